From an optimization exercise on the open Yosys and OpenROAD flow, aimed at a short achievable clock period and few clock cycles; shortcuts taken in it are not production practice.
In this exercise RTL edits were held to simulation tests only and were not proved equivalent to the original.
The runs stand in the order in which they began. Some may have run side by side, so a run need not build on the results above it, and the first need not be the original design.
Some runs may be left out. An edit can pass the tests and still lose a function that they never use.
Power and IR drop assume default switching activity.

==> flow/design.v <==
module antares_top (
    input         clk,
    input         rst,
    output        halted,
    input  [31:0] iport_data_i,
    input         iport_ready,
    output [31:0] iport_address,
    output [3:0]  iport_wr,
    output        iport_enable,
    input  [31:0] dport_data_i,
    input         dport_ready,
    output [31:0] dport_address,
    output [31:0] dport_data_o,
    output [3:0]  dport_wr,
    output        dport_enable
);
    antares_core #(.ENABLE_HW_MULT(1), .ENABLE_HW_DIV(1), .ENABLE_HW_CLOZ(1)) core (
        .clk           (clk),
        .rst           (rst),
        .halted        (halted),
        .interrupts    (5'b0),
        .nmi           (1'b0),
        .iport_data_i  (iport_data_i),
        .iport_ready   (iport_ready),
        .iport_error   (1'b0),
        .iport_address (iport_address),
        .iport_wr      (iport_wr),
        .iport_enable  (iport_enable),
        .dport_data_i  (dport_data_i),
        .dport_ready   (dport_ready),
        .dport_error   (1'b0),
        .dport_address (dport_address),
        .dport_data_o  (dport_data_o),
        .dport_wr      (dport_wr),
        .dport_enable  (dport_enable)
    );
endmodule

module antares_add (
                    input [31:0]  a,
                    input [31:0]  b,
                    output [31:0] c
                    );
    assign c = a + b;
endmodule  
module antares_mux_2_1 #(parameter WIDTH = 32)
    (
     input [WIDTH-1:0]      in0,
     input [WIDTH-1:0]      in1,
     input                  select,
     output reg [WIDTH-1:0] out
    );
    always @( in0 or in1 or select) begin
        case (select)
            1'b0: out = in0;
            1'b1: out = in1;
        endcase  
    end  
endmodule  
module antares_mux_4_1 #(parameter WIDTH = 32)
    (
     input [1:0]            select,
     input [WIDTH-1:0]      in0,
     input [WIDTH-1:0]      in1,
     input [WIDTH-1:0]      in2,
     input [WIDTH-1:0]      in3,
     output reg [WIDTH-1:0] out
     );
    always @ (  in0 or in1 or in2 or in3 or select) begin
        case (select)
            2'b00: out = in0;
            2'b01: out = in1;
            2'b10: out = in2;
            2'b11: out = in3;
        endcase  
    end  
endmodule  
module antares_pc_register (
                            input             clk,
                            input             rst,
                            input [31:0]      if_new_pc,
                            input             if_stall,
                            output reg [31:0] if_pc
                            );
    always @ ( posedge clk ) begin
        if_pc <= (rst) ? 32'h0000_0010 : ((if_stall) ? if_pc : if_new_pc);
    end
endmodule  
module antares_ifid_register (
                              input             clk,              
                              input             rst,              
                              input [31:0]      if_instruction,   
                              input [31:0]      if_pc_add4,       
                              input [31:0]      if_exception_pc,  
                              input             if_is_bds,        
                              input             if_flush,         
                              input             if_stall,         
                              input             id_stall,         
                              output reg [31:0] id_instruction,   
                              output reg [31:0] id_pc_add4,       
                              output reg [31:0] id_exception_pc,  
                              output reg        id_is_bds,        
                              output reg        id_is_flushed     
                              );
    always @(posedge clk) begin
        id_instruction  <= (rst) ? 32'b0 : ((id_stall) ? id_instruction  : ((if_stall | if_flush) ? 32'b0 : if_instruction));
        id_pc_add4      <= (rst) ? 32'b0 : ((id_stall) ? id_pc_add4                                       : if_pc_add4);
        id_exception_pc <= (rst) ? 32'b0 : ((id_stall) ? id_exception_pc                                  : if_exception_pc);
        id_is_bds       <= (rst) ? 1'b0  : ((id_stall) ? id_is_bds                                        : if_is_bds);
        id_is_flushed   <= (rst) ? 1'b0  : ((id_stall) ? id_is_flushed                                    : if_flush);
    end
endmodule  
module antares_reg_file (
                         input         clk,
                         input [4:0]   gpr_ra_a,
                         input [4:0]   gpr_ra_b,
                         input [4:0]   gpr_wa,
                         input [31:0]  gpr_wd,
                         input         gpr_we,
                         output [31:0] gpr_rd_a,
                         output [31:0] gpr_rd_b
                         );
    reg [31:0]    registers [1:31];
    always @ ( posedge clk ) begin
        if(gpr_wa != 5'b0)
          registers[gpr_wa] <= (gpr_we) ? gpr_wd :  registers[gpr_wa];
    end
    assign gpr_rd_a = (gpr_ra_a == 5'b0) ? 32'b0 : registers[gpr_ra_a];
    assign gpr_rd_b = (gpr_ra_b == 5'b0) ? 32'b0 : registers[gpr_ra_b];
endmodule  
module antares_branch_unit (
                            input [5:0]       opcode,             
                            input [31:0]      id_pc_add4,         
                            input [31:0]      id_data_rs,         
                            input [31:0]      id_data_rt,         
                            input [25:0]      op_imm26,           
                            output reg [31:0] pc_branch_address,  
                            output reg        id_take_branch      
                            ) ;
    wire              beq;
    wire              bne;
    wire              bgez;
    wire              bgtz;
    wire              blez;
    wire              bltz;
    wire [31:0]       long_jump;
    wire [31:0]       short_jump;
    wire [5:0]        inst_function;
    wire [4:0]        op_rt;
    assign beq           = id_data_rs == id_data_rt;
    assign bne           = ~beq;
    assign bgez          = ~bltz;
    assign bgtz          = ~blez;
    assign blez          = bltz | ~(|id_data_rs);
    assign bltz          = id_data_rs[31];
    assign long_jump     = {id_pc_add4[31:28], op_imm26, 2'b00 };
    assign short_jump    = $signed(id_pc_add4) + $signed( { {14{op_imm26[15]}}, op_imm26[15:0], 2'b00 } );
    assign inst_function = op_imm26[5:0];
    assign op_rt         = op_imm26[20:16];
    always @(*) begin
        case (opcode)
            6'b00_0100         : begin pc_branch_address = short_jump; id_take_branch = beq;  end
            6'b00_0111        : begin pc_branch_address = short_jump; id_take_branch = bgtz; end
            6'b00_0110        : begin pc_branch_address = short_jump; id_take_branch = blez; end
            6'b00_0101         : begin pc_branch_address = short_jump; id_take_branch = bne;  end
            6'b00_0010           : begin pc_branch_address = long_jump;  id_take_branch = 1'b1; end
            6'b00_0011         : begin pc_branch_address = long_jump;  id_take_branch = 1'b1; end
            6'b00_0001 : begin
                case (op_rt)
                    5'b00001   : begin pc_branch_address = short_jump; id_take_branch = bgez; end
                    5'b10001 : begin pc_branch_address = short_jump; id_take_branch = bgez; end
                    5'b00000   : begin pc_branch_address = short_jump; id_take_branch = bltz; end
                    5'b10000 : begin pc_branch_address = short_jump; id_take_branch = bltz; end
                    default       : begin pc_branch_address = 32'bx;    id_take_branch = 1'b0; end
                endcase  
            end
            6'b00_0000      : begin
                case(inst_function)
                    6'b00_1001 : begin pc_branch_address = id_data_rs; id_take_branch = 1'b1; end
                    6'b00_1000   : begin pc_branch_address = id_data_rs; id_take_branch = 1'b1; end
                    default           : begin pc_branch_address = 32'bx; id_take_branch = 1'b0; end
                endcase  
            end
            default         : begin pc_branch_address = 32'bx; id_take_branch = 1'b0;    end
        endcase  
    end  
endmodule  
module antares_control_unit #(parameter ENABLE_HW_MULT = 1,  
                              parameter ENABLE_HW_DIV = 1,   
                              parameter ENABLE_HW_CLOZ = 1   
                              )(
                                input [5:0]  opcode,                   
                                input [5:0]  op_function,              
                                input [4:0]  op_rs,                    
                                input [4:0]  op_rt,                    
                                output [7:0] dp_hazard,
                                output       id_imm_sign_ext,          
                                output       id_movn,                  
                                output       id_movz,                  
                                output       id_llsc,                  
                                output       id_syscall,               
                                output       id_breakpoint,            
                                output       id_reserved,              
                                output       id_mfc0,                  
                                output       id_mtc0,                  
                                output       id_eret,                  
                                output       id_cp1_instruction,       
                                output       id_cp2_instruction,       
                                output       id_cp3_instruction,       
                                output       id_id_exception_source,   
                                output       id_ex_exception_source,   
                                output       id_mem_exception_source,  
                                output       id_trap,                  
                                output       id_trap_condition,        
                                output       id_gpr_we,                
                                output       id_mem_to_gpr_select,     
                                output [4:0] id_alu_operation,         
                                output [1:0] id_alu_port_a_select,     
                                output [1:0] id_alu_port_b_select,     
                                output [1:0] id_gpr_wa_select,         
                                output       id_jump,                  
                                output       id_branch,                
                                output       id_mem_write,             
                                output       id_mem_byte,              
                                output       id_mem_halfword,          
                                output       id_mem_data_sign_ext      
                                );
    reg     [31:0]  datapath;                
    wire    no_mult;
    wire    no_div;
    wire    no_clo_clz;
    assign id_imm_sign_ext     = (opcode != 6'b00_1100) & (opcode != 6'b00_1101) & (opcode != 6'b00_1110);
    assign id_movn             = (opcode == 6'b00_0000) & (op_function == 6'b00_1011);
    assign id_movz             = (opcode == 6'b00_0000) & (op_function == 6'b00_1010);
    assign id_llsc             = (opcode == 6'b11_0000) | (opcode == 6'b11_1000);
    assign id_syscall          = (opcode == 6'b00_0000) & (op_function == 6'b00_1100);
    assign id_breakpoint       = (opcode == 6'b00_0000) & (op_function == 6'b00_1101);
    assign id_mfc0             = (opcode == 6'b01_0000) & (op_rs == 5'b00000);
    assign id_mtc0             = (opcode == 6'b01_0000) & (op_rs == 5'b00100);
    assign id_eret             = (opcode == 6'b01_0000) & (op_rs == 5'b10000) & (op_function == 6'b01_1000);
    assign id_cp1_instruction  = (opcode == 6'b01_0001);
    assign id_cp2_instruction  = (opcode == 6'b01_0010);
    assign id_cp3_instruction  = (opcode == 6'b01_0011);
    assign id_reserved         = no_mult | no_div | no_clo_clz;
    generate
        if(ENABLE_HW_MULT) begin
            assign no_mult = 1'b0;
        end
        else begin
            assign no_mult = ((datapath[20:16] == 5'd23) | (datapath[20:16] == 5'd24) |
                              (datapath[20:16] == 5'd25) | (datapath[20:16] == 5'd26) |
                              (datapath[20:16] == 5'd5) | (datapath[20:16] == 5'd6));
        end
    endgenerate
    generate
        if(ENABLE_HW_DIV) begin
            assign no_div = 1'b0;
        end
        else begin
            assign no_div = ((datapath[20:16] == 5'd19) | (datapath[20:16] == 5'd20));
        end
    endgenerate
    generate
        if(ENABLE_HW_CLOZ) begin
            assign no_clo_clz = 1'b0;
        end
        else begin
            assign no_clo_clz = ((datapath[20:16] == 5'd21) | (datapath[20:16] == 5'd22));
        end
    endgenerate
    assign dp_hazard                = datapath[31:24];
    assign id_id_exception_source   = datapath[23];
    assign id_ex_exception_source   = datapath[22];
    assign id_mem_exception_source  = datapath[21];
    assign id_alu_operation         = datapath[20:16];
    assign id_trap                  = datapath[15];
    assign id_trap_condition        = datapath[14];
    assign id_gpr_we                = datapath[13];
    assign id_mem_to_gpr_select     = datapath[12];
    assign id_alu_port_a_select     = datapath[11:10];
    assign id_alu_port_b_select     = datapath[9:8];
    assign id_gpr_wa_select         = datapath[7:6];
    assign id_jump                  = datapath[5];
    assign id_branch                = datapath[4];
    assign id_mem_write             = datapath[3];
    assign id_mem_byte              = datapath[2];
    assign id_mem_halfword          = datapath[1];
    assign id_mem_data_sign_ext     = datapath[0];
    always @(*) begin
        case(opcode)
            6'b00_0000      :   begin
                                    case (op_function)
                                        6'b10_0000     : begin datapath = {8'b10101111, 3'b010  , 5'd1,   16'b00_10_000000_00_0000};     end
                                        6'b10_0001    : begin datapath = {8'b10101111, 3'b000, 5'd0,  16'b00_10_000000_00_0000};    end
                                        6'b10_0100     : begin datapath = {8'b10101111, 3'b000, 5'd4,   16'b00_10_000000_00_0000};     end
                                        6'b00_1101   : begin datapath = {8'b00000000    , 3'b100  , 5'd4,   16'b00_00_000000_00_0000};   end
                                        6'b01_1010     : begin datapath = {8'b10101111, 3'b000, 5'd19,   16'b00_00_000000_00_0000};     end
                                        6'b01_1011    : begin datapath = {8'b10101111, 3'b000, 5'd20,  16'b00_00_000000_00_0000};    end
                                        6'b00_1001    : begin datapath = {8'b11000000      , 3'b000, 5'd1,   16'b00_10_101010_01_0000};    end
                                        6'b00_1000      : begin datapath = {8'b11000000      , 3'b000, 5'd4,   16'b00_00_000000_01_0000};      end
                                        6'b01_0000    : begin datapath = {8'b00000000    , 3'b000, 5'd13,  16'b00_10_000000_00_0000};    end
                                        6'b01_0010    : begin datapath = {8'b00000000    , 3'b000, 5'd14,  16'b00_10_000000_00_0000};    end
                                        6'b00_1011    : begin datapath = {8'b10111100, 3'b000, 5'd27,     16'b00_00_000000_00_0000};    end
                                        6'b00_1010    : begin datapath = {8'b10111100, 3'b000, 5'd27,     16'b00_00_000000_00_0000};    end
                                        6'b01_0001    : begin datapath = {8'b10001100      , 3'b000, 5'd15,  16'b00_00_000000_00_0000};    end
                                        6'b01_0011    : begin datapath = {8'b10001100      , 3'b000, 5'd16,  16'b00_00_000000_00_0000};    end
                                        6'b01_1000    : begin datapath = {8'b10101111, 3'b000, 5'd5,  16'b00_00_000000_00_0000};    end
                                        6'b01_1001   : begin datapath = {8'b10101111, 3'b000, 5'd6,  16'b00_00_000000_00_0000};   end
                                        6'b10_0111     : begin datapath = {8'b10101111, 3'b000, 5'd7,   16'b00_10_000000_00_0000};     end
                                        6'b10_0101      : begin datapath = {8'b10101111, 3'b000, 5'd8,    16'b00_10_000000_00_0000};      end
                                        6'b00_0000     : begin datapath = {8'b00100011      , 3'b000, 5'd9,   16'b00_10_010000_00_0000};     end
                                        6'b00_0100    : begin datapath = {8'b10101111, 3'b000, 5'd9,   16'b00_10_000000_00_0000};    end
                                        6'b10_1010     : begin datapath = {8'b10101111, 3'b000, 5'd17,   16'b00_10_000000_00_0000};     end
                                        6'b10_1011    : begin datapath = {8'b10101111, 3'b000, 5'd18,  16'b00_10_000000_00_0000};    end
                                        6'b00_0011     : begin datapath = {8'b00100011      , 3'b000, 5'd10,   16'b00_10_010000_00_0000};     end
                                        6'b00_0111    : begin datapath = {8'b10101111, 3'b000, 5'd10,   16'b00_10_000000_00_0000};    end
                                        6'b00_0010     : begin datapath = {8'b00100011      , 3'b000, 5'd11,   16'b00_10_010000_00_0000};     end
                                        6'b00_0110    : begin datapath = {8'b10101111, 3'b000, 5'd11,   16'b00_10_000000_00_0000};    end
                                        6'b10_0010     : begin datapath = {8'b10101111, 3'b010  , 5'd2,   16'b00_10_000000_00_0000};     end
                                        6'b10_0011    : begin datapath = {8'b10101111, 3'b010  , 5'd3,  16'b00_10_000000_00_0000};    end
                                        6'b00_1100 : begin datapath = {8'b00000000    , 3'b100  , 5'd0,  16'b00_00_000000_00_0000}; end
                                        6'b11_0100     : begin datapath = {8'b10101111, 3'b001 , 5'd3,  16'b10_00_000000_00_0000};     end
                                        6'b11_0000     : begin datapath = {8'b10101111, 3'b001 , 5'd17,   16'b10_00_000000_00_0000};     end
                                        6'b11_0001    : begin datapath = {8'b10101111, 3'b001 , 5'd18,  16'b10_00_000000_00_0000};    end
                                        6'b11_0010     : begin datapath = {8'b10101111, 3'b001 , 5'd17,   16'b11_00_000000_00_0000};     end
                                        6'b11_0011    : begin datapath = {8'b10101111, 3'b001 , 5'd18,  16'b11_00_000000_00_0000};    end
                                        6'b11_0110     : begin datapath = {8'b10101111, 3'b001 , 5'd3,  16'b11_00_000000_00_0000};     end
                                        6'b10_0110     : begin datapath = {8'b10101111, 3'b000, 5'd12,   16'b00_10_000000_00_0000};     end
                                        default              : begin datapath = {8'b00000000    , 3'b000, 5'd4,   16'b00_00_000000_00_0000};    end
                                    endcase  
            end  
            6'b01_1100     :   begin
                                    case (op_function)
                                        6'b10_0001   : begin datapath = {8'b10001100      , 3'b000, 5'd21,   16'b00_10_000000_00_0000};   end
                                        6'b10_0000   : begin datapath = {8'b10001100      , 3'b000, 5'd22,   16'b00_10_000000_00_0000};   end
                                        6'b00_0000  : begin datapath = {8'b10101111, 3'b000, 5'd23,  16'b00_00_000000_00_0000};  end
                                        6'b00_0001 : begin datapath = {8'b10101111, 3'b000, 5'd24, 16'b00_00_000000_00_0000}; end
                                        6'b00_0100  : begin datapath = {8'b10101111, 3'b000, 5'd25,  16'b00_00_000000_00_0000};  end
                                        6'b00_0101 : begin datapath = {8'b10101111, 3'b000, 5'd26, 16'b00_00_000000_00_0000}; end
                                        default            : begin datapath = {8'b00000000    , 3'b000, 5'd4,   16'b00_00_000000_00_0000};  end
                                    endcase  
            end  
            6'b00_0001 :   begin
                                    case (op_rt)
                                        5'b00001   : begin datapath = {8'b11000000      , 3'b000, 5'd4,   16'b00_00_000000_01_0000};   end
                                        5'b10001 : begin datapath = {8'b11000000      , 3'b000, 5'd1,   16'b00_10_101010_01_0000}; end
                                        5'b00000   : begin datapath = {8'b11000000      , 3'b000, 5'd4,   16'b00_00_000000_01_0000};   end
                                        5'b10000 : begin datapath = {8'b11000000      , 3'b000, 5'd1,   16'b00_10_101010_01_0000}; end
                                        5'b01100   : begin datapath = {8'b10001100      , 3'b001 , 5'd3,  16'b10_00_000000_00_0000};   end
                                        5'b01000   : begin datapath = {8'b10001100      , 3'b001 , 5'd17,   16'b10_00_000000_00_0000};   end
                                        5'b01001  : begin datapath = {8'b10001100      , 3'b001 , 5'd18,  16'b10_00_000000_00_0000};  end
                                        5'b01010   : begin datapath = {8'b10001100      , 3'b001 , 5'd17,   16'b11_00_000000_00_0000};   end
                                        5'b01011  : begin datapath = {8'b10001100      , 3'b001 , 5'd18,  16'b11_00_000000_00_0000};  end
                                        5'b01110   : begin datapath = {8'b10001100      , 3'b001 , 5'd3,  16'b11_00_000000_00_0000};   end
                                        default       : begin datapath = {8'b00000000    , 3'b000, 5'd4,   16'b00_00_000000_00_0000};   end
                                    endcase  
            end  
            6'b01_0000    :   begin
                                    case (op_rs)
                                        5'b00000  : begin datapath = {8'b00000000    , 3'b100  , 5'd28,     16'b00_10_001101_00_0000}; end
                                        5'b00100  : begin datapath = {8'b00110000      , 3'b100  , 5'd4,   16'b00_00_000000_00_0000}; end
                                        5'b10000 : begin datapath = {8'b00000000    , 3'b100  , 5'd4,   16'b00_00_000000_00_0000}; end
                                        default     : begin datapath = {8'b00000000    , 3'b000, 5'd4,   16'b00_00_000000_00_0000}; end
                                    endcase  
            end
            6'b00_1000        :   begin datapath = {8'b10001100      , 3'b010  , 5'd1,   16'b00_10_000101_00_0000};  end
            6'b00_1001       :   begin datapath = {8'b10001100      , 3'b000, 5'd0,  16'b00_10_000101_00_0000}; end
            6'b00_1100        :   begin datapath = {8'b10001100      , 3'b000, 5'd4,   16'b00_10_000101_00_0000};  end
            6'b00_0100         :   begin datapath = {8'b11110000, 3'b000, 5'd4,   16'b00_00_000000_01_0000};   end
            6'b00_0111        :   begin datapath = {8'b11000000      , 3'b000, 5'd4,   16'b00_00_000000_01_0000};  end
            6'b00_0110        :   begin datapath = {8'b11000000      , 3'b000, 5'd4,   16'b00_00_000000_01_0000};  end
            6'b00_0101         :   begin datapath = {8'b11110000, 3'b000, 5'd4,   16'b00_00_000000_01_0000};   end
            6'b00_0010           :   begin datapath = {8'b00000000    , 3'b000, 5'd4,   16'b00_00_000000_10_0000};     end
            6'b00_0011         :   begin datapath = {8'b00000000    , 3'b000, 5'd1,   16'b00_10_101010_10_0000};   end
            6'b10_0000          :   begin datapath = {8'b10001100      , 3'b001 , 5'd0,  16'b00_11_000101_00_0101};    end
            6'b10_0100         :   begin datapath = {8'b10001100      , 3'b001 , 5'd0,  16'b00_11_000101_00_0100};   end
            6'b10_0001          :   begin datapath = {8'b10001100      , 3'b001 , 5'd0,  16'b00_11_000101_00_0011};    end
            6'b10_0101         :   begin datapath = {8'b10001100      , 3'b001 , 5'd0,  16'b00_11_000101_00_0010};   end
            6'b11_0000          :   begin datapath = {8'b10001100      , 3'b001 , 5'd0,  16'b00_11_000101_00_0000};    end
            6'b00_1111         :   begin datapath = {8'b00000000    , 3'b000, 5'd9,   16'b00_10_110101_00_0000};   end
            6'b10_0011          :   begin datapath = {8'b10001100      , 3'b001 , 5'd0,  16'b00_11_000101_00_0000};    end
            6'b00_1101         :   begin datapath = {8'b10001100      , 3'b000, 5'd8,    16'b00_10_000101_00_0000};   end
            6'b10_1000          :   begin datapath = {8'b10101110 , 3'b001 , 5'd0,  16'b00_00_000100_00_1100};    end
            6'b11_1000          :   begin datapath = {8'b10101110 , 3'b001 , 5'd0,  16'b00_11_000101_00_1000};    end
            6'b10_1001          :   begin datapath = {8'b10101110 , 3'b001 , 5'd0,  16'b00_00_000100_00_1010};    end
            6'b00_1010        :   begin datapath = {8'b10001100      , 3'b000, 5'd17,   16'b00_10_000101_00_0000};  end
            6'b00_1011       :   begin datapath = {8'b10001100      , 3'b000, 5'd18,  16'b00_10_000101_00_0000}; end
            6'b10_1011          :   begin datapath = {8'b10101110 , 3'b001 , 5'd0,  16'b00_00_000100_00_1000};    end
            6'b00_1110        :   begin datapath = {8'b10001100      , 3'b000, 5'd12,   16'b00_10_000101_00_0000};  end
            default         :   begin datapath = {8'b00000000    , 3'b000, 5'd4,   16'b00_00_000000_00_0000};  end
        endcase  
    end  
endmodule  
module antares_hazard_unit (
                            input [7:0]  DP_Hazards,          
                            input [4:0]  id_rs,                
                            input [4:0]  id_rt,                
                            input [4:0]  ex_rs,                
                            input [4:0]  ex_rt,                
                            input [4:0]  ex_gpr_wa,            
                            input [4:0]  mem_gpr_wa,           
                            input [4:0]  wb_gpr_wa,            
                            input        ex_gpr_we,            
                            input        mem_gpr_we,           
                            input        wb_gpr_we,            
                            input        mem_mem_write,       
                            input        mem_mem_read,        
                            input        ex_request_stall,     
                            input        dmem_request_stall,   
                            input        imem_request_stall,   
                            input        if_exception_stall,   
                            input        id_exception_stall,   
                            input        ex_exception_stall,   
                            input        mem_exception_stall, 
                            output [1:0] forward_id_rs,        
                            output [1:0] forward_id_rt,        
                            output [1:0] forward_ex_rs,        
                            output [1:0] forward_ex_rt,        
                            output       if_stall,             
                            output       id_stall,             
                            output       ex_stall,             
                            output       mem_stall,            
                            output       wb_stall              
                            );
    wire         ex_wa_nz;
    wire         mem_wa_nz;
    wire         wb_wa_nz;
    wire         WantRsID;
    wire         WantRtID;
    wire         WantRsEX;
    wire         WantRtEX;
    wire         NeedRsID;
    wire         NeedRtID;
    wire         NeedRsEX;
    wire         NeedRtEX;
    wire         id_ex_rs_match;
    wire         id_ex_rt_match;
    wire         id_mem_rs_match;
    wire         id_mem_rt_match;
    wire         id_wb_rs_match;
    wire         id_wb_rt_match;
    wire         ex_mem_rs_match;
    wire         ex_mem_rt_match;
    wire         ex_wb_rs_match;
    wire         ex_wb_rt_match;
    wire         stall_id_1;
    wire         stall_id_2;
    wire         stall_id_3;
    wire         stall_id_4;
    wire         stall_ex_1;
    wire         stall_ex_2;
    wire         forward_mem_id_rs;
    wire         forward_mem_id_rt;
    wire         forward_wb_id_rs;
    wire         forward_wb_id_rt;
    wire         forward_mem_ex_rs;
    wire         forward_mem_ex_rt;
    wire         forward_wb_ex_rs;
    wire         forward_wb_ex_rt;
    assign WantRsID = DP_Hazards[7];
    assign NeedRsID = DP_Hazards[6];
    assign WantRtID = DP_Hazards[5];
    assign NeedRtID = DP_Hazards[4];
    assign WantRsEX = DP_Hazards[3];
    assign NeedRsEX = DP_Hazards[2];
    assign WantRtEX = DP_Hazards[1];
    assign NeedRtEX = DP_Hazards[0];
    assign ex_wa_nz  = |(ex_gpr_wa);
    assign mem_wa_nz = |(mem_gpr_wa);
    assign wb_wa_nz  = |(wb_gpr_wa);
    assign id_ex_rs_match  = (ex_wa_nz)  & (id_rs == ex_gpr_wa)  & (WantRsID | NeedRsID) & ex_gpr_we;
    assign id_ex_rt_match  = (ex_wa_nz)  & (id_rt == ex_gpr_wa)  & (WantRtID | NeedRtID) & ex_gpr_we;
    assign id_mem_rs_match = (mem_wa_nz) & (id_rs == mem_gpr_wa) & (WantRsID | NeedRsID) & mem_gpr_we;
    assign id_mem_rt_match = (mem_wa_nz) & (id_rt == mem_gpr_wa) & (WantRtID | NeedRtID) & mem_gpr_we;
    assign id_wb_rs_match  = (wb_wa_nz)  & (id_rs == wb_gpr_wa)  & (WantRsID | NeedRsID) & wb_gpr_we;
    assign id_wb_rt_match  = (wb_wa_nz)  & (id_rt == wb_gpr_wa)  & (WantRtID | NeedRtID) & wb_gpr_we;
    assign ex_mem_rs_match = (mem_wa_nz) & (ex_rs == mem_gpr_wa) & (WantRsEX | NeedRsEX) & mem_gpr_we;
    assign ex_mem_rt_match = (mem_wa_nz) & (ex_rt == mem_gpr_wa) & (WantRtEX | NeedRtEX) & mem_gpr_we;
    assign ex_wb_rs_match  = (wb_wa_nz)  & (ex_rs == wb_gpr_wa)  & (WantRsEX | NeedRsEX) & wb_gpr_we;
    assign ex_wb_rt_match  = (wb_wa_nz)  & (ex_rt == wb_gpr_wa)  & (WantRtEX | NeedRtEX) & wb_gpr_we;
    assign stall_id_1 = id_ex_rs_match & NeedRsID;  
    assign stall_id_2 = id_ex_rt_match & NeedRtID;  
    assign stall_id_3 = id_mem_rs_match & NeedRsID & (mem_mem_read | mem_mem_write);  
    assign stall_id_4 = id_mem_rt_match & NeedRtID & (mem_mem_read | mem_mem_write);  
    assign stall_ex_1 = ex_mem_rs_match & NeedRsEX & (mem_mem_read | mem_mem_write);  
    assign stall_ex_2 = ex_mem_rt_match & NeedRtEX & (mem_mem_read | mem_mem_write);  
    assign forward_mem_id_rs = id_mem_rs_match & ~(mem_mem_read | mem_mem_write);  
    assign forward_mem_id_rt = id_mem_rt_match & ~(mem_mem_read | mem_mem_write);  
    assign forward_wb_id_rs  = id_wb_rs_match;
    assign forward_wb_id_rt  = id_wb_rt_match;
    assign forward_mem_ex_rs = ex_mem_rs_match & ~(mem_mem_read | mem_mem_write);
    assign forward_mem_ex_rt = ex_mem_rt_match & ~(mem_mem_read | mem_mem_write);
    assign forward_wb_ex_rs  = ex_wb_rs_match;
    assign forward_wb_ex_rt  = ex_wb_rt_match;
    assign wb_stall  = mem_stall;
    assign mem_stall = dmem_request_stall | mem_exception_stall | if_stall;  
    assign ex_stall  = stall_ex_1 | stall_ex_2 | ex_exception_stall | ex_request_stall | mem_stall;
    assign id_stall  = stall_id_1 | stall_id_2 | stall_id_3 | stall_id_4 | id_exception_stall | ex_stall;
    assign if_stall  = imem_request_stall | if_exception_stall;
    assign forward_id_rs = (forward_mem_id_rs) ? 2'b01 : ((forward_wb_id_rs) ? 2'b10 : 2'b00);
    assign forward_id_rt = (forward_mem_id_rt) ? 2'b01 : ((forward_wb_id_rt) ? 2'b10 : 2'b00);
    assign forward_ex_rs = (forward_mem_ex_rs) ? 2'b01 : ((forward_wb_ex_rs) ? 2'b10 : 2'b00);
    assign forward_ex_rt = (forward_mem_ex_rt) ? 2'b01 : ((forward_wb_ex_rt) ? 2'b10 : 2'b00);
endmodule  
module antares_idex_register (
                              input             clk,                      
                              input             rst,                      
                              input [4:0]       id_alu_operation,         
                              input [31:0]      id_data_rs,               
                              input [31:0]      id_data_rt,               
                              input             id_gpr_we,                
                              input             id_mem_to_gpr_select,     
                              input             id_mem_write,             
                              input [1:0]       id_alu_port_a_select,     
                              input [1:0]       id_alu_port_b_select,     
                              input [1:0]       id_gpr_wa_select,         
                              input             id_mem_byte,              
                              input             id_mem_halfword,          
                              input             id_mem_data_sign_ext,     
                              input [4:0]       id_rs,                    
                              input [4:0]       id_rt,                    
                              input [3:0]       id_dp_hazard,
                              input             id_imm_sign_ext,          
                              input [15:0]      id_sign_imm16,            
                              input [31:0]      id_cp0_data,             
                              input [31:0]      id_exception_pc,          
                              input             id_movn,
                              input             id_movz,
                              input             id_llsc,
                              input             id_kernel_mode,
                              input             id_is_bds,
                              input             id_trap,
                              input             id_trap_condition,
                              input             id_ex_exception_source,
                              input             id_mem_exception_source,
                              input             id_flush,                 
                              input             id_stall,                 
                              input             ex_stall,                 
                              output reg [4:0]  ex_alu_operation,         
                              output reg [31:0] ex_data_rs,              
                              output reg [31:0] ex_data_rt,              
                              output reg        ex_gpr_we,               
                              output reg        ex_mem_to_gpr_select,    
                              output reg        ex_mem_write,            
                              output reg [1:0]  ex_alu_port_a_select,    
                              output reg [1:0]  ex_alu_port_b_select,    
                              output reg [1:0]  ex_gpr_wa_select,        
                              output reg        ex_mem_byte,             
                              output reg        ex_mem_halfword,         
                              output reg        ex_mem_data_sign_ext,    
                              output reg [4:0]  ex_rs,                   
                              output reg [4:0]  ex_rt,                   
                              output reg [3:0]  ex_dp_hazard,
                              output reg [16:0] ex_sign_imm16,           
                              output reg [31:0] ex_cp0_data,
                              output reg [31:0] ex_exception_pc,
                              output reg        ex_movn,
                              output reg        ex_movz,
                              output reg        ex_llsc,
                              output reg        ex_kernel_mode,
                              output reg        ex_is_bds,
                              output reg        ex_trap,
                              output reg        ex_trap_condition,
                              output reg        ex_ex_exception_source,
                              output reg        ex_mem_exception_source
                              );
    wire [16:0] id_imm_extended = (id_imm_sign_ext) ? {id_sign_imm16[15], id_sign_imm16[15:0]} : {1'b0, id_sign_imm16};
    always @(posedge clk) begin
        ex_alu_operation        <= (rst) ? 5'b0  : ((ex_stall & ~id_flush) ? ex_alu_operation        : ((id_stall | id_flush) ? 5'b0 : id_alu_operation));
        ex_data_rs              <= (rst) ? 32'b0 : ((ex_stall & ~id_flush) ? ex_data_rs                                              : id_data_rs);
        ex_data_rt              <= (rst) ? 32'b0 : ((ex_stall & ~id_flush) ? ex_data_rt                                              : id_data_rt);
        ex_gpr_we               <= (rst) ? 1'b0  : ((ex_stall & ~id_flush) ? ex_gpr_we               : ((id_stall | id_flush) ? 1'b0 : id_gpr_we));
        ex_mem_to_gpr_select    <= (rst) ? 1'b0  : ((ex_stall & ~id_flush) ? ex_mem_to_gpr_select    : ((id_stall | id_flush) ? 1'b0 : id_mem_to_gpr_select));
        ex_mem_write            <= (rst) ? 1'b0  : ((ex_stall & ~id_flush) ? ex_mem_write            : ((id_stall | id_flush) ? 1'b0 : id_mem_write));
        ex_alu_port_a_select    <= (rst) ? 2'b0  : ((ex_stall & ~id_flush) ? ex_alu_port_a_select                                    : id_alu_port_a_select);
        ex_alu_port_b_select    <= (rst) ? 2'b0  : ((ex_stall & ~id_flush) ? ex_alu_port_b_select                                    : id_alu_port_b_select);
        ex_gpr_wa_select        <= (rst) ? 2'b0  : ((ex_stall & ~id_flush) ? ex_gpr_wa_select                                        : id_gpr_wa_select);
        ex_mem_byte             <= (rst) ? 1'b0  : ((ex_stall & ~id_flush) ? ex_mem_byte                                             : id_mem_byte);
        ex_mem_halfword         <= (rst) ? 1'b0  : ((ex_stall & ~id_flush) ? ex_mem_halfword                                         : id_mem_halfword);
        ex_mem_data_sign_ext    <= (rst) ? 1'b0  : ((ex_stall & ~id_flush) ? ex_mem_data_sign_ext                                    : id_mem_data_sign_ext);
        ex_rs                   <= (rst) ? 5'b0  : ((ex_stall & ~id_flush) ? ex_rs                                                   : id_rs);
        ex_rt                   <= (rst) ? 5'b0  : ((ex_stall & ~id_flush) ? ex_rt                                                   : id_rt);
        ex_dp_hazard            <= (rst) ? 4'b0  : ((ex_stall & ~id_flush) ? ex_dp_hazard            : ((id_stall | id_flush) ? 4'b0 : id_dp_hazard));
        ex_sign_imm16           <= (rst) ? 17'b0 : ((ex_stall & ~id_flush) ? ex_sign_imm16                                           : id_imm_extended);
        ex_cp0_data             <= (rst) ? 32'b0 : ((ex_stall & ~id_flush) ? ex_cp0_data                                             : id_cp0_data);
        ex_exception_pc         <= (rst) ? 32'b0 : ((ex_stall & ~id_flush) ? ex_exception_pc                                         : id_exception_pc);
        ex_movn                 <= (rst) ? 1'b0  : ((ex_stall & ~id_flush) ? ex_movn                 : ((id_stall | id_flush) ? 1'b0 : id_movn));
        ex_movz                 <= (rst) ? 1'b0  : ((ex_stall & ~id_flush) ? ex_movz                 : ((id_stall | id_flush) ? 1'b0 : id_movz));
        ex_llsc                 <= (rst) ? 1'b0  : ((ex_stall & ~id_flush) ? ex_llsc                                                 : id_llsc);
        ex_kernel_mode          <= (rst) ? 1'b0  : ((ex_stall & ~id_flush) ? ex_kernel_mode                                          : id_kernel_mode);
        ex_is_bds               <= (rst) ? 1'b0  : ((ex_stall & ~id_flush) ? ex_is_bds                                               : id_is_bds);
        ex_trap                 <= (rst) ? 1'b0  : ((ex_stall & ~id_flush) ? ex_trap                 : ((id_stall | id_flush) ? 1'b0 : id_trap));
        ex_trap_condition       <= (rst) ? 1'b0  : ((ex_stall & ~id_flush) ? ex_trap_condition                                       : id_trap_condition);
        ex_ex_exception_source  <= (rst) ? 1'b0  : ((ex_stall & ~id_flush) ? ex_ex_exception_source  : ((id_stall | id_flush) ? 1'b0 : id_ex_exception_source));
        ex_mem_exception_source <= (rst) ? 1'b0  : ((ex_stall & ~id_flush) ? ex_mem_exception_source : ((id_stall | id_flush) ? 1'b0 : id_mem_exception_source));
    end  
endmodule  
module antares_cloz (
                     input [31:0] A,
                     output reg [5:0] clo_result,
                     output reg [5:0] clz_result
                     );
    always @(*) begin
        casez (A)
            32'b0zzz_zzzz_zzzz_zzzz_zzzz_zzzz_zzzz_zzzz : clo_result  = 6'd0;
            32'b10zz_zzzz_zzzz_zzzz_zzzz_zzzz_zzzz_zzzz : clo_result  = 6'd1;
            32'b110z_zzzz_zzzz_zzzz_zzzz_zzzz_zzzz_zzzz : clo_result  = 6'd2;
            32'b1110_zzzz_zzzz_zzzz_zzzz_zzzz_zzzz_zzzz : clo_result  = 6'd3;
            32'b1111_0zzz_zzzz_zzzz_zzzz_zzzz_zzzz_zzzz : clo_result  = 6'd4;
            32'b1111_10zz_zzzz_zzzz_zzzz_zzzz_zzzz_zzzz : clo_result  = 6'd5;
            32'b1111_110z_zzzz_zzzz_zzzz_zzzz_zzzz_zzzz : clo_result  = 6'd6;
            32'b1111_1110_zzzz_zzzz_zzzz_zzzz_zzzz_zzzz : clo_result  = 6'd7;
            32'b1111_1111_0zzz_zzzz_zzzz_zzzz_zzzz_zzzz : clo_result  = 6'd8;
            32'b1111_1111_10zz_zzzz_zzzz_zzzz_zzzz_zzzz : clo_result  = 6'd9;
            32'b1111_1111_110z_zzzz_zzzz_zzzz_zzzz_zzzz : clo_result  = 6'd10;
            32'b1111_1111_1110_zzzz_zzzz_zzzz_zzzz_zzzz : clo_result  = 6'd11;
            32'b1111_1111_1111_0zzz_zzzz_zzzz_zzzz_zzzz : clo_result  = 6'd12;
            32'b1111_1111_1111_10zz_zzzz_zzzz_zzzz_zzzz : clo_result  = 6'd13;
            32'b1111_1111_1111_110z_zzzz_zzzz_zzzz_zzzz : clo_result  = 6'd14;
            32'b1111_1111_1111_1110_zzzz_zzzz_zzzz_zzzz : clo_result  = 6'd15;
            32'b1111_1111_1111_1111_0zzz_zzzz_zzzz_zzzz : clo_result  = 6'd16;
            32'b1111_1111_1111_1111_10zz_zzzz_zzzz_zzzz : clo_result  = 6'd17;
            32'b1111_1111_1111_1111_110z_zzzz_zzzz_zzzz : clo_result  = 6'd18;
            32'b1111_1111_1111_1111_1110_zzzz_zzzz_zzzz : clo_result  = 6'd19;
            32'b1111_1111_1111_1111_1111_0zzz_zzzz_zzzz : clo_result  = 6'd20;
            32'b1111_1111_1111_1111_1111_10zz_zzzz_zzzz : clo_result  = 6'd21;
            32'b1111_1111_1111_1111_1111_110z_zzzz_zzzz : clo_result  = 6'd22;
            32'b1111_1111_1111_1111_1111_1110_zzzz_zzzz : clo_result  = 6'd23;
            32'b1111_1111_1111_1111_1111_1111_0zzz_zzzz : clo_result  = 6'd24;
            32'b1111_1111_1111_1111_1111_1111_10zz_zzzz : clo_result  = 6'd25;
            32'b1111_1111_1111_1111_1111_1111_110z_zzzz : clo_result  = 6'd26;
            32'b1111_1111_1111_1111_1111_1111_1110_zzzz : clo_result  = 6'd27;
            32'b1111_1111_1111_1111_1111_1111_1111_0zzz : clo_result  = 6'd28;
            32'b1111_1111_1111_1111_1111_1111_1111_10zz : clo_result  = 6'd29;
            32'b1111_1111_1111_1111_1111_1111_1111_110z : clo_result  = 6'd30;
            32'b1111_1111_1111_1111_1111_1111_1111_1110 : clo_result  = 6'd31;
            32'b1111_1111_1111_1111_1111_1111_1111_1111 : clo_result  = 6'd32;
            default : clo_result                                      = 6'd0;
        endcase  
    end  
    always @(*) begin
        casez (A)
            32'b1zzz_zzzz_zzzz_zzzz_zzzz_zzzz_zzzz_zzzz : clz_result  = 6'd0;
            32'b01zz_zzzz_zzzz_zzzz_zzzz_zzzz_zzzz_zzzz : clz_result  = 6'd1;
            32'b001z_zzzz_zzzz_zzzz_zzzz_zzzz_zzzz_zzzz : clz_result  = 6'd2;
            32'b0001_zzzz_zzzz_zzzz_zzzz_zzzz_zzzz_zzzz : clz_result  = 6'd3;
            32'b0000_1zzz_zzzz_zzzz_zzzz_zzzz_zzzz_zzzz : clz_result  = 6'd4;
            32'b0000_01zz_zzzz_zzzz_zzzz_zzzz_zzzz_zzzz : clz_result  = 6'd5;
            32'b0000_001z_zzzz_zzzz_zzzz_zzzz_zzzz_zzzz : clz_result  = 6'd6;
            32'b0000_0001_zzzz_zzzz_zzzz_zzzz_zzzz_zzzz : clz_result  = 6'd7;
            32'b0000_0000_1zzz_zzzz_zzzz_zzzz_zzzz_zzzz : clz_result  = 6'd8;
            32'b0000_0000_01zz_zzzz_zzzz_zzzz_zzzz_zzzz : clz_result  = 6'd9;
            32'b0000_0000_001z_zzzz_zzzz_zzzz_zzzz_zzzz : clz_result  = 6'd10;
            32'b0000_0000_0001_zzzz_zzzz_zzzz_zzzz_zzzz : clz_result  = 6'd11;
            32'b0000_0000_0000_1zzz_zzzz_zzzz_zzzz_zzzz : clz_result  = 6'd12;
            32'b0000_0000_0000_01zz_zzzz_zzzz_zzzz_zzzz : clz_result  = 6'd13;
            32'b0000_0000_0000_001z_zzzz_zzzz_zzzz_zzzz : clz_result  = 6'd14;
            32'b0000_0000_0000_0001_zzzz_zzzz_zzzz_zzzz : clz_result  = 6'd15;
            32'b0000_0000_0000_0000_1zzz_zzzz_zzzz_zzzz : clz_result  = 6'd16;
            32'b0000_0000_0000_0000_01zz_zzzz_zzzz_zzzz : clz_result  = 6'd17;
            32'b0000_0000_0000_0000_001z_zzzz_zzzz_zzzz : clz_result  = 6'd18;
            32'b0000_0000_0000_0000_0001_zzzz_zzzz_zzzz : clz_result  = 6'd19;
            32'b0000_0000_0000_0000_0000_1zzz_zzzz_zzzz : clz_result  = 6'd20;
            32'b0000_0000_0000_0000_0000_01zz_zzzz_zzzz : clz_result  = 6'd21;
            32'b0000_0000_0000_0000_0000_001z_zzzz_zzzz : clz_result  = 6'd22;
            32'b0000_0000_0000_0000_0000_0001_zzzz_zzzz : clz_result  = 6'd23;
            32'b0000_0000_0000_0000_0000_0000_1zzz_zzzz : clz_result  = 6'd24;
            32'b0000_0000_0000_0000_0000_0000_01zz_zzzz : clz_result  = 6'd25;
            32'b0000_0000_0000_0000_0000_0000_001z_zzzz : clz_result  = 6'd26;
            32'b0000_0000_0000_0000_0000_0000_0001_zzzz : clz_result  = 6'd27;
            32'b0000_0000_0000_0000_0000_0000_0000_1zzz : clz_result  = 6'd28;
            32'b0000_0000_0000_0000_0000_0000_0000_01zz : clz_result  = 6'd29;
            32'b0000_0000_0000_0000_0000_0000_0000_001z : clz_result  = 6'd30;
            32'b0000_0000_0000_0000_0000_0000_0000_0001 : clz_result  = 6'd31;
            32'b0000_0000_0000_0000_0000_0000_0000_0000 : clz_result  = 6'd32;
            default : clz_result                                      = 6'd0;
        endcase  
    end  
endmodule  
module antares_shifter (
                        input [31:0]  shift_input_data,   
                        input [4:0]   shift_shamnt,       
                        input         shift_direction,    
                        input         shift_sign_extend,  
                        output [31:0] shift_result        
                        );
    reg [31:0]    input_inv;           
    reg [31:0]    result_shift_temp;   
    reg [31:0]    result_inv;          
    wire          sign;
    wire [31:0]   operand;
    assign sign         = (shift_sign_extend) ? shift_input_data[31] : 1'b0;
    assign operand      = (shift_direction) ? input_inv : shift_input_data;
    assign shift_result = (shift_direction) ? result_inv : result_shift_temp;
    integer       index0;
    integer       index1;
    always @ (*) begin
        for (index0 = 0; index0 < 32; index0 = index0 + 1) begin
            input_inv[31 - index0] = shift_input_data[index0];
        end
    end
    always @(*) begin
        for (index1 = 0; index1 < 32; index1 = index1 + 1)
          result_inv[31 - index1] = result_shift_temp[index1];
    end
    always @(*) begin
        case(shift_shamnt)
            5'd0    : result_shift_temp =               operand[31:0];
            5'd1    : result_shift_temp = { {1 {sign}}, operand[31:1] };
            5'd2    : result_shift_temp = { {2 {sign}}, operand[31:2] };
            5'd3    : result_shift_temp = { {3 {sign}}, operand[31:3] };
            5'd4    : result_shift_temp = { {4 {sign}}, operand[31:4] };
            5'd5    : result_shift_temp = { {5 {sign}}, operand[31:5] };
            5'd6    : result_shift_temp = { {6 {sign}}, operand[31:6] };
            5'd7    : result_shift_temp = { {7 {sign}}, operand[31:7] };
            5'd8    : result_shift_temp = { {8 {sign}}, operand[31:8] };
            5'd9    : result_shift_temp = { {9 {sign}}, operand[31:9] };
            5'd10   : result_shift_temp = { {10{sign}}, operand[31:10] };
            5'd11   : result_shift_temp = { {11{sign}}, operand[31:11] };
            5'd12   : result_shift_temp = { {12{sign}}, operand[31:12] };
            5'd13   : result_shift_temp = { {13{sign}}, operand[31:13] };
            5'd14   : result_shift_temp = { {14{sign}}, operand[31:14] };
            5'd15   : result_shift_temp = { {15{sign}}, operand[31:15] };
            5'd16   : result_shift_temp = { {16{sign}}, operand[31:16] };
            5'd17   : result_shift_temp = { {17{sign}}, operand[31:17] };
            5'd18   : result_shift_temp = { {18{sign}}, operand[31:18] };
            5'd19   : result_shift_temp = { {19{sign}}, operand[31:19] };
            5'd20   : result_shift_temp = { {20{sign}}, operand[31:20] };
            5'd21   : result_shift_temp = { {21{sign}}, operand[31:21] };
            5'd22   : result_shift_temp = { {22{sign}}, operand[31:22] };
            5'd23   : result_shift_temp = { {23{sign}}, operand[31:23] };
            5'd24   : result_shift_temp = { {24{sign}}, operand[31:24] };
            5'd25   : result_shift_temp = { {25{sign}}, operand[31:25] };
            5'd26   : result_shift_temp = { {26{sign}}, operand[31:26] };
            5'd27   : result_shift_temp = { {27{sign}}, operand[31:27] };
            5'd28   : result_shift_temp = { {28{sign}}, operand[31:28] };
            5'd29   : result_shift_temp = { {29{sign}}, operand[31:29] };
            5'd30   : result_shift_temp = { {30{sign}}, operand[31:30] };
            5'd31   : result_shift_temp = { {31{sign}}, operand[31:31] };
            default : result_shift_temp = 32'bx;
        endcase
    end
endmodule  
module antares_multiplier(
                          input         clk,             
                          input         rst,             
                          input [31:0]  mult_input_a,    
                          input [31:0]  mult_input_b,    
                          input         mult_signed_op,  
                          input         mult_enable_op,  
                          input         mult_stall,      
                          input         flush,           
                          output [63:0] mult_result,     
                          output        mult_active,     
                          output        mult_ready       
                          );
    reg [32:0]    A;
    reg [32:0]    B;
    reg [31:0]    result_ll_0;
    reg [31:0]    result_lh_0;
    reg [31:0]    result_hl_0;
    reg [31:0]    result_hh_0;  
    reg [31:0]    result_ll_1;
    reg [31:0]    result_hh_1;  
    reg [32:0]    result_mid_1;
    reg [63:0]    result_mult;
    reg           active0;      
    reg           active1;
    reg           active2;
    reg           active3;
    reg           sign_result0;
    reg           sign_result1;
    reg           sign_result2;
    reg           sign_result3;
    wire          sign_a;
    wire          sign_b;
    wire [47:0]   partial_sum;
    wire [32:0]   a_sign_ext;
    wire [32:0]   b_sign_ext;
    assign sign_a      = (mult_signed_op) ? mult_input_a[31] : 1'b0;
    assign sign_b      = (mult_signed_op) ? mult_input_b[31] : 1'b0;
    assign a_sign_ext  = {sign_a, mult_input_a};
    assign b_sign_ext  = {sign_b, mult_input_b};
    assign partial_sum = {15'b0, result_mid_1} + {result_hh_1[31:0], result_ll_1[31:16]};
    assign mult_result = (sign_result3) ? -result_mult : result_mult;                          
    assign mult_ready  = active3;
    assign mult_active = active0 | active1 | active2 | active3;                              
    always @(posedge clk) begin
        if (rst | flush) begin
            A <= 33'h0;
            B <= 33'h0;
            active0 <= 1'h0;
            active1 <= 1'h0;
            active2 <= 1'h0;
            active3 <= 1'h0;
            result_hh_0 <= 32'h0;
            result_hh_1 <= 32'h0;
            result_hl_0 <= 32'h0;
            result_lh_0 <= 32'h0;
            result_ll_0 <= 32'h0;
            result_ll_1 <= 32'h0;
            result_mid_1 <= 33'h0;
            result_mult <= 64'h0;
            sign_result0 <= 1'h0;
            sign_result1 <= 1'h0;
            sign_result2 <= 1'h0;
            sign_result3 <= 1'h0;
        end
        else if(~mult_stall) begin
            A            <= sign_a ? -a_sign_ext : a_sign_ext;
            B            <= sign_b ? -b_sign_ext : b_sign_ext;
            sign_result0 <= sign_a ^ sign_b;
            active0      <= mult_enable_op;
            result_ll_0  <= A[15:0]  *  B[15:0];        
            result_lh_0  <= A[15:0]  *  B[32:16];       
            result_hl_0  <= A[32:16] *  B[15:0];        
            result_hh_0  <= A[31:16] *  B[31:16];       
            sign_result1 <= sign_result0;
            active1      <= active0;
            result_ll_1  <= result_ll_0;
            result_hh_1  <= result_hh_0;
            result_mid_1 <= result_lh_0 + result_hl_0;       
            sign_result2 <= sign_result1;
            active2      <= active1;
            result_mult  <= {partial_sum, result_ll_1[15:0]};
            sign_result3 <= sign_result2;
            active3      <= active2;
        end
    end
endmodule
module antares_divider (
                        input         clk,
                        input         rst,
                        input         op_divs,
                        input         op_divu,
                        input [31:0]  dividend,
                        input [31:0]  divisor,
                        output [31:0] quotient,
                        output [31:0] remainder,
                        output        div_stall
                        );
    reg           active;           
    reg           neg_result;       
    reg           neg_remainder;    
    reg [4:0]     cycle;            
    reg [31:0]    result;           
    reg [31:0]    denominator;      
    reg [31:0]    residual;         
    wire [32:0]   partial_sub;         
    assign quotient    = !neg_result ? result : -result;
    assign remainder   = !neg_remainder ? residual : -residual;
    assign div_stall   = active;
    assign partial_sub = {residual[30:0], result[31]} - denominator;             
    always @(posedge clk) begin
        if (rst) begin
            active <= 1'h0;
            cycle <= 5'h0;
            denominator <= 32'h0;
            neg_result <= 1'h0;
            neg_remainder <= 1'h0;
            residual <= 32'h0;
            result <= 32'h0;
        end
        else begin
            if(op_divs) begin
                cycle         <= 5'd31;
                result        <= (dividend[31] == 1'b0) ? dividend : -dividend;
                denominator   <= (divisor[31] == 1'b0) ? divisor : -divisor;
                residual      <= 32'b0;
                neg_result    <= dividend[31] ^ divisor[31];
                neg_remainder <= dividend[31];
                active        <= 1'b1;
            end
            else if (op_divu) begin
                cycle         <= 5'd31;
                result        <= dividend;
                denominator   <= divisor;
                residual      <= 32'b0;
                neg_result    <= 1'b0;
                neg_remainder <= 1'h0;
                active        <= 1'b1;
            end
            else if (active) begin
                if(partial_sub[32] == 1'b0) begin
                    residual <= partial_sub[31:0];
                    result   <= {result[30:0], 1'b1};
                end
                else begin
                    residual <= {residual[30:0], result[31]};
                    result   <= {result[30:0], 1'b0};
                end
                if (cycle == 5'b0) begin
                    active <= 1'b0;
                end
                cycle <= cycle - 5'd1;
            end
        end
    end
endmodule  
module antares_alu #(parameter ENABLE_HW_MULT = 1,
                     parameter ENABLE_HW_DIV  = 1,
                     parameter ENABLE_HW_CLOZ = 1
                     )(
                       input             clk,
                       input             rst,
                       input [31:0]      ex_alu_port_a,
                       input [31:0]      ex_alu_port_b,
                       input [4:0]       ex_alu_operation,
                       input             ex_stall,
                       input             ex_flush,
                       output            ex_request_stall,
                       output reg [31:0] ex_alu_result,
                       output            ex_b_is_zero,
                       output reg        exc_overflow
                       );
    reg [63:0]         hilo;  
    reg                div_active;  
    reg                hilo_access;         
    wire [31:0]        A;                 
    wire [31:0]        B;                 
    wire signed [31:0] add_sub_result;    
    wire [63:0]        mult_result;       
    wire [31:0]        hi;                
    wire [31:0]        lo;                
    wire [31:0]        shift_result;      
    wire [31:0]        quotient;          
    wire [31:0]        remainder;         
    wire               op_divs;           
    wire               op_divu;           
    wire               div_stall;         
    wire [31:0]        dividend;
    wire [31:0]        divisor;
    wire               enable_ex;         
    wire               op_mults;          
    wire               op_multu;          
    wire               mult_active;       
    wire               mult_ready;        
    wire               mult_stall;
    wire [31:0]        mult_input_a;
    wire [31:0]        mult_input_b;
    wire               mult_signed_op;
    wire               mult_enable_op;
    wire               _op_divs;
    wire               _op_divu;
    wire               _op_mults;
    wire               _op_multu;
    wire [31:0]        shift_input_data;
    wire [4:0]         shift_shamnt;
    wire               shift_direction;
    wire               shift_sign_extend;
    wire [5:0]         clo_result;
    wire [5:0]         clz_result;
    assign A                  = ex_alu_port_a;                                                   
    assign B                  = ex_alu_port_b;                                                   
    assign ex_b_is_zero       = (B == 32'b0);
    assign add_sub_result     = ((ex_alu_operation == 5'd1) | (ex_alu_operation == 5'd0)) ? (A + B) : (A - B);
    assign hi                 = hilo[63:32];
    assign lo                 = hilo[31:0];
    assign enable_ex          = ~((ex_stall ^ ex_request_stall) | ex_flush);
    assign _op_divs           = (B != 32'd0) & (div_active == 1'b0) & (ex_alu_operation == 5'd19);
    assign _op_divu           = (B != 32'd0) & (div_active == 1'b0) & (ex_alu_operation == 5'd20);
    assign _op_mults          = (mult_active == 1'b0) & (ex_alu_operation == 5'd5);
    assign _op_multu          = (mult_active == 1'b0) & (ex_alu_operation == 5'd6);
    assign op_divs            =  _op_divs & enable_ex;
    assign op_divu            =  _op_divu & enable_ex;
    assign op_mults           =  _op_mults & enable_ex;
    assign op_multu           =  _op_multu & enable_ex;
    assign ex_request_stall   = (_op_divu | _op_divs | div_stall | _op_mults | _op_multu | (mult_active ^ mult_ready)) & hilo_access;
    assign mult_stall         = ex_stall ^ex_request_stall;
    assign mult_input_a       = ex_alu_port_a[31:0];
    assign mult_input_b       = ex_alu_port_b[31:0];
    assign mult_signed_op     = ex_alu_operation == 5'd5;
    assign mult_enable_op     = op_mults | op_multu;
    assign shift_input_data   = ex_alu_port_b;
    assign shift_shamnt       = ex_alu_port_a[4:0];
    assign shift_direction    = ex_alu_operation == 5'd9;
    assign shift_sign_extend  = ex_alu_operation == 5'd10;
    assign dividend           = ex_alu_port_a[31:0];
    assign divisor            = ex_alu_port_b[31:0];
    always @(*) begin
        case(ex_alu_operation)
            5'd1  : ex_alu_result = add_sub_result;
            5'd0 : ex_alu_result = add_sub_result;
            5'd2  : ex_alu_result = add_sub_result;
            5'd3 : ex_alu_result = add_sub_result;
            5'd4  : ex_alu_result = ex_alu_port_a & ex_alu_port_b;
            5'd21  : ex_alu_result = {26'b0, clo_result};
            5'd22  : ex_alu_result = {26'b0, clz_result};
            5'd7  : ex_alu_result = ~(ex_alu_port_a | ex_alu_port_b);
            5'd8   : ex_alu_result = ex_alu_port_a | ex_alu_port_b;
            5'd9  : ex_alu_result = shift_result;
            5'd10  : ex_alu_result = shift_result;
            5'd11  : ex_alu_result = shift_result;
            5'd12  : ex_alu_result = ex_alu_port_a ^ ex_alu_port_b;
            5'd13 : ex_alu_result = hi;
            5'd14 : ex_alu_result = lo;
            5'd17  : ex_alu_result = {31'b0, $signed(ex_alu_port_a) < $signed(ex_alu_port_b)};
            5'd18 : ex_alu_result = {31'b0, ex_alu_port_a < ex_alu_port_b};
            5'd27    : ex_alu_result = ex_alu_port_a;
            5'd28    : ex_alu_result = ex_alu_port_b;
            default      : ex_alu_result = 32'bx;
        endcase  
    end  
    always @(*) begin
        case (ex_alu_operation)
            5'd1 : exc_overflow = ((A[31] ~^ B[31]) & (A[31] ^ add_sub_result[31]));
            5'd2 : exc_overflow = ((A[31]  ^ B[31]) & (A[31] ^ add_sub_result[31]));
            default     : exc_overflow = 1'b0;
        endcase  
    end
    always @(posedge clk) begin
        if (rst) begin
            hilo <= 64'h0;
        end
        else if ((div_stall == 1'b0) & (div_active == 1'b1)) begin  
            hilo <= {remainder, quotient};
        end
        else if(mult_ready) begin
            case (ex_alu_operation)
                5'd5    : hilo <= mult_result;
                5'd6    : hilo <= mult_result;
                5'd23    : hilo <= hilo + mult_result;
                5'd24   : hilo <= hilo + mult_result;
                5'd25    : hilo <= hilo - mult_result;
                5'd26   : hilo <= hilo - mult_result;
                default         : hilo <= hilo;
            endcase  
        end  
        else if (enable_ex) begin
            case (ex_alu_operation)
                5'd15    : hilo <= {A, lo};
                5'd16    : hilo <= {hi, A};
                default         : hilo <= hilo;
            endcase  
        end
    end  
    always @(posedge clk) begin
        if (rst) begin
            div_active <= 1'h0;
        end
        else begin
            case(div_active)
                1'd0 : div_active <= (op_divs || op_divu) ? 1'b1 : 1'b0;
                1'd1 : div_active <= (~div_stall) ? 1'b0 : 1'b1;
            endcase  
        end  
    end  
    always @(*) begin
        case (ex_alu_operation)
            5'd19   : hilo_access = 1'b1;
            5'd20  : hilo_access = 1'b1;
            5'd5  : hilo_access = 1'b1;
            5'd6  : hilo_access = 1'b1;
            5'd23  : hilo_access = 1'b1;
            5'd24 : hilo_access = 1'b1;
            5'd25  : hilo_access = 1'b1;
            5'd26 : hilo_access = 1'b1;
            5'd15  : hilo_access = 1'b1;
            5'd16  : hilo_access = 1'b1;
            5'd13  : hilo_access = 1'b1;
            5'd14  : hilo_access = 1'b1;
            default       : hilo_access = 1'b0;
        endcase
    end
    antares_cloz cloz( 
                      .clo_result       (clo_result[5:0]),
                      .clz_result       (clz_result[5:0]),
                      .A                (A[31:0]));
    antares_shifter shifter( 
                            .shift_result       (shift_result[31:0]),
                            .shift_input_data   (shift_input_data[31:0]),
                            .shift_shamnt       (shift_shamnt[4:0]),
                            .shift_direction    (shift_direction),
                            .shift_sign_extend  (shift_sign_extend));
    antares_multiplier mult( 
                            .flush              (ex_flush),
                            .mult_result        (mult_result[63:0]),
                            .mult_active        (mult_active),
                            .mult_ready         (mult_ready),
                            .clk                (clk),
                            .rst                (rst),
                            .mult_input_a       (mult_input_a[31:0]),
                            .mult_input_b       (mult_input_b[31:0]),
                            .mult_signed_op     (mult_signed_op),
                            .mult_enable_op     (mult_enable_op),
                            .mult_stall         (mult_stall));
    antares_divider divider( 
                            .quotient           (quotient[31:0]),
                            .remainder          (remainder[31:0]),
                            .div_stall          (div_stall),
                            .clk                (clk),
                            .rst                (rst),
                            .op_divs            (op_divs),
                            .op_divu            (op_divu),
                            .dividend           (dividend[31:0]),
                            .divisor            (divisor[31:0]));
endmodule  
module antares_exmem_register (
                               input             clk,                       
                               input             rst,                       
                               input [31:0]      ex_alu_result,             
                               input [31:0]      ex_mem_store_data,         
                               input [4:0]       ex_gpr_wa,                 
                               input             ex_gpr_we,                 
                               input             ex_mem_to_gpr_select,      
                               input             ex_mem_write,              
                               input             ex_mem_byte,               
                               input             ex_mem_halfword,           
                               input             ex_mem_data_sign_ext,      
                               input [31:0]      ex_exception_pc,
                               input             ex_movn,
                               input             ex_movz,
                               input             ex_b_is_zero,
                               input             ex_llsc,
                               input             ex_kernel_mode,
                               input             ex_is_bds,
                               input             ex_trap,
                               input             ex_trap_condition,
                               input             ex_mem_exception_source,  
                               input             ex_flush,                  
                               input             ex_stall,                  
                               input             mem_stall,                 
                               output reg [31:0] mem_alu_result,            
                               output reg [31:0] mem_mem_store_data,       
                               output reg [4:0]  mem_gpr_wa,               
                               output reg        mem_gpr_we,               
                               output reg        mem_mem_to_gpr_select,    
                               output reg        mem_mem_write,            
                               output reg        mem_mem_byte,             
                               output reg        mem_mem_halfword,         
                               output reg        mem_mem_data_sign_ext,    
                               output reg [31:0] mem_exception_pc,
                               output reg        mem_llsc,
                               output reg        mem_kernel_mode,
                               output reg        mem_is_bds,
                               output reg        mem_trap,
                               output reg        mem_trap_condition,
                               output reg        mem_mem_exception_source
                               );
    wire    mov_reg_write = (ex_movn &  ~ex_b_is_zero) | (ex_movz &  ex_b_is_zero);
    always @(posedge clk) begin
        mem_alu_result           <= (rst) ? 32'b0 : ((mem_stall) ? mem_alu_result                                           : ex_alu_result);
        mem_mem_store_data       <= (rst) ? 32'b0 : ((mem_stall) ? mem_mem_store_data                                       : ex_mem_store_data);
        mem_gpr_wa               <= (rst) ? 5'b0  : ((mem_stall) ? mem_gpr_wa                                               : ex_gpr_wa);
        mem_gpr_we               <= (rst) ? 1'b0  : ((mem_stall) ? mem_gpr_we               : ((ex_stall | ex_flush) ? 1'b0 : ((ex_movz | ex_movn) ? mov_reg_write : ex_gpr_we)));
        mem_mem_to_gpr_select    <= (rst) ? 1'b0  : ((mem_stall) ? mem_mem_to_gpr_select    : ((ex_stall | ex_flush) ? 1'b0 : ex_mem_to_gpr_select));      
        mem_mem_write            <= (rst) ? 1'b0  : ((mem_stall) ? mem_mem_write            : ((ex_stall | ex_flush) ? 1'b0 : ex_mem_write));
        mem_mem_byte             <= (rst) ? 1'b0  : ((mem_stall) ? mem_mem_byte                                             : ex_mem_byte);
        mem_mem_halfword         <= (rst) ? 1'b0  : ((mem_stall) ? mem_mem_halfword                                         : ex_mem_halfword);
        mem_mem_data_sign_ext    <= (rst) ? 1'b0  : ((mem_stall) ? mem_mem_data_sign_ext                                    : ex_mem_data_sign_ext);
        mem_exception_pc         <= (rst) ? 32'b0 : ((mem_stall) ? mem_exception_pc                                         : ex_exception_pc);
        mem_llsc                 <= (rst) ? 1'b0  : ((mem_stall) ? mem_llsc                                                 : ex_llsc);
        mem_kernel_mode          <= (rst) ? 1'b0  : ((mem_stall) ? mem_kernel_mode                                          : ex_kernel_mode);
        mem_is_bds               <= (rst) ? 1'b0  : ((mem_stall) ? mem_is_bds                                               : ex_is_bds);
        mem_trap                 <= (rst) ? 1'b0  : ((mem_stall) ? mem_trap                 : ((ex_stall | ex_flush) ? 1'b0 : ex_trap));
        mem_trap_condition       <= (rst) ? 1'b0  : ((mem_stall) ? mem_trap_condition                                       : ex_trap_condition);
        mem_mem_exception_source <= (rst) ? 1'b0  : ((mem_stall) ? mem_mem_exception_source : ((ex_stall | ex_flush) ? 1'b0 : ex_mem_exception_source));
    end  
endmodule  
module antares_load_store_unit (
                                input             clk,                 
                                input             rst,                 
                                input [31:0]      imem_address,        
                                output reg [31:0] imem_data,           
                                input [31:0]      dmem_address,        
                                input [31:0]      dmem_data_i,         
                                input             dmem_halfword,       
                                input             dmem_byte,           
                                input             dmem_read,           
                                input             dmem_write,          
                                input             dmem_sign_extend,    
                                output reg [31:0] dmem_data_o,         
                                input [31:0]      iport_data_i,        
                                input             iport_ready,         
                                input             iport_error,         
                                output [31:0]     iport_address,       
                                output [3:0]      iport_wr,            
                                output            iport_enable,        
                                input [31:0]      dport_data_i,        
                                input             dport_ready,         
                                input             dport_error,         
                                output [31:0]     dport_address,       
                                output [31:0]     dport_data_o,        
                                output reg [3:0]  dport_wr,            
                                output            dport_enable,        
                                input             exception_ready,
                                input             mem_stall,           
                                input             mem_kernel_mode,     
                                input             mem_llsc,            
                                input             id_eret,             
                                output            exc_address_if,      
                                output            exc_address_l_mem,   
                                output            exc_address_s_mem,   
                                output            imem_request_stall,  
                                output            dmem_request_stall   
                                );
    wire              exc_invalid_word_iaddress;       
    wire              exc_invalid_space_iaddress;      
    wire              exc_invalid_word_maddress;       
    wire              exc_invalid_half_maddress;       
    wire              exc_invalid_space_maddress;      
    wire              dmem_operation;                  
    wire              data_word;                       
    wire              exc_invalid_maddress;
    wire              write_enable;
    wire              read_enable;
    reg [29:0]        llsc_address;
    reg               llsc_atomic;
    wire              llsc_mem_write_mask;
    assign exc_invalid_word_iaddress  = imem_address[1] | imem_address[0];
    assign exc_invalid_space_iaddress = 0;  
    assign exc_invalid_word_maddress  = (dmem_address[1] | dmem_address[0]) & data_word;
    assign exc_invalid_half_maddress  = dmem_address[0] & dmem_halfword;
    assign exc_invalid_space_maddress = ~mem_kernel_mode & (dmem_address < 32'h2000_0000);
    assign exc_invalid_maddress       = exc_invalid_space_maddress | exc_invalid_word_maddress | exc_invalid_half_maddress;
    assign exc_address_if             = exc_invalid_word_iaddress | exc_invalid_space_iaddress;
    assign exc_address_l_mem          = dmem_read  & exc_invalid_maddress;
    assign exc_address_s_mem          = dmem_write & exc_invalid_maddress;
    assign write_enable               = dmem_write & ~exc_invalid_maddress & ~llsc_mem_write_mask;
    assign read_enable                = dmem_read  & ~exc_invalid_maddress;
    assign dmem_operation             = (write_enable ^ read_enable) | mem_llsc;
    assign data_word                  = ~(dmem_halfword | dmem_byte);
    assign imem_request_stall         = iport_enable;
    assign dmem_request_stall         = dport_enable;
    assign iport_enable               = (~rst & ~iport_ready & ~exception_ready & ~iport_error);
    assign dport_enable               = ~dport_ready & ~dport_done & dmem_operation & ~dport_error;
    reg               dport_done;
    reg [31:0]        dport_data_hold;
    wire [31:0]       dport_rdata = (dport_done) ? dport_data_hold : dport_data_i;
    always @(posedge clk) begin
        if (rst | ~mem_stall) begin
            dport_done <= 1'b0;
        end
        else if (dport_ready) begin
            dport_done <= 1'b1;
        end
    end
    always @(posedge clk) begin
        if (dport_ready & ~dport_done) dport_data_hold <= dport_data_i;
    end
    always @(posedge clk) begin
        llsc_address <= (rst) ? 30'b0 : ( (dmem_read & mem_llsc) ? dmem_address[31:2] : llsc_address );
    end
    always @(posedge clk) begin
        if (rst) begin
            llsc_atomic <= 1'h0;
        end
        else if (dmem_read) begin
            llsc_atomic <= (mem_llsc) ? 1'b1 : llsc_atomic;
        end
        else if (id_eret | (~dmem_request_stall & dmem_write & (dmem_address[31:2] == llsc_address))) begin
            llsc_atomic <= 1'b0;
        end
        else begin
            llsc_atomic <= llsc_atomic;
        end
    end  
    assign llsc_mem_write_mask = (mem_llsc & dmem_write & (~llsc_atomic | (dmem_address[31:2] != llsc_address)));
    assign iport_address = imem_address[31:0];  
    assign dport_address = dmem_address[31:0];  
    assign iport_wr = 4'b0000;   
    always @(*) begin
        imem_data = iport_data_i;   
    end
    always @(*) begin
        if (dmem_byte) begin
            case (dmem_address[1:0])
                2'b00   : dmem_data_o = (dmem_sign_extend) ? { {24{dport_rdata[7]} },  dport_rdata[7:0] }   : {24'b0, dport_rdata[7:0]};
                2'b01   : dmem_data_o = (dmem_sign_extend) ? { {24{dport_rdata[15]} }, dport_rdata[15:8] }  : {24'b0, dport_rdata[15:8]};
                2'b10   : dmem_data_o = (dmem_sign_extend) ? { {24{dport_rdata[23]} }, dport_rdata[23:16] } : {24'b0, dport_rdata[23:16]};
                2'b11   : dmem_data_o = (dmem_sign_extend) ? { {24{dport_rdata[31]} }, dport_rdata[31:24] } : {24'b0, dport_rdata[31:24]};
                default : dmem_data_o = 32'hx;
            endcase  
        end
        else if (dmem_halfword) begin
            case (dmem_address[1])
                1'b0    : dmem_data_o = (dmem_sign_extend) ? { {16{dport_rdata[15]} }, dport_rdata[15:0] }   : {16'b0, dport_rdata[15:0]};
                1'b1    : dmem_data_o = (dmem_sign_extend) ? { {16{dport_rdata[31]} }, dport_rdata[31:16] }  : {16'b0, dport_rdata[31:16]};
                default : dmem_data_o = 32'hx;
            endcase  
        end
        else if (mem_llsc & dmem_write) begin
            dmem_data_o = (llsc_atomic & (dmem_address[31:2] == llsc_address)) ? 32'h0000_0001 : 32'h0000_0000;
        end
        else begin
            dmem_data_o = dport_rdata;
        end
    end  
    always @(*) begin
        dport_wr = 4'b0000;
        if (write_enable) begin
             dport_wr[3] = (dmem_byte & (dmem_address[1:0] == 2'b11)) | (dmem_halfword & dmem_address[1])  | data_word;
             dport_wr[2] = (dmem_byte & (dmem_address[1:0] == 2'b10)) | (dmem_halfword & dmem_address[1])  | data_word;
             dport_wr[1] = (dmem_byte & (dmem_address[1:0] == 2'b01)) | (dmem_halfword & ~dmem_address[1]) | data_word;
             dport_wr[0] = (dmem_byte & (dmem_address[1:0] == 2'b00)) | (dmem_halfword & ~dmem_address[1]) | data_word;
        end
    end
    assign dport_data_o[31:24] = (dmem_byte) ? dmem_data_i[7:0] : ((dmem_halfword) ? dmem_data_i[15:8] : dmem_data_i[31:24]);
    assign dport_data_o[23:16] = (dmem_byte | dmem_halfword) ? dmem_data_i[7:0] : dmem_data_i[23:16];
    assign dport_data_o[15:8]  = (dmem_byte) ? dmem_data_i[7:0]: dmem_data_i[15:8];
    assign dport_data_o[7:0]   = dmem_data_i[7:0];
endmodule  
module antares_memwb_register (
                               input             clk,                    
                               input             rst,                    
                               input [31:0]      mem_read_data,          
                               input [31:0]      mem_alu_data,           
                               input [4:0]       mem_gpr_wa,             
                               input             mem_mem_to_gpr_select,  
                               input             mem_gpr_we,             
                               input             mem_flush,
                               input             mem_stall,              
                               input             wb_stall,               
                               output reg [31:0] wb_read_data,           
                               output reg [31:0] wb_alu_data,            
                               output reg [4:0]  wb_gpr_wa,              
                               output reg        wb_mem_to_gpr_select,   
                               output reg        wb_gpr_we               
                               );
    always @(posedge clk) begin
        wb_read_data         <= (rst) ? 32'b0 : ((wb_stall) ? wb_read_data                                           : mem_read_data);
        wb_alu_data          <= (rst) ? 32'b0 : ((wb_stall) ? wb_alu_data                                            : mem_alu_data);
        wb_gpr_wa            <= (rst) ? 5'b0  : ((wb_stall) ? wb_gpr_wa                                              : mem_gpr_wa);
        wb_mem_to_gpr_select <= (rst) ? 1'b0  : ((wb_stall) ? wb_mem_to_gpr_select                                   : mem_mem_to_gpr_select);
        wb_gpr_we            <= (rst) ? 1'b0  : ((wb_stall) ? wb_gpr_we            : ((mem_stall | mem_flush) ? 1'b0 : mem_gpr_we));
    end
endmodule  
module antares_cpzero (
                       input             clk,
                       input             mfc0,                  
                       input             mtc0,                  
                       input             eret,                  
                       input             cp1_instruction,       
                       input             cp2_instruction,       
                       input             cp3_instruction,       
                       input [4:0]       register_address,      
                       input [2:0]       select,                
                       input [31:0]      data_input,            
                       input             if_stall,              
                       input             id_stall,              
                       output reg [31:0] cp0_data_output,       
                       output            id_kernel_mode,        
                       input [4:0]       interrupts,            
                       input             rst,                   
                       input             exc_nmi,               
                       input             exc_address_if,        
                       input             exc_address_l_mem,     
                       input             exc_address_s_mem,     
                       input             exc_ibus_error,        
                       input             exc_dbus_error,        
                       input             exc_overflow,          
                       input             exc_trap,              
                       input             exc_syscall,           
                       input             exc_breakpoint,        
                       input             exc_reserved,          
                       input [31:0]      id_exception_pc,       
                       input [31:0]      ex_exception_pc,       
                       input [31:0]      mem_exception_pc,      
                       input [31:0]      bad_address_if,        
                       input [31:0]      bad_address_mem,       
                       input             id_exception_source,   
                       input             ex_exception_source,   
                       input             mem_exception_source,  
                       input             id_is_flushed,         
                       input             if_is_bds,             
                       input             id_is_bds,             
                       input             ex_is_bds,             
                       input             mem_is_bds,            
                       output            halt,                  
                       output            if_exception_stall,    
                       output            id_exception_stall,    
                       output            ex_exception_stall,    
                       output            mem_exception_stall,   
                       output            if_flush,              
                       output            id_flush,              
                       output            ex_flush,              
                       output            mem_flush,             
                       output            exception_ready,
                       output            exception_pc_select,   
                       output reg [31:0] pc_exception           
                       );
    wire              exception_cp;             
    wire              interrupt_5;              
    wire              interrupt_enabled;        
    wire              exception_interrupt;      
    wire              cp0_enable_write;         
    wire              exception_no_interrupts;  
    reg [4:0]         cause_ExcCode_aux;        
    wire              if_exception;             
    wire              id_exception;             
    wire              ex_exception;             
    wire              mem_exception;            
    wire              if_exception_mask;        
    wire              id_exception_mask;        
    wire              ex_exception_mask;        
    wire              mem_exception_mask;       
    wire              if_exception_ready;       
    wire              id_exception_ready;       
    wire              ex_exception_ready;       
    wire              mem_exception_ready;      
    wire    [2:0]   Status_CU_321 = 3'b000;                  
    reg             Status_CU_0;                             
    wire            Status_RP     = 0;
    wire            Status_FR     = 0;
    wire            Status_RE     = 0;                       
    wire            Status_MX     = 0;
    wire            Status_PX     = 0;
    reg             Status_BEV;                              
    wire            Status_TS     = 0;
    wire            Status_SR     = 0;                       
    reg             Status_NMI;                              
    wire    [1:0]   Status_RES    = 0;                       
    reg             Status_HALT;                             
    reg     [7:0]   Status_IM;                               
    wire            Status_KX     = 0;                       
    wire            Status_SX     = 0;                       
    wire            Status_UX     = 0;                       
    reg     [1:0]   Status_KSU;                              
    reg             Status_ERL;                              
    reg             Status_EXL;                              
    reg             Status_IE;                               
    wire    [31:0]  Status;                                  
    reg             Cause_BD;                                
    reg     [1:0]   Cause_CE;                                
    reg             Cause_IV;                                
    wire            Cause_WP = 0;                            
    reg     [7:0]   Cause_IP;                                
    reg     [4:0]   Cause_ExcCode;                           
    wire    [31:0]  Cause;                                   
    wire    [7:0]   ID_Options = 8'b0000_0000;               
    wire    [7:0]   ID_CID     = 8'b0000_0000;               
    wire    [7:0]   ID_PID     = 8'b0000_0000;               
    wire    [7:0]   ID_Rev     = 8'b0000_0001;               
    wire    [31:0]  PRId;                                    
    wire            Config_M    = 1;                         
    wire    [14:0]  Config_Impl = 15'b000_0000_0000_0000;    
    wire            Config_BE   = 0;    
    wire    [1:0]   Config_AT   = 2'b00;                     
    wire    [2:0]   Config_AR   = 3'b000;                    
    wire    [2:0]   Config_MT   = 3'b000;                    
    wire            Config_VI   = 1'b0;                      
    wire    [2:0]   Config_K0   = 3'b000;                    
    wire    [31:0]  Config;                                  
    wire            Config1_M   = 0;                         
    wire    [5:0]   Config1_MMU = 6'b000000;                 
    wire    [2:0]   Config1_IS  = 3'b000;                    
    wire    [2:0]   Config1_IL  = 3'b000;                    
    wire    [2:0]   Config1_IA  = 3'b000;                    
    wire    [2:0]   Config1_DS  = 3'b000;                    
    wire    [2:0]   Config1_DL  = 3'b000;                    
    wire    [2:0]   Config1_DA  = 3'b000;                    
    wire            Config1_C2  = 0;                         
    wire            Config1_MD  = 0;                         
    wire            Config1_PC  = 0;                         
    wire            Config1_WR  = 0;                         
    wire            Config1_CA  = 0;                         
    wire            Config1_EP  = 0;                         
    wire            Config1_FP  = 0;                         
    wire    [31:0]  Config1;                                 
    reg     [31:0]  BadVAddr;                                
    reg     [31:0]  Count;                                   
    reg     [31:0]  Compare;                                 
    reg     [31:0]  EPC;                                     
    reg     [31:0]  ErrorEPC;                                
    assign  Status  = {Status_CU_321, Status_CU_0, Status_RP, Status_FR, Status_RE, Status_MX,            
                       Status_PX, Status_BEV, Status_TS, Status_SR, Status_NMI, Status_RES, Status_HALT,  
                       Status_IM,                                                                         
                       Status_KX, Status_SX, Status_UX, Status_KSU, Status_ERL, Status_EXL, Status_IE};   
    assign  Cause   = {Cause_BD, 1'b0, Cause_CE, 4'b0000,                                                 
                       Cause_IV, Cause_WP, 6'b000000,                                                     
                       Cause_IP,                                                                          
                       1'b0, Cause_ExcCode, 2'b0};                                                        
    assign  PRId    = {ID_Options,                                                                        
                       ID_CID,                                                                            
                       ID_PID,                                                                            
                       ID_Rev};                                                                           
    assign  Config  = {Config_M, Config_Impl,                                                             
                       Config_BE, Config_AT, Config_AR, Config_MT,                                        
                       3'b000, Config_VI, Config_K0};                                                     
    assign  Config1 = {Config1_M, Config1_MMU,
                       Config1_IS, Config1_IL, Config1_IA,
                       Config1_DS, Config1_DL, Config1_DA,
                       Config1_C2, Config1_MD, Config1_PC, Config1_WR, Config1_CA, Config1_EP, Config1_FP};
    assign exception_cp = cp1_instruction | cp2_instruction | cp3_instruction |                          
                          ( (mtc0 | mfc0 | eret) & ~(Status_CU_0 | id_kernel_mode) );                       
    assign exception_no_interrupts = exc_address_if | exc_ibus_error | exc_syscall | exc_breakpoint | exc_reserved |     
                                     exception_cp | exc_overflow | exc_address_l_mem | exc_address_s_mem |              
                                     exc_dbus_error | exc_trap;                                                         
    assign id_kernel_mode         = (Status_KSU != 2'b10) | Status_EXL | Status_ERL;                         
    assign interrupt_5         = (Count == Compare) & Status_IM[7];                                       
    assign interrupt_enabled   = exc_nmi | ( Status_IE & ( (Cause_IP[7:0] & Status_IM[7:0]) != 8'b0 ) );  
    assign exception_interrupt = interrupt_enabled & ~Status_EXL & ~Status_ERL & ~id_is_flushed;          
    assign cp0_enable_write    = mtc0 & ~id_stall & (Status_CU_0 | id_kernel_mode) &
                               (~mem_exception & ~ex_exception & ~id_exception & ~if_exception);          
    assign halt                = Status_HALT;
    assign mem_exception = exc_address_l_mem | exc_address_s_mem | exc_dbus_error | exc_trap;                 
    assign ex_exception  = exc_overflow;                                                                      
    assign id_exception  = exc_syscall | exc_breakpoint | exc_reserved | exception_cp | exception_interrupt;  
    assign if_exception  = exc_address_if | exc_ibus_error;                                                   
    assign mem_exception_mask = 0;
    assign ex_exception_mask  = mem_exception_source;
    assign id_exception_mask  = mem_exception_source | ex_exception_source;
    assign if_exception_mask  = mem_exception_source | ex_exception_source | id_exception_source | exception_interrupt;  
    assign mem_exception_stall = mem_exception & mem_exception_mask;
    assign ex_exception_stall  = ex_exception & ex_exception_mask & ~mem_exception;
    assign id_exception_stall  = (id_exception | eret | mtc0) & id_exception_mask & ~(mem_exception | ex_exception);
    assign if_exception_stall  = if_exception & if_exception_mask & ~(mem_exception | ex_exception | id_exception);
    assign mem_exception_ready = mem_exception & ~mem_exception_mask;
    assign ex_exception_ready  = ex_exception & ~ex_exception_mask;
    assign id_exception_ready  = id_exception & ~id_exception_mask;
    assign if_exception_ready  = if_exception & ~if_exception_mask;
    assign mem_flush = mem_exception;
    assign ex_flush  = mem_exception | ex_exception;
    assign id_flush  = mem_exception | ex_exception | id_exception;
    assign if_flush  = mem_exception | ex_exception | id_exception | if_exception | (eret & ~id_stall);        
    always @(*) begin
        if(mfc0 & (Status_CU_0 | id_kernel_mode)) begin
            case (register_address)
                5'd8   : cp0_data_output = BadVAddr;
                5'd9   : cp0_data_output = Count;
                5'd11  : cp0_data_output = Compare;
                5'd12  : cp0_data_output = Status;
                5'd13  : cp0_data_output = Cause;
                5'd14  : cp0_data_output = EPC;
                5'd15  : cp0_data_output = PRId;
                5'd16  : cp0_data_output = (select == 3'b000) ? Config : Config1;
                5'd30  : cp0_data_output = ErrorEPC;
                default: cp0_data_output = 32'h0000_0000;
            endcase
        end
        else begin
            cp0_data_output = 32'h0000_0000;
        end
    end
    always @(posedge clk) begin
        if (rst) begin
            Status_BEV <= 1'b1;
            Status_NMI <= 1'b0;
            Status_ERL <= 1'b1;
            ErrorEPC   <= 32'b0;
        end
        else if (id_exception_ready & exc_nmi) begin
            Status_BEV <= 1'b1;
            Status_NMI <= 1'b1;
            Status_ERL <= 1'b1;
            ErrorEPC   <= id_exception_pc;
        end
        else begin
            Status_BEV <= (cp0_enable_write & (register_address == 5'd12) & (select == 3'b000)) ? data_input[22] : Status_BEV;
            Status_NMI <= (cp0_enable_write & (register_address == 5'd12) & (select == 3'b000)) ? data_input[19] : Status_NMI;
            Status_ERL <= (cp0_enable_write & (register_address == 5'd12) & (select == 3'b000)) ? data_input[2]  : ((Status_ERL & eret & ~id_stall) ? 1'b0 : Status_ERL);
            ErrorEPC   <= (cp0_enable_write & (register_address == 5'd30) & (select == 3'b000)) ? data_input     : ErrorEPC;
        end
    end
    always @(posedge clk) begin
        if (rst) begin
            Count         <= 32'b0;
            Compare       <= 32'b0;
            Status_HALT   <= 1'b0;
            Status_CU_0   <= 1'b0;
            Status_IM     <= 8'b0;
            Status_KSU    <= 2'b0;
            Status_IE     <= 1'b0;
            Cause_IV      <= 1'b0;
            Cause_IP      <= 8'b0;
        end
        else begin
            Count         <= (cp0_enable_write & (register_address == 5'd9 ) & (select == 3'b000)) ? data_input       : Count + 1'b1;
            Compare       <= (cp0_enable_write & (register_address == 5'd11) & (select == 3'b000)) ? data_input       : Compare;
            Status_HALT   <= (cp0_enable_write & (register_address == 5'd12) & (select == 3'b000)) ? data_input[16]   : Status_HALT;
            Status_CU_0   <= (cp0_enable_write & (register_address == 5'd12) & (select == 3'b000)) ? data_input[28]   : Status_CU_0;
            Status_IM     <= (cp0_enable_write & (register_address == 5'd12) & (select == 3'b000)) ? data_input[15:8] : Status_IM;
            Status_KSU    <= (cp0_enable_write & (register_address == 5'd12) & (select == 3'b000)) ? data_input[4:3]  : Status_KSU;
            Status_IE     <= (cp0_enable_write & (register_address == 5'd12) & (select == 3'b000)) ? data_input[0]    : Status_IE;
            Cause_IV      <= (cp0_enable_write & (register_address == 5'd13) & (select == 3'b000)) ? data_input[23]   : Cause_IV;
            Cause_IP[7]   <= (cp0_enable_write & (register_address == 5'd11) & (select == 3'b000)) ? 1'b0 : ((Cause_IP[7] == 0) ? interrupt_5 : Cause_IP[7]);     
            Cause_IP[6:2] <= interrupts[4:0];
            Cause_IP[1:0] <= (cp0_enable_write & (register_address == 5'd13) & (select == 3'b000)) ? data_input[9:8] : Cause_IP[1:0];
        end
    end
    always @(posedge clk) begin
        if (rst) begin
            Cause_BD      <= 1'b0;
            Cause_CE      <= 2'b00;
            Cause_ExcCode <= 5'b0;
            Status_EXL    <= 1'b0;
            EPC           <= 32'h0;
            BadVAddr      <= 32'h0;
        end
        else begin
            if (mem_exception_ready) begin
                Cause_BD      <= (Status_EXL) ? Cause_BD : mem_is_bds;
                Cause_CE      <= (cp3_instruction) ? 2'b11 : ((cp2_instruction) ? 2'b10 : ((cp1_instruction) ? 2'b01 : 2'b00));
                Cause_ExcCode <= cause_ExcCode_aux;
                Status_EXL    <= 1'b1;
                EPC           <= (Status_EXL) ? EPC : mem_exception_pc;
                BadVAddr      <= bad_address_mem;
            end
            else if (ex_exception_ready) begin
                Cause_BD      <= (Status_EXL) ? Cause_BD : ex_is_bds;
                Cause_CE      <= (cp3_instruction) ? 2'b11 : ((cp2_instruction) ? 2'b10 : ((cp1_instruction) ? 2'b01 : 2'b00));
                Cause_ExcCode <= cause_ExcCode_aux;
                Status_EXL    <= 1'b1;
                EPC           <= (Status_EXL) ? EPC : ex_exception_pc;
                BadVAddr      <= BadVAddr;
            end
            else if (id_exception_ready) begin
                Cause_BD      <= (Status_EXL) ? Cause_BD : id_is_bds;
                Cause_CE      <= (cp3_instruction) ? 2'b11 : ((cp2_instruction) ? 2'b10 : ((cp1_instruction) ? 2'b01 : 2'b00));
                Cause_ExcCode <= cause_ExcCode_aux;
                Status_EXL    <= 1'b1;
                EPC           <= (Status_EXL) ? EPC : id_exception_pc;
                BadVAddr      <= BadVAddr;
            end
            else if (if_exception_ready) begin
                Cause_BD      <= (Status_EXL) ? Cause_BD : if_is_bds;
                Cause_CE      <= (cp3_instruction) ? 2'b11 : ((cp2_instruction) ? 2'b10 : ((cp1_instruction) ? 2'b01 : 2'b00));
                Cause_ExcCode <= cause_ExcCode_aux;
                Status_EXL    <= 1'b1;
                EPC           <= (Status_EXL) ? EPC : bad_address_if;
                BadVAddr      <= bad_address_if;
            end
            else begin
                Cause_BD      <= 1'b0;
                Cause_CE      <= Cause_CE;
                Cause_ExcCode <= Cause_ExcCode;
                Status_EXL    <= (cp0_enable_write & (register_address == 5'd12) & (select == 3'b000)) ? data_input[1] : ((Status_EXL & eret & ~id_stall) ? 1'b0 : Status_EXL);
                EPC           <= (cp0_enable_write & (register_address == 5'd14) & (select == 3'b000)) ? data_input : EPC;
                BadVAddr      <= BadVAddr;
            end
        end
    end
    always @(*) begin
        if (rst) begin
            pc_exception = 32'h0000_0010;
        end
        if (eret & ~id_stall) begin
            pc_exception = (Status_ERL) ? ErrorEPC : EPC;
        end
        else if (exception_no_interrupts) begin
            pc_exception = (Status_BEV) ? (32'h0000_0000 + 32'h0000_0000) : (32'h0000_0000 + 32'h0000_0000);
        end
        else if (exc_nmi) begin
            pc_exception = 32'h0000_0010;
        end
        else if (exception_interrupt & Cause_IV) begin
            pc_exception = (Status_BEV) ? (32'h0000_0000 + 32'h0000_0008) : (32'h0000_0000 + 32'h0000_0008);
        end
        else begin
            pc_exception = (Status_BEV) ? (32'h0000_0000 + 32'h0000_0000) : (32'h0000_0000 + 32'h0000_0000);
        end
    end
    assign exception_ready     = if_exception_ready | id_exception_ready | ex_exception_ready | mem_exception_ready;
    assign exception_pc_select = rst | (eret & ~id_stall) | exception_ready;
    always @(*) begin
        if      (exc_address_l_mem)   cause_ExcCode_aux = 5'h4;      
        else if (exc_address_s_mem)   cause_ExcCode_aux = 5'h5;      
        else if (exc_dbus_error)      cause_ExcCode_aux = 5'h7;      
        else if (exc_trap)            cause_ExcCode_aux = 5'hd;      
        else if (exc_overflow)        cause_ExcCode_aux = 5'hc;      
        else if (exc_syscall)         cause_ExcCode_aux = 5'h8;      
        else if (exc_breakpoint)      cause_ExcCode_aux = 5'h9;      
        else if (exc_reserved)        cause_ExcCode_aux = 5'ha;      
        else if (exception_cp)        cause_ExcCode_aux = 5'hb;      
        else if (exc_address_if)      cause_ExcCode_aux = 5'h4;      
        else if (exc_ibus_error)      cause_ExcCode_aux = 5'h6;      
        else if (exception_interrupt) cause_ExcCode_aux = 5'h0;      
        else                          cause_ExcCode_aux = 5'bxxxx;   
    end
endmodule  
module antares_core #(parameter ENABLE_HW_MULT = 1,
                      parameter ENABLE_HW_DIV = 1,
                      parameter ENABLE_HW_CLOZ = 1
                      )(
                        input         clk,
                        input         rst,
                        output        halted,  
                        input [4:0]   interrupts,  
                        input         nmi,  
                        input [31:0]  iport_data_i,  
                        input         iport_ready,  
                        input         iport_error,  
                        output [31:0] iport_address,  
                        output [3:0]  iport_wr,  
                        output        iport_enable,  
                        input [31:0]  dport_data_i,  
                        input         dport_ready,  
                        input         dport_error,  
                        output [31:0] dport_address,  
                        output [31:0] dport_data_o,  
                        output [3:0]  dport_wr,  
                        output        dport_enable    
                        );
    wire [31:0]         cp0_data_output;         
    wire                dmem_request_stall;      
    wire [7:0]          dp_hazard;               
    wire [4:0]          ex_alu_operation;        
    wire [1:0]          ex_alu_port_a_select;    
    wire [1:0]          ex_alu_port_b_select;    
    wire [31:0]         ex_data_rs;              
    wire [31:0]         ex_data_rt;              
    wire [3:0]          ex_dp_hazard;            
    wire                ex_flush;                
    wire [1:0]          ex_gpr_wa_select;        
    wire                ex_gpr_we;               
    wire                ex_mem_byte;             
    wire                ex_mem_data_sign_ext;    
    wire                ex_mem_halfword;         
    wire                ex_mem_to_gpr_select;    
    wire                ex_mem_write;            
    wire [4:0]          ex_rs;                   
    wire [4:0]          ex_rt;                   
    wire [16:0]         ex_sign_imm16;           
    wire                ex_stall;                
    wire                exc_address_if;          
    wire                exc_address_l_mem;       
    wire                exc_address_s_mem;       
    wire                exc_syscall;             
    wire [1:0]          forward_ex_rs;           
    wire [1:0]          forward_ex_rt;           
    wire [1:0]          forward_id_rs;           
    wire [1:0]          forward_id_rt;           
    wire [4:0]          id_alu_operation;        
    wire [1:0]          id_alu_port_a_select;    
    wire [1:0]          id_alu_port_b_select;    
    wire                id_branch;               
    wire                id_flush;                
    wire [1:0]          id_gpr_wa_select;        
    wire                id_gpr_we;               
    wire [31:0]         id_instruction;          
    wire                id_jump;                 
    wire                id_mem_byte;             
    wire                id_mem_data_sign_ext;    
    wire                id_mem_halfword;         
    wire                id_mem_to_gpr_select;    
    wire                id_mem_write;            
    wire [31:0]         id_pc_add4;              
    wire                id_stall;                
    wire                id_take_branch;          
    wire                if_flush;                
    wire [31:0]         if_new_pc;               
    wire [31:0]         if_pc;                   
    wire [31:0]         if_pc_add4;              
    wire                if_stall;                
    wire                imem_request_stall;      
    wire [31:0]         mem_alu_result;          
    wire                mem_flush;               
    wire [4:0]          mem_gpr_wa;              
    wire                mem_gpr_we;              
    wire                mem_mem_byte;            
    wire                mem_mem_data_sign_ext;   
    wire                mem_mem_halfword;        
    wire [31:0]         mem_mem_store_data;      
    wire                mem_mem_to_gpr_select;   
    wire                mem_mem_write;           
    wire                mem_stall;               
    wire [31:0]         pc_branch_address;       
    wire [31:0]         wb_alu_data;             
    wire [4:0]          wb_gpr_wa;               
    wire                wb_gpr_we;               
    wire                wb_mem_to_gpr_select;    
    wire [31:0]         wb_read_data;            
    wire                wb_stall;                
    wire [5:0]          opcode;
    wire [4:0]          op_rs;
    wire [4:0]          op_rt;
    wire [4:0]          op_rd;
    wire [5:0]          op_function;
    wire [15:0]         op_imm16;
    wire [25:0]         op_imm26;
    wire [2:0]          op_cp0_select;
    wire    [31:0]  if_instruction;
    wire    [31:0]  id_gpr_rs;
    wire    [31:0]  id_gpr_rt;
    wire    [31:0]  wb_gpr_wd;
    wire    [31:0]  id_forward_rs;
    wire    [31:0]  id_forward_rt;
    wire    [31:0]  ex_forward_rs;
    wire    [31:0]  ex_forward_rt;
    wire    [31:0]  ex_alu_result;
    wire            ex_request_stall;
    wire    [31:0]  ex_alu_port_a;
    wire    [31:0]  ex_alu_port_b;
    wire    [4:0]   ex_gpr_wa;
    wire    [31:0]  mem_read_data;
    wire            halt_0;
    reg             halt_1;
    reg             halt_2;
    reg             halt_3;
    wire            id_mfc0;
    wire            id_mtc0;
    wire            id_eret;
    wire            id_cp1_instruction;
    wire            id_cp2_instruction;
    wire            id_cp3_instruction;
    wire            exc_overflow;
    wire            exc_trap;
    wire            exc_breakpoint;
    wire            exc_reserved;
    wire    [31:0]  id_exception_pc;
    wire    [31:0]  ex_exception_pc;
    wire    [31:0]  mem_exception_pc;
    wire            id_exception_source;
    wire            ex_exception_source;
    wire            mem_exception_source;
    wire            id_is_flushed;
    wire            if_is_bds;
    wire            id_is_bds;
    wire            ex_is_bds;
    wire            mem_is_bds;
    wire            id_kernel_mode;
    wire            ex_kernel_mode;
    wire            mem_kernel_mode;
    wire            if_exception_stall;
    wire            id_exception_stall;
    wire            ex_exception_stall;
    wire            mem_exception_stall;
    wire            exception_pc_select;
    wire    [31:0]  pc_exception;
    wire    [31:0]  pc_pre_exc_selection;
    wire            id_llsc;
    wire            ex_llsc;
    wire            mem_llsc;
    wire            id_movn;
    wire            id_movz;
    wire            ex_movn;
    wire            ex_movz;
    wire            ex_b_is_zero;
    wire            id_trap;
    wire            ex_trap;
    wire            id_trap_condition;
    wire            ex_trap_condition;
    wire            mem_trap;
    wire            mem_trap_condition;
    wire            id_id_exception_source;
    wire            id_ex_exception_source;
    wire            id_mem_exception_source;
    wire            ex_ex_exception_source;
    wire            ex_mem_exception_source;
    wire            mem_mem_exception_source;
    wire            id_imm_sign_ext;
    wire    [31:0]  ex_cp0_data;
    wire            exception_ready;
    wire            pc_source_select;
    wire            if_stall_pc_register;
    wire            ifid_stall;
    wire [7:0]      haz_dp_hazards;
    assign opcode                = id_instruction[31:26];
    assign op_rs                 = id_instruction[25:21];
    assign op_rt                 = id_instruction[20:16];
    assign op_rd                 = id_instruction[15:11];
    assign op_function           = id_instruction[5:0];
    assign op_imm16              = id_instruction[15:0];
    assign op_imm26              = id_instruction[25:0];
    assign op_cp0_select         = id_instruction[2:0];
    assign id_exception_source   = id_id_exception_source | id_ex_exception_source | id_mem_exception_source;
    assign ex_exception_source   = ex_ex_exception_source | ex_mem_exception_source;
    assign mem_exception_source  = mem_mem_exception_source;
    assign if_is_bds             = id_take_branch;
    assign exc_trap              = mem_trap & (mem_trap_condition ^ (mem_alu_result == 32'b0));
    assign pc_source_select      = (id_take_branch & id_branch) | id_jump;
    assign if_stall_pc_register  = (if_stall | id_stall | halt_0) & ~exception_ready;
    assign ifid_stall            = id_stall & ~exception_ready;
    assign haz_dp_hazards = {dp_hazard[7:4], ex_dp_hazard};
    always @(posedge clk) begin
        if (rst) begin
            halt_1 <= 1'b0;
            halt_2 <= 1'b0;
            halt_3 <= 1'b0;
        end
        else begin
            halt_1 <= halt_0;
            halt_2 <= halt_1;
            halt_3 <= halt_2;
        end
    end  
    assign halted  = halt_3;
    antares_mux_2_1 pc_source( 
                              .out    (pc_pre_exc_selection[31:0]),
                              .in0    (if_pc_add4[31:0]),
                              .in1    (pc_branch_address[31:0]),
                              .select (pc_source_select)
                               );
    antares_mux_2_1 pc_source_exception ( 
                                         .out    (if_new_pc[31:0]),
                                         .in0    (pc_pre_exc_selection[31:0]),
                                         .in1    (pc_exception[31:0]),
                                         .select (exception_pc_select)
                                          );
    antares_pc_register pc_register ( 
                                     .if_stall          (if_stall_pc_register),
                                     .if_pc             (if_pc[31:0]),
                                     .clk               (clk),
                                     .rst               (rst),
                                     .if_new_pc         (if_new_pc[31:0]));
    antares_add pc_add4 ( 
                         .c (if_pc_add4[31:0]),
                         .a (if_pc[31:0]),
                         .b (32'd4)
                          );
    antares_ifid_register IFID_register ( 
                                         .if_exception_pc       (if_pc[31:0]),
                                         .id_instruction        (id_instruction[31:0]),
                                         .id_pc_add4            (id_pc_add4[31:0]),
                                         .id_exception_pc       (id_exception_pc[31:0]),
                                         .id_is_bds             (id_is_bds),
                                         .id_is_flushed         (id_is_flushed),
                                         .clk                   (clk),
                                         .rst                   (rst),
                                         .if_instruction        (if_instruction[31:0]),
                                         .if_pc_add4            (if_pc_add4[31:0]),
                                         .if_is_bds             (if_is_bds),
                                         .if_flush              (if_flush),
                                         .if_stall              (if_stall),
                                         .id_stall              (ifid_stall));
    antares_reg_file GPR ( 
                          .gpr_rd_a   (id_gpr_rs[31:0]),
                          .gpr_rd_b   (id_gpr_rt[31:0]),
                          .clk        (clk),
                          .gpr_ra_a   (op_rs[4:0]),
                          .gpr_ra_b   (op_rt[4:0]),
                          .gpr_wa     (wb_gpr_wa[4:0]),
                          .gpr_wd     (wb_gpr_wd[31:0]),
                          .gpr_we     (wb_gpr_we)
                           );
    antares_branch_unit branch_unit0 ( 
                                      .id_data_rs       (id_forward_rs[31:0]),
                                      .id_data_rt       (id_forward_rt[31:0]),
                                      .pc_branch_address(pc_branch_address[31:0]),
                                      .id_take_branch   (id_take_branch),
                                      .opcode           (opcode[5:0]),
                                      .id_pc_add4       (id_pc_add4[31:0]),
                                      .op_imm26         (op_imm26[25:0]));
    antares_control_unit #( 
                           .ENABLE_HW_MULT      (ENABLE_HW_MULT),
                           .ENABLE_HW_DIV       (ENABLE_HW_DIV),
                           .ENABLE_HW_CLOZ      (ENABLE_HW_CLOZ))
                         control_unit0 ( 
                                        .id_syscall              (exc_syscall),
                                        .id_breakpoint           (exc_breakpoint),
                                        .id_reserved             (exc_reserved),
                                        .dp_hazard               (dp_hazard[7:0]),
                                        .id_imm_sign_ext         (id_imm_sign_ext),
                                        .id_movn                 (id_movn),
                                        .id_movz                 (id_movz),
                                        .id_llsc                 (id_llsc),
                                        .id_mfc0                 (id_mfc0),
                                        .id_mtc0                 (id_mtc0),
                                        .id_eret                 (id_eret),
                                        .id_cp1_instruction      (id_cp1_instruction),
                                        .id_cp2_instruction      (id_cp2_instruction),
                                        .id_cp3_instruction      (id_cp3_instruction),
                                        .id_id_exception_source  (id_id_exception_source),
                                        .id_ex_exception_source  (id_ex_exception_source),
                                        .id_mem_exception_source (id_mem_exception_source),
                                        .id_trap                 (id_trap),
                                        .id_trap_condition       (id_trap_condition),
                                        .id_gpr_we               (id_gpr_we),
                                        .id_mem_to_gpr_select    (id_mem_to_gpr_select),
                                        .id_alu_operation        (id_alu_operation[4:0]),
                                        .id_alu_port_a_select    (id_alu_port_a_select[1:0]),
                                        .id_alu_port_b_select    (id_alu_port_b_select[1:0]),
                                        .id_gpr_wa_select        (id_gpr_wa_select[1:0]),
                                        .id_jump                 (id_jump),
                                        .id_branch               (id_branch),
                                        .id_mem_write            (id_mem_write),
                                        .id_mem_byte             (id_mem_byte),
                                        .id_mem_halfword         (id_mem_halfword),
                                        .id_mem_data_sign_ext    (id_mem_data_sign_ext),
                                        .opcode                  (opcode[5:0]),
                                        .op_function             (op_function[5:0]),
                                        .op_rs                   (op_rs[4:0]),
                                        .op_rt                   (op_rt[4:0]));
    antares_mux_4_1 ForwardRsID ( 
                                   .out    (id_forward_rs[31:0]),
                                   .in0    (id_gpr_rs[31:0]),
                                   .in1    (mem_alu_result[31:0]),
                                   .in2    (wb_gpr_wd[31:0]),
                                   .in3    (32'bx),
                                   .select (forward_id_rs[1:0])
                                    );
    antares_mux_4_1 ForwardRtID ( 
                                   .out    (id_forward_rt[31:0]),
                                   .in0    (id_gpr_rt[31:0]),
                                   .in1    (mem_alu_result[31:0]),
                                   .in2    (wb_gpr_wd[31:0]),
                                   .in3    (32'bx),
                                   .select (forward_id_rt[1:0])
                                    );
    antares_idex_register IDEX_register ( 
                                         .id_data_rs              (id_forward_rs[31:0]),
                                         .id_data_rt              (id_forward_rt[31:0]),
                                         .id_sign_imm16           (op_imm16[15:0]),
                                         .id_cp0_data             (cp0_data_output[31:0]),
                                         .id_rs                   (op_rs[4:0]),
                                         .id_rt                   (op_rt[4:0]),
                                         .id_dp_hazard            (dp_hazard[3:0]),
                                         .ex_alu_operation        (ex_alu_operation[4:0]),
                                         .ex_data_rs              (ex_data_rs[31:0]),
                                         .ex_data_rt              (ex_data_rt[31:0]),
                                         .ex_gpr_we               (ex_gpr_we),
                                         .ex_mem_to_gpr_select    (ex_mem_to_gpr_select),
                                         .ex_mem_write            (ex_mem_write),
                                         .ex_alu_port_a_select    (ex_alu_port_a_select[1:0]),
                                         .ex_alu_port_b_select    (ex_alu_port_b_select[1:0]),
                                         .ex_gpr_wa_select        (ex_gpr_wa_select[1:0]),
                                         .ex_mem_byte             (ex_mem_byte),
                                         .ex_mem_halfword         (ex_mem_halfword),
                                         .ex_mem_data_sign_ext    (ex_mem_data_sign_ext),
                                         .ex_rs                   (ex_rs[4:0]),
                                         .ex_rt                   (ex_rt[4:0]),
                                         .ex_dp_hazard            (ex_dp_hazard[3:0]),
                                         .ex_sign_imm16           (ex_sign_imm16[16:0]),
                                         .ex_cp0_data             (ex_cp0_data[31:0]),
                                         .ex_exception_pc         (ex_exception_pc[31:0]),
                                         .ex_movn                 (ex_movn),
                                         .ex_movz                 (ex_movz),
                                         .ex_llsc                 (ex_llsc),
                                         .ex_kernel_mode          (ex_kernel_mode),
                                         .ex_is_bds               (ex_is_bds),
                                         .ex_trap                 (ex_trap),
                                         .ex_trap_condition       (ex_trap_condition),
                                         .ex_ex_exception_source  (ex_ex_exception_source),
                                         .ex_mem_exception_source (ex_mem_exception_source),
                                         .clk                     (clk),
                                         .rst                     (rst),
                                         .id_alu_operation        (id_alu_operation[4:0]),
                                         .id_gpr_we               (id_gpr_we),
                                         .id_mem_to_gpr_select    (id_mem_to_gpr_select),
                                         .id_mem_write            (id_mem_write),
                                         .id_alu_port_a_select    (id_alu_port_a_select[1:0]),
                                         .id_alu_port_b_select    (id_alu_port_b_select[1:0]),
                                         .id_gpr_wa_select        (id_gpr_wa_select[1:0]),
                                         .id_mem_byte             (id_mem_byte),
                                         .id_mem_halfword         (id_mem_halfword),
                                         .id_mem_data_sign_ext    (id_mem_data_sign_ext),
                                         .id_imm_sign_ext         (id_imm_sign_ext),
                                         .id_exception_pc         (id_exception_pc[31:0]),
                                         .id_movn                 (id_movn),
                                         .id_movz                 (id_movz),
                                         .id_llsc                 (id_llsc),
                                         .id_kernel_mode          (id_kernel_mode),
                                         .id_is_bds               (id_is_bds),
                                         .id_trap                 (id_trap),
                                         .id_trap_condition       (id_trap_condition),
                                         .id_ex_exception_source  (id_ex_exception_source),
                                         .id_mem_exception_source (id_mem_exception_source),
                                         .id_flush                (id_flush),
                                         .id_stall                (id_stall),
                                         .ex_stall                (ex_stall));
    antares_alu #( 
                  .ENABLE_HW_MULT       (ENABLE_HW_MULT),
                  .ENABLE_HW_DIV        (ENABLE_HW_DIV),
                  .ENABLE_HW_CLOZ       (ENABLE_HW_CLOZ))
                execution_unit ( 
                                .ex_request_stall (ex_request_stall),
                                .ex_alu_result    (ex_alu_result[31:0]),
                                .ex_b_is_zero     (ex_b_is_zero),
                                .exc_overflow     (exc_overflow),
                                .clk              (clk),
                                .rst              (rst),
                                .ex_alu_port_a    (ex_alu_port_a[31:0]),
                                .ex_alu_port_b    (ex_alu_port_b[31:0]),
                                .ex_alu_operation (ex_alu_operation[4:0]),
                                .ex_stall         (ex_stall),
                                .ex_flush         (ex_flush));
    antares_mux_4_1 forward_rs_ex ( 
                                   .out    (ex_forward_rs[31:0]),
                                   .in0    (ex_data_rs[31:0]),
                                   .in1    (mem_alu_result[31:0]),
                                   .in2    (wb_gpr_wd[31:0]),
                                   .in3    (32'bx),
                                   .select (forward_ex_rs[1:0])
                                    );
    antares_mux_4_1 forward_rt_ex ( 
                                   .out    (ex_forward_rt[31:0]),
                                   .in0    (ex_data_rt[31:0]),
                                   .in1    (mem_alu_result[31:0]),
                                   .in2    (wb_gpr_wd[31:0]),
                                   .in3    (32'bx),
                                   .select (forward_ex_rt[1:0])
                                    );
    antares_mux_4_1 ALUPortA ( 
                              .out    (ex_alu_port_a[31:0]),
                              .in0    (ex_forward_rs[31:0]),
                              .in1    ({27'b0, ex_sign_imm16[10:6]}),  
                              .in2    (32'd8),  
                              .in3    (32'd16),
                              .select (ex_alu_port_a_select[1:0])
                               );
    antares_mux_4_1 ALUPortB ( 
                              .out    (ex_alu_port_b[31:0]),
                              .in0    (ex_forward_rt[31:0]),
                              .in1    ({{15{ex_sign_imm16[16]}}, ex_sign_imm16[16:0]}),
                              .in2    (ex_exception_pc[31:0]),
                              .in3    (ex_cp0_data[31:0]),
                              .select (ex_alu_port_b_select[1:0])
                               );
    antares_mux_4_1 #(.WIDTH(5))
        mux_reg_wa( 
                   .out    (ex_gpr_wa[4:0]),
                   .in0    (ex_sign_imm16[15:11]),  
                   .in1    (ex_rt[4:0]),
                   .in2    (5'b11111),  
                   .in3    (5'b00000),  
                   .select (ex_gpr_wa_select[1:0])
                    );
    antares_exmem_register EXMEM_register ( 
                                           .ex_mem_store_data        (ex_forward_rt[31:0]),
                                           .mem_alu_result           (mem_alu_result[31:0]),
                                           .mem_mem_store_data       (mem_mem_store_data[31:0]),
                                           .mem_gpr_wa               (mem_gpr_wa[4:0]),
                                           .mem_gpr_we               (mem_gpr_we),
                                           .mem_mem_to_gpr_select    (mem_mem_to_gpr_select),
                                           .mem_mem_write            (mem_mem_write),
                                           .mem_mem_byte             (mem_mem_byte),
                                           .mem_mem_halfword         (mem_mem_halfword),
                                           .mem_mem_data_sign_ext    (mem_mem_data_sign_ext),
                                           .mem_exception_pc         (mem_exception_pc[31:0]),
                                           .mem_llsc                 (mem_llsc),
                                           .mem_kernel_mode          (mem_kernel_mode),
                                           .mem_is_bds               (mem_is_bds),
                                           .mem_trap                 (mem_trap),
                                           .mem_trap_condition       (mem_trap_condition),
                                           .mem_mem_exception_source (mem_mem_exception_source),
                                           .clk                      (clk),
                                           .rst                      (rst),
                                           .ex_alu_result            (ex_alu_result[31:0]),
                                           .ex_gpr_wa                (ex_gpr_wa[4:0]),
                                           .ex_gpr_we                (ex_gpr_we),
                                           .ex_mem_to_gpr_select     (ex_mem_to_gpr_select),
                                           .ex_mem_write             (ex_mem_write),
                                           .ex_mem_byte              (ex_mem_byte),
                                           .ex_mem_halfword          (ex_mem_halfword),
                                           .ex_mem_data_sign_ext     (ex_mem_data_sign_ext),
                                           .ex_exception_pc          (ex_exception_pc[31:0]),
                                           .ex_movn                  (ex_movn),
                                           .ex_movz                  (ex_movz),
                                           .ex_b_is_zero             (ex_b_is_zero),
                                           .ex_llsc                  (ex_llsc),
                                           .ex_kernel_mode           (ex_kernel_mode),
                                           .ex_is_bds                (ex_is_bds),
                                           .ex_trap                  (ex_trap),
                                           .ex_trap_condition        (ex_trap_condition),
                                           .ex_mem_exception_source  (ex_mem_exception_source),
                                           .ex_flush                 (ex_flush),
                                           .ex_stall                 (ex_stall),
                                           .mem_stall                (mem_stall));
    antares_memwb_register MEMWB_register ( 
                                           .mem_alu_data          (mem_alu_result[31:0]),
                                           .wb_read_data          (wb_read_data[31:0]),
                                           .wb_alu_data           (wb_alu_data[31:0]),
                                           .wb_gpr_wa             (wb_gpr_wa[4:0]),
                                           .wb_mem_to_gpr_select  (wb_mem_to_gpr_select),
                                           .wb_gpr_we             (wb_gpr_we),
                                           .clk                   (clk),
                                           .rst                   (rst),
                                           .mem_read_data         (mem_read_data[31:0]),
                                           .mem_gpr_wa            (mem_gpr_wa[4:0]),
                                           .mem_mem_to_gpr_select (mem_mem_to_gpr_select),
                                           .mem_gpr_we            (mem_gpr_we),
                                           .mem_flush             (mem_flush),
                                           .mem_stall             (mem_stall),
                                           .wb_stall              (wb_stall));
    antares_mux_2_1 mux_mem_ex_result ( 
                                       .out    (wb_gpr_wd[31:0]),
                                       .in0    (wb_alu_data[31:0]),
                                       .in1    (wb_read_data[31:0]),
                                       .select (wb_mem_to_gpr_select)
                                        );
    antares_hazard_unit hazard_unit0 ( 
                                      .id_rs               (op_rs[4:0]),
                                      .id_rt               (op_rt[4:0]),
                                      .mem_mem_read        (mem_mem_to_gpr_select),
                                      .DP_Hazards          (haz_dp_hazards[7:0]),
                                      .forward_id_rs       (forward_id_rs[1:0]),
                                      .forward_id_rt       (forward_id_rt[1:0]),
                                      .forward_ex_rs       (forward_ex_rs[1:0]),
                                      .forward_ex_rt       (forward_ex_rt[1:0]),
                                      .if_stall            (if_stall),
                                      .id_stall            (id_stall),
                                      .ex_stall            (ex_stall),
                                      .mem_stall           (mem_stall),
                                      .wb_stall            (wb_stall),
                                      .ex_rs               (ex_rs[4:0]),
                                      .ex_rt               (ex_rt[4:0]),
                                      .ex_gpr_wa           (ex_gpr_wa[4:0]),
                                      .mem_gpr_wa          (mem_gpr_wa[4:0]),
                                      .wb_gpr_wa           (wb_gpr_wa[4:0]),
                                      .ex_gpr_we           (ex_gpr_we),
                                      .mem_gpr_we          (mem_gpr_we),
                                      .wb_gpr_we           (wb_gpr_we),
                                      .mem_mem_write       (mem_mem_write),
                                      .ex_request_stall    (ex_request_stall),
                                      .dmem_request_stall  (dmem_request_stall),
                                      .imem_request_stall  (imem_request_stall),
                                      .if_exception_stall  (if_exception_stall),
                                      .id_exception_stall  (id_exception_stall),
                                      .ex_exception_stall  (ex_exception_stall),
                                      .mem_exception_stall (mem_exception_stall));
    antares_load_store_unit load_store_unit0 ( 
                                              .imem_data          (if_instruction[31:0]),
                                              .dmem_data_o        (mem_read_data[31:0]),
                                              .imem_address       (if_pc[31:0]),
                                              .dmem_address       (mem_alu_result[31:0]),
                                              .dmem_data_i        (mem_mem_store_data[31:0]),
                                              .dmem_halfword      (mem_mem_halfword),
                                              .dmem_byte          (mem_mem_byte),
                                              .dmem_read          (mem_mem_to_gpr_select),
                                              .dmem_write         (mem_mem_write),
                                              .dmem_sign_extend   (mem_mem_data_sign_ext),
                                              .iport_address      (iport_address[31:0]),
                                              .iport_wr           (iport_wr[3:0]),
                                              .iport_enable       (iport_enable),
                                              .dport_address      (dport_address[31:0]),
                                              .dport_data_o       (dport_data_o[31:0]),
                                              .dport_wr           (dport_wr[3:0]),
                                              .dport_enable       (dport_enable),
                                              .exc_address_if     (exc_address_if),
                                              .exc_address_l_mem  (exc_address_l_mem),
                                              .exc_address_s_mem  (exc_address_s_mem),
                                              .imem_request_stall (imem_request_stall),
                                              .dmem_request_stall (dmem_request_stall),
                                              .mem_stall          (mem_stall),
                                              .clk                (clk),
                                              .rst                (rst),
                                              .iport_data_i       (iport_data_i[31:0]),
                                              .iport_ready        (iport_ready),
                                              .iport_error        (iport_error),
                                              .dport_data_i       (dport_data_i[31:0]),
                                              .dport_ready        (dport_ready),
                                              .dport_error        (dport_error),
                                              .exception_ready    (exception_ready),
                                              .mem_kernel_mode    (mem_kernel_mode),
                                              .mem_llsc           (mem_llsc),
                                              .id_eret            (id_eret));
    antares_cpzero cpzero0 ( 
                            .halt                 (halt_0),
                            .mfc0                 (id_mfc0),
                            .mtc0                 (id_mtc0),
                            .eret                 (id_eret),
                            .cp1_instruction      (id_cp1_instruction),
                            .cp2_instruction      (id_cp2_instruction),
                            .cp3_instruction      (id_cp3_instruction),
                            .register_address     (op_rd[4:0]),
                            .select               (op_cp0_select[2:0]),
                            .data_input           (id_forward_rt[31:0]),
                            .exc_nmi              (nmi),
                            .exc_ibus_error       (iport_error),
                            .exc_dbus_error       (dport_error),
                            .bad_address_if       (if_pc[31:0]),
                            .bad_address_mem      (mem_alu_result[31:0]),
                            .cp0_data_output      (cp0_data_output[31:0]),
                            .id_kernel_mode       (id_kernel_mode),
                            .if_exception_stall   (if_exception_stall),
                            .id_exception_stall   (id_exception_stall),
                            .ex_exception_stall   (ex_exception_stall),
                            .mem_exception_stall  (mem_exception_stall),
                            .if_flush             (if_flush),
                            .id_flush             (id_flush),
                            .ex_flush             (ex_flush),
                            .mem_flush            (mem_flush),
                            .exception_ready      (exception_ready),
                            .exception_pc_select  (exception_pc_select),
                            .pc_exception         (pc_exception[31:0]),
                            .clk                  (clk),
                            .if_stall             (if_stall),
                            .id_stall             (id_stall),
                            .interrupts           (interrupts[4:0]),
                            .rst                  (rst),
                            .exc_address_if       (exc_address_if),
                            .exc_address_l_mem    (exc_address_l_mem),
                            .exc_address_s_mem    (exc_address_s_mem),
                            .exc_overflow         (exc_overflow),
                            .exc_trap             (exc_trap),
                            .exc_syscall          (exc_syscall),
                            .exc_breakpoint       (exc_breakpoint),
                            .exc_reserved         (exc_reserved),
                            .id_exception_pc      (id_exception_pc[31:0]),
                            .ex_exception_pc      (ex_exception_pc[31:0]),
                            .mem_exception_pc     (mem_exception_pc[31:0]),
                            .id_exception_source  (id_exception_source),
                            .ex_exception_source  (ex_exception_source),
                            .mem_exception_source (mem_exception_source),
                            .id_is_flushed        (id_is_flushed),
                            .if_is_bds            (if_is_bds),
                            .id_is_bds            (id_is_bds),
                            .ex_is_bds            (ex_is_bds),
                            .mem_is_bds           (mem_is_bds));
endmodule  
==> flow/run.sh <==
#!/bin/bash
# synth_recipe.tcl (not shown) runs the flow's synth.tcl, then flattens the netlist and writes it again
# the make line also repeats each setting of config.mk as NAME=value (left out here)
make -C /OpenROAD-flow-scripts/flow DESIGN_CONFIG=/design/flow/config.mk WORK_HOME=/design/flow/orfs CLKGATE_MAP_FILE= SYNTH_SCRIPT=/design/flow/synth_recipe.tcl finish
==> flow/config.mk <==
export PLATFORM = sky130hd
export DESIGN_NAME = antares_top
export DESIGN_NICKNAME = antares_top
export VERILOG_FILES = /design/flow/design.v
export SDC_FILE = /design/flow/constraint.sdc
export NUM_CORES = 4
export LEC_CHECK = 0
export CAP_MARGIN = 20
export CORE_MARGIN = 2
export CORE_UTILIZATION = 40
export SLEW_MARGIN = 20
==> flow/constraint.sdc <==
create_clock -name core_clock -period 13.0 [get_ports {clk}]
set_input_delay 2.6000 -clock core_clock [delete_from_list [all_inputs] [get_ports {clk}]]
set_output_delay 2.6000 -clock core_clock [all_outputs]
set_load 0.01 [all_outputs]
==> key figures, run 1 <==
Outcome
  • Status: complete, no violations

Finish
  • Layout Nets: 19,400
  • Area Growth Syn to Fin: 10.5%
  • Commonest non-fill, non-tap cells in the layout: nand2_1, nor2_1, a21oi_1
  • Final Non-Filler Cells: 23,500
  • Final instance area: 0.186 mm2
  • Final core occ: 0.444
  • Filler cell count: 40,200
  • Most common cell after layout, fill and taps aside: nand2_1
  • Layout cells sized above 1: 0.105

Place
  • Dpl cell area: 0.177 mm2
  • Post-placement setup slack: 2.20 ns
  • Placed Cells: 23,000
  • Gpl congestion: 1.05
  • Placed wire-length estimate: 494 mm
  • Number of port buffers: 170

Timing
  • Min Tclk post-route: 12.11 ns
  • Final Worst Setup Slack: 0.892 ns
  • Setup TNS: 0 ns
  • Worst hold-check slack: 0.443 ns
  • Final Hold Fails: 0
  • Worst Tran Pin Value: 1.38 ns
  • RSZ-0062 raised after global routing: false
  • Slew margin rel.: 0.0639
  • Fmax: 82.6 MHz
  • Final Setup Violations: 0
  • Tcrit/Tclk final: 0.931
  • Pins Over Slew Limit: 0
  • Max Clock Skew: 0.115 ns

Yosys
  • Sequential element share of the synthesized area: 0.336
  • Synth Area in XOR/XNOR: 0.0400
  • Mux cell area share after synthesis: 0.106
  • Synth Instances: 18,100
  • Number of synthesized flops with an enable pin: 1,024
  • Commonest register cell after synthesis: dfxtp_1
  • Post-Syn Area: 0.168 mm2
  • Adder and majority cell fraction of the synthesized area: 0.150
  • Fraction of registers with async set/reset: 0
  • Synth Area per Inst: 9.28 um2
  • Post-synthesis cell type count: 107
  • YS warnings: 19
  • Largest family of logic cells by synthesized area: simple AND/OR/NAND/NOR gates
  • Post-Synth Simple-Gate Area: 0.155
  • FF+latch count, synth: 2,313
  • Synth Area in Compound Gates: 0.154

Clock network
  • # clock sinks: 2,313
  • Worst-path clk slew: 0.06 ns
  • CTS root buf: clkbuf_16
  • Post-cts sizing count: 0
  • CTS Buf Count: 274
  • Bufs on Longest Clock Path: 4
  • CTS Hold Buffers Added: 0
  • CTS tree: done
  • H-tree depth: 5
  • Post-CTS setup buffer count: 0
  • Clk Latency, worst-skew pair: 1.00 ns

Setup path
  • Worst reg2reg path depth: 27
  • Arrival @ worst endpoint: 9.51 ns
  • Setup CP Type: reg -> out
  • Max FO, Critical Path: 36
  • CP max stage cell: o31ai_4
  • CP startpoint kind: flop
  • Buffer and inverter count on the worst path: 3
  • Levels on crit path: 22
  • CP Capture Type: primary output
  • Required @ worst endpoint: 10.40 ns
  • Delay-heaviest family, CP: compound AO/OA/AOI/OAI gates
  • CP peak stage delay: 0.74 ns
  • CP Cell Sequence: or3_1 > o31ai_4 > nor3_4 > buf_4 > mux2i_1 > o21ai_0 > mux4_2 > inv_1 > ha_1 > a211oi_1 > o21ai_0 > a311oi_1 > o221ai_1 > a21oi_1 > a22o_1 > o41ai_1 > mux2i_1 > o311a_1 > or2_2 > nand2_1 > nor3_1 > clkdlybuf4s50_1

Routing
  • DR vias: 148,000
  • Routed vias/inst: 6.28
  • Post-route DRC: 0
  • Post-route ant nets: 0
  • 1st-iter DRT viols: 19,700
  • DR WL/cell: 30.4 um
  • First-pass iteration count of the detailed router: 8
  • Final WL: 716 mm

Floorplan
  • Core box area: 0.420 mm2
  • Die ar.: 0.426 mm2
  • I/O Pins: 175
  • Initial Util: 0.401
  • Row count: 238
  • Die width: 653 um
  • Die Y: 653 um

Global route
  • First-pass GRT wire length: 1020 mm
  • Total Routing Usage GR: 0.327
  • Vias in the first global route: 141,000
  • Pin count of the biggest net entering global routing: 192
  • Initial antenna violation count: 39
  • GR Util met3: 0.0780
  • Global-route met2 utilization: 0.496
  • Gr busiest metal: met2
  • Gr ovfl total: 0
  • Met1 Use GR: 0.411

Pwr
  • Peak supply drop: 0.000266 V
  • Leakage power: 69.1 nW
  • Cell Pwr Density: 258 mW/mm2
  • Pwr Total: 48.1 mW

Flow run
  • Max-Cap Viols: 0

Worst hold path
  • Hold path depth: 2
  • Hold Crit Class: reg -> reg
-- synthesized netlist by cell type, drive strengths merged, types with 32 or more instances --
master,count,area (um2)
a211o,35,307
a211oi,416,3120
a21o,117,878
a21oi,1342,6720
a221o,46,460
a221oi,131,1150
a22o,32,280
a22oi,121,908
a311oi,53,464
a31oi,106,669
and2,434,2720
and3,97,607
buf,190,835
clkbuf,1187,4460
dfxtp,1289,25800
edfxtp,1024,30700
fa,809,16200
ha,725,9070
inv,1218,4570
mux2,64,721
mux2i,401,4020
mux4,583,13100
nand2,2585,9710
nand2b,87,544
nand3,254,1270
nand4,112,701
nor2,1426,5350
nor2b,76,475
nor3,385,1940
nor4,144,920
o211ai,162,1220
o21a,52,390
o21ai,579,2910
o21bai,57,428
o221ai,83,727
o22ai,245,1530
o311ai,48,428
o31ai,93,712
o41ai,35,333
or2,45,282
or3,100,626
or4,39,300
xnor2,473,4140
xor2,296,2590
-- path summary, 6_finish.rpt --
| kind | startpoint | to | slack [ns] |
|---|---|---|---|
| setup / recovery | core.MEMWB_register.wb_gpr_wa[4]$_SDFFE_PP0N_ | iport_enable | 0.89 |
| hold / removal | core.execution_unit.mult.result_ll_1[9]$_SDFFE_PP0N_ | core.execution_unit.mult.result_mult[9]$_SDFFE_PP0N_ | 0.44 |
| setup reg to reg | core.MEMWB_register.wb_gpr_wa[4]$_SDFFE_PP0N_ | core.execution_unit.divider.denominator[8]$_SDFFE_PP0P_ | 1.71 |
| hold reg to reg | core.execution_unit.mult.result_ll_1[9]$_SDFFE_PP0N_ | core.execution_unit.mult.result_mult[9]$_SDFFE_PP0N_ | 0.44 |
-- layer usage --
metal / vias up / part of all wire
met5: - / 0.00029
met4: 18 / 0.086
met3: 2216 / 0.11
met2: 8843 / 0.43
met1: 73100 / 0.38
li1: 63700 / -
-- flip-flops by register name, indices dropped and copies added, names as in the netlist, 33 cells and up, named ones only --
| register | cells |
|---|---|
| core.GPR.registers | 992 |
| core.execution_unit.hilo | 64 |
| core.execution_unit.mult.result_mult | 64 |
| core.execution_unit.mult.A | 33 |
| core.execution_unit.mult.B | 33 |
| core.execution_unit.mult.result_mid_1 | 33 |
-- layout make-up --
type	count	area [um2]	area share
tap	5520	6910	0.0371
clock inverter	120	1210	0.00653
sequential	2313	56600	0.304
multi-input combinational	13200	103000	0.552
inverter	1236	4640	0.0249
clock buffer	371	7760	0.0417
antenna	26	65.1	0.000350
timing repair buffer	746	6240	0.0335
-- worst reg2reg max path, cell delays in order (launching register included) --
cell and delay (ns):
dfxtp_1 0.46, or3_1 0.62, o31ai_4 0.74, nor3_4 0.11, buf_4 0.31, mux2i_1 0.18
o21ai_0 0.26, mux4_2 0.51, inv_1 0.27, ha_1 0.40, a211oi_1 0.12, o21ai_0 0.68
a311oi_1 0.34, o221ai_1 0.33, a21oi_1 0.14, a22o_1 0.30, o41ai_1 0.56, mux2i_1 0.35
o311a_1 0.58, buf_4 0.27, o21ai_0 0.27, buf_4 0.27, o21ai_4 0.85, nand2_1 0.71
nand2_2 0.53, buf_4 0.53, nor2_1 0.16, a211oi_1 0.24
-- report_power, final --
| group | switching [mW] | total, mW | internal [mW] |
|---|---|---|---|
| registers | 1.19 | 9.89 | 8.69 |
| logic | 20.7 | 30.3 | 9.55 |
| clock network | 3.37 | 7.89 | 4.51 |
| total | 25.3 | 48.1 | 22.8 |
-- cell families (layout without fill, tap and decap cells) --
logic type	Yosys count	after routing
AND/OR/NAND/NOR	5859	5859
AO/OA/AOI/OAI	4000	4000
buffers and inverters	2613	2473
flip-flops	2313	2313
adder cells (fa/ha/maj)	1534	1534
multiplexers	1048	1048
XOR/XNOR	769	769
other	1	30
Testbench counts, summed over its fixed seeds: cycles 175,616.
==> run 2: changes to the inputs <==
--- a/flow/design.v
+++ b/flow/design.v
@@ -87,4 +87,134 @@
     end
 endmodule  
+module antares_fetch_unit #(parameter DEPTH = 4)
+    (
+     input             clk,
+     input             rst,
+     input             pop,             
+     input             redirect,        
+     input [31:0]      target,
+     input             halt,            
+     input             dport_free,      
+     input [31:0]      iport_data_i,
+     input [31:0]      dport_data_i,
+     output            iport_enable,
+     output [31:0]     iport_address,
+     output            dfetch_enable,
+     output [31:0]     dfetch_address,
+     output            if_avail,        
+     output [31:0]     if_instruction,
+     output [31:0]     if_pc
+     );
+    reg [DEPTH-1:0]    valid;
+    reg [DEPTH-1:0]    pend_i;
+    reg [DEPTH-1:0]    pend_d;
+    reg [31:0]         instr [0:DEPTH-1];
+    reg [29:0]         pc    [0:DEPTH-1];
+    reg [2:0]          cnt;              
+    reg [29:0]         fpc;              
+    reg [29:0]         fpc4;             
+    reg                i_busy;           
+    wire               room1   = (cnt < DEPTH);
+    wire               room2   = (cnt < DEPTH - 1);
+    wire               issue_i = ~i_busy & ~halt & room1;
+    wire               issue_d = dport_free & ~halt & (issue_i ? room2 : room1);
+    assign iport_enable   = issue_i;
+    assign iport_address  = {fpc, 2'b00};
+    assign dfetch_enable  = issue_d;
+    assign dfetch_address = {(issue_i ? fpc4 : fpc), 2'b00};
+    assign if_avail       = valid[0] | pend_i[0] | pend_d[0];
+    assign if_instruction = pend_i[0] ? iport_data_i : (pend_d[0] ? dport_data_i : instr[0]);
+    assign if_pc          = {pc[0], 2'b00};
+    reg [DEPTH-1:0]    n_valid, n_pend_i, n_pend_d;
+    reg [31:0]         n_instr [0:DEPTH-1];
+    reg [29:0]         n_pc    [0:DEPTH-1];
+    reg [DEPTH-1:0]    f_valid;
+    reg [31:0]         f_instr [0:DEPTH-1];
+    reg [2:0]          n_cnt;
+    integer            i;
+    always @(*) begin
+        for (i = 0; i < DEPTH; i = i + 1) begin
+            f_valid[i] = valid[i] | pend_i[i] | pend_d[i];
+            f_instr[i] = pend_i[i] ? iport_data_i : (pend_d[i] ? dport_data_i : instr[i]);
+        end
+        for (i = 0; i < DEPTH; i = i + 1) begin
+            if (pop) begin
+                if (i < DEPTH - 1) begin
+                    n_valid[i] = f_valid[i+1];
+                    n_instr[i] = f_instr[i+1];
+                    n_pc[i]    = pc[i+1];
+                end
+                else begin
+                    n_valid[i] = 1'b0;
+                    n_instr[i] = f_instr[i];
+                    n_pc[i]    = pc[i];
+                end
+            end
+            else begin
+                n_valid[i] = f_valid[i];
+                n_instr[i] = f_instr[i];
+                n_pc[i]    = pc[i];
+            end
+            n_pend_i[i] = 1'b0;
+            n_pend_d[i] = 1'b0;
+        end
+        n_cnt = cnt - {2'b0, pop};
+        if (redirect | halt) begin
+            n_valid = {DEPTH{1'b0}};
+            n_cnt   = 3'd0;
+        end
+        else begin
+            if (issue_i) begin
+                for (i = 0; i < DEPTH; i = i + 1) begin
+                    if (i == n_cnt) begin
+                        n_pend_i[i] = 1'b1;
+                        n_valid[i]  = 1'b0;
+                        n_pc[i]     = fpc;
+                    end
+                end
+                n_cnt = n_cnt + 3'd1;
+            end
+            if (issue_d) begin
+                for (i = 0; i < DEPTH; i = i + 1) begin
+                    if (i == n_cnt) begin
+                        n_pend_d[i] = 1'b1;
+                        n_valid[i]  = 1'b0;
+                        n_pc[i]     = issue_i ? fpc4 : fpc;
+                    end
+                end
+                n_cnt = n_cnt + 3'd1;
+            end
+        end
+    end
+    wire [1:0]  nissue  = {1'b0, issue_i} + {1'b0, issue_d};
+    wire [29:0] fpc_seq = (nissue == 2'd2) ? fpc + 30'd2 : ((nissue == 2'd1) ? fpc4 : fpc);
+    wire [29:0] fpc_n   = redirect ? target[31:2] : fpc_seq;
+    always @(posedge clk) begin
+        if (rst) begin
+            valid  <= {DEPTH{1'b0}};
+            pend_i <= {DEPTH{1'b0}};
+            pend_d <= {DEPTH{1'b0}};
+            cnt    <= 3'd0;
+            fpc    <= 30'h4;             
+            fpc4   <= 30'h5;
+            i_busy <= 1'b0;
+        end
+        else begin
+            valid  <= n_valid;
+            pend_i <= n_pend_i;
+            pend_d <= n_pend_d;
+            cnt    <= n_cnt;
+            fpc    <= fpc_n;
+            fpc4   <= fpc_n + 30'd1;
+            i_busy <= issue_i;
+        end
+    end
+    always @(posedge clk) begin
+        for (i = 0; i < DEPTH; i = i + 1) begin
+            instr[i] <= n_instr[i];
+            pc[i]    <= n_pc[i];
+        end
+    end
+endmodule  
 module antares_ifid_register (
                               input             clk,              
@@ -421,5 +551,7 @@
                             output       ex_stall,             
                             output       mem_stall,            
-                            output       wb_stall              
+                            output       wb_stall,             
+                            input        id_exc_hold,          
+                            output       ex_stall_other        
                             );
     wire         ex_wa_nz;
@@ -495,4 +627,5 @@
     assign wb_stall  = mem_stall;
     assign mem_stall = dmem_request_stall | mem_exception_stall | if_stall;  
+    assign ex_stall_other = stall_ex_1 | stall_ex_2 | ex_exception_stall | dmem_request_stall | mem_exception_stall | id_exc_hold;
     assign ex_stall  = stall_ex_1 | stall_ex_2 | ex_exception_stall | ex_request_stall | mem_stall;
     assign id_stall  = stall_id_1 | stall_id_2 | stall_id_3 | stall_id_4 | id_exception_stall | ex_stall;
@@ -536,5 +669,8 @@
                               input             id_flush,                 
                               input             id_stall,                 
-                              input             ex_stall,                 
+                              input             ex_stall,
+                              input             ex_refresh,       
+                              input [31:0]      ex_forward_rs,
+                              input [31:0]      ex_forward_rt,                 
                               output reg [4:0]  ex_alu_operation,         
                               output reg [31:0] ex_data_rs,              
@@ -568,6 +704,6 @@
     always @(posedge clk) begin
         ex_alu_operation        <= (rst) ? 5'b0  : ((ex_stall & ~id_flush) ? ex_alu_operation        : ((id_stall | id_flush) ? 5'b0 : id_alu_operation));
-        ex_data_rs              <= (rst) ? 32'b0 : ((ex_stall & ~id_flush) ? ex_data_rs                                              : id_data_rs);
-        ex_data_rt              <= (rst) ? 32'b0 : ((ex_stall & ~id_flush) ? ex_data_rt                                              : id_data_rt);
+        ex_data_rs              <= (rst) ? 32'b0 : ((ex_stall & ~id_flush) ? (ex_refresh ? ex_forward_rs : ex_data_rs)               : id_data_rs);
+        ex_data_rt              <= (rst) ? 32'b0 : ((ex_stall & ~id_flush) ? (ex_refresh ? ex_forward_rt : ex_data_rt)               : id_data_rt);
         ex_gpr_we               <= (rst) ? 1'b0  : ((ex_stall & ~id_flush) ? ex_gpr_we               : ((id_stall | id_flush) ? 1'b0 : id_gpr_we));
         ex_mem_to_gpr_select    <= (rst) ? 1'b0  : ((ex_stall & ~id_flush) ? ex_mem_to_gpr_select    : ((id_stall | id_flush) ? 1'b0 : id_mem_to_gpr_select));
@@ -829,5 +965,6 @@
     end
 endmodule
-module antares_divider (
+module antares_divider #(parameter STEPS = 2)    
+    (
                         input         clk,
                         input         rst,
@@ -847,9 +984,26 @@
     reg [31:0]    denominator;      
     reg [31:0]    residual;         
-    wire [32:0]   partial_sub;         
     assign quotient    = !neg_result ? result : -result;
     assign remainder   = !neg_remainder ? residual : -residual;
     assign div_stall   = active;
-    assign partial_sub = {residual[30:0], result[31]} - denominator;             
+    reg [31:0]    s_res [0:STEPS];
+    reg [31:0]    s_quo [0:STEPS];
+    reg [32:0]    s_sub;
+    integer       k;
+    always @(*) begin
+        s_res[0] = residual;
+        s_quo[0] = result;
+        for (k = 0; k < STEPS; k = k + 1) begin
+            s_sub = {s_res[k][30:0], s_quo[k][31]} - denominator;
+            if (s_sub[32] == 1'b0) begin
+                s_res[k+1] = s_sub[31:0];
+                s_quo[k+1] = {s_quo[k][30:0], 1'b1};
+            end
+            else begin
+                s_res[k+1] = {s_res[k][30:0], s_quo[k][31]};
+                s_quo[k+1] = {s_quo[k][30:0], 1'b0};
+            end
+        end
+    end
     always @(posedge clk) begin
         if (rst) begin
@@ -864,5 +1018,5 @@
         else begin
             if(op_divs) begin
-                cycle         <= 5'd31;
+                cycle         <= 32 / STEPS - 1;
                 result        <= (dividend[31] == 1'b0) ? dividend : -dividend;
                 denominator   <= (divisor[31] == 1'b0) ? divisor : -divisor;
@@ -873,5 +1027,5 @@
             end
             else if (op_divu) begin
-                cycle         <= 5'd31;
+                cycle         <= 32 / STEPS - 1;
                 result        <= dividend;
                 denominator   <= divisor;
@@ -882,12 +1036,6 @@
             end
             else if (active) begin
-                if(partial_sub[32] == 1'b0) begin
-                    residual <= partial_sub[31:0];
-                    result   <= {result[30:0], 1'b1};
-                end
-                else begin
-                    residual <= {residual[30:0], result[31]};
-                    result   <= {result[30:0], 1'b0};
-                end
+                residual <= s_res[STEPS];
+                result   <= s_quo[STEPS];
                 if (cycle == 5'b0) begin
                     active <= 1'b0;
@@ -909,5 +1057,8 @@
                        input             ex_stall,
                        input             ex_flush,
+                       input             ex_load,         
+                       input             id_exception,    
                        output            ex_request_stall,
+                       output            ex_hilo_wait,    
                        output reg [31:0] ex_alu_result,
                        output            ex_b_is_zero,
@@ -957,17 +1108,61 @@
     assign hi                 = hilo[63:32];
     assign lo                 = hilo[31:0];
-    assign enable_ex          = ~((ex_stall ^ ex_request_stall) | ex_flush);
-    assign _op_divs           = (B != 32'd0) & (div_active == 1'b0) & (ex_alu_operation == 5'd19);
-    assign _op_divu           = (B != 32'd0) & (div_active == 1'b0) & (ex_alu_operation == 5'd20);
-    assign _op_mults          = (mult_active == 1'b0) & (ex_alu_operation == 5'd5);
-    assign _op_multu          = (mult_active == 1'b0) & (ex_alu_operation == 5'd6);
-    assign op_divs            =  _op_divs & enable_ex;
-    assign op_divu            =  _op_divu & enable_ex;
+    assign enable_ex          = ~(ex_stall | ex_flush);
+    reg                md_cap;
+    reg [31:0]         md_a;
+    reg [31:0]         md_b;
+    wire               is_mult  = (ex_alu_operation == 5'd5) | (ex_alu_operation == 5'd6);
+    wire               is_div   = (ex_alu_operation == 5'd19)  | (ex_alu_operation == 5'd20);
+    wire               cand_ok  = is_mult | (B != 32'd0);
+    wire [31:0]        md_op_a  = md_cap ? md_a : A;
+    wire [31:0]        md_op_b  = md_cap ? md_b : B;
+    wire               md_have  = md_cap | cand_ok;
+    always @(posedge clk) begin
+        if (rst | ex_load) begin
+            md_cap <= 1'b0;
+        end
+        else if ((is_mult | is_div) & ~md_cap & cand_ok) begin
+            md_cap <= 1'b1;
+            md_a   <= A;
+            md_b   <= B;
+        end
+    end
+    wire               units_busy = div_active | mult_active;
+    reg                kpend;
+    reg                kpend_s;
+    reg [31:0]         kpend_a;
+    reg [31:0]         kpend_b;
+    wire               hilo_busy  = units_busy | kpend;
+    wire               md_kill    = id_exception & ~ex_flush & (is_mult | (is_div & md_have));
+    wire               kill_div   = md_kill & is_div;
+    wire               kpend_go   = kpend & ~units_busy;
+    always @(posedge clk) begin
+        if (rst) begin
+            kpend <= 1'b0;
+        end
+        else if (kpend_go) begin
+            kpend <= 1'b0;
+        end
+        else if (kill_div & hilo_busy) begin
+            kpend   <= 1'b1;
+            kpend_s <= (ex_alu_operation == 5'd19);
+            kpend_a <= md_op_a;
+            kpend_b <= md_op_b;
+        end
+    end
+    assign _op_divs           = md_have & (ex_alu_operation == 5'd19);
+    assign _op_divu           = md_have & (ex_alu_operation == 5'd20);
+    assign _op_mults          = (ex_alu_operation == 5'd5);
+    assign _op_multu          = (ex_alu_operation == 5'd6);
+    wire               ex_div_go  = (enable_ex | kill_div) & ~hilo_busy;
+    assign op_divs            = (kpend_go & kpend_s)  | (_op_divs & ex_div_go);
+    assign op_divu            = (kpend_go & ~kpend_s) | (_op_divu & ex_div_go);
     assign op_mults           =  _op_mults & enable_ex;
     assign op_multu           =  _op_multu & enable_ex;
-    assign ex_request_stall   = (_op_divu | _op_divs | div_stall | _op_mults | _op_multu | (mult_active ^ mult_ready)) & hilo_access;
-    assign mult_stall         = ex_stall ^ex_request_stall;
-    assign mult_input_a       = ex_alu_port_a[31:0];
-    assign mult_input_b       = ex_alu_port_b[31:0];
+    assign ex_request_stall   = (hilo_busy & hilo_access) | md_kill;
+    assign ex_hilo_wait       = hilo_busy & hilo_access & ~md_kill;
+    assign mult_stall         = 1'b0;
+    assign mult_input_a       = md_op_a;
+    assign mult_input_b       = md_op_b;
     assign mult_signed_op     = ex_alu_operation == 5'd5;
     assign mult_enable_op     = op_mults | op_multu;
@@ -976,6 +1171,6 @@
     assign shift_direction    = ex_alu_operation == 5'd9;
     assign shift_sign_extend  = ex_alu_operation == 5'd10;
-    assign dividend           = ex_alu_port_a[31:0];
-    assign divisor            = ex_alu_port_b[31:0];
+    assign dividend           = kpend ? kpend_a : md_op_a;
+    assign divisor            = kpend ? kpend_b : md_op_b;
     always @(*) begin
         case(ex_alu_operation)
@@ -1017,13 +1212,5 @@
         end
         else if(mult_ready) begin
-            case (ex_alu_operation)
-                5'd5    : hilo <= mult_result;
-                5'd6    : hilo <= mult_result;
-                5'd23    : hilo <= hilo + mult_result;
-                5'd24   : hilo <= hilo + mult_result;
-                5'd25    : hilo <= hilo - mult_result;
-                5'd26   : hilo <= hilo - mult_result;
-                default         : hilo <= hilo;
-            endcase  
+            hilo <= mult_result;
         end  
         else if (enable_ex) begin
@@ -1074,5 +1261,5 @@
                             .shift_sign_extend  (shift_sign_extend));
     antares_multiplier mult( 
-                            .flush              (ex_flush),
+                            .flush              (1'b0),
                             .mult_result        (mult_result[63:0]),
                             .mult_active        (mult_active),
@@ -1161,6 +1348,8 @@
                                 input             clk,                 
                                 input             rst,                 
-                                input [31:0]      imem_address,        
-                                output reg [31:0] imem_data,           
+                                input             dfetch_enable,       
+                                input [31:0]      dfetch_address,      
+                                input             ex_mem_op,           
+                                output            dport_free,          
                                 input [31:0]      dmem_address,        
                                 input [31:0]      dmem_data_i,         
@@ -1171,10 +1360,4 @@
                                 input             dmem_sign_extend,    
                                 output reg [31:0] dmem_data_o,         
-                                input [31:0]      iport_data_i,        
-                                input             iport_ready,         
-                                input             iport_error,         
-                                output [31:0]     iport_address,       
-                                output [3:0]      iport_wr,            
-                                output            iport_enable,        
                                 input [31:0]      dport_data_i,        
                                 input             dport_ready,         
@@ -1192,5 +1375,4 @@
                                 output            exc_address_l_mem,   
                                 output            exc_address_s_mem,   
-                                output            imem_request_stall,  
                                 output            dmem_request_stall   
                                 );
@@ -1208,5 +1390,5 @@
     reg               llsc_atomic;
     wire              llsc_mem_write_mask;
-    assign exc_invalid_word_iaddress  = imem_address[1] | imem_address[0];
+    assign exc_invalid_word_iaddress  = 1'b0;
     assign exc_invalid_space_iaddress = 0;  
     assign exc_invalid_word_maddress  = (dmem_address[1] | dmem_address[0]) & data_word;
@@ -1221,9 +1403,23 @@
     assign dmem_operation             = (write_enable ^ read_enable) | mem_llsc;
     assign data_word                  = ~(dmem_halfword | dmem_byte);
-    assign imem_request_stall         = iport_enable;
-    assign dmem_request_stall         = dport_enable;
-    assign iport_enable               = (~rst & ~iport_ready & ~exception_ready & ~iport_error);
-    assign dport_enable               = ~dport_ready & ~dport_done & dmem_operation & ~dport_error;
-    reg               dport_done;
+    reg               d_busy;        
+    reg               dport_done;    
+    reg               mem_issued;    
+    wire              mem_need    = dmem_operation & ~mem_issued & ~dport_done;
+    wire              mem_issue   = mem_need & ~d_busy;
+    wire              mem_wait    = mem_need & d_busy;
+    assign dmem_request_stall         = mem_need;
+    assign dport_free                 = ~d_busy & ~mem_need & ~ex_mem_op;
+    assign dport_enable               = mem_issue | dfetch_enable;
+    always @(posedge clk) begin
+        if (rst) begin
+            d_busy     <= 1'b0;
+            mem_issued <= 1'b0;
+        end
+        else begin
+            d_busy     <= dport_enable;
+            mem_issued <= mem_issue;
+        end
+    end
     reg [31:0]        dport_data_hold;
     wire [31:0]       dport_rdata = (dport_done) ? dport_data_hold : dport_data_i;
@@ -1232,13 +1428,13 @@
             dport_done <= 1'b0;
         end
-        else if (dport_ready) begin
+        else if (mem_issued) begin
             dport_done <= 1'b1;
         end
     end
     always @(posedge clk) begin
-        if (dport_ready & ~dport_done) dport_data_hold <= dport_data_i;
+        if (mem_issued & ~dport_done) dport_data_hold <= dport_data_i;
     end
     always @(posedge clk) begin
-        llsc_address <= (rst) ? 30'b0 : ( (dmem_read & mem_llsc) ? dmem_address[31:2] : llsc_address );
+        llsc_address <= (rst) ? 30'b0 : ( (dmem_read & mem_llsc & ~mem_wait) ? dmem_address[31:2] : llsc_address );
     end
     always @(posedge clk) begin
@@ -1246,5 +1442,5 @@
             llsc_atomic <= 1'h0;
         end
-        else if (dmem_read) begin
+        else if (dmem_read & ~mem_wait) begin      
             llsc_atomic <= (mem_llsc) ? 1'b1 : llsc_atomic;
         end
@@ -1257,10 +1453,5 @@
     end  
     assign llsc_mem_write_mask = (mem_llsc & dmem_write & (~llsc_atomic | (dmem_address[31:2] != llsc_address)));
-    assign iport_address = imem_address[31:0];  
-    assign dport_address = dmem_address[31:0];  
-    assign iport_wr = 4'b0000;   
-    always @(*) begin
-        imem_data = iport_data_i;   
-    end
+    assign dport_address = mem_issue ? dmem_address[31:0] : dfetch_address;
     always @(*) begin
         if (dmem_byte) begin
@@ -1289,5 +1480,5 @@
     always @(*) begin
         dport_wr = 4'b0000;
-        if (write_enable) begin
+        if (write_enable & mem_issue) begin
              dport_wr[3] = (dmem_byte & (dmem_address[1:0] == 2'b11)) | (dmem_halfword & dmem_address[1])  | data_word;
              dport_wr[2] = (dmem_byte & (dmem_address[1:0] == 2'b10)) | (dmem_halfword & dmem_address[1])  | data_word;
@@ -1361,4 +1552,5 @@
                        input             id_exception_source,   
                        input             ex_exception_source,   
+                       input             ex_hilo_wait,          
                        input             mem_exception_source,  
                        input             id_is_flushed,         
@@ -1377,4 +1569,6 @@
                        output            mem_flush,             
                        output            exception_ready,
+                       output            id_exception_raw,      
+                       output            id_exception_held,     
                        output            exception_pc_select,   
                        output reg [31:0] pc_exception           
@@ -1500,5 +1694,5 @@
     assign mem_exception_mask = 0;
     assign ex_exception_mask  = mem_exception_source;
-    assign id_exception_mask  = mem_exception_source | ex_exception_source;
+    assign id_exception_mask  = mem_exception_source | ex_exception_source | ex_hilo_wait;
     assign if_exception_mask  = mem_exception_source | ex_exception_source | id_exception_source | exception_interrupt;  
     assign mem_exception_stall = mem_exception & mem_exception_mask;
@@ -1651,4 +1845,6 @@
         end
     end
+    assign id_exception_raw    = id_exception;
+    assign id_exception_held   = id_exception & (mem_exception_source | ex_exception_source);
     assign exception_ready     = if_exception_ready | id_exception_ready | ex_exception_ready | mem_exception_ready;
     assign exception_pc_select = rst | (eret & ~id_stall) | exception_ready;
@@ -1785,7 +1981,4 @@
     wire    [31:0]  mem_read_data;
     wire            halt_0;
-    reg             halt_1;
-    reg             halt_2;
-    reg             halt_3;
     wire            id_mfc0;
     wire            id_mtc0;
@@ -1860,43 +2053,46 @@
     assign exc_trap              = mem_trap & (mem_trap_condition ^ (mem_alu_result == 32'b0));
     assign pc_source_select      = (id_take_branch & id_branch) | id_jump;
-    assign if_stall_pc_register  = (if_stall | id_stall | halt_0) & ~exception_ready;
     assign ifid_stall            = id_stall & ~exception_ready;
     assign haz_dp_hazards = {dp_hazard[7:4], ex_dp_hazard};
+    assign halted  = halt_0;
+    wire        if_avail;
+    wire        dfetch_enable;
+    wire [31:0] dfetch_address;
+    wire        dport_free;
+    wire        fetch_redirect = exception_pc_select | (pc_source_select & ~id_stall & ~halt_0);
+    wire [31:0] fetch_target   = exception_pc_select ? pc_exception : pc_branch_address;
+    wire        fetch_pop      = if_avail & ~id_stall;
+    wire        ex_mem_op      = ex_mem_to_gpr_select | ex_mem_write | ex_llsc;
+    antares_fetch_unit fetch_unit (
+                                   .clk              (clk),
+                                   .rst              (rst),
+                                   .pop              (fetch_pop),
+                                   .redirect         (fetch_redirect),
+                                   .target           (fetch_target[31:0]),
+                                   .halt             (halt_0),
+                                   .dport_free       (dport_free),
+                                   .iport_data_i     (iport_data_i[31:0]),
+                                   .dport_data_i     (dport_data_i[31:0]),
+                                   .iport_enable     (iport_enable),
+                                   .iport_address    (iport_address[31:0]),
+                                   .dfetch_enable    (dfetch_enable),
+                                   .dfetch_address   (dfetch_address[31:0]),
+                                   .if_avail         (if_avail),
+                                   .if_instruction   (if_instruction[31:0]),
+                                   .if_pc            (if_pc[31:0]));
+    assign iport_wr           = 4'b0000;
+    assign if_pc_add4         = if_pc + 32'd4;
+    wire        id_exception_raw;
+    wire        ex_hilo_wait;
+    wire        ex_stall_other;
+    wire        ex_hilo_protect = ex_hilo_wait & ~ex_stall_other;
+    wire        idex_flush      = id_flush & ~ex_hilo_protect;
+    wire        id_exception_held;
+    reg         id_first;
     always @(posedge clk) begin
-        if (rst) begin
-            halt_1 <= 1'b0;
-            halt_2 <= 1'b0;
-            halt_3 <= 1'b0;
-        end
-        else begin
-            halt_1 <= halt_0;
-            halt_2 <= halt_1;
-            halt_3 <= halt_2;
-        end
-    end  
-    assign halted  = halt_3;
-    antares_mux_2_1 pc_source( 
-                              .out    (pc_pre_exc_selection[31:0]),
-                              .in0    (if_pc_add4[31:0]),
-                              .in1    (pc_branch_address[31:0]),
-                              .select (pc_source_select)
-                               );
-    antares_mux_2_1 pc_source_exception ( 
-                                         .out    (if_new_pc[31:0]),
-                                         .in0    (pc_pre_exc_selection[31:0]),
-                                         .in1    (pc_exception[31:0]),
-                                         .select (exception_pc_select)
-                                          );
-    antares_pc_register pc_register ( 
-                                     .if_stall          (if_stall_pc_register),
-                                     .if_pc             (if_pc[31:0]),
-                                     .clk               (clk),
-                                     .rst               (rst),
-                                     .if_new_pc         (if_new_pc[31:0]));
-    antares_add pc_add4 ( 
-                         .c (if_pc_add4[31:0]),
-                         .a (if_pc[31:0]),
-                         .b (32'd4)
-                          );
+        id_first <= rst ? 1'b0 : ~(id_stall & ~exception_ready);
+    end
+    wire        id_exc_hold = id_first & id_exception_held;
+    assign imem_request_stall = (~if_avail | id_exc_hold) & ~exception_ready;
     antares_ifid_register IFID_register ( 
                                          .if_exception_pc       (if_pc[31:0]),
@@ -2046,7 +2242,10 @@
                                          .id_ex_exception_source  (id_ex_exception_source),
                                          .id_mem_exception_source (id_mem_exception_source),
-                                         .id_flush                (id_flush),
+                                         .id_flush                (idex_flush),
                                          .id_stall                (id_stall),
-                                         .ex_stall                (ex_stall));
+                                         .ex_stall                (ex_stall),
+                                         .ex_refresh              (ex_request_stall),
+                                         .ex_forward_rs           (ex_forward_rs[31:0]),
+                                         .ex_forward_rt           (ex_forward_rt[31:0]));
     antares_alu #( 
                   .ENABLE_HW_MULT       (ENABLE_HW_MULT),
@@ -2055,4 +2254,5 @@
                 execution_unit ( 
                                 .ex_request_stall (ex_request_stall),
+                                .ex_hilo_wait     (ex_hilo_wait),
                                 .ex_alu_result    (ex_alu_result[31:0]),
                                 .ex_b_is_zero     (ex_b_is_zero),
@@ -2064,5 +2264,7 @@
                                 .ex_alu_operation (ex_alu_operation[4:0]),
                                 .ex_stall         (ex_stall),
-                                .ex_flush         (ex_flush));
+                                .ex_flush         (ex_flush),
+                                .ex_load          (~(ex_stall & ~idex_flush)),
+                                .id_exception     (id_exception_raw));
     antares_mux_4_1 forward_rs_ex ( 
                                    .out    (ex_forward_rs[31:0]),
@@ -2183,4 +2385,6 @@
                                       .mem_stall           (mem_stall),
                                       .wb_stall            (wb_stall),
+                                      .ex_stall_other      (ex_stall_other),
+                                      .id_exc_hold         (id_exc_hold),
                                       .ex_rs               (ex_rs[4:0]),
                                       .ex_rt               (ex_rt[4:0]),
@@ -2200,7 +2404,9 @@
                                       .mem_exception_stall (mem_exception_stall));
     antares_load_store_unit load_store_unit0 ( 
-                                              .imem_data          (if_instruction[31:0]),
                                               .dmem_data_o        (mem_read_data[31:0]),
-                                              .imem_address       (if_pc[31:0]),
+                                              .dfetch_enable      (dfetch_enable),
+                                              .dfetch_address     (dfetch_address[31:0]),
+                                              .ex_mem_op          (ex_mem_op),
+                                              .dport_free         (dport_free),
                                               .dmem_address       (mem_alu_result[31:0]),
                                               .dmem_data_i        (mem_mem_store_data[31:0]),
@@ -2210,7 +2416,4 @@
                                               .dmem_write         (mem_mem_write),
                                               .dmem_sign_extend   (mem_mem_data_sign_ext),
-                                              .iport_address      (iport_address[31:0]),
-                                              .iport_wr           (iport_wr[3:0]),
-                                              .iport_enable       (iport_enable),
                                               .dport_address      (dport_address[31:0]),
                                               .dport_data_o       (dport_data_o[31:0]),
@@ -2220,12 +2423,8 @@
                                               .exc_address_l_mem  (exc_address_l_mem),
                                               .exc_address_s_mem  (exc_address_s_mem),
-                                              .imem_request_stall (imem_request_stall),
                                               .dmem_request_stall (dmem_request_stall),
                                               .mem_stall          (mem_stall),
                                               .clk                (clk),
                                               .rst                (rst),
-                                              .iport_data_i       (iport_data_i[31:0]),
-                                              .iport_ready        (iport_ready),
-                                              .iport_error        (iport_error),
                                               .dport_data_i       (dport_data_i[31:0]),
                                               .dport_ready        (dport_ready),
@@ -2262,4 +2461,6 @@
                             .mem_flush            (mem_flush),
                             .exception_ready      (exception_ready),
+                            .id_exception_raw     (id_exception_raw),
+                            .id_exception_held    (id_exception_held),
                             .exception_pc_select  (exception_pc_select),
                             .pc_exception         (pc_exception[31:0]),
@@ -2282,4 +2483,5 @@
                             .id_exception_source  (id_exception_source),
                             .ex_exception_source  (ex_exception_source),
+                            .ex_hilo_wait         (ex_hilo_protect),
                             .mem_exception_source (mem_exception_source),
                             .id_is_flushed        (id_is_flushed),
==> run 2 against run 1 <==
Compared with the run above: cell area up 8.8%; area after synthesis rose by 8.6%; via count is 7.1% higher; maximum frequency rose by 6.6%; clock skew decreased by 0.032 ns; clock-buffer cell count increased by 62; global-route usage decreased by 1.1 points; critical endpoint is now core.fetch_unit.pc[3][21]$_DFFE_PN_.
==> key figures, run 2 <==
Outcome
  • Status: complete, no violations

Global route
  • Pin count of the biggest net entering global routing: 228
  • Total Routing Usage GR: 0.317
  • Initial antenna violation count: 49
  • First-pass GRT wire length: 1080 mm
  • Vias in the first global route: 150,000
  • Gr ovfl total: 0

Yosys
  • YS warnings: 26
  • Fraction of registers with async set/reset: 0
  • Post-synth top area cell: edfxtp_1
  • Top-count cell post-synth: nand2_1
  • Commonest register cell after synthesis: dfxtp_1
  • Post-Syn Area: 0.183 mm2
  • Main area contributors after synthesis: edfxtp_1, dfxtp_1, fa_1
  • FF+latch count, synth: 2,729
  • Synth top area share: 0.194
  • Number of synthesized flops with an enable pin: 1,183
  • Synth Instances: 19,600
  • Synth Area per Inst: 9.32 um2
  • Post-synth top cells: nand2_1, nor2_1, dfxtp_1, inv_1, edfxtp_1
  • Post-synthesis cell type count: 116
  • Sequential element share of the synthesized area: 0.363

Place
  • Number of port buffers: 166
  • Placed Cells: 25,000
  • Placed wire-length estimate: 526 mm
  • Gpl congestion: 1.04

Finish
  • Final Non-Filler Cells: 25,600
  • Most flops, register: core.GPR.registers
  • Area Growth Syn to Fin: 10.7%
  • Layout cells sized above 1: 0.0965
  • Max FFs per register: 992
  • Filler cell count: 43,400
  • Most common cell after layout, fill and taps aside: nand2_1
  • Layout Nets: 20,900
  • Commonest non-fill, non-tap cells in the layout: nand2_1, nor2_1, dfxtp_1
  • Largest regs: core.GPR.registers: 992 flops, core.fetch_unit.instr: 128 flops, core.fetch_unit.pc: 120 flops

Timing
  • Setup TNS: 0 ns
  • Final Hold Fails: 0
  • Fmax: 88.0 MHz
  • Worst hold-check slack: 0.433 ns
  • Min Tclk post-route: 11.36 ns
  • Slew margin rel.: 0.128
  • Pins Over Slew Limit: 0
  • Final Setup Violations: 0
  • Worst Tran Pin Value: 1.27 ns
  • RSZ-0062 raised after global routing: false
  • Max Clock Skew: 0.0827 ns
  • Tcrit/Tclk final: 0.874

Flow run
  • Max-Cap Viols: 0

Floorplan
  • Core box area: 0.456 mm2
  • Row count: 248
  • I/O Pins: 175
  • Initial Util: 0.401
  • Die Y: 680 um
  • Die ar.: 0.463 mm2
  • Die width: 680 um

Setup path
  • Top cell by count, worst path: ha_1
  • CP peak stage delay: 0.81 ns
  • Max FO, Critical Path: 13
  • Setup CP Type: reg -> reg
  • CP max stage cell: o21ai_1
  • Required @ worst endpoint: 13.73 ns
  • CP Capture Type: flop
  • CP startpoint kind: flop
  • Arrival @ worst endpoint: 12.09 ns

Pwr
  • Peak supply drop: 0.000182 V
  • Cell Pwr Density: 189 mW/mm2
  • Leakage power: 75.2 nW

Clock network
  • Post-CTS setup buffer count: 0
  • CTS tree: done
  • # clock sinks: 2,729
  • H-tree depth: 5
  • Bufs on Longest Clock Path: 4
  • Post-cts sizing count: 0
  • CTS Hold Buffers Added: 0
  • CTS Buf Count: 312
  • CTS root buf: clkbuf_16
  • Clk Latency, worst-skew pair: 1.01 ns
  • Worst-path clk slew: 0.06 ns

Routing
  • Met1 wire length: 290 mm
  • Routed wl met3: 75.0 mm
  • Post-route DRC: 0
  • 1st-iter DRT viols: 19,900
  • Final WL: 756 mm
  • First-pass iteration count of the detailed router: 9
  • Post-route ant nets: 0
  • Routed vias/inst: 6.19
  • DR vias: 158,000
  • DR WL/cell: 29.5 um
  • Met2 Wirelength: 330 mm
  • Top routing layer in use: met5

Worst hold path
  • Hold Crit Class: reg -> reg
## run 2: cell count changes after synthesis, moves of 244 or more
cell,delta
o21ai_0,+266
mux2i_1,+443
dfxtp_1,+257
mux4_2,-263
nor2_1,+244
## run 2: metrics by stage
stage / instance area [um2] / util / setup slack (ns) / power [mW]
CTS: 202000 / 0.444 / 2.03 / 37.6
finish: 203000 / 0.444 / 1.64 / 38.4
global placement: 192000 / 0.422 / 2.01 / 28.6
detailed placement: 192000 / 0.422 / 2.12 / 28.6
floorplan: 183000 / - / 2.43 / 20.8
global route: 202000 / 0.444 / 1.17 / 39.3
## run 2: routing by layer
metal | track usage | vias to the layer above
li1 | - | 69100
met1 | 0.402 | 78200
met2 | 0.488 | 8922
met3 | 0.0685 | 2164
met4 | 0.203 | 14
met5 | 0.00208 | -
## run 2: kinds of logic after synthesis
| group | Yosys count | share of synthesized area |
|---|---|---|
| AOI/OAI and AO/OA | 4449 | 0.159 |
| xor gates and xnor gates | 714 | 0.0342 |
| adders and majority gates | 1514 | 0.137 |
| buffers and inverters | 2669 | 0.0570 |
| DFF | 2729 | 0.363 |
| muxes | 1315 | 0.0950 |
| other | 1 | 0.0000205 |
| and+or+nand+nor | 6232 | 0.154 |
## run 2: worst paths after layout
check                                                   startpoint                                               end  slack, ns  depth (start not counted)
setup / recovery     core.MEMWB_register.wb_gpr_wa[4]$_SDFFE_PP0N_               core.fetch_unit.pc[3][21]$_DFFE_PN_       1.64                         35
hold / removal    core.execution_unit.mult.sign_result1$_SDFF_PP0_  core.execution_unit.mult.sign_result2$_SDFF_PP0_       0.43                          1
setup reg to reg     core.MEMWB_register.wb_gpr_wa[4]$_SDFFE_PP0N_               core.fetch_unit.pc[3][21]$_DFFE_PN_       1.64                         35
hold reg to reg   core.execution_unit.mult.sign_result1$_SDFF_PP0_  core.execution_unit.mult.sign_result2$_SDFF_PP0_       0.43                          1
## run 2: worst max-delay path, delay by kind of cell (launching register included)
family | cells | cell delay (ns)
AO/OA/AOI/OAI | 14 | 5.44
adder cells (fa/ha/maj) | 6 | 1.26
buffers and inverters | 6 | 0.92
flip-flops | 1 | 0.74
multiplexers | 1 | 0.17
AND/OR/NAND/NOR | 8 | 2.52
## run 2: where the power goes
part           internal (mW)  leakage (nW)  switching, mW
Combinational           5.46          46.6           13.0
Clock                   5.15          5.04           3.83
Sequential              9.93          23.6          0.986
## run 2: final cells by class
class | count | area, um2 | share of cell area
antenna | 35 | 87.6 | 0.000432
clock buffer | 433 | 8960 | 0.0443
clock inverter | 131 | 1290 | 0.00636
inverter | 1238 | 4650 | 0.0230
multi-input combinational | 14200 | 107000 | 0.528
sequential | 2729 | 66500 | 0.328
tap | 6000 | 7510 | 0.0371
timing repair buffer | 803 | 6590 | 0.0325
Testbench counts for the RTL of run 2, summed over its fixed seeds: cycles 101,841.
==> run 3: changes to the inputs <==
--- a/flow/design.v
+++ b/flow/design.v
@@ -44,4 +44,40 @@
     assign c = a + b;
 endmodule  
+module antares_fastadd #(parameter W = 32)
+    (
+     input [W-1:0]  a,
+     input [W-1:0]  b,
+     input          cin,
+     output [W-1:0] sum,
+     output         cout,
+     output         c_msb           
+     );
+    localparam L = (W > 32) ? 6 : ((W > 16) ? 5 : ((W > 8) ? 4 : ((W > 4) ? 3 : 2)));
+    wire [W-1:0] p0 = a ^ b;
+    wire [W-1:0] g0 = a & b;
+    wire [W-1:0] gl [0:L];
+    wire [W-1:0] pl [0:L];
+    assign gl[0] = {g0[W-1:1], g0[0] | (p0[0] & cin)};
+    assign pl[0] = p0;
+    genvar l, i;
+    generate
+        for (l = 0; l < L; l = l + 1) begin : level
+            for (i = 0; i < W; i = i + 1) begin : bitn
+                if (i >= (1 << l)) begin : comb
+                    assign gl[l+1][i] = gl[l][i] | (pl[l][i] & gl[l][i - (1 << l)]);
+                    assign pl[l+1][i] = pl[l][i] & pl[l][i - (1 << l)];
+                end
+                else begin : pass
+                    assign gl[l+1][i] = gl[l][i];
+                    assign pl[l+1][i] = pl[l][i];
+                end
+            end
+        end
+    endgenerate
+    wire [W:0]   c = {gl[L], cin};
+    assign sum   = p0 ^ c[W-1:0];
+    assign cout  = c[W];
+    assign c_msb = c[W-1];
+endmodule  
 module antares_mux_2_1 #(parameter WIDTH = 32)
     (
@@ -93,7 +129,12 @@
      input             pop,             
      input             redirect,        
+     input             br_redirect,     
      input [31:0]      target,
+     input             id_load,         
+     input             spec_req,        
+     input [31:0]      spec_target,
      input             halt,            
-     input             dport_free,      
+     input             iport_ok,        
+     input             dport_ok,        
      input [31:0]      iport_data_i,
      input [31:0]      dport_data_i,
@@ -113,17 +154,33 @@
     reg [2:0]          cnt;              
     reg [29:0]         fpc;              
-    reg [29:0]         fpc4;             
-    reg                i_busy;           
+    reg  [29:0]        fpc4;             
+    reg                fpc4_ok;
+    reg                tq_done;          
+    reg                tq_v;             
+    reg                tq_pi;            
+    reg                tq_pd;            
+    reg [31:0]         tq_data;
+    reg [29:0]         tq_pc;
+    reg                head_tq;
+    wire [31:0]        tq_word    = tq_pi ? iport_data_i : (tq_pd ? dport_data_i : tq_data);
+    wire               spec_issue = spec_req & ~tq_done & ~head_tq & ~halt & (iport_ok | dport_ok);
+    wire               spec_on_i  = iport_ok;
+    wire               avail_i    = iport_ok & ~(spec_issue & spec_on_i);
+    wire               avail_d    = dport_ok & ~(spec_issue & ~spec_on_i);
+    wire               use_tq     = br_redirect & (tq_done | spec_issue);
+    wire               q_pop   = pop & ~head_tq;
     wire               room1   = (cnt < DEPTH);
     wire               room2   = (cnt < DEPTH - 1);
-    wire               issue_i = ~i_busy & ~halt & room1;
-    wire               issue_d = dport_free & ~halt & (issue_i ? room2 : room1);
-    assign iport_enable   = issue_i;
-    assign iport_address  = {fpc, 2'b00};
-    assign dfetch_enable  = issue_d;
-    assign dfetch_address = {(issue_i ? fpc4 : fpc), 2'b00};
-    assign if_avail       = valid[0] | pend_i[0] | pend_d[0];
-    assign if_instruction = pend_i[0] ? iport_data_i : (pend_d[0] ? dport_data_i : instr[0]);
-    assign if_pc          = {pc[0], 2'b00};
+    wire               issue_i = avail_i & ~halt & room1;
+    wire               issue_d = avail_d & ~halt & (issue_i ? (room2 & fpc4_ok) : room1);
+    assign iport_enable   = issue_i | (spec_issue & spec_on_i);
+    assign iport_address  = (spec_issue & spec_on_i) ? spec_target : {fpc, 2'b00};
+    assign dfetch_enable  = issue_d | (spec_issue & ~spec_on_i);
+    assign dfetch_address = (spec_issue & ~spec_on_i) ? spec_target : {(issue_i ? fpc4 : fpc), 2'b00};
+    wire               q_avail = valid[0] | pend_i[0] | pend_d[0];
+    wire [31:0]        q_instr = pend_i[0] ? iport_data_i : (pend_d[0] ? dport_data_i : instr[0]);
+    assign if_avail       = head_tq ? (tq_v | tq_pi | tq_pd) : q_avail;
+    assign if_instruction = head_tq ? tq_word : q_instr;
+    assign if_pc          = {(head_tq ? tq_pc : pc[0]), 2'b00};
     reg [DEPTH-1:0]    n_valid, n_pend_i, n_pend_d;
     reg [31:0]         n_instr [0:DEPTH-1];
@@ -131,4 +188,5 @@
     reg [DEPTH-1:0]    f_valid;
     reg [31:0]         f_instr [0:DEPTH-1];
+    reg [2:0]          base;
     reg [2:0]          n_cnt;
     integer            i;
@@ -139,18 +197,11 @@
         end
         for (i = 0; i < DEPTH; i = i + 1) begin
-            if (pop) begin
-                if (i < DEPTH - 1) begin
-                    n_valid[i] = f_valid[i+1];
-                    n_instr[i] = f_instr[i+1];
-                    n_pc[i]    = pc[i+1];
-                end
-                else begin
-                    n_valid[i] = 1'b0;
-                    n_instr[i] = f_instr[i];
-                    n_pc[i]    = pc[i];
-                end
+            if (q_pop & (i < DEPTH - 1)) begin
+                n_valid[i] = f_valid[i+1];
+                n_instr[i] = f_instr[i+1];
+                n_pc[i]    = pc[i+1];
             end
             else begin
-                n_valid[i] = f_valid[i];
+                n_valid[i] = f_valid[i] & ~q_pop;
                 n_instr[i] = f_instr[i];
                 n_pc[i]    = pc[i];
@@ -159,54 +210,95 @@
             n_pend_d[i] = 1'b0;
         end
-        n_cnt = cnt - {2'b0, pop};
-        if (redirect | halt) begin
-            n_valid = {DEPTH{1'b0}};
-            n_cnt   = 3'd0;
-        end
-        else begin
-            if (issue_i) begin
-                for (i = 0; i < DEPTH; i = i + 1) begin
-                    if (i == n_cnt) begin
-                        n_pend_i[i] = 1'b1;
-                        n_valid[i]  = 1'b0;
-                        n_pc[i]     = fpc;
-                    end
-                end
-                n_cnt = n_cnt + 3'd1;
+        base  = cnt - {2'b0, q_pop};
+        n_cnt = base + {2'b0, issue_i} + {2'b0, issue_d};
+        for (i = 0; i < DEPTH; i = i + 1) begin
+            if (issue_i & (i == base)) begin
+                n_pend_i[i] = 1'b1;
+                n_valid[i]  = 1'b0;
+                n_pc[i]     = fpc;
             end
-            if (issue_d) begin
-                for (i = 0; i < DEPTH; i = i + 1) begin
-                    if (i == n_cnt) begin
-                        n_pend_d[i] = 1'b1;
-                        n_valid[i]  = 1'b0;
-                        n_pc[i]     = issue_i ? fpc4 : fpc;
-                    end
-                end
-                n_cnt = n_cnt + 3'd1;
+            if (issue_d & (i == base + {2'b0, issue_i})) begin
+                n_pend_d[i] = 1'b1;
+                n_valid[i]  = 1'b0;
+                n_pc[i]     = issue_i ? fpc4 : fpc;
             end
         end
     end
     wire [1:0]  nissue  = {1'b0, issue_i} + {1'b0, issue_d};
-    wire [29:0] fpc_seq = (nissue == 2'd2) ? fpc + 30'd2 : ((nissue == 2'd1) ? fpc4 : fpc);
-    wire [29:0] fpc_n   = redirect ? target[31:2] : fpc_seq;
+    wire [29:0] fpc_p1  = fpc + 30'd1;
+    wire [29:0] fpc_p2  = fpc + 30'd2;
+    wire [29:0] fpc_p3  = fpc + 30'd3;
+    wire [29:0] fpc_seq = (nissue == 2'd2) ? fpc_p2 : ((nissue == 2'd1) ? fpc_p1 : fpc);
+    wire [29:0] fpc4_seq = (nissue == 2'd2) ? fpc_p3 : ((nissue == 2'd1) ? fpc_p2 : fpc_p1);
+    wire [29:0] tq_next = (spec_issue ? spec_target[31:2] : tq_pc) + 30'd1;
+    wire [29:0] fpc_n   = use_tq ? tq_next : (redirect ? target[31:2] : fpc_seq);
+    wire        flush   = redirect | halt;
     always @(posedge clk) begin
         if (rst) begin
-            valid  <= {DEPTH{1'b0}};
-            pend_i <= {DEPTH{1'b0}};
-            pend_d <= {DEPTH{1'b0}};
-            cnt    <= 3'd0;
-            fpc    <= 30'h4;             
-            fpc4   <= 30'h5;
-            i_busy <= 1'b0;
+            valid   <= {DEPTH{1'b0}};
+            pend_i  <= {DEPTH{1'b0}};
+            pend_d  <= {DEPTH{1'b0}};
+            cnt     <= 3'd0;
+            fpc     <= 30'h4;             
+            fpc4    <= 30'h5;
+            fpc4_ok <= 1'b1;
+            tq_done <= 1'b0;
+            tq_v    <= 1'b0;
+            tq_pi   <= 1'b0;
+            tq_pd   <= 1'b0;
+            head_tq <= 1'b0;
         end
         else begin
-            valid  <= n_valid;
-            pend_i <= n_pend_i;
-            pend_d <= n_pend_d;
-            cnt    <= n_cnt;
-            fpc    <= fpc_n;
-            fpc4   <= fpc_n + 30'd1;
-            i_busy <= issue_i;
+            valid   <= flush ? {DEPTH{1'b0}} : n_valid;
+            pend_i  <= flush ? {DEPTH{1'b0}} : n_pend_i;
+            pend_d  <= flush ? {DEPTH{1'b0}} : n_pend_d;
+            cnt     <= flush ? 3'd0 : n_cnt;
+            fpc     <= fpc_n;
+            fpc4    <= fpc4_seq;
+            fpc4_ok <= ~(use_tq | redirect);
+            if (use_tq & ~halt) begin
+                head_tq <= 1'b1;
+                tq_done <= 1'b0;
+                tq_v    <= tq_v | tq_pi | tq_pd;
+                tq_pi   <= spec_issue & spec_on_i;
+                tq_pd   <= spec_issue & ~spec_on_i;
+                if (spec_issue) begin
+                    tq_v  <= 1'b0;
+                    tq_pc <= spec_target[31:2];
+                end
+            end
+            else if (flush) begin
+                head_tq <= 1'b0;
+                tq_done <= 1'b0;
+                tq_v    <= 1'b0;
+                tq_pi   <= 1'b0;
+                tq_pd   <= 1'b0;
+            end
+            else if (head_tq) begin
+                tq_pi <= 1'b0;
+                tq_pd <= 1'b0;
+                if (tq_pi | tq_pd) tq_v <= 1'b1;
+                if (pop) begin
+                    head_tq <= 1'b0;
+                    tq_v    <= 1'b0;
+                end
+            end
+            else if (id_load) begin
+                tq_done <= 1'b0;
+                tq_v    <= 1'b0;
+                tq_pi   <= 1'b0;
+                tq_pd   <= 1'b0;
+            end
+            else begin
+                tq_pi <= spec_issue & spec_on_i;
+                tq_pd <= spec_issue & ~spec_on_i;
+                if (spec_issue) begin
+                    tq_done <= 1'b1;
+                    tq_pc   <= spec_target[31:2];
+                end
+                if (tq_pi | tq_pd) tq_v <= 1'b1;
+            end
         end
+        if (tq_pi | tq_pd) tq_data <= tq_pi ? iport_data_i : dport_data_i;
     end
     always @(posedge clk) begin
@@ -552,6 +644,8 @@
                             output       mem_stall,            
                             output       wb_stall,             
-                            input        id_exc_hold,          
-                            output       ex_stall_other        
+                            input        id_exc_hold,
+                            input [3:0]  ex_match_r,           
+                            output       ex_stall_other,       
+                            output       id_rs_inflight        
                             );
     wire         ex_wa_nz;
@@ -607,8 +701,8 @@
     assign id_wb_rs_match  = (wb_wa_nz)  & (id_rs == wb_gpr_wa)  & (WantRsID | NeedRsID) & wb_gpr_we;
     assign id_wb_rt_match  = (wb_wa_nz)  & (id_rt == wb_gpr_wa)  & (WantRtID | NeedRtID) & wb_gpr_we;
-    assign ex_mem_rs_match = (mem_wa_nz) & (ex_rs == mem_gpr_wa) & (WantRsEX | NeedRsEX) & mem_gpr_we;
-    assign ex_mem_rt_match = (mem_wa_nz) & (ex_rt == mem_gpr_wa) & (WantRtEX | NeedRtEX) & mem_gpr_we;
-    assign ex_wb_rs_match  = (wb_wa_nz)  & (ex_rs == wb_gpr_wa)  & (WantRsEX | NeedRsEX) & wb_gpr_we;
-    assign ex_wb_rt_match  = (wb_wa_nz)  & (ex_rt == wb_gpr_wa)  & (WantRtEX | NeedRtEX) & wb_gpr_we;
+    assign ex_mem_rs_match = ex_match_r[3];
+    assign ex_mem_rt_match = ex_match_r[2];
+    assign ex_wb_rs_match  = ex_match_r[1];
+    assign ex_wb_rt_match  = ex_match_r[0];
     assign stall_id_1 = id_ex_rs_match & NeedRsID;  
     assign stall_id_2 = id_ex_rt_match & NeedRtID;  
@@ -627,7 +721,8 @@
     assign wb_stall  = mem_stall;
     assign mem_stall = dmem_request_stall | mem_exception_stall | if_stall;  
+    assign id_rs_inflight = id_ex_rs_match | (id_mem_rs_match & (mem_mem_read | mem_mem_write));
     assign ex_stall_other = stall_ex_1 | stall_ex_2 | ex_exception_stall | dmem_request_stall | mem_exception_stall | id_exc_hold;
-    assign ex_stall  = stall_ex_1 | stall_ex_2 | ex_exception_stall | ex_request_stall | mem_stall;
-    assign id_stall  = stall_id_1 | stall_id_2 | stall_id_3 | stall_id_4 | id_exception_stall | ex_stall;
+    assign ex_stall  = stall_ex_1 | stall_ex_2 | ex_request_stall | mem_stall;
+    assign id_stall  = stall_id_1 | stall_id_2 | stall_id_3 | stall_id_4 | id_exception_stall | ex_exception_stall | ex_stall;
     assign if_stall  = imem_request_stall | if_exception_stall;
     assign forward_id_rs = (forward_mem_id_rs) ? 2'b01 : ((forward_wb_id_rs) ? 2'b10 : 2'b00);
@@ -671,4 +766,8 @@
                               input             ex_stall,
                               input             ex_refresh,       
+                              input [31:0]      id_ld_addr,       
+                              input             id_ld_ok,         
+                              output reg [31:0] ex_ld_addr,
+                              output reg        ex_ld_ok,
                               input [31:0]      ex_forward_rs,
                               input [31:0]      ex_forward_rt,                 
@@ -704,4 +803,6 @@
     always @(posedge clk) begin
         ex_alu_operation        <= (rst) ? 5'b0  : ((ex_stall & ~id_flush) ? ex_alu_operation        : ((id_stall | id_flush) ? 5'b0 : id_alu_operation));
+        ex_ld_addr              <= (rst) ? 32'b0 : ((ex_stall & ~id_flush) ? ex_ld_addr                                              : id_ld_addr);
+        ex_ld_ok                <= (rst) ? 1'b0  : ((ex_stall & ~id_flush) ? ex_ld_ok                : ((id_stall | id_flush) ? 1'b0 : id_ld_ok));
         ex_data_rs              <= (rst) ? 32'b0 : ((ex_stall & ~id_flush) ? (ex_refresh ? ex_forward_rs : ex_data_rs)               : id_data_rs);
         ex_data_rt              <= (rst) ? 32'b0 : ((ex_stall & ~id_flush) ? (ex_refresh ? ex_forward_rt : ex_data_rt)               : id_data_rt);
@@ -978,7 +1079,11 @@
                         );
     reg           active;           
+    reg           prep;             
+    reg           prep2;            
+    reg [5:0]     k_r;
+    reg           q_zero_r;
     reg           neg_result;       
     reg           neg_remainder;    
-    reg [4:0]     cycle;            
+    reg [5:0]     count;            
     reg [31:0]    result;           
     reg [31:0]    denominator;      
@@ -987,27 +1092,35 @@
     assign remainder   = !neg_remainder ? residual : -residual;
     assign div_stall   = active;
-    reg [31:0]    s_res [0:STEPS];
-    reg [31:0]    s_quo [0:STEPS];
-    reg [32:0]    s_sub;
-    integer       k;
-    always @(*) begin
-        s_res[0] = residual;
-        s_quo[0] = result;
-        for (k = 0; k < STEPS; k = k + 1) begin
-            s_sub = {s_res[k][30:0], s_quo[k][31]} - denominator;
-            if (s_sub[32] == 1'b0) begin
-                s_res[k+1] = s_sub[31:0];
-                s_quo[k+1] = {s_quo[k][30:0], 1'b1};
-            end
-            else begin
-                s_res[k+1] = {s_res[k][30:0], s_quo[k][31]};
-                s_quo[k+1] = {s_quo[k][30:0], 1'b0};
-            end
-        end
-    end
+    function [5:0] clz32;
+        input [31:0] v;
+        integer j;
+        begin
+            clz32 = 6'd32;
+            for (j = 0; j < 32; j = j + 1)
+                if (v[j]) clz32 = 6'd31 - j[5:0];
+        end
+    endfunction
+    wire [5:0]    na     = clz32(result);
+    wire [5:0]    nd     = clz32(denominator);
+    wire          q_zero = (nd < na);
+    wire [5:0]    k      = nd - na + 6'd1;                  
+    wire [63:0]   k_ext  = {32'b0, result} << (6'd32 - k_r);   
+    wire [32:0]   d0, d1;
+    wire [31:0]   r1, q1, r2, q2;
+    wire          u0, u1;
+    antares_fastadd #(.W(33)) sub0 (.a({1'b0, residual[30:0], result[31]}), .b({1'b1, ~denominator}),
+                                     .cin(1'b1), .sum(d0), .cout(), .c_msb(u0));
+    assign r1 = (count == 6'd0) ? residual : (d0[32] ? {residual[30:0], result[31]} : d0[31:0]);
+    assign q1 = (count == 6'd0) ? result   : {result[30:0], ~d0[32]};
+    antares_fastadd #(.W(33)) sub1 (.a({1'b0, r1[30:0], q1[31]}), .b({1'b1, ~denominator}),
+                                     .cin(1'b1), .sum(d1), .cout(), .c_msb(u1));
+    assign r2 = (count <= 6'd1) ? r1 : (d1[32] ? {r1[30:0], q1[31]} : d1[31:0]);
+    assign q2 = (count <= 6'd1) ? q1 : {q1[30:0], ~d1[32]};
     always @(posedge clk) begin
         if (rst) begin
             active <= 1'h0;
-            cycle <= 5'h0;
+            prep <= 1'h0;
+            prep2 <= 1'h0;
+            count <= 6'h0;
             denominator <= 32'h0;
             neg_result <= 1'h0;
@@ -1018,5 +1131,4 @@
         else begin
             if(op_divs) begin
-                cycle         <= 32 / STEPS - 1;
                 result        <= (dividend[31] == 1'b0) ? dividend : -dividend;
                 denominator   <= (divisor[31] == 1'b0) ? divisor : -divisor;
@@ -1025,7 +1137,7 @@
                 neg_remainder <= dividend[31];
                 active        <= 1'b1;
+                prep          <= 1'b1;
             end
             else if (op_divu) begin
-                cycle         <= 32 / STEPS - 1;
                 result        <= dividend;
                 denominator   <= divisor;
@@ -1034,12 +1146,35 @@
                 neg_remainder <= 1'h0;
                 active        <= 1'b1;
+                prep          <= 1'b1;
+            end
+            else if (active & prep) begin
+                prep     <= 1'b0;
+                prep2    <= 1'b1;
+                k_r      <= k;
+                q_zero_r <= q_zero;
+            end
+            else if (active & prep2) begin
+                prep2 <= 1'b0;
+                if (q_zero_r) begin
+                    residual <= result;
+                    result   <= 32'b0;
+                    active   <= 1'b0;
+                end
+                else begin
+                    residual <= k_ext[63:32];
+                    result   <= k_ext[31:0];
+                    count    <= k_r;
+                end
             end
             else if (active) begin
-                residual <= s_res[STEPS];
-                result   <= s_quo[STEPS];
-                if (cycle == 5'b0) begin
+                residual <= r2;
+                result   <= q2;
+                if (count <= STEPS) begin
                     active <= 1'b0;
+                    count  <= 6'd0;
+                end
+                else begin
+                    count <= count - STEPS;
                 end
-                cycle <= cycle - 5'd1;
             end
         end
@@ -1105,5 +1240,13 @@
     assign B                  = ex_alu_port_b;                                                   
     assign ex_b_is_zero       = (B == 32'b0);
-    assign add_sub_result     = ((ex_alu_operation == 5'd1) | (ex_alu_operation == 5'd0)) ? (A + B) : (A - B);
+    wire               as_add   = (ex_alu_operation == 5'd1) | (ex_alu_operation == 5'd0);
+    wire               as_cout;
+    wire               as_cmsb;
+    wire [31:0]        as_sum;
+    antares_fastadd #(.W(32)) add_sub (.a(A), .b(as_add ? B : ~B), .cin(~as_add), .sum(as_sum), .cout(as_cout), .c_msb(as_cmsb));
+    assign add_sub_result     = as_sum;
+    wire               as_ovf   = as_cmsb ^ as_cout;
+    wire               as_slt   = as_sum[31] ^ as_ovf;
+    wire               as_sltu  = ~as_cout;
     assign hi                 = hilo[63:32];
     assign lo                 = hilo[31:0];
@@ -1190,6 +1333,6 @@
             5'd13 : ex_alu_result = hi;
             5'd14 : ex_alu_result = lo;
-            5'd17  : ex_alu_result = {31'b0, $signed(ex_alu_port_a) < $signed(ex_alu_port_b)};
-            5'd18 : ex_alu_result = {31'b0, ex_alu_port_a < ex_alu_port_b};
+            5'd17  : ex_alu_result = {31'b0, as_slt};
+            5'd18 : ex_alu_result = {31'b0, as_sltu};
             5'd27    : ex_alu_result = ex_alu_port_a;
             5'd28    : ex_alu_result = ex_alu_port_b;
@@ -1199,6 +1342,6 @@
     always @(*) begin
         case (ex_alu_operation)
-            5'd1 : exc_overflow = ((A[31] ~^ B[31]) & (A[31] ^ add_sub_result[31]));
-            5'd2 : exc_overflow = ((A[31]  ^ B[31]) & (A[31] ^ add_sub_result[31]));
+            5'd1 : exc_overflow = as_ovf;
+            5'd2 : exc_overflow = as_ovf;
             default     : exc_overflow = 1'b0;
         endcase  
@@ -1350,6 +1493,18 @@
                                 input             dfetch_enable,       
                                 input [31:0]      dfetch_address,      
+                                input             ifetch_enable,       
+                                input [31:0]      ifetch_address,      
+                                output            iport_ok,            
+                                output            iport_enable,
+                                output [31:0]     iport_address,
+                                input [31:0]      iport_data_i,
                                 input             ex_mem_op,           
+                                input             id_mem_op,           
+                                input             ex_plain_load,       
+                                input [31:0]      ex_address,          
+                                input             ex_to_mem,           
+                                input             ex_load,             
                                 output            dport_free,          
+                                output            store_pending,       
                                 input [31:0]      dmem_address,        
                                 input [31:0]      dmem_data_i,         
@@ -1400,28 +1555,91 @@
     assign exc_address_s_mem          = dmem_write & exc_invalid_maddress;
     assign write_enable               = dmem_write & ~exc_invalid_maddress & ~llsc_mem_write_mask;
-    assign read_enable                = dmem_read  & ~exc_invalid_maddress;
-    assign dmem_operation             = (write_enable ^ read_enable) | mem_llsc;
+    assign read_enable                = dmem_read  & ~exc_invalid_maddress & ~mem_early;
+    assign dmem_operation             = (mem_llsc & ~dmem_write & ~mem_early) |
+                                        (~exc_invalid_maddress & (dmem_write | (dmem_read & ~mem_early)));
     assign data_word                  = ~(dmem_halfword | dmem_byte);
     reg               d_busy;        
+    reg               e_act;         
+    reg               e_in_mem;      
+    reg               e_pend;        
+    reg               e_on_i;        
+    reg [31:0]        e_data;
+    reg               i_busy;        
+    wire              mem_early   = e_act & e_in_mem;
+    wire [31:0]       e_port_data = e_on_i ? iport_data_i : dport_data_i;
+    wire [31:0]       e_rdata     = e_pend ? e_port_data : e_data;
     reg               dport_done;    
     reg               mem_issued;    
     wire              mem_need    = dmem_operation & ~mem_issued & ~dport_done;
-    wire              mem_issue   = mem_need & ~d_busy;
-    wire              mem_wait    = mem_need & d_busy;
-    assign dmem_request_stall         = mem_need;
-    assign dport_free                 = ~d_busy & ~mem_need & ~ex_mem_op;
-    assign dport_enable               = mem_issue | dfetch_enable;
+    reg               sb_valid;
+    reg [31:0]        sb_addr;
+    reg [3:0]         sb_wr;
+    reg [31:0]        sb_data;
+    wire              sb_drain    = sb_valid & ~d_busy;
+    wire              mem_plain_load = dmem_read & ~dmem_write & ~mem_llsc;
+    wire              mem_issue_d = mem_need & ~d_busy & ~sb_valid;
+    wire              mem_issue_i = mem_need & mem_plain_load & ~mem_issue_d & ~i_busy & ~sb_valid;
+    wire              mem_issue   = mem_issue_d | mem_issue_i;
+    reg               mem_on_i;
+    wire              plain_store = dmem_write;
+    wire              store_buf   = mem_need & plain_store & ~mem_issue_d & (~sb_valid | sb_drain);
+    wire              store_go    = (mem_issue_d & plain_store) | store_buf;
+    wire              mem_wait    = mem_need & ~mem_issue & ~store_go;
+    assign store_pending              = sb_valid;
+    wire              mem_store_pending = dmem_write & ~mem_issued & ~dport_done;
+    wire              d_avail     = ~d_busy & ~mem_need & ~sb_valid;
+    wire              early_ok    = ex_plain_load & ~e_act & ~mem_store_pending & ~sb_valid;
+    wire              early_d     = early_ok & d_avail;
+    wire              early_i     = early_ok & ~d_avail & ~i_busy & ~mem_issue_i;
+    wire              early_issue = early_d | early_i;
+    assign dmem_request_stall         = mem_need & ~store_go;
+    assign dport_free                 = d_avail & ~early_d;
+    assign iport_ok                   = ~i_busy & ~early_i & ~mem_issue_i;
+    assign dport_enable               = sb_drain | mem_issue_d | early_d | dfetch_enable;
+    assign iport_enable               = mem_issue_i | early_i | ifetch_enable;
+    assign iport_address              = mem_issue_i ? dmem_address : (early_i ? ex_address : ifetch_address);
     always @(posedge clk) begin
         if (rst) begin
             d_busy     <= 1'b0;
+            i_busy     <= 1'b0;
+            sb_valid   <= 1'b0;
             mem_issued <= 1'b0;
+            mem_on_i   <= 1'b0;
         end
         else begin
             d_busy     <= dport_enable;
-            mem_issued <= mem_issue;
+            i_busy     <= iport_enable;
+            if (store_buf)     sb_valid <= 1'b1;
+            else if (sb_drain) sb_valid <= 1'b0;
+            mem_issued <= (mem_issue | store_buf) & mem_stall;
+            mem_on_i   <= mem_issue_i;
+        end
+    end
+    always @(posedge clk) begin
+        if (rst) begin
+            e_act  <= 1'b0;
+            e_pend <= 1'b0;
+        end
+        else if (early_issue) begin
+            e_act    <= ex_to_mem | ~ex_load;
+            e_in_mem <= ex_to_mem;
+            e_pend   <= 1'b1;
+            e_on_i   <= early_i;
+        end
+        else begin
+            e_pend <= 1'b0;
+            if (e_pend) e_data <= e_port_data;
+            if (e_act & ~e_in_mem) begin
+                if (ex_to_mem)    e_in_mem <= 1'b1;
+                else if (ex_load) e_act    <= 1'b0;
+            end
+            else if (e_act & ~mem_stall) begin
+                e_act <= 1'b0;
+            end
         end
     end
     reg [31:0]        dport_data_hold;
-    wire [31:0]       dport_rdata = (dport_done) ? dport_data_hold : dport_data_i;
+    wire [31:0]       mem_port_data = mem_on_i ? iport_data_i : dport_data_i;
+    wire [31:0]       dport_rdata = mem_early ? e_rdata : ((dport_done) ? dport_data_hold : mem_port_data);
     always @(posedge clk) begin
         if (rst | ~mem_stall) begin
@@ -1433,5 +1651,5 @@
     end
     always @(posedge clk) begin
-        if (mem_issued & ~dport_done) dport_data_hold <= dport_data_i;
+        if (mem_issued & ~dport_done) dport_data_hold <= mem_port_data;
     end
     always @(posedge clk) begin
@@ -1442,6 +1660,6 @@
             llsc_atomic <= 1'h0;
         end
-        else if (dmem_read & ~mem_wait) begin      
-            llsc_atomic <= (mem_llsc) ? 1'b1 : llsc_atomic;
+        else if (dmem_read) begin                 
+            llsc_atomic <= (mem_llsc & ~mem_wait) ? 1'b1 : llsc_atomic;
         end
         else if (id_eret | (~dmem_request_stall & dmem_write & (dmem_address[31:2] == llsc_address))) begin
@@ -1453,5 +1671,5 @@
     end  
     assign llsc_mem_write_mask = (mem_llsc & dmem_write & (~llsc_atomic | (dmem_address[31:2] != llsc_address)));
-    assign dport_address = mem_issue ? dmem_address[31:0] : dfetch_address;
+    assign dport_address = sb_drain ? sb_addr : (mem_issue_d ? dmem_address[31:0] : (early_d ? ex_address : dfetch_address));
     always @(*) begin
         if (dmem_byte) begin
@@ -1472,5 +1690,5 @@
         end
         else if (mem_llsc & dmem_write) begin
-            dmem_data_o = (llsc_atomic & (dmem_address[31:2] == llsc_address)) ? 32'h0000_0001 : 32'h0000_0000;
+            dmem_data_o = 32'h0000_0001;
         end
         else begin
@@ -1478,17 +1696,30 @@
         end
     end  
+    reg [3:0]  st_wr;
+    wire [31:0] st_data;
+    always @(posedge clk) begin
+        if (store_buf) begin
+            sb_addr <= dmem_address;
+            sb_wr   <= st_wr;
+            sb_data <= st_data;
+        end
+    end
+    always @(*) begin
+        dport_wr = sb_drain ? sb_wr : ((mem_issue_d) ? st_wr : 4'b0000);
+    end
     always @(*) begin
-        dport_wr = 4'b0000;
-        if (write_enable & mem_issue) begin
-             dport_wr[3] = (dmem_byte & (dmem_address[1:0] == 2'b11)) | (dmem_halfword & dmem_address[1])  | data_word;
-             dport_wr[2] = (dmem_byte & (dmem_address[1:0] == 2'b10)) | (dmem_halfword & dmem_address[1])  | data_word;
-             dport_wr[1] = (dmem_byte & (dmem_address[1:0] == 2'b01)) | (dmem_halfword & ~dmem_address[1]) | data_word;
-             dport_wr[0] = (dmem_byte & (dmem_address[1:0] == 2'b00)) | (dmem_halfword & ~dmem_address[1]) | data_word;
+        st_wr = 4'b0000;
+        if (write_enable) begin
+             st_wr[3] = (dmem_byte & (dmem_address[1:0] == 2'b11)) | (dmem_halfword & dmem_address[1])  | data_word;
+             st_wr[2] = (dmem_byte & (dmem_address[1:0] == 2'b10)) | (dmem_halfword & dmem_address[1])  | data_word;
+             st_wr[1] = (dmem_byte & (dmem_address[1:0] == 2'b01)) | (dmem_halfword & ~dmem_address[1]) | data_word;
+             st_wr[0] = (dmem_byte & (dmem_address[1:0] == 2'b00)) | (dmem_halfword & ~dmem_address[1]) | data_word;
         end
     end
-    assign dport_data_o[31:24] = (dmem_byte) ? dmem_data_i[7:0] : ((dmem_halfword) ? dmem_data_i[15:8] : dmem_data_i[31:24]);
-    assign dport_data_o[23:16] = (dmem_byte | dmem_halfword) ? dmem_data_i[7:0] : dmem_data_i[23:16];
-    assign dport_data_o[15:8]  = (dmem_byte) ? dmem_data_i[7:0]: dmem_data_i[15:8];
-    assign dport_data_o[7:0]   = dmem_data_i[7:0];
+    assign st_data[31:24] = (dmem_byte) ? dmem_data_i[7:0] : ((dmem_halfword) ? dmem_data_i[15:8] : dmem_data_i[31:24]);
+    assign st_data[23:16] = (dmem_byte | dmem_halfword) ? dmem_data_i[7:0] : dmem_data_i[23:16];
+    assign st_data[15:8]  = (dmem_byte) ? dmem_data_i[7:0]: dmem_data_i[15:8];
+    assign st_data[7:0]   = dmem_data_i[7:0];
+    assign dport_data_o   = sb_drain ? sb_data : st_data;
 endmodule  
 module antares_memwb_register (
@@ -1570,4 +1801,5 @@
                        output            exception_ready,
                        output            id_exception_raw,      
+                       output            exception_ready_nex,   
                        output            id_exception_held,     
                        output            exception_pc_select,   
@@ -1846,4 +2078,5 @@
     end
     assign id_exception_raw    = id_exception;
+    assign exception_ready_nex = if_exception_ready | id_exception_ready | mem_exception_ready;
     assign id_exception_held   = id_exception & (mem_exception_source | ex_exception_source);
     assign exception_ready     = if_exception_ready | id_exception_ready | ex_exception_ready | mem_exception_ready;
@@ -2055,13 +2288,39 @@
     assign ifid_stall            = id_stall & ~exception_ready;
     assign haz_dp_hazards = {dp_hazard[7:4], ex_dp_hazard};
-    assign halted  = halt_0;
+    wire    store_pending;
+    assign halted  = halt_0 & ~store_pending;
     wire        if_avail;
     wire        dfetch_enable;
     wire [31:0] dfetch_address;
     wire        dport_free;
-    wire        fetch_redirect = exception_pc_select | (pc_source_select & ~id_stall & ~halt_0);
+    wire        iport_ok;
+    wire        ifetch_enable;
+    wire [31:0] ifetch_address;
+    wire        fetch_br_redirect = pc_source_select & ~id_stall & ~halt_0 & ~exception_pc_select;
+    wire        fetch_redirect = exception_pc_select | fetch_br_redirect;
+    wire        spec_regimm = (opcode == 6'b00_0001) & ((op_rt == 5'b00000) | (op_rt == 5'b00001) |
+                                                             (op_rt == 5'b10000) | (op_rt == 5'b10001));
+    wire        spec_cond   = (opcode == 6'b00_0100) | (opcode == 6'b00_0101) | (opcode == 6'b00_0110) | (opcode == 6'b00_0111) | spec_regimm;
+    wire        spec_jump   = (opcode == 6'b00_0010) | (opcode == 6'b00_0011);
+    wire        spec_req    = spec_jump | (spec_cond & op_imm16[15]);
+    wire        if_jump        = (if_instruction[31:26] == 6'b00_0010) | (if_instruction[31:26] == 6'b00_0011);
+    wire [31:0] if_spec_target = if_jump ? {if_pc_add4[31:28], if_instruction[25:0], 2'b00}
+                                         : if_pc_add4 + {{14{if_instruction[15]}}, if_instruction[15:0], 2'b00};
+    reg  [31:0] spec_target;
+    always @(posedge clk) begin
+        if (rst)
+            spec_target <= 32'b0;
+        else if (~(id_stall & ~exception_ready))
+            spec_target <= if_spec_target;
+    end
     wire [31:0] fetch_target   = exception_pc_select ? pc_exception : pc_branch_address;
     wire        fetch_pop      = if_avail & ~id_stall;
-    wire        ex_mem_op      = ex_mem_to_gpr_select | ex_mem_write | ex_llsc;
+    wire        ex_mem_op      = ex_mem_write | ex_llsc;
+    wire        id_mem_op      = id_mem_to_gpr_select | id_mem_write;
+    wire        id_rs_inflight;
+    wire [31:0] ex_ld_addr;
+    wire        ex_ld_ok;
+    wire [31:0] id_ld_addr = id_forward_rs + {{16{op_imm16[15]}}, op_imm16};
+    wire        id_ld_ok   = id_mem_to_gpr_select & ~id_mem_write & ~id_rs_inflight;
     antares_fetch_unit fetch_unit (
                                    .clk              (clk),
@@ -2069,11 +2328,16 @@
                                    .pop              (fetch_pop),
                                    .redirect         (fetch_redirect),
+                                   .br_redirect      (fetch_br_redirect),
+                                   .id_load          (~(id_stall & ~exception_ready)),
+                                   .spec_req         (spec_req),
+                                   .spec_target      (spec_target[31:0]),
                                    .target           (fetch_target[31:0]),
                                    .halt             (halt_0),
-                                   .dport_free       (dport_free),
+                                   .iport_ok         (iport_ok),
+                                   .dport_ok         (dport_free),
                                    .iport_data_i     (iport_data_i[31:0]),
                                    .dport_data_i     (dport_data_i[31:0]),
-                                   .iport_enable     (iport_enable),
-                                   .iport_address    (iport_address[31:0]),
+                                   .iport_enable     (ifetch_enable),
+                                   .iport_address    (ifetch_address[31:0]),
                                    .dfetch_enable    (dfetch_enable),
                                    .dfetch_address   (dfetch_address[31:0]),
@@ -2094,5 +2358,30 @@
     end
     wire        id_exc_hold = id_first & id_exception_held;
-    assign imem_request_stall = (~if_avail | id_exc_hold) & ~exception_ready;
+    reg  [3:0]  ex_match_r;                  
+    wire        mx_id_rs_w  = dp_hazard[3] | dp_hazard[2];
+    wire        mx_id_rt_w  = dp_hazard[1] | dp_hazard[0];
+    wire        mx_ex_we    = (ex_movz | ex_movn) ? ((ex_movn & ~ex_b_is_zero) | (ex_movz & ex_b_is_zero)) : ex_gpr_we;
+    wire        mx_ex_wa_nz = |ex_gpr_wa;
+    wire        mx_mem_wa_nz = |mem_gpr_wa;
+    wire        c_id_ex_rs  = mx_id_rs_w & (op_rs == ex_gpr_wa) & mx_ex_wa_nz & mx_ex_we;
+    wire        c_id_ex_rt  = mx_id_rt_w & (op_rt == ex_gpr_wa) & mx_ex_wa_nz & mx_ex_we;
+    wire        c_id_mem_rs = mx_id_rs_w & (op_rs == mem_gpr_wa) & mx_mem_wa_nz & mem_gpr_we;
+    wire        c_id_mem_rt = mx_id_rt_w & (op_rt == mem_gpr_wa) & mx_mem_wa_nz & mem_gpr_we;
+    wire        nex_is_ex   = ex_stall & ~idex_flush;
+    wire        nex_is_id   = ~ex_stall & ~(id_stall | idex_flush);
+    always @(posedge clk) begin
+        if (rst)
+            ex_match_r <= 4'b0;
+        else if (mem_stall)
+            ex_match_r <= idex_flush ? 4'b0 : ex_match_r;
+        else begin
+            ex_match_r[3] <= nex_is_id & ~ex_flush & c_id_ex_rs;
+            ex_match_r[2] <= nex_is_id & ~ex_flush & c_id_ex_rt;
+            ex_match_r[1] <= ~mem_flush & (nex_is_ex ? ex_match_r[3] : (nex_is_id & c_id_mem_rs));
+            ex_match_r[0] <= ~mem_flush & (nex_is_ex ? ex_match_r[2] : (nex_is_id & c_id_mem_rt));
+        end
+    end
+    wire        exception_ready_nex;
+    assign imem_request_stall = (~if_avail | id_exc_hold) & ~exception_ready_nex;
     antares_ifid_register IFID_register ( 
                                          .if_exception_pc       (if_pc[31:0]),
@@ -2246,4 +2535,8 @@
                                          .ex_stall                (ex_stall),
                                          .ex_refresh              (ex_request_stall),
+                                         .id_ld_addr              (id_ld_addr[31:0]),
+                                         .id_ld_ok                (id_ld_ok),
+                                         .ex_ld_addr              (ex_ld_addr[31:0]),
+                                         .ex_ld_ok                (ex_ld_ok),
                                          .ex_forward_rs           (ex_forward_rs[31:0]),
                                          .ex_forward_rt           (ex_forward_rt[31:0]));
@@ -2358,5 +2651,5 @@
                                            .clk                   (clk),
                                            .rst                   (rst),
-                                           .mem_read_data         (mem_read_data[31:0]),
+                                           .mem_read_data         (mem_mem_to_gpr_select ? mem_read_data[31:0] : mem_alu_result[31:0]),
                                            .mem_gpr_wa            (mem_gpr_wa[4:0]),
                                            .mem_mem_to_gpr_select (mem_mem_to_gpr_select),
@@ -2365,10 +2658,5 @@
                                            .mem_stall             (mem_stall),
                                            .wb_stall              (wb_stall));
-    antares_mux_2_1 mux_mem_ex_result ( 
-                                       .out    (wb_gpr_wd[31:0]),
-                                       .in0    (wb_alu_data[31:0]),
-                                       .in1    (wb_read_data[31:0]),
-                                       .select (wb_mem_to_gpr_select)
-                                        );
+    assign wb_gpr_wd = wb_read_data;
     antares_hazard_unit hazard_unit0 ( 
                                       .id_rs               (op_rs[4:0]),
@@ -2386,5 +2674,7 @@
                                       .wb_stall            (wb_stall),
                                       .ex_stall_other      (ex_stall_other),
+                                      .id_rs_inflight      (id_rs_inflight),
                                       .id_exc_hold         (id_exc_hold),
+                                      .ex_match_r          (ex_match_r),
                                       .ex_rs               (ex_rs[4:0]),
                                       .ex_rt               (ex_rt[4:0]),
@@ -2407,6 +2697,18 @@
                                               .dfetch_enable      (dfetch_enable),
                                               .dfetch_address     (dfetch_address[31:0]),
+                                              .ifetch_enable      (ifetch_enable),
+                                              .ifetch_address     (ifetch_address[31:0]),
+                                              .iport_ok           (iport_ok),
+                                              .iport_enable       (iport_enable),
+                                              .iport_address      (iport_address[31:0]),
+                                              .iport_data_i       (iport_data_i[31:0]),
                                               .ex_mem_op          (ex_mem_op),
+                                              .id_mem_op          (id_mem_op),
+                                              .ex_plain_load      (ex_mem_to_gpr_select & ~ex_mem_write & ex_ld_ok),
+                                              .ex_address         (ex_ld_addr[31:0]),
+                                              .ex_to_mem          (~ex_stall & ~ex_flush),
+                                              .ex_load            (~(ex_stall & ~idex_flush)),
                                               .dport_free         (dport_free),
+                                              .store_pending      (store_pending),
                                               .dmem_address       (mem_alu_result[31:0]),
                                               .dmem_data_i        (mem_mem_store_data[31:0]),
@@ -2462,4 +2764,5 @@
                             .exception_ready      (exception_ready),
                             .id_exception_raw     (id_exception_raw),
+                            .exception_ready_nex  (exception_ready_nex),
                             .id_exception_held    (id_exception_held),
                             .exception_pc_select  (exception_pc_select),
==> flow/flow/run.sh (new file) <==
#!/bin/bash
set -euo pipefail
export SETUP_SLACK_MARGIN=7
bash standard.sh > standard.log 2>&1
==> flow/standard.sh (new file) <==
#!/bin/bash
# synth_recipe.tcl (not shown) runs the flow's synth.tcl, then flattens the netlist and writes it again
# the make line also repeats each setting of config.mk as NAME=value (left out here)
make -C /OpenROAD-flow-scripts/flow DESIGN_CONFIG=/design/flow/config.mk WORK_HOME=/design/flow/orfs CLKGATE_MAP_FILE= SYNTH_SCRIPT=/design/flow/synth_recipe.tcl "${@:-finish}"
--- a/flow/config.mk
+++ b/flow/config.mk
@@ -10,2 +10,3 @@
 export CORE_UTILIZATION = 40
 export SLEW_MARGIN = 20
+export TNS_END_PERCENT = 100
removed: flow/run.sh
==> run 3 against run 2 <==
Compared with the run above: still clean on timing, DRC and antenna; final cell count grew 16%; area after synthesis increased by 11%; combinational power increased by 100%; flip-flop and latch count rose by 212; clock skew down 0.0036 ns; global-route usage increased by 4.8 points; critical path depth shrank 20; die area is 11% higher; first-iteration DRC count is 56% higher; largest power group unchanged.
==> key figures, run 3 <==
Global route
  • First-pass GRT wire length: 1340 mm
  • Total Routing Usage GR: 0.364
  • Vias in the first global route: 175,000
  • Pin count of the biggest net entering global routing: 174
  • Gr ovfl total: 0
  • Initial antenna violation count: 94

Finish
  • Most common cell after layout, fill and taps aside: nand2_1
  • Largest regs: core.GPR.registers: 992 flops, core.fetch_unit.instr: 128 flops, core.fetch_unit.pc: 120 flops
  • Most flops, register: core.GPR.registers
  • Commonest non-fill, non-tap cells in the layout: nand2_1, nor2_1, edfxtp_1
  • Layout Nets: 24,300
  • Layout cells sized above 1: 0.237
  • Area Growth Syn to Fin: 27.0%
  • Filler cell count: 45,000
  • Max FFs per register: 992

Timing
  • Max Clock Skew: 0.0790 ns
  • Setup TNS: 0 ns
  • Final Setup Violations: 0
  • RSZ-0062 raised after global routing: true
  • Worst Tran Pin Value: 1.39 ns
  • Final Hold Fails: 0
  • Min Tclk post-route: 7.78 ns
  • Pins Over Slew Limit: 0
  • Tcrit/Tclk final: 0.598
  • Worst hold-check slack: 0.415 ns
  • Fmax: 129 MHz
  • Slew margin rel.: 0.0752

Yosys
  • Post-synth top cells: nand2_1, nor2_1, a21oi_1, dfxtp_1, edfxtp_1
  • YS warnings: 26
  • Top-count cell post-synth: nand2_1
  • Fraction of registers with async set/reset: 0
  • Post-Syn Area: 0.203 mm2
  • Number of synthesized flops with an enable pin: 1,444
  • Synth top area share: 0.214
  • Main area contributors after synthesis: edfxtp_1, dfxtp_1, fa_1
  • Post-synthesis cell type count: 119
  • Synth Area per Inst: 9.32 um2
  • Commonest register cell after synthesis: dfxtp_1
  • Post-synth top area cell: edfxtp_1
  • FF+latch count, synth: 2,941
  • Sequential element share of the synthesized area: 0.362
  • Synth Instances: 21,700

Clock network
  • # clock sinks: 2,941
  • CTS root buf: clkbuf_16
  • Worst-path clk slew: 0.06 ns
  • CTS tree: done
  • Clk Latency, worst-skew pair: 1.06 ns
  • Bufs on Longest Clock Path: 4
  • H-tree depth: 5
  • CTS Buf Count: 340

Routing
  • Post-route DRC: 0
  • Post-route ant nets: 0
  • DR WL/cell: 33.8 um
  • First-pass iteration count of the detailed router: 13
  • Routed vias/inst: 6.50
  • DR vias: 193,000
  • Final WL: 1000 mm
  • 1st-iter DRT viols: 31,000

Setup path
  • Arrival @ worst endpoint: 5.18 ns
  • CP startpoint kind: flop
  • Required @ worst endpoint: 10.40 ns
  • Max FO, Critical Path: 5
  • CP Capture Type: primary output
  • Setup CP Type: reg -> out

Floorplan
  • Die Y: 716 um
  • Die ar.: 0.512 mm2
  • Die width: 716 um
  • Core box area: 0.505 mm2
  • Initial Util: 0.401
  • I/O Pins: 175
  • Row count: 261

Worst hold path
  • Hold Crit Class: reg -> reg

Place
  • Gpl congestion: 1.03
  • Placed wire-length estimate: 629 mm
  • Number of port buffers: 168

Pwr
  • Peak supply drop: 0.000276 V
  • Cell Pwr Density: 236 mW/mm2
  • Leakage power: 97.5 nW

Outcome
  • Status: complete, no violations

Flow run
  • Max-Cap Viols: 0
==> run 3: cell count changes in the layout (fill, tap and decap cells not counted), moves of 123 or more <==
cell      previous run  this run
buf_16               0       144
a211oi_2             1       179
buf_4              626      1047
buf_12              11       296
dfxtp_1           1520      1395
nor2_4              40       163
a211oi_1           397       233
edfxtp_1          1183      1444
a21oi_2              6       227
buf_6                0       393
o21ai_2              6       165
==> run 3: layer usage <==
layer | global-route usage | up-vias | routed length, um
met5 | 0 | - | 644
met4 | 0.229 | 46 | 84400
met3 | 0.124 | 3721 | 150000
met2 | 0.512 | 15000 | 400000
met1 | 0.478 | 94900 | 369000
li1 | - | 79500 | -
==> run 3: cells by family (layout without fill, tap and decap cells) <==
kind of cell,Yosys count,count (layout),synth area share
buf+inv,2910,4119,0.0567
xor+xnor,834,834,0.0361
simple gates,6754,6787,0.150
fa+ha+maj,1586,1586,0.128
other cells,1,62,0.0000185
flops,2941,2941,0.362
compound gates,5171,5172,0.164
mux,1529,1529,0.103
==> run 3: stage by stage <==
stage	instance area [um2]	util	power (mW)	setup WS, ns	std cells
6_report	257000	0.510	60.8	5.22	29700
5_1_grt	257000	0.509	61.4	5.28	29700
4_1_cts	245000	0.485	54.6	5.23	29200
3_5_place_dp	213000	0.422	38.9	3.41	27700
3_3_place_gp	213000	0.422	38.7	3.52	27700
2_1_floorplan	205000	-	27.8	6.20	21700
==> run 3: critical path, cell delays in order (launching register included) <==
cell,delay (ns)
dfxtp_4,0.37
or3_4,0.45
or4_4,0.46
nand2b_4,0.13
a21oi_4,0.11
or4_4,0.48
and3_4,0.24
buf_16,0.17
buf_12,0.14
mux2i_4,0.22
a211oi_4,0.53
a21oi_2,0.09
nand2_1,0.11
o21ai_2,0.08
a21oi_4,0.37
buf_6,0.18
==> run 3: layout make-up <==
| cell class | count | area, um2 | share of cell area |
|---|---|---|---|
| diodes | 56 | 140 | 0.000545 |
| clock buffers | 451 | 9540 | 0.0371 |
| clock inverters | 175 | 2120 | 0.00824 |
| inverters | 1314 | 5050 | 0.0196 |
| multi-input cells | 15900 | 131000 | 0.510 |
| flip-flops and latches | 2941 | 73600 | 0.286 |
| well taps | 6706 | 8390 | 0.0326 |
| repair buffers | 2170 | 27000 | 0.105 |
| repair inverters | 9 | 186 | 0.000725 |
==> run 3: path summary, 6_finish.rpt <==
path,from,to,slack (ns),cells past startpoint
worst min register to register,core.execution_unit.mult.result_ll_1[4]$_SDFF_PP0_,core.execution_unit.mult.result_mult[4]$_SDFF_PP0_,0.42,1
worst min-delay path,core.execution_unit.mult.result_ll_1[4]$_SDFF_PP0_,core.execution_unit.mult.result_mult[4]$_SDFF_PP0_,0.42,1
worst max register to register,core.EXMEM_register.mem_mem_to_gpr_select$_SDFFE_PP0N_,core.fetch_unit.pc[0][21]$_DFFE_PP_,5.30,37
worst max-delay path,core.IFID_register.id_instruction[18]$_SDFFE_PP0N_,dport_address[18],5.22,15
==> run 3: power breakdown <==
part	internal, mW	switching (mW)	total [mW]
clock network	5.77	4.44	10.2
logic	13.6	24.2	37.7
registers	11.5	1.37	12.8
==> run 3: repair_timing <==
item                                     CTS  global route
pin swaps                                547           720
gates cloned                             185            99
gates resized for setup                 2452          1768
hold buffers                               0             0
endpoints found under the setup margin  1512          1359
buffers inserted                         715           373
Testbench counts for the RTL of run 3, summed over its fixed seeds: cycles 90,950.
==> run 4: changes to the inputs <==
--- a/flow/design.v
+++ b/flow/design.v
@@ -1556,6 +1556,5 @@
     assign write_enable               = dmem_write & ~exc_invalid_maddress & ~llsc_mem_write_mask;
     assign read_enable                = dmem_read  & ~exc_invalid_maddress & ~mem_early;
-    assign dmem_operation             = (mem_llsc & ~dmem_write & ~mem_early) |
-                                        (~exc_invalid_maddress & (dmem_write | (dmem_read & ~mem_early)));
+    assign dmem_operation             = (write_enable ^ read_enable) | mem_llsc;
     assign data_word                  = ~(dmem_halfword | dmem_byte);
     reg               d_busy;        
@@ -1582,8 +1581,8 @@
     wire              mem_issue   = mem_issue_d | mem_issue_i;
     reg               mem_on_i;
-    wire              plain_store = dmem_write;
+    wire              mem_wait    = mem_need & ~mem_issue;
+    wire              plain_store = dmem_write & ~mem_llsc;
     wire              store_buf   = mem_need & plain_store & ~mem_issue_d & (~sb_valid | sb_drain);
     wire              store_go    = (mem_issue_d & plain_store) | store_buf;
-    wire              mem_wait    = mem_need & ~mem_issue & ~store_go;
     assign store_pending              = sb_valid;
     wire              mem_store_pending = dmem_write & ~mem_issued & ~dport_done;
@@ -1660,6 +1659,6 @@
             llsc_atomic <= 1'h0;
         end
-        else if (dmem_read) begin                 
-            llsc_atomic <= (mem_llsc & ~mem_wait) ? 1'b1 : llsc_atomic;
+        else if (dmem_read & ~mem_wait) begin      
+            llsc_atomic <= (mem_llsc) ? 1'b1 : llsc_atomic;
         end
         else if (id_eret | (~dmem_request_stall & dmem_write & (dmem_address[31:2] == llsc_address))) begin
@@ -1690,5 +1689,5 @@
         end
         else if (mem_llsc & dmem_write) begin
-            dmem_data_o = 32'h0000_0001;
+            dmem_data_o = (llsc_atomic & (dmem_address[31:2] == llsc_address)) ? 32'h0000_0001 : 32'h0000_0000;
         end
         else begin
@@ -2322,5 +2321,5 @@
     wire        ex_ld_ok;
     wire [31:0] id_ld_addr = id_forward_rs + {{16{op_imm16[15]}}, op_imm16};
-    wire        id_ld_ok   = id_mem_to_gpr_select & ~id_mem_write & ~id_rs_inflight;
+    wire        id_ld_ok   = id_mem_to_gpr_select & ~id_mem_write & ~id_llsc & ~id_rs_inflight;
     antares_fetch_unit fetch_unit (
                                    .clk              (clk),
@@ -2651,5 +2650,5 @@
                                            .clk                   (clk),
                                            .rst                   (rst),
-                                           .mem_read_data         (mem_mem_to_gpr_select ? mem_read_data[31:0] : mem_alu_result[31:0]),
+                                           .mem_read_data         (mem_read_data[31:0]),
                                            .mem_gpr_wa            (mem_gpr_wa[4:0]),
                                            .mem_mem_to_gpr_select (mem_mem_to_gpr_select),
@@ -2658,5 +2657,10 @@
                                            .mem_stall             (mem_stall),
                                            .wb_stall              (wb_stall));
-    assign wb_gpr_wd = wb_read_data;
+    antares_mux_2_1 mux_mem_ex_result ( 
+                                       .out    (wb_gpr_wd[31:0]),
+                                       .in0    (wb_alu_data[31:0]),
+                                       .in1    (wb_read_data[31:0]),
+                                       .select (wb_mem_to_gpr_select)
+                                        );
     antares_hazard_unit hazard_unit0 ( 
                                       .id_rs               (op_rs[4:0]),
@@ -2705,5 +2709,5 @@
                                               .ex_mem_op          (ex_mem_op),
                                               .id_mem_op          (id_mem_op),
-                                              .ex_plain_load      (ex_mem_to_gpr_select & ~ex_mem_write & ex_ld_ok),
+                                              .ex_plain_load      (ex_mem_to_gpr_select & ~ex_mem_write & ~ex_llsc & ex_ld_ok),
                                               .ex_address         (ex_ld_addr[31:0]),
                                               .ex_to_mem          (~ex_stall & ~ex_flush),
==> flow/run.sh (new file) <==
#!/bin/bash
# synth_recipe.tcl (not shown) runs the flow's synth.tcl, then flattens the netlist and writes it again
# the make line also repeats each setting of config.mk as NAME=value (left out here)
make -C /OpenROAD-flow-scripts/flow DESIGN_CONFIG=/design/flow/config.mk WORK_HOME=/design/flow/orfs CLKGATE_MAP_FILE= SYNTH_SCRIPT=/design/flow/synth_recipe.tcl finish
--- a/flow/config.mk
+++ b/flow/config.mk
@@ -9,4 +9,5 @@
 export CORE_MARGIN = 2
 export CORE_UTILIZATION = 40
+export SETUP_SLACK_MARGIN = 5
 export SLEW_MARGIN = 20
 export TNS_END_PERCENT = 100
removed: flow/flow/run.sh
removed: flow/standard.sh
==> run 4 against run 3 <==
Compared with the run above: synthesized cell count rose by 1.1%; clock power about the same; critical path depth increased by 7; die area grew 0.49%; total power decreased by 19%; area after synthesis grew 0.49%; via count down 7.0%; cell area down 12%; register-to-register slack worse by 0.34 ns; largest cell class unchanged; highest routed layer unchanged.
==> key figures, run 4 <==
Outcome
  • Status: complete, no violations

Setup path
  • Flop2flop setup slack: 4.96 ns
  • CP startpoint kind: flop
  • Critical Path Start: core.MEMWB_register.wb_mem_to_gpr_select$_SDFFE_PP0N_
  • CP Capture Type: flop
  • Crit path capture: core.execution_unit.md_b[9]$_DFFE_PP_
  • Setup CP Type: reg -> reg
  • Top cell by count, worst path: buf_4
  • Max FO, Critical Path: 42
  • Arrival @ worst endpoint: 8.72 ns
  • Worst reg2reg path depth: 22
  • Required @ worst endpoint: 13.67 ns
  • CP Cell Sequence: buf_12 > mux2i_2 > a21oi_1 > o32ai_2 > buf_4 > xor2_1 > ha_1 > nor3_1 > nor2_1 > o2111ai_1 > a21boi_2 > a211oi_4 > buf_4 > o31ai_4 > a211oi_2 > or2_2 > o32ai_2 > buf_4 > nand2_8 > nor4_4 > buf_4 > buf_4
  • Worst R2R Start: core.MEMWB_register.wb_mem_to_gpr_select$_SDFFE_PP0N_
  • Reg2reg end: core.execution_unit.md_b[9]$_DFFE_PP_
  • CP peak stage delay: 0.98 ns
  • CP max stage cell: mux2i_2

Place
  • Number of port buffers: 168
  • Placed Cells: 27,800
  • Placed wire-length estimate: 582 mm
  • Gpl congestion: 1.03

Timing
  • Min Tclk post-route: 8.04 ns
  • Worst hold-check slack: 0.356 ns
  • Worst Tran Pin Value: 1.33 ns
  • Slew margin rel.: 0.108
  • Pins Over Slew Limit: 0
  • Setup TNS: 0 ns
  • Final Hold Fails: 0
  • Max Clock Skew: 0.143 ns
  • Fmax: 124 MHz
  • Final Setup Violations: 0
  • Tcrit/Tclk final: 0.619
  • RSZ-0062 raised after global routing: true

Finish
  • Most common cell after layout, fill and taps aside: nand2_1
  • Max FFs per register: 992
  • Area Growth Syn to Fin: 11.4%
  • Final Non-Filler Cells: 28,600
  • Layout Nets: 23,200
  • Area occupied by multi-input gates: 0.120 mm2
  • Largest regs: core.GPR.registers: 992 flops, core.fetch_unit.instr: 128 flops, core.fetch_unit.pc: 120 flops
  • Most flops, register: core.GPR.registers
  • Filler cell count: 48,500
  • Storage element area: 0.0741 mm2
  • Commonest non-fill, non-tap cells in the layout: nand2_1, nor2_1, dfxtp_1
  • Layout cells sized above 1: 0.104

Clock network
  • Worst-path clk slew: 0.06 ns
  • Bufs on Longest Clock Path: 4
  • # clock sinks: 2,974
  • H-tree depth: 5
  • CTS Hold Buffers Added: 0
  • CTS root buf: clkbuf_16
  • Clk Latency, worst-skew pair: 1.07 ns
  • CTS Buf Count: 342
  • CTS tree: done

Pwr
  • Cell Pwr Density: 218 mW/mm2
  • Peak supply drop: 0.000287 V
  • Leakage power: 85.1 nW

Yosys
  • Top-count cell post-synth: nand2_1
  • Post-synthesis cell type count: 105
  • FF+latch count, synth: 2,974
  • Fraction of registers with async set/reset: 0
  • Sequential element share of the synthesized area: 0.364
  • Synth Area per Inst: 9.27 um2
  • YS warnings: 27
  • Post-synth top area cell: edfxtp_1
  • Synth top area share: 0.213
  • Commonest register cell after synthesis: dfxtp_1
  • Post-synth top cells: nand2_1, nor2_1, dfxtp_1, edfxtp_1, a21oi_1
  • Post-Syn Area: 0.204 mm2
  • Synth Instances: 22,000
  • Number of synthesized flops with an enable pin: 1,444
  • Main area contributors after synthesis: edfxtp_1, dfxtp_1, fa_1

Floorplan
  • Row count: 261
  • I/O Pins: 175
  • Core box area: 0.506 mm2
  • Initial Util: 0.402
  • Die Y: 717 um
  • Die width: 717 um
  • Die ar.: 0.515 mm2

Routing
  • Routed vias/inst: 6.29
  • Post-route ant nets: 0
  • First-pass iteration count of the detailed router: 12
  • Post-route DRC: 0
  • DR vias: 180,000
  • DR WL/cell: 29.4 um
  • 1st-iter DRT viols: 26,000
  • Final WL: 839 mm

Global route
  • Gr ovfl total: 0
  • Initial antenna violation count: 59
  • Total Routing Usage GR: 0.313
  • First-pass GRT wire length: 1190 mm
  • Pin count of the biggest net entering global routing: 165
  • Vias in the first global route: 165,000

Flow run
  • Max-Cap Viols: 0

Worst hold path
  • Hold Crit Class: reg -> reg
==> run 4: cell families after synthesis <==
group | count (synthesis) | share of synthesized area
fa+ha+maj | 1587 | 0.128
flops | 2974 | 0.364
simple gates | 6855 | 0.154
mux | 1631 | 0.103
other cells | 1 | 0.0000184
compound gates | 5153 | 0.162
buf+inv | 2956 | 0.0551
xor+xnor | 802 | 0.0345
==> run 4: final cells by class <==
class / instances / area share
well taps: 6706 / 0.0370
repair inverters: 3 / 0.0000662
repair buffers: 862 / 0.0333
diodes: 36 / 0.000397
inverters: 1328 / 0.0222
clock buffers: 459 / 0.0417
multi-input cells: 16000 / 0.530
flip-flops and latches: 2974 / 0.327
clock inverters: 173 / 0.00814
==> run 4: power by group <==
part / internal, mW / switching (mW)
registers: 11.4 / 1.23
clock network: 5.58 / 4.33
logic: 8.11 / 18.6
total: 25.1 / 24.2
==> run 4: metrics by stage <==
step / utilization / total power [mW] / setup slack, ns / cell area [um2]
global placement: 0.421 / 37.4 / 2.77 / 213000
global route: 0.448 / 50.6 / 4.85 / 227000
CTS: 0.445 / 47.7 / 5.00 / 225000
detailed placement: 0.421 / 37.6 / 2.78 / 213000
finish: 0.448 / 49.3 / 4.96 / 227000
floorplan: - / 27.0 / 5.01 / 204000
==> run 4: critical path, delay by kind of cell, from the launching register on <==
family	cells	cell delay [ns]
AO/OA/AOI/OAI	8	2.36
XOR/XNOR	1	0.11
adder cells (fa/ha/maj)	1	0.46
buffers and inverters	6	2.00
flip-flops	1	0.42
multiplexers	1	0.98
AND/OR/NAND/NOR	5	1.17
==> run 4: how the worst min path moves through the flow <==
stage,startpoint,end,cells after the start
2_1_floorplan,core.EXMEM_register.mem_alu_result[1]$_SDFFE_PP0N_,core.load_store_unit0.sb_addr[1]$_DFFE_PP_,0
3_3_place_gp,core.execution_unit.mult.result_ll_0[0]$_SDFF_PP0_,core.execution_unit.mult.result_ll_1[0]$_SDFF_PP0_,1
3_5_place_dp,core.execution_unit.mult.result_hh_0[23]$_SDFF_PP0_,core.execution_unit.mult.result_hh_1[23]$_SDFF_PP0_,1
4_1_cts,core.execution_unit.mult.result_ll_0[14]$_SDFF_PP0_,core.execution_unit.mult.result_ll_1[14]$_SDFF_PP0_,1
5_1_grt,core.execution_unit.mult.result_ll_0[14]$_SDFF_PP0_,core.execution_unit.mult.result_ll_1[14]$_SDFF_PP0_,1
6_report,core.execution_unit.mult.result_ll_0[14]$_SDFF_PP0_,core.execution_unit.mult.result_ll_1[14]$_SDFF_PP0_,1
==> run 4: what timing repair did <==
item,4_1_cts,5_1_grt
pin swaps,6,14
gates resized for setup,153,143
setup endpoints to repair,1201,536
buffers inserted,23,32
endpoints found under the hold margin,0,0
cloned,5,6
==> run 4: layer usage <==
layer / vias to the layer above / wire length, um / GRT usage / part of all wire
met5: - / 839 / 0.00635 / 0.0010
met3: 2213 / 113000 / 0.101 / 0.13
met4: 41 / 51100 / 0.159 / 0.061
li1: 77700 / - / - / -
met1: 88300 / 338000 / 0.431 / 0.40
met2: 11500 / 336000 / 0.438 / 0.40
Testbench counts for the RTL of run 4, summed over its fixed seeds: cycles 91,406.

==> afterwards: timing with drivers on the ports <==
The flow's constraints put no driver on any port. The routed layouts listed below were extracted and timed again, unchanged, in two steps. Step 1 (the two cells are an assumption about what drives the block):
set clk [get_ports {clk}]
set_driving_cell -lib_cell sky130_fd_sc_hd__clkbuf_16 $clk
set_driving_cell -lib_cell sky130_fd_sc_hd__buf_2 [delete_from_list [all_inputs] $clk]
Step 2 moves the port delays by t, midway between the first and last clock arrival at a register: inputs arrive t later, outputs are due t later. That takes back most of the time a late clock gives input paths. a / b / c = ideal / step 1 / step 2; a / b = the first two.
run	shift t [ns]	setup WS [ns]	clock arrival spread, ns
run 1	1.077	0.892 / 0.758 / 1.713	0.120 / 0.120
run 2	1.091	1.639 / 1.639 / 1.639	0.102 / 0.102
run 3	1.140	5.221 / 5.098 / 5.300	0.080 / 0.080
run 4	1.117	4.958 / 4.917 / 4.431	0.145 / 0.145
After both steps setup and hold are still met in every run listed. The setup slack of run 4, which loses most, moves by -0.041 ns with the drivers and by -0.527 ns with both steps.
